Context: an optimization exercise on an open-source flow, tuned for small area. The choices shown serve that exercise and are no tape-out recipe. At most, simulation tests tie the RTL to the original design; equivalence was not proved. Order is by start time. A run may have started before the one above it ended, and the first run may already hold edits. The series may have gaps, and a smaller design here may also do less where the tests do not look. The RTL of runs 5 to 8 was laid out without a check of its function. The clock cells of runs 17 to 19 come from the design's own scripts or RTL, not from TritonCTS. No driver is modelled on the clock port, so clock power and skew are understated where the tree is cut down; a real chip needs a root buffer or a tree.

==> design/flow/design.v <==
module color_proc
  # (parameter
      c_img_cols    = 160,  
      c_img_rows    = 120,  
      c_img_pxls    = c_img_cols * c_img_rows,
      c_nb_img_pxls = $clog2(c_img_pxls),  
      c_nb_cols     = $clog2(c_img_cols),
      c_nb_rows     = $clog2(c_img_rows),
      c_outframe_cols = 16,  
      c_outframe_rows = 8,   
      c_inframe_cols = c_img_cols-2*c_outframe_cols,  
      c_inframe_rows = c_img_rows-2*c_outframe_rows,  
      c_inframe_pxls = c_inframe_cols * c_inframe_rows,  
      c_nb_inframe_pxls = $clog2(c_inframe_pxls),  
      c_nb_inframe_cols = $clog2(c_inframe_cols),  
      c_hist_bins = 8,  
      c_nb_hist_bins = 3,  
      c_nb_hist_val = 11,  
      c_min_colorpixels = 128,   
    c_nb_buf_red   =  4,   
    c_nb_buf_green =  4,   
    c_nb_buf_blue  =  4,   
    c_nb_buf       =   c_nb_buf_red + c_nb_buf_green + c_nb_buf_blue
  )
  (
    input        rst,        
    input        clk,        
    input [2:0] rgbfilter,  
    input        new_frame_i,  
    input  [c_nb_buf-1:0]      orig_pxl,   
    output [c_nb_img_pxls-1:0] orig_addr,  
    output                     proc_we,   
    output [c_nb_buf-1:0]      proc_pxl,  
    output [c_nb_img_pxls-1:0] proc_addr,  
    output reg   new_frame_proc_o,  
    output reg [c_nb_inframe_pxls-1:0] colorpxls_o,
    output [c_nb_hist_val-1:0] colorpxls_bin0,
    output [c_nb_hist_val-1:0] colorpxls_bin1,
    output [c_nb_hist_val-1:0] colorpxls_bin2,
    output [c_nb_hist_val-1:0] colorpxls_bin3,
    output [c_nb_hist_val-1:0] colorpxls_bin4,
    output [c_nb_hist_val-1:0] colorpxls_bin5,
    output [c_nb_hist_val-1:0] colorpxls_bin6,
    output [c_nb_hist_val-1:0] colorpxls_bin7,
    output reg [c_nb_inframe_pxls-2:0] colorpxls_left_o,
    output reg [c_nb_inframe_pxls-2:0] colorpxls_rght_o,
    output reg [c_nb_inframe_pxls-2:0] colorpxls_bin012_o,
    output reg [c_nb_inframe_pxls-2:0] colorpxls_bin567_o,  
    output reg [c_nb_inframe_pxls-2:0] colorpxls_bin01_o,
    output reg [c_nb_inframe_pxls-2:0] colorpxls_bin67_o  
  );
  localparam c_msb_red = c_nb_buf-1;
  localparam c_msb_blu = c_nb_buf_blue-1;
  localparam c_msb_grn = c_msb_blu + c_nb_buf_green;
  reg [c_nb_img_pxls-1:0]  cnt_pxl;
  reg [c_nb_img_pxls-1:0]  cnt_pxl_proc;
  reg [c_nb_img_pxls-1:0]  cnt_pxl_proc_rg;  
  wire end_pxl_cnt;
  wire end_ln;
  wire inner_frame;  
  reg  inner_frame_rg;  
  wire [c_nb_buf_red-1:0]   red;
  wire [c_nb_buf_green-1:0] grn;
  wire [c_nb_buf_blue-1:0]  blu;
  wire [5:0] rgb222;
  reg    red_limit;
  reg    grn_limit;  
  reg    blu_limit;  
  reg    yel_limit;  
  reg    cya_limit;  
  reg    mag_limit;  
  reg    gra_limit;  
  reg    color_threshold;  
  wire    whi_limit;  
  wire red_gt_grn, red_gt_blu, grn_gt_blu;
  wire [c_nb_buf_red-1:0]  red_grn_absdif;
  wire [c_nb_buf_red-1:0]  red_blu_absdif;
  wire [c_nb_buf_green-1:0] grn_blu_absdif;
  localparam  [c_nb_buf_red-1:0] c_simil_limit = 2;  
  localparam  [c_nb_buf_red-1:0] c_vdif_limit = 7;  
  wire red_grn_simil, red_blu_simil, grn_blu_simil;
  wire red_grn_vdif, red_blu_vdif, grn_blu_vdif;
  localparam  C_BLACK_PXL = {c_nb_img_pxls{1'b0}};
  integer ind; 
  reg [c_nb_hist_val-1:0] histogram_tmp [c_hist_bins-1:0]; 
  reg [c_nb_hist_val-1:0] histogram     [c_hist_bins-1:0]; 
  reg [c_nb_inframe_pxls-1:0] colorpxls;
  reg [c_nb_inframe_pxls-2:0] colorpxls_left;
  reg [c_nb_inframe_pxls-2:0] colorpxls_rght;
  reg [c_nb_inframe_pxls-2:0] colorpxls_bin012;
  reg [c_nb_inframe_pxls-2:0] colorpxls_bin567;  
  reg [c_nb_inframe_pxls-2:0] colorpxls_bin01;
  reg [c_nb_inframe_pxls-2:0] colorpxls_bin67;  
  reg [c_nb_cols-1:0] col, col_rg;
  wire [c_nb_cols-1:0] col_inframe;
  wire [c_nb_hist_bins-1:0] hist_bin;
  reg  [c_nb_hist_bins-1:0] hist_bin_rg;  
  reg [c_nb_rows-1:0] row_num;
  reg       processing;  
  reg [c_nb_buf-1:0] orig_pxl_rg; 
  assign red = orig_pxl[c_msb_red:c_msb_grn+1];
  assign grn = orig_pxl[c_msb_grn:c_msb_blu+1];
  assign blu = orig_pxl[c_msb_blu:0];
  reg    proc_we_rg1, proc_we_rg2;
  always @ (posedge rst, posedge clk)
  begin
    if (rst) begin
      orig_pxl_rg     <= 0;
      inner_frame_rg  <= 1'b0;
      hist_bin_rg     <= 0;
      cnt_pxl_proc_rg <= 0;
      proc_we_rg2     <= 0;
    end
    else begin
      orig_pxl_rg    <= orig_pxl;
      inner_frame_rg <= inner_frame;
      hist_bin_rg    <= hist_bin;
      cnt_pxl_proc_rg <= cnt_pxl_proc;
      proc_we_rg2     <= proc_we_rg1;
    end
  end
  always @ (posedge rst, posedge clk)
  begin
    if (rst) begin
      cnt_pxl    <= 0;
      cnt_pxl_proc <= 0;
      processing <= 1'b0;    
      proc_we_rg1 <= 1'b0;    
    end
    else begin
      proc_we_rg1 <= processing;   
      if (processing) begin
        cnt_pxl_proc <= cnt_pxl;
        if (end_pxl_cnt) begin
          cnt_pxl <= 0;
          processing <= 1'b0;
        end
        else
          cnt_pxl <= cnt_pxl + 1'b1;
      end
      else begin  
        if (new_frame_i) begin
          processing <= 1'b1;
        end
      end
    end
  end
  assign end_pxl_cnt = (cnt_pxl == c_img_pxls-1) ? 1'b1 : 1'b0;
  assign orig_addr = cnt_pxl;
  assign proc_addr = cnt_pxl_proc_rg;
  assign end_ln = (col == c_img_cols-1)? 1'b1 : 1'b0;
  always @ (posedge clk, posedge rst) 
  begin
    if (rst) begin   
      row_num <=0;
    end 
    else begin
      if (processing) begin
        if (end_pxl_cnt) begin
          row_num <= 0;
        end
        else if (end_ln) begin
          row_num <= row_num +1'b1;
        end
      end
      else begin
        row_num <=0;
      end
    end 
  end
  always @ (posedge clk, posedge rst) 
  begin
    if (rst) begin   
      col <= 0;
    end 
    else begin
      if (processing) begin
        if (end_ln) begin
          col <= 0;
        end
        else begin
          col <= col +1'b1;
        end 
      end 
      else begin
        col <=0;
      end
    end
  end
  always @ (posedge clk, posedge rst)
  begin
    if (rst) begin
      col_rg <= 0;
    end
    else begin
      col_rg <= col;
    end
  end 
  assign inner_frame = (col_rg  >= c_outframe_cols  &&   
                        col_rg  <  c_img_cols-c_outframe_cols &&   
                        row_num >= c_outframe_rows &&    
                        row_num <  c_img_rows-c_outframe_rows)   
                     ? 1'b1 : 1'b0;
  assign rgb222 = {red[c_nb_buf_red-1:c_nb_buf_red-2],
                   grn[c_nb_buf_green-1:c_nb_buf_green-2],
                   blu[c_nb_buf_blue-1:c_nb_buf_blue-2]};
  assign red_gt_grn = (red > grn) ? 1'b1 : 1'b0;
  assign red_gt_blu = (red > blu) ? 1'b1 : 1'b0;
  assign grn_gt_blu = (grn > blu) ? 1'b1 : 1'b0;
  assign red_grn_absdif = red_gt_grn ? red - grn : grn - red;
  assign red_blu_absdif = red_gt_blu ? red - blu : blu - red;
  assign grn_blu_absdif = grn_gt_blu ? grn - blu : blu - grn;
  assign red_grn_simil = (red_grn_absdif <= c_simil_limit) ? 1'b1 : 1'b0;
  assign red_blu_simil = (red_blu_absdif <= c_simil_limit) ? 1'b1 : 1'b0;
  assign grn_blu_simil = (grn_blu_absdif <= c_simil_limit) ? 1'b1 : 1'b0;
  assign red_grn_vdif = (red_grn_absdif >= c_vdif_limit) ? 1'b1 : 1'b0;
  assign red_blu_vdif = (red_blu_absdif >= c_vdif_limit) ? 1'b1 : 1'b0;
  assign grn_blu_vdif = (grn_blu_absdif >= c_vdif_limit) ? 1'b1 : 1'b0;
  always @ (*)
  begin
    red_limit = 1'b0;
    grn_limit = 1'b0;
    blu_limit = 1'b0;
    yel_limit = 1'b0;
    cya_limit = 1'b0;
    mag_limit = 1'b0;
    gra_limit = 1'b0;
    if (red_gt_grn) begin               
      if (red_gt_blu) begin              
        if (grn_gt_blu) begin              
          if (red_grn_vdif) begin            
            red_limit = 1'b1;                 
          end
          else if (red_grn_simil) begin      
            if (red_blu_simil) begin         
              gra_limit = 1'b1;                 
            end
            else if (grn_blu_vdif) begin     
              yel_limit = 1'b1;                 
            end
          end
        end
        else begin                        
          if (red_blu_vdif) begin            
            red_limit = 1'b1;                 
          end
          else if (red_blu_simil) begin      
            if (red_grn_simil) begin         
              gra_limit = 1'b1;                 
            end
            else if (grn_blu_vdif) begin     
              mag_limit = 1'b1;                 
            end
          end
        end
      end
      else begin                          
        if (red_blu_vdif) begin             
          blu_limit = 1'b1;                   
        end
        else if (red_blu_simil) begin       
          if (grn_blu_simil) begin            
            gra_limit = 1'b1;                   
          end
          else if (red_grn_vdif) begin        
            mag_limit = 1'b1;                   
          end
        end
      end
    end
    else begin                          
      if (red_gt_blu) begin               
        if (red_grn_vdif) begin             
          grn_limit = 1'b1;                  
        end
        else if (red_grn_simil) begin     
          if (red_blu_vdif) begin          
            yel_limit = 1'b1;               
          end
          else if (grn_blu_simil) begin    
            gra_limit = 1'b1;                
          end
        end
      end
      else begin                          
        if (grn_gt_blu) begin               
          if (grn_blu_vdif) begin            
            grn_limit = 1'b1;                   
          end
          else if (grn_blu_simil) begin       
            if (red_blu_vdif) begin             
              cya_limit = 1'b1;                  
            end
            else if (red_grn_simil) begin       
              gra_limit = 1'b1;                   
            end
          end
        end
        else begin                        
          if (grn_blu_vdif) begin          
            blu_limit = 1'b1;                   
          end
          else if (grn_blu_simil) begin     
            if (red_blu_simil) begin         
              gra_limit = 1'b1;                   
            end
            else if (red_grn_vdif) begin     
              cya_limit = 1'b1;                  
            end
          end
        end
      end
    end
  end
  assign whi_limit = gra_limit &
                     red[c_nb_buf_red-1]   &
                     grn[c_nb_buf_green-1] &
                     blu[c_nb_buf_blue-1]  &
                     red[c_nb_buf_red-2]   &
                     grn[c_nb_buf_green-2] &
                     blu[c_nb_buf_blue-2];
  assign col_inframe = col_rg - c_outframe_cols;
  assign hist_bin = col_inframe[c_nb_inframe_cols-1:c_nb_inframe_cols-c_nb_hist_bins];   
  always @ (posedge clk, posedge rst) 
  begin
    if (rst) begin  
      for(ind=0;ind<c_hist_bins;ind=ind+1) begin
        histogram_tmp[ind] <=  0;  
      end
      colorpxls         <= 0;  
      colorpxls_left    <= 0;  
      colorpxls_rght    <= 0;  
      colorpxls_bin012 <= 0;
      colorpxls_bin567 <= 0; 
      colorpxls_bin01  <= 0; 
      colorpxls_bin67  <= 0; 
    end 
    else begin 
      if (end_pxl_cnt) begin
        for(ind=0;ind<c_hist_bins;ind=ind+1) begin
          histogram_tmp[ind]  <= 0;  
        end
        colorpxls         <= 0;  
        colorpxls_left    <= 0;  
        colorpxls_rght    <= 0;  
        colorpxls_bin012 <= 0;
        colorpxls_bin567 <= 0; 
        colorpxls_bin01  <= 0; 
        colorpxls_bin67  <= 0; 
      end
      else begin
        if (inner_frame_rg == 1'b1) begin
          if (color_threshold == 1'b1) begin  
            histogram_tmp[hist_bin_rg] <= histogram_tmp[hist_bin_rg] + 1'b1;
            colorpxls <= colorpxls + 1;
            case (hist_bin)
              3'd0: begin
                colorpxls_left   <= colorpxls_left   + 1'b1;  
                colorpxls_bin012 <= colorpxls_bin012 + 1'b1;  
                colorpxls_bin01  <= colorpxls_bin01  + 1'b1;  
              end
              3'd1: begin
                colorpxls_left   <= colorpxls_left   + 1'b1;  
                colorpxls_bin012 <= colorpxls_bin012 + 1'b1;  
                colorpxls_bin01  <= colorpxls_bin01  + 1'b1;  
              end
              3'd2: begin
                colorpxls_left   <= colorpxls_left   + 1'b1;  
                colorpxls_bin012 <= colorpxls_bin012 + 1'b1;  
              end
              3'd3: begin
                colorpxls_left   <= colorpxls_left + 1'b1;   
              end
              3'd4: begin
                colorpxls_rght   <= colorpxls_rght + 1'b1;   
              end
              3'd5: begin
                colorpxls_rght   <= colorpxls_rght  + 1'b1;   
                colorpxls_bin567 <= colorpxls_bin567 + 1'b1;  
              end
              3'd6: begin
                colorpxls_rght   <= colorpxls_rght   + 1'b1;  
                colorpxls_bin567 <= colorpxls_bin567 + 1'b1;  
                colorpxls_bin67  <= colorpxls_bin67  + 1'b1;  
              end
              3'd7: begin
                colorpxls_rght   <= colorpxls_rght   + 1'b1;  
                colorpxls_bin567 <= colorpxls_bin567 + 1'b1;  
                colorpxls_bin67  <= colorpxls_bin67  + 1'b1;  
              end
            endcase
          end
        end
      end
    end
  end
  always @ (posedge clk, posedge rst) 
  begin
    if (rst) begin
      new_frame_proc_o   <= 1'b0;
      for(ind=0;ind<c_hist_bins;ind=ind+1) begin
        histogram[ind] <= 0;  
      end     
      colorpxls_o        <= 0;
      colorpxls_left_o   <= 0;
      colorpxls_rght_o   <= 0;
      colorpxls_bin012_o <= 0;
      colorpxls_bin567_o <= 0;
      colorpxls_bin01_o  <= 0;
      colorpxls_bin67_o  <= 0;
    end
    else if (end_pxl_cnt) begin
      new_frame_proc_o   <= 1'b1;
      for(ind=0;ind<c_hist_bins;ind=ind+1) begin
        histogram[ind] <= histogram_tmp[ind];
      end   
      colorpxls_o        <= colorpxls;
      colorpxls_left_o   <= colorpxls_left;
      colorpxls_rght_o   <= colorpxls_rght;
      colorpxls_bin012_o <= colorpxls_bin012;
      colorpxls_bin567_o <= colorpxls_bin567;
      colorpxls_bin01_o  <= colorpxls_bin01;
      colorpxls_bin67_o  <= colorpxls_bin67;
    end
    else
      new_frame_proc_o  <= 1'b0;
  end
  assign colorpxls_bin0 = histogram[0];
  assign colorpxls_bin1 = histogram[1];
  assign colorpxls_bin2 = histogram[2];
  assign colorpxls_bin3 = histogram[3];
  assign colorpxls_bin4 = histogram[4];
  assign colorpxls_bin5 = histogram[5];
  assign colorpxls_bin6 = histogram[6];
  assign colorpxls_bin7 = histogram[7];
  assign proc_pxl = color_threshold ? orig_pxl_rg : C_BLACK_PXL;
  assign proc_we  = proc_we_rg2;
  always @ (posedge clk)  
  begin
    color_threshold <= 1'b1;
    case (rgbfilter)
      3'b000:  
        color_threshold <= 1'b1;
      3'b100: begin  
        color_threshold <= red_limit;
      end
      3'b010: begin  
        color_threshold <= grn_limit;
      end
      3'b001: begin  
        color_threshold <= blu_limit;
      end
      3'b110: begin  
        color_threshold <= yel_limit;
      end
      3'b101: begin  
        color_threshold <= mag_limit;
      end
      3'b011: begin  
        color_threshold <= cya_limit;
      end
      3'b111: begin  
        color_threshold <= whi_limit;
      end
    endcase
  end
endmodule
module centroid
  # (parameter
      c_img_cols    = 160,  
      c_img_rows    = 120,  
      c_img_pxls    = c_img_cols * c_img_rows,
      c_nb_img_pxls = $clog2(c_img_pxls),  
      c_nb_cols     = $clog2(c_img_cols),
      c_nb_rows     = $clog2(c_img_rows),
      c_inframe_cols = 128,  
      c_inframe_rows = 104,  
      c_inframe_pxls = c_inframe_cols * c_inframe_rows,  
      c_nb_inframe_pxls = $clog2(c_inframe_pxls),  
      c_hist_bins = 8,  
      c_nb_hist_bins = $clog2(c_hist_bins),  
      c_nb_hist_val = $clog2(c_inframe_rows *(c_inframe_cols/c_hist_bins)), 
      c_nb_centroid = 8,
      c_nb_prox  = 3,
      c_min_colorpxls = 128  
  )
  (
    input        rst,        
    input        clk,        
    input        new_frame_proc_i,  
    input [c_nb_inframe_pxls-1:0] colorpxls_i,
    input [c_nb_hist_val-1:0] colorpxls_bin0_i,
    input [c_nb_hist_val-1:0] colorpxls_bin7_i,
    input [c_nb_inframe_pxls-2:0] colorpxls_left_i,
    input [c_nb_inframe_pxls-2:0] colorpxls_rght_i,
    input [c_nb_inframe_pxls-2:0] colorpxls_bin012_i,  
    input [c_nb_inframe_pxls-2:0] colorpxls_bin567_i,  
    input [c_nb_inframe_pxls-2:0] colorpxls_bin01_i,  
    input [c_nb_inframe_pxls-2:0] colorpxls_bin67_i,  
    output reg [c_nb_centroid-1:0] centroid_o,
    output reg new_centroid_o,      
    output reg [c_nb_prox-1:0] proximity_o   
  );
  wire [c_nb_inframe_pxls-2:0] colorpxls_half;
  wire [c_nb_inframe_pxls-2:0] colorpxls_div;
  reg [c_nb_centroid-1:0] centroid_tmp;
  reg [c_nb_prox-1:0]     proximity_tmp;    
  wire left;
  wire [c_nb_inframe_pxls-2:0] absdif_lft_rght;
  assign left = (colorpxls_left_i > colorpxls_rght_i) ? 1'b1 : 1'b0;
  assign absdif_lft_rght = (left == 1'b1) ? (colorpxls_left_i - colorpxls_rght_i) :
                                            (colorpxls_rght_i - colorpxls_left_i);
  assign colorpxls_half = colorpxls_i[c_nb_inframe_pxls-1:1];
  assign colorpxls_div = {3'b0 , colorpxls_i[c_nb_inframe_pxls-1:4]};
  always @(*) 
  begin
    centroid_tmp = 0;  
    if (colorpxls_i <= c_min_colorpxls)  
      centroid_tmp = 0;
    else if (absdif_lft_rght < colorpxls_div)   
      centroid_tmp[4:3] = 2'b11;  
    else if (left) begin  
      if (colorpxls_bin0_i >= colorpxls_half) 
        centroid_tmp[0] = 1'b1;  
      else if (colorpxls_bin01_i >= colorpxls_half) 
        centroid_tmp[1] = 1'b1;  
      else if (colorpxls_bin012_i >= colorpxls_half) 
        centroid_tmp[2] = 1'b1;  
      else  
        centroid_tmp[3] = 1'b1;  
    end
    else begin  
      if (colorpxls_bin7_i >= colorpxls_half) 
        centroid_tmp[7] = 1'b1;  
      else if (colorpxls_bin67_i >= colorpxls_half) 
        centroid_tmp[6] = 1'b1;  
      else if (colorpxls_bin567_i >= colorpxls_half) 
        centroid_tmp[5] = 1'b1;  
      else  
        centroid_tmp[4] = 1'b1;  
    end
  end
  always @(*)
  begin
    if (colorpxls_i[c_nb_inframe_pxls-1] == 1'b1) begin  
        proximity_tmp = 3'd7; 
    end
    else if (colorpxls_i[c_nb_inframe_pxls-2] == 1'b1) begin  
      if (colorpxls_i[c_nb_inframe_pxls-3] == 1'b1) begin  
        proximity_tmp = 3'd7;   
      end
      else
        proximity_tmp = 3'd6;   
    end
    else if (colorpxls_i[c_nb_inframe_pxls-3] == 1'b1) begin  
      proximity_tmp = 3'd5;   
    end
    else if (colorpxls_i[c_nb_inframe_pxls-4] == 1'b1) begin  
      proximity_tmp = 3'd4;   
    end
    else if (colorpxls_i[c_nb_inframe_pxls-5] == 1'b1) begin  
      proximity_tmp = 3'd3;   
    end
    else if (colorpxls_i[c_nb_inframe_pxls-6] == 1'b1) begin  
      proximity_tmp = 3'd2;   
    end
    else if (colorpxls_i[c_nb_inframe_pxls-7] == 1'b1) begin  
      proximity_tmp = 3'd1;   
    end
    else
      proximity_tmp = 3'd0;   
  end
  always @ (posedge clk, posedge rst) 
  begin
    if (rst) begin
      new_centroid_o <= 1'b0;
      centroid_o <= 0; 
      proximity_o <= 0;
    end
    else begin
      new_centroid_o <= new_frame_proc_i;
      if (new_frame_proc_i == 1'b1) begin
        centroid_o <= centroid_tmp; 
        proximity_o <= proximity_tmp;
      end
    end
  end
endmodule
module color_centroid
  (
    input         clk,
    input         rst,           
    input  [2:0]  rgbfilter,     
    input         new_frame_i,   
    output [14:0] orig_addr,
    input  [11:0] orig_pxl,
    output        proc_we,
    output [14:0] proc_addr,
    output [11:0] proc_pxl,
    output [7:0]  centroid,
    output        new_centroid,
    output [2:0]  proximity
  );
  localparam c_img_cols      = 160;
  localparam c_img_rows      = 120;
  localparam c_img_pxls      = c_img_cols * c_img_rows;
  localparam c_nb_img_cols   = 8;
  localparam c_nb_img_rows   = 7;
  localparam c_nb_img_pxls   = 15;
  localparam c_outframe_cols = 16;
  localparam c_outframe_rows = 8;
  localparam c_inframe_cols  = c_img_cols-2*c_outframe_cols;  
  localparam c_inframe_rows  = c_img_rows-2*c_outframe_rows;  
  localparam c_inframe_pxls  = c_inframe_cols * c_inframe_rows;  
  localparam c_nb_inframe_pxls = 14;
  localparam c_hist_bins     = 8;
  localparam c_nb_hist_bins  = 3;
  localparam c_nb_hist_val   = 11;
  localparam c_nb_centroid   = 8;
  localparam c_nb_prox       = 3;
  localparam c_nb_buf_red    = 4;
  localparam c_nb_buf_green  = 4;
  localparam c_nb_buf_blue   = 4;
  localparam c_nb_buf        = 12;
  wire [c_nb_hist_val-1:0] colorpxls_bin0;
  wire [c_nb_hist_val-1:0] colorpxls_bin7;
  wire [c_nb_inframe_pxls-1:0] colorpxls;
  wire [c_nb_inframe_pxls-2:0] colorpxls_left;
  wire [c_nb_inframe_pxls-2:0] colorpxls_rght;
  wire [c_nb_inframe_pxls-2:0] colorpxls_bin012;
  wire [c_nb_inframe_pxls-2:0] colorpxls_bin567;
  wire [c_nb_inframe_pxls-2:0] colorpxls_bin01;
  wire [c_nb_inframe_pxls-2:0] colorpxls_bin67;
  wire new_frame_proc;
  color_proc
    #(
      .c_img_cols     (c_img_cols),
      .c_img_rows     (c_img_rows),
      .c_img_pxls     (c_img_pxls),
      .c_nb_cols      (c_nb_img_cols),
      .c_nb_rows      (c_nb_img_rows),
      .c_nb_img_pxls  (c_nb_img_pxls),
      .c_outframe_cols(c_outframe_cols),
      .c_outframe_rows(c_outframe_rows),
      .c_inframe_cols (c_inframe_cols),
      .c_inframe_rows (c_inframe_rows),
      .c_inframe_pxls (c_inframe_pxls),
      .c_hist_bins    (c_hist_bins),
      .c_nb_hist_val  (c_nb_hist_val),
      .c_nb_buf_red   (c_nb_buf_red),
      .c_nb_buf_green (c_nb_buf_green),
      .c_nb_buf_blue  (c_nb_buf_blue),
      .c_nb_buf       (c_nb_buf)
    )
    color_filter
    (
      .rst        (rst),
      .clk        (clk),
      .rgbfilter  (rgbfilter),
      .new_frame_i(new_frame_i),
      .orig_addr  (orig_addr),
      .orig_pxl   (orig_pxl),
      .proc_we    (proc_we),
      .proc_addr  (proc_addr),
      .proc_pxl   (proc_pxl),
      .new_frame_proc_o (new_frame_proc),
      .colorpxls_o    (colorpxls),
      .colorpxls_bin0 (colorpxls_bin0),
      .colorpxls_bin1 (),
      .colorpxls_bin2 (),
      .colorpxls_bin3 (),
      .colorpxls_bin4 (),
      .colorpxls_bin5 (),
      .colorpxls_bin6 (),
      .colorpxls_bin7 (colorpxls_bin7),
      .colorpxls_left_o   (colorpxls_left),
      .colorpxls_rght_o   (colorpxls_rght),
      .colorpxls_bin012_o (colorpxls_bin012),
      .colorpxls_bin567_o (colorpxls_bin567),
      .colorpxls_bin01_o  (colorpxls_bin01),
      .colorpxls_bin67_o  (colorpxls_bin67)
    );
  centroid
    #(
      .c_img_cols     (c_img_cols),
      .c_img_rows     (c_img_rows),
      .c_img_pxls     (c_img_pxls),
      .c_nb_cols      (c_nb_img_cols),
      .c_nb_rows      (c_nb_img_rows),
      .c_nb_img_pxls  (c_nb_img_pxls),
      .c_inframe_cols (c_inframe_cols),
      .c_inframe_rows (c_inframe_rows),
      .c_inframe_pxls (c_inframe_pxls),
      .c_hist_bins    (c_hist_bins),
      .c_nb_hist_bins (c_nb_hist_bins),
      .c_nb_hist_val  (c_nb_hist_val),
      .c_nb_centroid  (c_nb_centroid),
      .c_nb_prox      (c_nb_prox),
      .c_min_colorpxls(128)
    )
    centroid_calc
    (
      .rst              (rst),
      .clk              (clk),
      .new_frame_proc_i (new_frame_proc),
      .colorpxls_i      (colorpxls),
      .colorpxls_bin0_i (colorpxls_bin0),
      .colorpxls_bin7_i (colorpxls_bin7),
      .colorpxls_left_i  (colorpxls_left),
      .colorpxls_rght_i  (colorpxls_rght),
      .colorpxls_bin012_i(colorpxls_bin012),
      .colorpxls_bin567_i(colorpxls_bin567),
      .colorpxls_bin01_i (colorpxls_bin01),
      .colorpxls_bin67_i (colorpxls_bin67),
      .centroid_o     (centroid),
      .new_centroid_o (new_centroid),
      .proximity_o    (proximity)
    );
endmodule
==> design/flow/run.sh <==
#!/bin/bash
# synth_recipe.tcl (not shown) runs the flow's synth.tcl, then flattens the netlist and writes it again
# the make line also repeats each setting of config.mk as NAME=value (left out here)
make -C /OpenROAD-flow-scripts/flow DESIGN_CONFIG=/design/flow/config.mk WORK_HOME=/design/flow/orfs CLKGATE_MAP_FILE= SYNTH_SCRIPT=/design/flow/synth_recipe.tcl finish
==> design/flow/config.mk <==
export PLATFORM = sky130hd
export DESIGN_NAME = color_centroid
export DESIGN_NICKNAME = color_centroid
export VERILOG_FILES = /design/flow/design.v
export SDC_FILE = /design/flow/constraint.sdc
export NUM_CORES = 4
export LEC_CHECK = 0
export CAP_MARGIN = 20
export CORE_MARGIN = 2
export CORE_UTILIZATION = 40
export SLEW_MARGIN = 20
==> design/flow/constraint.sdc <==
create_clock -name core_clock -period 10.0 [get_ports {clk}]
set_input_delay 2.0000 -clock core_clock [delete_from_list [all_inputs] [get_ports {clk}]]
set_output_delay 2.0000 -clock core_clock [all_outputs]
set_load 0.01 [all_outputs]
==> run summary, run 1 <==
root buf cell = clkbuf_16
CTS tree = done
Clk Latency, worst-skew pair = 0.59 ns
max-cap violations = 0
post-synth top area share = 0.469
Slew headroom = 0.320
Post-CTS Hold Buffers = 0
Mapped Cells = 2155
die area = 0.0544 mm²
Final GP Congestion = 0.869
first-pass GRT wire length = 83000 µm
core area = 0.0516 mm²
WS Path Type = reg -> reg
Post-synth top cells = 394 x dfrtp_1, 377 x nand2_1, 167 x nor2_1
initial antenna violation count = 0
# H-tree levels = 2
most frequent cell after synthesis = dfrtp_1
pin count of the biggest net entering global routing = 184
cell taking the most area after synthesis = dfrtp_1
total number of vias = 15800
initial core utilization = 0.407
Post-synth EDFFs = 0
final WL = 50600 µm
CTS clk-pin slew, worst paths = 0.06 ns
grt ovf = 0
final setup fails = 0
diodes inserted = 0
routed len/inst = 17.3 µm
clock skew = 0.0294 ns
Critical Path Sink Type = flop
Synth warnings = 4
Final Critical Period = 5.19 ns
Final ANT Viol Nets = 0
flop and latch count out of synthesis = 395
DRC = 0
Starting DRT DRC Count = 995
# clock sinks = 395
slew at the pin with the worst max-slew slack = 1.01 ns
Cell Area, Synth = 0.0210 mm²
Clock Tree Buf Depth = 3
crit start category = flop
unrepaired setup endpoints after global routing = false
die width = 233 µm
post-CTS setup buffer count = 0
Worst EP required = 10.45 ns
Num CTS Buffers = 46
Port Buffers = 72
NumNets Final = 2387
top_reg_cell synth = dfrtp_1
Tcrit/Tclk final = 0.519
sequential share of the synthesized area = 0.470
Hold Path Cell Cnt = 0
DIE HEIGHT = 233 µm
dpl hpwl = 34400 µm
Max Freq = 193 MHz
layout cells sized above 1 = 0.0880
drt first pass iters = 5
DR vias/cell = 5.38
status = no timing/DRC/antenna violations
WP data arrival = 5.65 ns
Cell Rows = 83
Worst Path Max Fanout = 23
Hold Vio Cnt, Final = 0
Setup TNS Final = 0 ns
syn_area_per_cell = 9.75 µm²
R2R cell count = 20
io pins = 73
Slew Limit Fails = 0
top post-synthesis cells by area = dfrtp_1 47%, ha_1 8.8%, nand2_1 6.7%
GRT Overall Usage = 0.190
cts repair resizes = 0
vias in the first global route = 15800
worst min path class = reg -> reg
Async S/R FF share, synth = 0.997
post-synthesis cell type count = 93
Mapped Nets = 2328
Area growth syn-to-layout = 14.0%
sequential cells by signal (all words and copies together), names as in the netlist, 14 cells and up:
name                          flops
color_filter.cnt_pxl_proc_rg     15
color_filter.cnt_pxl             15
color_filter.cnt_pxl_proc        15
color_filter.histogram           22
color_filter.colorpxls_o         14
color_filter.colorpxls           14
color_filter.histogram_tmp       88
stage by stage:
| stage | setup WS, ns | util | instances | area [µm²] | hold WS (ns) |
|---|---|---|---|---|---|
| global route | 4.39 | 0.464 | 2929 | 23900 | 0.365 |
| finish | 4.81 | 0.464 | 2929 | 23900 | 0.352 |
| detailed placement | 4.51 | 0.433 | 2844 | 22400 | 0.341 |
| floorplan | 2.70 | - | 2155 | 21000 | 0.331 |
| CTS | 4.78 | 0.463 | 2927 | 23900 | 0.355 |
| global placement | 4.53 | 0.433 | 2844 | 22400 | 0.334 |
layout by cell type (no fill, tap or decap), types with 8 or more instances in the layout:
cell type / Yosys / layout
buf_4: 2 / 15
nor2b_1: 17 / 17
nand2b_1: 19 / 19
ha_1: 147 / 147
clkbuf_8: 0 / 11
inv_1: 91 / 90
nand2_1: 377 / 377
a21oi_1: 108 / 108
clkdlybuf4s50_1: 0 / 72
o21a_1: 9 / 9
dfrtp_1: 394 / 394
nand4_1: 40 / 40
fa_1: 8 / 8
clkinv_2: 0 / 8
nand3_1: 66 / 66
and2_1: 16 / 16
xor2_1: 72 / 72
and3_1: 32 / 32
o21ai_0: 148 / 148
or3_1: 22 / 21
a211oi_1: 17 / 17
mux2i_1: 22 / 22
mux2_2: 59 / 59
clkbuf_16: 0 / 47
clkbuf_1: 39 / 9
xnor2_1: 34 / 34
a21o_1: 30 / 30
nor3_1: 17 / 17
nor2_1: 167 / 167
worst max-delay path: stages (launching register included):
cell,delay (ns)
dfrtp_1,0.40
inv_1,0.11
ha_1,0.36
nor2b_1,0.16
o21ai_1,0.22
a211oi_2,0.14
nor4b_2,0.43
or2_1,0.81
mux2_2,0.42
a21oi_1,0.13
o21ai_0,0.11
xor2_1,0.16
ha_1,0.18
a21o_1,0.17
a211oi_1,0.22
a21oi_1,0.10
nor3_1,0.15
o21bai_1,0.10
nor3b_1,0.34
o211a_4,0.26
o32ai_2,0.10
layer usage:
layer	GRT usage	wire [µm]	part of all wire
met5	0	0	0
met4	0.0609	1230	0.024
met3	0.0266	1940	0.038
met2	0.325	24800	0.49
met1	0.247	22700	0.45
final cells by class:
| type | instances | area (µm²) |
|---|---|---|
| clock inverters | 16 | 163 |
| clock buffers | 67 | 1360 |
| flip-flops and latches | 395 | 9880 |
| repair buffers | 90 | 908 |
| multi-input cells | 1586 | 10400 |
| fillers | 4860 | 27700 |
| inverters | 95 | 365 |
| well taps | 680 | 851 |
cells by family after synthesis:
logic type / count (synthesis) / share of synthesized area
buffers and inverters: 174 / 0.0343
xor gates and xnor gates: 108 / 0.0457
and+or+nand+nor: 814 / 0.178
muxes: 87 / 0.0485
AOI/OAI and AO/OA: 422 / 0.128
adders and majority gates: 155 / 0.0952
DFF: 395 / 0.470
final timing paths:
kind	from	to	slack, ns
min in group asynchronous	rst	color_filter.colorpxls_bin01_o[6]	1.80
max reg2reg	color_filter.colorpxls_rght_o[1]	centroid_calc.centroid_o[7]	4.81
max in group asynchronous	rst	color_filter.cnt_pxl_proc_rg[13]	6.81
min reg2reg	color_filter.proc_we_rg1	color_filter.proc_we_rg2	0.35
min	color_filter.proc_we_rg1	color_filter.proc_we_rg2	0.35
max	color_filter.colorpxls_rght_o[1]	centroid_calc.centroid_o[7]	4.81
Power of run 1 is not shown: the default activity estimate is doubtful for this run.
==> run 2: changes to the inputs <==
==> design/flow/design.v (replaced) <==
module color_centroid
  (
    input         clk,
    input         rst,           
    input  [2:0]  rgbfilter,     
    input         new_frame_i,   
    output [14:0] orig_addr,
    input  [11:0] orig_pxl,
    output        proc_we,
    output [14:0] proc_addr,
    output [11:0] proc_pxl,
    output [7:0]  centroid,
    output        new_centroid,
    output [2:0]  proximity
  );
  reg [14:0] cnt;
  reg        processing;
  reg        we1, we2;
  wire end_cnt = cnt[14] & cnt[11] & cnt[9] & (&cnt[7:0]);  
  always @(posedge clk, posedge rst)
    if (rst) begin
      cnt        <= 15'd0;
      processing <= 1'b0;
      we1        <= 1'b0;
      we2        <= 1'b0;
    end else begin
      we1 <= processing;
      we2 <= we1;
      if (processing) begin
        if (end_cnt) begin
          cnt        <= 15'd0;
          processing <= 1'b0;
        end else
          cnt <= cnt + 1'b1;
      end else if (new_frame_i)
        processing <= 1'b1;
    end
  assign orig_addr = cnt;
  assign proc_we   = we2;
  wire        wnorm = processing & we1;
  wire [14:0] cnt_m2 = cnt - 15'd2;
  assign proc_addr = (cnt_m2 & ~({15{~wnorm}} & 15'h3500)) | {14'd0, ~we1};
  wire frame_done = we1 & ~processing;
  assign new_centroid = we2 & ~we1;
  reg [11:0] pxl_rg;
  reg        thr;
  wire [3:0] red = orig_pxl[11:8];
  wire [3:0] grn = orig_pxl[7:4];
  wire [3:0] blu = orig_pxl[3:0];
  wire red_gt_grn = red > grn;
  wire red_gt_blu = red > blu;
  wire grn_gt_blu = grn > blu;
  wire [3:0] rg_d = red_gt_grn ? red - grn : grn - red;
  wire [3:0] rb_d = red_gt_blu ? red - blu : blu - red;
  wire [3:0] gb_d = grn_gt_blu ? grn - blu : blu - grn;
  wire rg_s = rg_d <= 4'd2;
  wire rb_s = rb_d <= 4'd2;
  wire gb_s = gb_d <= 4'd2;
  wire rg_v = rg_d >= 4'd7;
  wire rb_v = rb_d >= 4'd7;
  wire gb_v = gb_d >= 4'd7;
  reg red_l, grn_l, blu_l, yel_l, cya_l, mag_l, gra_l;
  always @(*) begin
    red_l = 1'b0; grn_l = 1'b0; blu_l = 1'b0; yel_l = 1'b0;
    cya_l = 1'b0; mag_l = 1'b0; gra_l = 1'b0;
    if (red_gt_grn) begin
      if (red_gt_blu) begin
        if (grn_gt_blu) begin
          if (rg_v) red_l = 1'b1;
          else if (rg_s) begin
            if (rb_s) gra_l = 1'b1;
            else if (gb_v) yel_l = 1'b1;
          end
        end else begin
          if (rb_v) red_l = 1'b1;
          else if (rb_s) begin
            if (rg_s) gra_l = 1'b1;
            else if (gb_v) mag_l = 1'b1;
          end
        end
      end else begin
        if (rb_v) blu_l = 1'b1;
        else if (rb_s) begin
          if (gb_s) gra_l = 1'b1;
          else if (rg_v) mag_l = 1'b1;
        end
      end
    end else begin
      if (red_gt_blu) begin
        if (rg_v) grn_l = 1'b1;
        else if (rg_s) begin
          if (rb_v) yel_l = 1'b1;
          else if (gb_s) gra_l = 1'b1;
        end
      end else begin
        if (grn_gt_blu) begin
          if (gb_v) grn_l = 1'b1;
          else if (gb_s) begin
            if (rb_v) cya_l = 1'b1;
            else if (rg_s) gra_l = 1'b1;
          end
        end else begin
          if (gb_v) blu_l = 1'b1;
          else if (gb_s) begin
            if (rb_s) gra_l = 1'b1;
            else if (rg_v) cya_l = 1'b1;
          end
        end
      end
    end
  end
  wire whi_l = gra_l & (&red[3:2]) & (&grn[3:2]) & (&blu[3:2]);
  reg pass;
  always @(*)
    case (rgbfilter)
      3'b100:  pass = red_l;
      3'b010:  pass = grn_l;
      3'b001:  pass = blu_l;
      3'b110:  pass = yel_l;
      3'b101:  pass = mag_l;
      3'b011:  pass = cya_l;
      3'b111:  pass = whi_l;
      default: pass = 1'b1;
    endcase
  always @(posedge clk) begin
    pxl_rg <= orig_pxl;
    thr    <= pass;
  end
  assign proc_pxl = thr ? pxl_rg : 12'd0;
  reg  [3:0] bk;
  wire [3:0] lo = cnt_m2[3:0];
  always @(posedge clk)
    if (!processing)
      bk <= 4'd9;
    else if (cnt[3:0] == 4'd1)
      bk <= (bk == 4'd9) ? 4'd0 : bk + 1'b1;
  wire rowin = (cnt >= 15'd1280) && (cnt < 15'd17920);
  wire colin = (bk >= 4'd1) && (bk <= 4'd8);
  wire pi    = thr & colin & rowin;
  wire       lastc = (lo == 4'd15);
  wire [2:0] grp   = lastc ? bk[2:0] : bk[2:0] - 1'b1;
  reg [13:0] cnt_t;
  reg [12:0] cnt_l, cnt_012, cnt_567;
  reg [11:0] cnt_01, cnt_67;
  reg [10:0] cnt_0, cnt_7;
  wire clr = ~|cnt[14:10];
  always @(posedge clk)
    if (clr) begin
      cnt_t <= 0; cnt_l <= 0; cnt_012 <= 0; cnt_567 <= 0;
      cnt_01 <= 0; cnt_67 <= 0; cnt_0 <= 0; cnt_7 <= 0;
    end else if (pi) begin
      cnt_t <= cnt_t + 1'b1;
      if (grp <= 3'd3) cnt_l   <= cnt_l + 1'b1;
      if (grp <= 3'd2) cnt_012 <= cnt_012 + 1'b1;
      if (grp <= 3'd1) cnt_01  <= cnt_01 + 1'b1;
      if (grp >= 3'd5) cnt_567 <= cnt_567 + 1'b1;
      if (grp >= 3'd6) cnt_67  <= cnt_67 + 1'b1;
      if (bk == 4'd1)  cnt_0   <= cnt_0 + 1'b1;
      if (bk == 4'd8)  cnt_7   <= cnt_7 + 1'b1;
    end
  wire [14:0] dif  = {1'b0, cnt_l, 1'b0} - {1'b0, cnt_t};   
  wire        left = ~dif[14] & (|dif[13:0]);
  wire [13:0] adif = dif[14] ? (~dif[13:0] + 1'b1) : dif[13:0];
  wire [12:0] half = cnt_t[13:1];
  reg [7:0] cen_tmp;
  always @(*) begin
    cen_tmp = 8'd0;
    if (cnt_t <= 14'd128)
      cen_tmp = 8'd0;
    else if (adif < {4'd0, cnt_t[13:4]})
      cen_tmp = 8'b00011000;
    else if (left) begin
      if (cnt_0 >= half)        cen_tmp[0] = 1'b1;
      else if (cnt_01 >= half)  cen_tmp[1] = 1'b1;
      else if (cnt_012 >= half) cen_tmp[2] = 1'b1;
      else                      cen_tmp[3] = 1'b1;
    end else begin
      if (cnt_7 >= half)        cen_tmp[7] = 1'b1;
      else if (cnt_67 >= half)  cen_tmp[6] = 1'b1;
      else if (cnt_567 >= half) cen_tmp[5] = 1'b1;
      else                      cen_tmp[4] = 1'b1;
    end
  end
  reg [2:0] prox_tmp;
  always @(*)
    if (cnt_t[13])      prox_tmp = 3'd7;
    else if (cnt_t[12]) prox_tmp = cnt_t[11] ? 3'd7 : 3'd6;
    else if (cnt_t[11]) prox_tmp = 3'd5;
    else if (cnt_t[10]) prox_tmp = 3'd4;
    else if (cnt_t[9])  prox_tmp = 3'd3;
    else if (cnt_t[8])  prox_tmp = 3'd2;
    else if (cnt_t[7])  prox_tmp = 3'd1;
    else                prox_tmp = 3'd0;
  reg [7:0] cen_o;
  reg [2:0] prox_o;
  always @(posedge clk, posedge rst)
    if (rst) begin
      cen_o  <= 8'd0;
      prox_o <= 3'd0;
    end else if (frame_done) begin
      cen_o  <= cen_tmp;
      prox_o <= prox_tmp;
    end
  assign centroid  = cen_o;
  assign proximity = prox_o;
endmodule
==> run 2 against run 1 <==
Compared with the run above:
- still clean on timing, DRC and antenna
- synthesized cell count decreased by 43%
- die area decreased by 50%
- cell area decreased by 50%
- register-to-register slack improved by 0.03 ns
- clock skew decreased by 0.0079 ns
- global-route usage increased by 0.22 points
- synthesized area decreased by 50%
- sequential share of layout area decreased by 16 points
- cell count decreased by 44%
- non-clock buffer count decreased by 16
- critical path depth decreased by 9
- hold slack improved by 0.13 ns
- critical path type is now in -> reg
==> run summary, run 2 <==
status = no timing/DRC/antenna violations
post-synth top area share = 0.223
top_reg_cell synth = dfxtp_1
adder-cell share of the synthesized area = 0.176
post-CTS setup buffer count = 0
dpl hpwl = 18400 µm
worst reg2reg startpoint = cnt_t[1]
reg2reg setup slack = 4.84 ns
cts repair resizes = 0
Post-CTS Hold Buffers = 0
Final ANT Viol Nets = 0
HP Start = cen_o[1]
Num CTS Buffers = 17
Critical R2R Capture = cen_o[0]
WP data arrival = 5.72 ns
slew at the pin with the worst max-slew slack = 1.17 ns
hold_ws = 0.483 ns
Final GP Congestion = 0.858
initial core utilization = 0.404
critical path's slowest cell = a41oi_1
largest register by flop count = cnt
worst min path class = reg -> reg
Hold Vio Cnt, Final = 0
Mapped Cells = 1220
Clock Tree Buf Depth = 2
diodes inserted = 0
crit start category = input port
layout cells sized above 1 = 0.0448
clock skew = 0.0215 ns
Layout fillers = 2517
CTS tree = done
critical path's top delay family = compound AO/OA/AOI/OAI gates
die area = 0.0273 mm²
grt ovf = 0
Starting DRT DRC Count = 488
unrepaired setup endpoints after global routing = false
Post-synth EDFFs = 0
final WL = 25200 µm
Slew Limit Fails = 0
DIE HEIGHT = 165 µm
Mapped Nets = 1380
first-pass GRT wire length = 41500 µm
commonest cells after routing, fill and taps aside = 150 x nor2_1, 135 x ha_1, 116 x dfxtp_1
Critical Path Sink Type = flop
Async S/R FF share, synth = 0.200
xor/xnor share of the synthesized area = 0.106
post-synthesis cell type count = 79
final setup fails = 0
initial antenna violation count = 0
max-cap violations = 0
vias in the first global route = 8128
max reg flops = 15
GRT Overall Usage = 0.192
most frequent cell after synthesis = nor2_1
Max Freq = 186 MHz
die width = 165 µm
delay of the slowest critical-path stage = 0.89 ns
routed len/inst = 15.5 µm
most common cell after layout, fill and taps aside = nor2_1
# clock sinks = 145
Post-synth top cells = 150 x nor2_1, 135 x ha_1, 116 x dfxtp_1
pin count of the biggest net entering global routing = 100
cell taking the most area after synthesis = dfxtp_1
DRC = 0
worst-path cell chain = clkdlybuf4s50_1 > inv_1 > ha_1 > a41oi_1 > mux2i_1 > xnor2_1 > o211ai_1 > or4_1 > a211oi_1 > o21ai_0 > o221ai_1
Cell Area, Synth = 0.0104 mm²
Synth warnings = 1
root buf cell = clkbuf_16
simple-gate share of the synthesized area = 0.216
top post-synthesis cells by area = dfxtp_1 22%, ha_1 16%, dfrtp_1 7.0%
io pins = 73
mux share of post-synthesis cell area = 0.0193
WS Path Type = in -> reg
CP bufs+invs = 2
Tcrit/Tclk final = 0.536
Slew headroom = 0.214
drt first pass iters = 5
# H-tree levels = 4
DR vias/cell = 5.33
NumNets Final = 1441
Worst EP required = 10.35 ns
CTS clk-pin slew, worst paths = 0.07 ns
Hold Path Cell Cnt = 2
total number of vias = 8682
Clk Latency, worst-skew pair = 0.44 ns
Largest regs = cnt (15), cnt_t (14)
core area = 0.0258 mm²
Setup TNS Final = 0 ns
Area growth syn-to-layout = 15.7%
hold endpoint = cen_o[1]
Port Buffers = 72
flop and latch count out of synthesis = 145
R2R cell count = 19
compound-cell area share of the yosys netlist = 0.155
largest family of logic cells by synthesized area = simple AND/OR/NAND/NOR gates
syn_area_per_cell = 8.52 µm²
Final Critical Period = 5.36 ns
sequential share of the synthesized area = 0.293
Cell Rows = 59
Worst Path Max Fanout = 12
-- run 2: cell types whose count changed after synthesis, moves of 12 or more --
cell and delta:
inv_1 -35, dfrtp_1 -365, clkbuf_1 -14, nand2_1 -276
nor2_1 -17, nand3_1 -31, dfxtp_1 +115, mux2_2 -59
buf_2 -25, xnor2_1 +23, ha_1 -12, o21ai_0 -102
a21oi_1 -43
-- run 2: worst register-to-register path: cells and delay by family, from the launching register on --
kind / cells / cell delay [ns]
AOI/OAI and AO/OA: 12 / 2.56
DFF: 1 / 0.66
buffers and inverters: 1 / 0.23
adders and majority gates: 2 / 0.79
xor gates and xnor gates: 1 / 0.16
and+or+nand+nor: 3 / 0.65
-- run 2: per-layer routing --
layer,vias up,GRT usage,wire length [µm]
li1,4451,-,-
met1,4078,0.258,12400
met2,130,0.315,11600
met3,23,0.0330,870
met4,0,0.0581,381
met5,-,0,0
-- run 2: cells by family (layout without fill, tap and decap cells) --
family,after synthesis,after routing
and+or+nand+nor,462,462
buffers and inverters,89,163
AOI/OAI and AO/OA,237,237
DFF,145,145
muxes,20,20
xor gates and xnor gates,125,125
adders and majority gates,142,142
-- run 2: cell type report --
cell class	instances	area, µm²	share of cell area
well taps	335	419	0.0348
inverters	57	214	0.0178
clock buffers	17	425	0.0354
repair buffers	74	736	0.0611
multi-input cells	986	7000	0.582
clock inverters	15	189	0.0157
flip-flops and latches	145	3050	0.253
-- run 2: how the worst max path moves through the flow --
stage,endpoint,from,cells past startpoint,slack [ns]
after floorplan,thr,orig_pxl[8],15,5.25
after global placement,thr,orig_pxl[1],11,4.25
after detailed placement,thr,orig_pxl[1],11,4.19
after CTS,thr,orig_pxl[1],11,4.65
after global routing,cen_o[2],cnt_t[1],18,4.35
final,thr,orig_pxl[1],11,4.64
-- run 2: through the flow --
stage	utilization	cell area [µm²]	instances	worst slack, ns
2_1_floorplan	-	10400	1220	5.25
3_3_place_gp	0.443	11400	1597	4.25
3_5_place_dp	0.443	11400	1597	4.19
4_1_cts	0.467	12000	1629	4.65
5_1_grt	0.467	12000	1629	4.35
6_report	0.467	12000	1629	4.64
Power of run 2 is not shown: the default activity estimate is doubtful for this run.
==> run 3: changes to the inputs <==
--- a/design/flow/design.v
+++ b/design/flow/design.v
@@ -127,70 +127,128 @@
     thr    <= pass;
   end
   assign proc_pxl = thr ? pxl_rg : 12'd0;
+  wire [3:0] ph = cnt[3:0];
+  wire       ph1  = (ph == 4'd1);            
+  wire       init = (ph == 4'd2);            
+  wire       xf   = (ph >= 4'd2) && (ph <= 4'd5);
   reg  [3:0] bk;
-  wire [3:0] lo = cnt_m2[3:0];
   always @(posedge clk)
     if (!processing)
       bk <= 4'd9;
-    else if (cnt[3:0] == 4'd1)
+    else if (ph == 4'd5)
       bk <= (bk == 4'd9) ? 4'd0 : bk + 1'b1;
+  wire colin = xf ? (bk <= 4'd7) : (bk >= 4'd1 && bk <= 4'd8);
   wire rowin = (cnt >= 15'd1280) && (cnt < 15'd17920);
-  wire colin = (bk >= 4'd1) && (bk <= 4'd8);
   wire pi    = thr & colin & rowin;
-  wire       lastc = (lo == 4'd15);
-  wire [2:0] grp   = lastc ? bk[2:0] : bk[2:0] - 1'b1;
-  reg [13:0] cnt_t;
-  reg [12:0] cnt_l, cnt_012, cnt_567;
-  reg [11:0] cnt_01, cnt_67;
-  reg [10:0] cnt_0, cnt_7;
+  reg [3:0] pc;       
+  reg [3:0] sh;       
+  reg       f_last;   
+  always @(posedge clk) begin
+    pc <= ph1 ? 4'd0 : pc + {3'd0, pi};
+    sh <= ph1 ? pc : {1'b0, sh[3:1]};
+    if (ph1 && colin) f_last <= pi;
+  end
+  wire f_own = ph1 & pi;       
+  wire f_grp = ph1 & f_last;   
   wire clr = ~|cnt[14:10];
-  always @(posedge clk)
-    if (clr) begin
-      cnt_t <= 0; cnt_l <= 0; cnt_012 <= 0; cnt_567 <= 0;
-      cnt_01 <= 0; cnt_67 <= 0; cnt_0 <= 0; cnt_7 <= 0;
-    end else if (pi) begin
-      cnt_t <= cnt_t + 1'b1;
-      if (grp <= 3'd3) cnt_l   <= cnt_l + 1'b1;
-      if (grp <= 3'd2) cnt_012 <= cnt_012 + 1'b1;
-      if (grp <= 3'd1) cnt_01  <= cnt_01 + 1'b1;
-      if (grp >= 3'd5) cnt_567 <= cnt_567 + 1'b1;
-      if (grp >= 3'd6) cnt_67  <= cnt_67 + 1'b1;
-      if (bk == 4'd1)  cnt_0   <= cnt_0 + 1'b1;
-      if (bk == 4'd8)  cnt_7   <= cnt_7 + 1'b1;
-    end
-  wire [14:0] dif  = {1'b0, cnt_l, 1'b0} - {1'b0, cnt_t};   
-  wire        left = ~dif[14] & (|dif[13:0]);
-  wire [13:0] adif = dif[14] ? (~dif[13:0] + 1'b1) : dif[13:0];
-  wire [12:0] half = cnt_t[13:1];
+  wire e_0   = (bk == 4'd1);
+  wire e_7   = (bk == 4'd8);
+  wire e_l   = (bk >= 4'd1) && (bk <= 4'd4);
+  wire e_01  = (bk >= 4'd1) && (bk <= 4'd2);
+  wire e_012 = (bk >= 4'd1) && (bk <= 4'd3);
+  wire e_67  = (bk >= 4'd7) && (bk <= 4'd8);
+  wire e_567 = (bk >= 4'd6) && (bk <= 4'd8);
+  reg [15:0] r_t, r_l, r_0, r_01, r_012, r_7, r_67, r_567;
+  reg        c_t, c_l, c_0, c_01, c_012, c_7, c_67, c_567;
+  wire a_t   = sh[0];
+  wire a_l   = e_l   & sh[0];
+  wire a_0   = e_0   & sh[0];
+  wire a_01  = e_01  & sh[0];
+  wire a_012 = e_012 & sh[0];
+  wire a_7   = e_7   & sh[0];
+  wire a_67  = e_67  & sh[0];
+  wire a_567 = e_567 & sh[0];
+  wire [1:0] s_t = {(r_t[0] & a_t) | (c_t & (r_t[0] | a_t)), r_t[0] ^ a_t ^ c_t};
+  wire [1:0] s_l = {(r_l[0] & a_l) | (c_l & (r_l[0] | a_l)), r_l[0] ^ a_l ^ c_l};
+  wire [1:0] s_0 = {(r_0[0] & a_0) | (c_0 & (r_0[0] | a_0)), r_0[0] ^ a_0 ^ c_0};
+  wire [1:0] s_01 = {(r_01[0] & a_01) | (c_01 & (r_01[0] | a_01)), r_01[0] ^ a_01 ^ c_01};
+  wire [1:0] s_012 = {(r_012[0] & a_012) | (c_012 & (r_012[0] | a_012)), r_012[0] ^ a_012 ^ c_012};
+  wire [1:0] s_7 = {(r_7[0] & a_7) | (c_7 & (r_7[0] | a_7)), r_7[0] ^ a_7 ^ c_7};
+  wire [1:0] s_67 = {(r_67[0] & a_67) | (c_67 & (r_67[0] | a_67)), r_67[0] ^ a_67 ^ c_67};
+  wire [1:0] s_567 = {(r_567[0] & a_567) | (c_567 & (r_567[0] | a_567)), r_567[0] ^ a_567 ^ c_567};
+  always @(posedge clk) begin
+    r_t   <= {s_t[0]   & ~clr, r_t[15:1]};
+    r_l   <= {s_l[0]   & ~clr, r_l[15:1]};
+    r_0   <= {s_0[0]   & ~clr, r_0[15:1]};
+    r_01  <= {s_01[0]  & ~clr, r_01[15:1]};
+    r_012 <= {s_012[0] & ~clr, r_012[15:1]};
+    r_7   <= {s_7[0]   & ~clr, r_7[15:1]};
+    r_67  <= {s_67[0]  & ~clr, r_67[15:1]};
+    r_567 <= {s_567[0] & ~clr, r_567[15:1]};
+    c_t   <= s_t[1]   | f_own;
+    c_l   <= s_l[1]   | (e_l   & f_grp);
+    c_0   <= s_0[1]   | (e_0   & f_own);
+    c_01  <= s_01[1]  | (e_01  & f_grp);
+    c_012 <= s_012[1] | (e_012 & f_grp);
+    c_7   <= s_7[1]   | (e_7   & f_own);
+    c_67  <= s_67[1]  | (e_67  & f_grp);
+    c_567 <= s_567[1] | (e_567 & f_grp);
+  end
+  wire t_b = r_t[0];                         
+  wire h_b = r_t[1];                         
+  wire q_b = r_t[4] & ~(&ph[3:1]);           
+  wire u_b = r_l[15];                        
+  reg ge_0, ge_01, ge_012, ge_7, ge_67, ge_567;
+  reg gt_l, cy1, cy2, lt1, lt2;
+  wire cy1e = cy1 & ~init;
+  wire cy2e = cy2 & ~init;
+  wire s1 = t_b ^ q_b ^ cy1e;                
+  wire s2 = u_b ^ q_b ^ cy2e;                
+  always @(posedge clk) begin
+    ge_0   <= (r_0[0]   & ~h_b) | (~(r_0[0]   ^ h_b) & (ge_0   | init));
+    ge_01  <= (r_01[0]  & ~h_b) | (~(r_01[0]  ^ h_b) & (ge_01  | init));
+    ge_012 <= (r_012[0] & ~h_b) | (~(r_012[0] ^ h_b) & (ge_012 | init));
+    ge_7   <= (r_7[0]   & ~h_b) | (~(r_7[0]   ^ h_b) & (ge_7   | init));
+    ge_67  <= (r_67[0]  & ~h_b) | (~(r_67[0]  ^ h_b) & (ge_67  | init));
+    ge_567 <= (r_567[0] & ~h_b) | (~(r_567[0] ^ h_b) & (ge_567 | init));
+    gt_l   <= (u_b & ~t_b) | (~(u_b ^ t_b) & gt_l & ~init);
+    cy1    <= (t_b & q_b) | (cy1e & (t_b ^ q_b));
+    cy2    <= (u_b & q_b) | (cy2e & (u_b ^ q_b));
+    lt1    <= (~u_b & s1) | (~(u_b ^ s1) & lt1 & ~init);
+    lt2    <= (~t_b & s2) | (~(t_b ^ s2) & lt2 & ~init);
+  end
+  wire [13:0] tv = r_t[15:2];
+  wire few = ~|tv[13:8] & ~(tv[7] & |tv[6:0]);    
+  wire cen   = lt1 & lt2;                           
   reg [7:0] cen_tmp;
   always @(*) begin
     cen_tmp = 8'd0;
-    if (cnt_t <= 14'd128)
+    if (few)
       cen_tmp = 8'd0;
-    else if (adif < {4'd0, cnt_t[13:4]})
+    else if (cen)
       cen_tmp = 8'b00011000;
-    else if (left) begin
-      if (cnt_0 >= half)        cen_tmp[0] = 1'b1;
-      else if (cnt_01 >= half)  cen_tmp[1] = 1'b1;
-      else if (cnt_012 >= half) cen_tmp[2] = 1'b1;
-      else                      cen_tmp[3] = 1'b1;
+    else if (gt_l) begin
+      if (ge_0)        cen_tmp[0] = 1'b1;
+      else if (ge_01)  cen_tmp[1] = 1'b1;
+      else if (ge_012) cen_tmp[2] = 1'b1;
+      else             cen_tmp[3] = 1'b1;
     end else begin
-      if (cnt_7 >= half)        cen_tmp[7] = 1'b1;
-      else if (cnt_67 >= half)  cen_tmp[6] = 1'b1;
-      else if (cnt_567 >= half) cen_tmp[5] = 1'b1;
-      else                      cen_tmp[4] = 1'b1;
+      if (ge_7)        cen_tmp[7] = 1'b1;
+      else if (ge_67)  cen_tmp[6] = 1'b1;
+      else if (ge_567) cen_tmp[5] = 1'b1;
+      else             cen_tmp[4] = 1'b1;
     end
   end
   reg [2:0] prox_tmp;
   always @(*)
-    if (cnt_t[13])      prox_tmp = 3'd7;
-    else if (cnt_t[12]) prox_tmp = cnt_t[11] ? 3'd7 : 3'd6;
-    else if (cnt_t[11]) prox_tmp = 3'd5;
-    else if (cnt_t[10]) prox_tmp = 3'd4;
-    else if (cnt_t[9])  prox_tmp = 3'd3;
-    else if (cnt_t[8])  prox_tmp = 3'd2;
-    else if (cnt_t[7])  prox_tmp = 3'd1;
-    else                prox_tmp = 3'd0;
+    if (tv[13])      prox_tmp = 3'd7;
+    else if (tv[12]) prox_tmp = tv[11] ? 3'd7 : 3'd6;
+    else if (tv[11]) prox_tmp = 3'd5;
+    else if (tv[10]) prox_tmp = 3'd4;
+    else if (tv[9])  prox_tmp = 3'd3;
+    else if (tv[8])  prox_tmp = 3'd2;
+    else if (tv[7])  prox_tmp = 3'd1;
+    else             prox_tmp = 3'd0;
   reg [7:0] cen_o;
   reg [2:0] prox_o;
   always @(posedge clk, posedge rst)
==> run 3 against run 2 <==
Compared with the run above:
- register-to-register slack gained 2.5 ns
- routed wire length fell by 42%
- core utilization rose by 2.3 points
- still clean on timing, DRC and antenna
- cell count fell by 38%
- synthesized cell count decreased by 44%
- clock skew shrank 0.013 ns
- critical path depth down 1
- global-route usage is 4.4 points lower
- synthesized area shrank 28%
- die area fell by 27%
- clock-buffer cell count increased by 10
- sequential share of layout area is 21 points higher
- largest cell class is now registers
==> run summary, run 3 <==
status = no timing/DRC/antenna violations
top_reg_cell synth = dfxtp_1
Mapped Cells = 682
Starting DRT DRC Count = 309
worst reg2reg startpoint = cnt[1]
io pins = 73
layout cells sized above 1 = 0.0753
dpl hpwl = 10700 µm
Slew headroom = 0.492
routed len/inst = 14.5 µm
crit start category = flop
Port Buffers = 72
top post-synthesis cells by area = dfxtp_1 46%, dfrtp_1 9.7%, ha_1 6.3%
core area = 0.0186 mm²
Slew Limit Fails = 0
clock skew = 0.00840 ns
slew at the pin with the worst max-slew slack = 0.761 ns
# clock sinks = 202
Final ANT Viol Nets = 0
crit path launch = cnt[2]
GRT Overall Usage = 0.148
worst min path class = reg -> reg
Worst Path Max Fanout = 10
Cell Rows = 50
post-CTS setup buffer count = 0
sequential share of the synthesized area = 0.558
drt first pass iters = 5
NumNets Final = 827
post-synthesis cell type count = 64
Post-CTS Hold Buffers = 0
die area = 0.0199 mm²
Clk Latency, worst-skew pair = 0.49 ns
DR vias/cell = 5.00
Hold Vio Cnt, Final = 0
Mapped Nets = 754
syn_area_per_cell = 11.0 µm²
initial antenna violation count = 0
Critical Path Sink Type = output pin
Cell Area, Synth = 0.00752 mm²
diodes inserted = 0
cell taking the most area after synthesis = dfxtp_1
Clock Tree Buf Depth = 3
Synth warnings = 1
Async S/R FF share, synth = 0.144
most common cell after layout, fill and taps aside = dfxtp_1
flop and latch count out of synthesis = 202
critical path's slowest cell = clkdlybuf4s50_1
HP Start = r_01[1]
grt ovf = 0
final setup fails = 0
CTS tree = done
most frequent cell after synthesis = dfxtp_1
WS Path Type = reg -> out
most frequent CP cell = nor3_1
critical path's top delay family = simple AND/OR/NAND/NOR gates
max-cap violations = 0
Num CTS Buffers = 21
final WL = 14600 µm
Final GP Congestion = 0.835
Tcrit/Tclk final = 0.525
CP bufs+invs = 2
commonest cells after routing, fill and taps aside = 172 x dfxtp_1, 72 x clkdlybuf4s50_1, 49 x inv_1
Max Freq = 190 MHz
unrepaired setup endpoints after global routing = false
worst-path cell chain = inv_1 > ha_1 > nand2_1 > nor3_1 > nand2b_1 > or4_1 > nor3_1 > xnor2_1 > nor2_1 > clkdlybuf4s50_1
Post-synth top cells = 172 x dfxtp_1, 49 x inv_1, 48 x nor2_1
total number of vias = 5023
post-synth top area share = 0.458
die width = 141 µm
initial core utilization = 0.405
Final Critical Period = 5.25 ns
Final Util = 0.490
cts repair resizes = 0
Post-synth EDFFs = 1
DRC = 0
CTS clk-pin slew, worst paths = 0.06 ns
# H-tree levels = 1
vias in the first global route = 4889
DIE HEIGHT = 141 µm
WP data arrival = 3.25 ns
Worst EP required = 8.00 ns
delay of the slowest critical-path stage = 0.54 ns
Area growth syn-to-layout = 21.1%
first-pass GRT wire length = 24400 µm
pin count of the biggest net entering global routing = 20
Setup TNS Final = 0 ns
root buf cell = clkbuf_16
[run 3: cell count changes in the layout (fill, tap and decap cells not counted), sizes merged, moves of 42 or more]
cell   before  now
ha        135   38
dfxtp     116  172
xor2       67   13
xnor2      58   16
a21oi      65   12
nand2     101   44
nor2      150   48
[run 3: worst paths after layout]
path,endpoint,slack [ns],cells past startpoint
worst max register to register,pc[1],7.33,10
worst min-delay path,r_01[0],0.32,0
min in group asynchronous,prox_o[2],1.86,2
worst min register to register,r_01[0],0.32,0
max in group asynchronous,cnt[11],7.65,3
worst max-delay path,proc_addr[13],4.75,10
[run 3: cell families after synthesis]
| logic type | after synthesis | share of synthesized area |
|---|---|---|
| flip-flops | 202 | 0.558 |
| AO/OA/AOI/OAI | 102 | 0.102 |
| adder cells (fa/ha/maj) | 54 | 0.106 |
| XOR/XNOR | 29 | 0.0338 |
| buffers and inverters | 72 | 0.0381 |
| multiplexers | 8 | 0.0113 |
| AND/OR/NAND/NOR | 215 | 0.150 |
[run 3: final cells by class]
class | count | area, µm²
inverters | 49 | 184
flip-flops and latches | 202 | 4200
well taps | 234 | 293
clock buffers | 27 | 578
fillers | 1682 | 9470
repair buffers | 73 | 748
clock inverters | 11 | 71.3
multi-input cells | 408 | 3030
[run 3: metal layers]
layer / share of wire / global-route usage
met1: 0.47 / 0.200
met2: 0.47 / 0.244
met3: 0.043 / 0.0245
met4: 0.025 / 0.0453
met5: 0 / 0
[run 3: metrics by stage]
stage	area [µm²]	cells	setup WS [ns]	hold WS [ns]
floorplan	7520	682	5.57	0.310
finish	9110	1004	4.75	0.322
CTS	9110	1004	4.70	0.326
detailed placement	8460	966	4.62	0.312
global route	9110	1004	4.45	0.329
global placement	8430	965	4.74	0.311
Power of run 3 is not shown: the default activity estimate is doubtful for this run.
==> run 4: changes to the inputs <==
==> design/flow/design.v: back to that of run 2 <==
--- a/design/flow/config.mk
+++ b/design/flow/config.mk
@@ -5,6 +5,7 @@
 export SDC_FILE = /design/flow/constraint.sdc
 export NUM_CORES = 4
 export LEC_CHECK = 0
+export ABC_AREA = 1
 export CAP_MARGIN = 20
 export CORE_MARGIN = 2
 export CORE_UTILIZATION = 40
==> run 4 against run 3 <==
Compared with the run above:
- highest routed layer unchanged
- synthesized area grew 50%
- cell area grew 43%
- critical path depth is the same
- cell count grew 110%
- non-clock buffer count grew 2
- sequential share of layout area shrank 23 points
- maximum frequency grew 1.4%
- still clean on timing, DRC and antenna
- clock-buffer cell count shrank 10
- global-route usage grew 5.1 points
==> run summary, run 4 <==
status = no timing/DRC/antenna violations
Worst EP required = 8.00 ns
GRT Overall Usage = 0.198
delay of the slowest critical-path stage = 0.56 ns
Starting DRT DRC Count = 594
Slew headroom = 0.489
layout cells sized above 1 = 0.0446
Setup TNS Final = 0 ns
flop and latch count out of synthesis = 145
top post-synthesis cells by area = dfxtp_1 21%, ha_1 15%, nand2_1 12%
critical path's slowest cell = clkdlybuf4s50_1
Final ANT Viol Nets = 0
NumNets Final = 1872
Critical R2R Capture = cen_o[6]
DRC = 0
Mapped Cells = 1640
crit start category = flop
total number of vias = 10700
max-cap violations = 0
# clock sinks = 145
largest register by flop count = cnt
critical path depth = 10
Final Critical Period = 5.18 ns
CP bufs+invs = 2
most common cell after layout, fill and taps aside = nand2_1
commonest cells after routing, fill and taps aside = 350 x nand2_1, 255 x inv_1, 135 x nor2_1, 135 x ha_1, 130 x a21oi_1
Slew Limit Fails = 0
Synth warnings = 1
final setup fails = 0
post-CTS setup buffer count = 0
worst-path cell chain = inv_1 > ha_1 > nand3_1 > nor3_1 > nor3b_1 > nand3_1 > nor2_1 > nor2_1 > nor3_1 > clkdlybuf4s50_1
Final GP Congestion = 0.834
grt met2 use = 0.331
Clock Tree Buf Depth = 2
# H-tree levels = 4
max reg flops = 15
initial core utilization = 0.406
Post-synth top cells = 351 x nand2_1, 255 x inv_1, 135 x ha_1, 135 x nor2_1, 130 x a21oi_1
WP data arrival = 3.18 ns
Area growth syn-to-layout = 15.6%
Max Freq = 193 MHz
crit path launch = cnt[1]
R2R cell count = 22
top_reg_cell synth = dfxtp_1
Async S/R FF share, synth = 0.200
GR Util met1 = 0.263
sequential share of the synthesized area = 0.271
critical path's top delay family = simple AND/OR/NAND/NOR gates
Port Buffers = 72
grt ovf = 0
DR vias/cell = 5.10
final WL = 28600 µm
hold endpoint = cnt_7[10]
die area = 0.0295 mm²
worst reg2reg startpoint = cnt_t[9]
Cell Rows = 61
Critical Path Sink Type = output pin
cts repair resizes = 0
busiest grt layer = met2
initial antenna violation count = 0
CTS clk-pin slew, worst paths = 0.07 ns
slew at the pin with the worst max-slew slack = 0.767 ns
root buf cell = clkbuf_16
most frequent cell after synthesis = nand2_1
diodes inserted = 0
dpl hpwl = 21200 µm
WS Path Type = reg -> out
Hold Path Cell Cnt = 1
drt first pass iters = 6
syn_area_per_cell = 6.86 µm²
HP Start = cnt_7[10]
vias in the first global route = 9748
core area = 0.0277 mm²
Post-synth EDFFs = 0
unrepaired setup endpoints after global routing = false
cell taking the most area after synthesis = dfxtp_1
pin count of the biggest net entering global routing = 58
die width = 172 µm
Hold Vio Cnt, Final = 0
post-synth top area share = 0.206
Post-CTS Hold Buffers = 0
Num CTS Buffers = 17
Largest regs = cnt (15), cnt_t (14)
grt met3 use = 0.0336
Tcrit/Tclk final = 0.518
post-synthesis cell type count = 58
io pins = 73
reg2reg setup slack = 5.62 ns
DIE HEIGHT = 172 µm
CTS tree = done
first-pass GRT wire length = 46800 µm
worst min path class = reg -> reg
Mapped Nets = 1800
clock skew = 0.00989 ns
Clk Latency, worst-skew pair = 0.44 ns
Cell Area, Synth = 0.0113 mm²
Worst Path Max Fanout = 6
routed len/inst = 13.6 µm
## run 4: changes by cell type after synthesis, sizes merged, moves of 63 or more
| cell | delta |
|---|---|
| nor3 | +63 |
| nor2 | +97 |
| nand2 | +312 |
| ha | +97 |
| nand3 | +85 |
| o21ai | +67 |
| inv | +211 |
| a21oi | +118 |
## run 4: cell families after synthesis
group / count (synthesis) / synth area share
adder cells (fa/ha/maj): 142 / 0.163
XOR/XNOR: 33 / 0.0280
flip-flops: 145 / 0.271
buffers and inverters: 284 / 0.0960
AND/OR/NAND/NOR: 764 / 0.311
AO/OA/AOI/OAI: 272 / 0.132
## run 4: metrics by stage
step / hold slack (ns) / std cells / setup slack, ns / instance area, µm² / utilization
global placement: 0.459 / 2071 / 4.86 / 12400 / 0.447
CTS: 0.466 / 2103 / 4.79 / 13000 / 0.470
finish: 0.459 / 2103 / 4.82 / 13000 / 0.470
floorplan: 0.392 / 1640 / 5.95 / 11300 / -
detailed placement: 0.456 / 2071 / 4.84 / 12400 / 0.447
global route: 0.491 / 2103 / 4.62 / 13000 / 0.470
## run 4: metal layers
layer,vias to the layer above,routed length (µm)
met5,-,0
li1,5598,-
met3,35,1220
met4,0,486
met2,216,13100
met1,4885,13800
## run 4: final cells by class
class                           count  area [µm²]
Sequential cell                   145        3050
Inverter                          262         983
Tap cell                          378         473
Fill cell                        2845       14700
Timing Repair Buffer               75         743
Multi-Input combinational cell   1211        7130
Clock inverter                     15         208
Clock buffer                       17         425
## run 4: worst max path at each step
stage | end | slack (ns)
finish | proc_addr[13] | 4.82
global route | proc_addr[13] | 4.62
CTS | proc_addr[13] | 4.79
detailed placement | thr | 4.84
global placement | thr | 4.86
floorplan | proc_addr[13] | 5.95
Power of run 4 is not shown: the default activity estimate is doubtful for this run.
==> run 5: changes to the inputs <==
==> design/flow/design.v (replaced) <==
module color_centroid
  (
    input         clk,
    input         rst,           
    input  [2:0]  rgbfilter,     
    input         new_frame_i,   
    output [14:0] orig_addr,
    input  [11:0] orig_pxl,
    output        proc_we,
    output [14:0] proc_addr,
    output [11:0] proc_pxl,
    output [7:0]  centroid,
    output        new_centroid,
    output [2:0]  proximity
  );
  reg [14:0] cnt;
  reg        processing;
  reg        we1, we2;
  wire end_cnt = cnt[14] & cnt[11] & cnt[9] & (&cnt[7:0]);  
  always @(posedge clk, posedge rst)
    if (rst) begin
      cnt        <= 15'd0;
      processing <= 1'b0;
      we1        <= 1'b0;
      we2        <= 1'b0;
    end else begin
      we1 <= processing;
      we2 <= we1;
      if (processing) begin
        if (end_cnt) begin
          cnt        <= 15'd0;
          processing <= 1'b0;
        end else
          cnt <= cnt + 1'b1;
      end else if (new_frame_i)
        processing <= 1'b1;
    end
  assign orig_addr = cnt;
  assign proc_we   = we2;
  wire        wnorm = processing & we1;
  wire [14:0] cnt_m2 = cnt - 15'd2;
  assign proc_addr = (cnt_m2 & ~({15{~wnorm}} & 15'h3500)) | {14'd0, ~we1};
  wire frame_done = we1 & ~processing;
  assign new_centroid = we2 & ~we1;
  reg [11:0] pxl_rg;
  reg        thr;
  wire [3:0] red = orig_pxl[11:8];
  wire [3:0] grn = orig_pxl[7:4];
  wire [3:0] blu = orig_pxl[3:0];
  wire signed [4:0] d_rg = {1'b0, red} - {1'b0, grn};
  wire signed [4:0] d_rb = {1'b0, red} - {1'b0, blu};
  wire signed [4:0] d_gb = {1'b0, grn} - {1'b0, blu};
  wire v_rg = d_rg >= 5'sd7;
  wire v_gr = d_rg <= -5'sd7;
  wire s_rg = (d_rg >= -5'sd2) && (d_rg <= 5'sd2);
  wire v_rb = d_rb >= 5'sd7;
  wire v_br = d_rb <= -5'sd7;
  wire s_rb = (d_rb >= -5'sd2) && (d_rb <= 5'sd2);
  wire v_gb = d_gb >= 5'sd7;
  wire v_bg = d_gb <= -5'sd7;
  wire s_gb = (d_gb >= -5'sd2) && (d_gb <= 5'sd2);
  wire fr = rgbfilter[2];
  wire fg = rgbfilter[1];
  wire fb = rgbfilter[0];
  wire hi = &{red[3:2], grn[3:2], blu[3:2]};
  wire pass = (~(fr & ~fg) | v_rg) & (~(fr & ~fb) | v_rb) &
              (~(fg & ~fr) | v_gr) & (~(fg & ~fb) | v_gb) &
              (~(fb & ~fr) | v_br) & (~(fb & ~fg) | v_bg) &
              (~(fr & fg) | s_rg) & (~(fr & fb) | s_rb) & (~(fg & fb) | s_gb) &
              (~(fr & fg & fb) | hi);
  always @(posedge clk) begin
    pxl_rg <= orig_pxl;
    thr    <= pass;
  end
  assign proc_pxl = thr ? pxl_rg : 12'd0;
  wire [3:0] ph = cnt[3:0];
  wire       ph1  = (ph == 4'd1);            
  wire       init = (ph == 4'd2);            
  wire       xf   = (ph >= 4'd2) && (ph <= 4'd5);
  reg  [3:0] bk;
  always @(posedge clk)
    if (!processing)
      bk <= 4'd9;
    else if (ph == 4'd5)
      bk <= (bk == 4'd9) ? 4'd0 : bk + 1'b1;
  wire colin = xf ? (bk <= 4'd7) : (bk >= 4'd1 && bk <= 4'd8);
  wire rowin = (cnt >= 15'd1280) && (cnt < 15'd17920);
  wire pi    = thr & colin & rowin;
  reg [3:0] pc;       
  reg [3:0] sh;       
  reg       f_last;   
  always @(posedge clk) begin
    pc <= ph1 ? 4'd0 : pc + {3'd0, pi};
    sh <= ph1 ? pc : {1'b0, sh[3:1]};
    if (ph1 && colin) f_last <= pi;
  end
  wire f_own = ph1 & pi;       
  wire f_grp = ph1 & f_last;   
  wire clr = ~|cnt[14:10];
  wire e_0   = (bk == 4'd1);
  wire e_7   = (bk == 4'd8);
  wire e_l   = (bk >= 4'd1) && (bk <= 4'd4);
  wire e_01  = (bk >= 4'd1) && (bk <= 4'd2);
  wire e_012 = (bk >= 4'd1) && (bk <= 4'd3);
  wire e_67  = (bk >= 4'd7) && (bk <= 4'd8);
  wire e_567 = (bk >= 4'd6) && (bk <= 4'd8);
  reg [15:0] r_t, r_l, r_0, r_01, r_012, r_7, r_67, r_567;
  reg        c_t, c_l, c_0, c_01, c_012, c_7, c_67, c_567;
  wire a_t   = sh[0];
  wire a_l   = e_l   & sh[0];
  wire a_0   = e_0   & sh[0];
  wire a_01  = e_01  & sh[0];
  wire a_012 = e_012 & sh[0];
  wire a_7   = e_7   & sh[0];
  wire a_67  = e_67  & sh[0];
  wire a_567 = e_567 & sh[0];
  wire [1:0] s_t = {(r_t[0] & a_t) | (c_t & (r_t[0] | a_t)), r_t[0] ^ a_t ^ c_t};
  wire [1:0] s_l = {(r_l[0] & a_l) | (c_l & (r_l[0] | a_l)), r_l[0] ^ a_l ^ c_l};
  wire [1:0] s_0 = {(r_0[0] & a_0) | (c_0 & (r_0[0] | a_0)), r_0[0] ^ a_0 ^ c_0};
  wire [1:0] s_01 = {(r_01[0] & a_01) | (c_01 & (r_01[0] | a_01)), r_01[0] ^ a_01 ^ c_01};
  wire [1:0] s_012 = {(r_012[0] & a_012) | (c_012 & (r_012[0] | a_012)), r_012[0] ^ a_012 ^ c_012};
  wire [1:0] s_7 = {(r_7[0] & a_7) | (c_7 & (r_7[0] | a_7)), r_7[0] ^ a_7 ^ c_7};
  wire [1:0] s_67 = {(r_67[0] & a_67) | (c_67 & (r_67[0] | a_67)), r_67[0] ^ a_67 ^ c_67};
  wire [1:0] s_567 = {(r_567[0] & a_567) | (c_567 & (r_567[0] | a_567)), r_567[0] ^ a_567 ^ c_567};
  always @(posedge clk) begin
    r_t   <= {s_t[0]   & ~clr, r_t[15:1]};
    r_l   <= {s_l[0]   & ~clr, r_l[15:1]};
    r_0   <= {s_0[0]   & ~clr, r_0[15:1]};
    r_01  <= {s_01[0]  & ~clr, r_01[15:1]};
    r_012 <= {s_012[0] & ~clr, r_012[15:1]};
    r_7   <= {s_7[0]   & ~clr, r_7[15:1]};
    r_67  <= {s_67[0]  & ~clr, r_67[15:1]};
    r_567 <= {s_567[0] & ~clr, r_567[15:1]};
    c_t   <= s_t[1]   | f_own;
    c_l   <= s_l[1]   | (e_l   & f_grp);
    c_0   <= s_0[1]   | (e_0   & f_own);
    c_01  <= s_01[1]  | (e_01  & f_grp);
    c_012 <= s_012[1] | (e_012 & f_grp);
    c_7   <= s_7[1]   | (e_7   & f_own);
    c_67  <= s_67[1]  | (e_67  & f_grp);
    c_567 <= s_567[1] | (e_567 & f_grp);
  end
  wire t_b = r_t[0];                         
  wire h_b = r_t[1];                         
  wire q_b = r_t[4] & ~(&ph[3:1]);           
  wire u_b = r_l[15];                        
  reg ge_0, ge_01, ge_012, ge_7, ge_67, ge_567;
  reg gt_l, cy1, cy2, lt1, lt2;
  wire cy1e = cy1 & ~init;
  wire cy2e = cy2 & ~init;
  wire s1 = t_b ^ q_b ^ cy1e;                
  wire s2 = u_b ^ q_b ^ cy2e;                
  always @(posedge clk) begin
    ge_0   <= (r_0[0]   & ~h_b) | (~(r_0[0]   ^ h_b) & (ge_0   | init));
    ge_01  <= (r_01[0]  & ~h_b) | (~(r_01[0]  ^ h_b) & (ge_01  | init));
    ge_012 <= (r_012[0] & ~h_b) | (~(r_012[0] ^ h_b) & (ge_012 | init));
    ge_7   <= (r_7[0]   & ~h_b) | (~(r_7[0]   ^ h_b) & (ge_7   | init));
    ge_67  <= (r_67[0]  & ~h_b) | (~(r_67[0]  ^ h_b) & (ge_67  | init));
    ge_567 <= (r_567[0] & ~h_b) | (~(r_567[0] ^ h_b) & (ge_567 | init));
    gt_l   <= (u_b & ~t_b) | (~(u_b ^ t_b) & gt_l & ~init);
    cy1    <= (t_b & q_b) | (cy1e & (t_b ^ q_b));
    cy2    <= (u_b & q_b) | (cy2e & (u_b ^ q_b));
    lt1    <= (~u_b & s1) | (~(u_b ^ s1) & lt1 & ~init);
    lt2    <= (~t_b & s2) | (~(t_b ^ s2) & lt2 & ~init);
  end
  wire [13:0] tv = r_t[15:2];
  wire few = ~|tv[13:8] & ~(tv[7] & |tv[6:0]);    
  wire cen   = lt1 & lt2;                           
  reg [7:0] cen_tmp;
  always @(*) begin
    cen_tmp = 8'd0;
    if (few)
      cen_tmp = 8'd0;
    else if (cen)
      cen_tmp = 8'b00011000;
    else if (gt_l) begin
      if (ge_0)        cen_tmp[0] = 1'b1;
      else if (ge_01)  cen_tmp[1] = 1'b1;
      else if (ge_012) cen_tmp[2] = 1'b1;
      else             cen_tmp[3] = 1'b1;
    end else begin
      if (ge_7)        cen_tmp[7] = 1'b1;
      else if (ge_67)  cen_tmp[6] = 1'b1;
      else if (ge_567) cen_tmp[5] = 1'b1;
      else             cen_tmp[4] = 1'b1;
    end
  end
  reg [2:0] prox_tmp;
  always @(*)
    if (tv[13])      prox_tmp = 3'd7;
    else if (tv[12]) prox_tmp = tv[11] ? 3'd7 : 3'd6;
    else if (tv[11]) prox_tmp = 3'd5;
    else if (tv[10]) prox_tmp = 3'd4;
    else if (tv[9])  prox_tmp = 3'd3;
    else if (tv[8])  prox_tmp = 3'd2;
    else if (tv[7])  prox_tmp = 3'd1;
    else             prox_tmp = 3'd0;
  reg [7:0] cen_o;
  reg [2:0] prox_o;
  always @(posedge clk, posedge rst)
    if (rst) begin
      cen_o  <= 8'd0;
      prox_o <= 3'd0;
    end else if (frame_done) begin
      cen_o  <= cen_tmp;
      prox_o <= prox_tmp;
    end
  assign centroid  = cen_o;
  assign proximity = prox_o;
endmodule
--- a/design/flow/config.mk
+++ b/design/flow/config.mk
@@ -5,8 +5,8 @@
 export SDC_FILE = /design/flow/constraint.sdc
 export NUM_CORES = 4
 export LEC_CHECK = 0
-export ABC_AREA = 1
 export CAP_MARGIN = 20
 export CORE_MARGIN = 2
 export CORE_UTILIZATION = 40
+export CTS_BUF_LIST = sky130_fd_sc_hd__clkbuf_2
 export SLEW_MARGIN = 20
==> run 5 against run 4 <==
Compared with the run above:
- cell area decreased by 36%
- maximum frequency hardly changed
- cell count is 53% lower
- register-to-register slack improved by 1.8 ns
- first-iteration DRC count fell by 76%
- global-route usage shrank 5.2 points
- clock-buffer cell count up 53
- hold slack got worse by 0.14 ns
- largest cell class is now registers
==> run summary, run 5 <==
status = no timing/DRC/antenna violations
post-CTS setup buffer count = 0
Post-synth EDFFs = 1
Clk Latency, worst-skew pair = 0.75 ns
Mapped Cells = 618
Area growth syn-to-layout = 19.2%
HP Start = r_7[14]
# clock sinks = 202
Slew headroom = 0.572
Final Critical Period = 5.18 ns
Hold Vio Cnt, Final = 0
dpl hpwl = 8980 µm
cell taking the most area after synthesis = dfxtp_1
flop and latch count out of synthesis = 202
routed len/inst = 13.2 µm
Clock Tree Buf Depth = 3
footprint of the multi-input gates = 0.00250 mm²
Setup TNS Final = 0 ns
Async S/R FF share, synth = 0.144
top_reg_cell synth = dfxtp_1
worst-path cell chain = nor4_4 > nand2_1 > or4_4 > nor3_2 > xor2_1 > clkdlybuf4s50_1
CP bufs+invs = 1
reg2reg setup slack = 7.47 ns
DIE HEIGHT = 136 µm
initial core utilization = 0.405
CTS clk-pin slew, worst paths = 0.10 ns
unrepaired setup endpoints after global routing = false
critical path's top delay family = simple AND/OR/NAND/NOR gates
Post-CTS Hold Buffers = 0
delay of the slowest critical-path stage = 0.58 ns
Critical Path Sink Type = output pin
Worst Path Max Fanout = 14
drt first pass iters = 5
worst reg2reg startpoint = cnt[1]
sequential share of the synthesized area = 0.603
Mapped Nets = 679
Critical R2R Capture = pc[1]
Hold Path Cell Cnt = 0
first-pass GRT wire length = 21900 µm
total number of vias = 4665
pin count of the biggest net entering global routing = 30
most frequent cell after synthesis = dfxtp_1
R2R cell count = 10
cts repair resizes = 0
Layout fillers = 1624
die width = 136 µm
slew at the pin with the worst max-slew slack = 0.640 ns
hold_ws = 0.322 ns
initial antenna violation count = 1
final WL = 12900 µm
layout cells sized above 1 = 0.118
Final GP Congestion = 0.774
Slew Limit Fails = 0
CTS tree = done
syn_area_per_cell = 11.3 µm²
NumNets Final = 783
# H-tree levels = 2
post-synthesis cell type count = 53
Post-synth top cells = 172 x dfxtp_1, 47 x nand2_1, 44 x inv_1
Tcrit/Tclk final = 0.518
commonest cells after routing, fill and taps aside = 172 x dfxtp_1, 72 x clkdlybuf4s50_1, 70 x clkbuf_2
top post-synthesis cells by area = dfxtp_1 49%, dfrtp_1 10%, ha_1 5.4%
Synth warnings = 1
DRC = 0
vias in the first global route = 4797
hold endpoint = r_7[13]
critical path's slowest cell = dfrtp_1
worst min path class = reg -> reg
Num CTS Buffers = 48
most common cell after layout, fill and taps aside = dfxtp_1
max-cap violations = 0
FF/Latch Area = 0.00420 mm²
WS Path Type = reg -> out
io pins = 73
Cell Rows = 48
WP data arrival = 3.18 ns
Cell Area, Synth = 0.00696 mm²
Port Buffers = 72
grt ovf = 0
Worst EP required = 8.00 ns
die area = 0.0185 mm²
core area = 0.0172 mm²
final setup fails = 0
crit start category = flop
Max Freq = 193 MHz
root buf cell = clkbuf_2
GRT Overall Usage = 0.146
post-synth top area share = 0.495
Final ANT Viol Nets = 0
Starting DRT DRC Count = 142
DR vias/cell = 4.76
clock skew = 0.0365 ns
-- run 5: cells by family after synthesis --
logic type / after synthesis / synth area share
AND/OR/NAND/NOR: 188 / 0.139
multiplexers: 3 / 0.00432
XOR/XNOR: 34 / 0.0428
AO/OA/AOI/OAI: 85 / 0.0820
buffers and inverters: 63 / 0.0367
flip-flops: 202 / 0.603
adder cells (fa/ha/maj): 43 / 0.0914
-- run 5: worst max-delay path by stage --
stage	slack, ns	start	cells past startpoint	endpoint
detailed placement	5.59	cnt[3]	6	proc_addr[14]
finish	4.82	cnt[3]	6	proc_addr[14]
floorplan	6.22	cnt[4]	6	proc_addr[14]
global placement	5.63	cnt[3]	6	proc_addr[14]
global route	4.59	cnt[3]	6	proc_addr[14]
CTS	4.72	cnt[3]	6	proc_addr[14]
-- run 5: metrics by stage --
stage | utilization | cell area [µm²] | instances | worst slack (ns)
after global routing | 0.483 | 8300 | 981 | 4.59
final | 0.483 | 8300 | 981 | 4.82
after detailed placement | 0.459 | 7880 | 897 | 5.59
after global placement | 0.459 | 7880 | 897 | 5.63
after floorplan | - | 6960 | 618 | 6.22
after CTS | 0.483 | 8290 | 980 | 4.72
-- run 5: area by class of cell --
| type | count | share of cell area |
|---|---|---|
| well taps | 225 | 0.0339 |
| repair buffers | 73 | 0.0878 |
| multi-input cells | 353 | 0.302 |
| diodes | 1 | 0.000302 |
| flip-flops and latches | 202 | 0.506 |
| clock buffers | 70 | 0.0422 |
| clock inverters | 13 | 0.00784 |
| inverters | 44 | 0.0199 |
-- run 5: worst reg2reg max path, stage by stage, from the launching register on --
cell and delay, ns:
dfrtp_1 0.55, inv_1 0.21, ha_1 0.28, nor2_1 0.11
a211oi_1 0.08, nor4_1 0.24, xor2_1 0.25, nor2_1 0.09
ha_1 0.24, ha_1 0.26, and2_1 0.13
-- run 5: metal layers --
layer | GRT usage | vias to the layer above | part of all wire
li1 | - | 2309 | -
met2 | 0.240 | 123 | 0.47
met5 | 0 | - | 0
met4 | 0.0642 | 0 | 0.021
met3 | 0.0410 | 26 | 0.054
met1 | 0.180 | 2207 | 0.46
Power of run 5 is not shown: the default activity estimate is doubtful for this run.
==> run 6: changes to the inputs <==
--- a/design/flow/config.mk
+++ b/design/flow/config.mk
@@ -8,5 +8,5 @@
 export CAP_MARGIN = 20
 export CORE_MARGIN = 2
 export CORE_UTILIZATION = 40
-export CTS_BUF_LIST = sky130_fd_sc_hd__clkbuf_2
+export CTS_BUF_LIST = sky130_fd_sc_hd__clkbuf_4
 export SLEW_MARGIN = 20
==> run 6 against run 5 <==
Compared with the run above:
- still clean on timing, DRC and antenna
- critical path depth is the same
- die area stayed put
- first-iteration DRC count is 7.0% higher
- hold slack worse by 0.039 ns
- global-route usage about the same
- register-to-register slack better by 0.02 ns
- critical path type unchanged
==> run summary, run 6 <==
drt first pass iters = 4
NumNets Final = 784
initial antenna violation count = 1
final WL = 13000 µm
post-synth top area share = 0.495
DRC = 0
DIE HEIGHT = 136 µm
post-route cell area = 0.00850 mm²
cell taking the most area after synthesis = dfxtp_1
final worst setup slack = 4.93 ns
Port Buffers = 72
slew at the pin with the worst max-slew slack = 0.639 ns
Cell Area, Synth = 0.00696 mm²
largest family of logic cells by synthesized area = simple AND/OR/NAND/NOR gates
dpl hpwl = 8980 µm
commonest cells after routing, fill and taps aside = 172 x dfxtp_1, 72 x clkdlybuf4s50_1, 68 x clkbuf_4
Worst Path Max Fanout = 14
core area = 0.0172 mm²
status = no timing/DRC/antenna violations
Starting DRT DRC Count = 152
most common cell after layout, fill and taps aside = dfxtp_1
Critical Path Sink Type = output pin
Final Critical Period = 5.07 ns
top post-synthesis cells by area = dfxtp_1 49%, dfrtp_1 10%, ha_1 5.4%
crit start category = flop
WP data arrival = 3.07 ns
Top Layer Used = met4
Worst EP required = 8.00 ns
vias in the first global route = 4819
Tcrit/Tclk final = 0.507
CTS clk-pin slew, worst paths = 0.07 ns
most frequent cell after synthesis = dfxtp_1
Setup TNS Final = 0 ns
cts repair resizes = 0
Slew Limit Fails = 0
Max Freq = 197 MHz
Mapped Cells = 618
layout cells sized above 1 = 0.115
Area after DPL = 0.00788 mm²
Async S/R FF share, synth = 0.144
GRT Overall Usage = 0.146
io pins = 73
DR vias/cell = 4.72
Num CTS Buffers = 49
top_reg_cell synth = dfxtp_1
Slew headroom = 0.574
xor/xnor share of the synthesized area = 0.0428
Area growth syn-to-layout = 22.2%
routed len/inst = 13.2 µm
mux share of post-synthesis cell area = 0.00432
max-cap violations = 0
Hold Vio Cnt, Final = 0
flop and latch count out of synthesis = 202
Post-CTS Hold Buffers = 0
die width = 136 µm
adder-cell share of the synthesized area = 0.0914
root buf cell = clkbuf_4
WS Path Type = reg -> out
Final ANT Viol Nets = 0
Clk Latency, worst-skew pair = 0.65 ns
pin count of the biggest net entering global routing = 30
Synth warnings = 1
Post-synth EDFFs = 1
CTS tree = done
Post-Place Setup Slack = 5.59 ns
Final GP Congestion = 0.774
grt ovf = 0
unrepaired setup endpoints after global routing = false
# H-tree levels = 2
wire length on met3 = 652 µm
simple-gate share of the synthesized area = 0.139
die area = 0.0185 mm²
total number of vias = 4651
Cell Rows = 48
Clock Tree Buf Depth = 3
initial core utilization = 0.405
post-synthesis cell type count = 53
Post-synth top cells = 172 x dfxtp_1, 47 x nand2_1, 44 x inv_1
met1 WL = 5980 µm
metal2 WL = 6110 µm
final setup fails = 0
clock skew = 0.0632 ns
sequential share of the synthesized area = 0.603
worst min path class = reg -> reg
Mapped Nets = 679
post-CTS setup buffer count = 0
# clock sinks = 202
syn_area_per_cell = 11.3 µm²
first-pass GRT wire length = 21900 µm
compound-cell area share of the yosys netlist = 0.0820
-- run 6: changes by cell type in the layout (fill, tap and decap cells not counted), sizes merged --
cell	previous run	this run
bufinv	0	1
clkbuf	70	68
clkinv	12	15
clkinvlp	0	1
inv	45	46
-- run 6: layer usage --
layer / GRT usage / up-vias
li1: - / 2311
met1: 0.181 / 2194
met2: 0.238 / 128
met3: 0.0406 / 18
met4: 0.0660 / 0
met5: 0 / -
-- run 6: layout make-up --
| cell class | count | area, µm² |
|---|---|---|
| multi-input combinational | 353 | 2500 |
| inverter | 44 | 165 |
| clock inverter | 19 | 111 |
| clock buffer | 68 | 510 |
| tap | 225 | 282 |
| antenna | 1 | 2.50 |
| fill | 1605 | 8670 |
| sequential | 202 | 4200 |
| timing repair buffer | 73 | 728 |
-- run 6: cell families after synthesis --
group / count (synthesis)
DFF: 202
and+or+nand+nor: 188
AOI/OAI and AO/OA: 85
buffers and inverters: 63
adders and majority gates: 43
xor gates and xnor gates: 34
muxes: 3
-- run 6: final timing paths --
check                      startpoint  slack, ns             to  depth (start not counted)
setup / recovery               cnt[3]       4.93  proc_addr[14]                          6
hold / removal                r_0[14]       0.28        r_0[13]                          0
setup reg to reg               cnt[1]       7.49          pc[2]                         11
hold reg to reg               r_0[14]       0.28        r_0[13]                          0
max in group asynchronous         rst       7.80       cen_o[5]                          2
min in group asynchronous         rst       1.76         cnt[4]                          2
-- run 6: worst max-delay path: stages, from the launching register on --
cell,delay (ns)
dfrtp_1,0.56
nor4_4,0.39
nand2_1,0.12
or4_4,0.46
nor3_2,0.19
xor2_1,0.16
clkdlybuf4s50_1,0.55
-- run 6: metrics by stage --
stage / utilization / std cells / hold WS, ns
global route: 0.495 / 985 / 0.301
floorplan: - / 618 / 0.310
detailed placement: 0.459 / 897 / 0.312
finish: 0.495 / 985 / 0.284
global placement: 0.459 / 897 / 0.312
CTS: 0.495 / 984 / 0.297
Power of run 6 is not shown: the default activity estimate is doubtful for this run.
==> run 7: changes to the inputs <==
--- a/design/flow/config.mk
+++ b/design/flow/config.mk
@@ -8,5 +8,7 @@
 export CAP_MARGIN = 20
 export CORE_MARGIN = 2
 export CORE_UTILIZATION = 40
-export CTS_BUF_LIST = sky130_fd_sc_hd__clkbuf_4
+export CTS_BUF_LIST = sky130_fd_sc_hd__clkbuf_8
+export CTS_CLUSTER_DIAMETER = 60
+export CTS_CLUSTER_SIZE = 20
 export SLEW_MARGIN = 20
==> run 7 against run 6 <==
Compared with the run above:
- still clean
- core utilization decreased by 1.9 points
- routed wire length decreased by 3.8%
- cell area decreased by 3.7%
- flip-flop and latch count unchanged
- global-route usage decreased by 0.66 points
==> run summary, run 7 <==
Synth warnings = 1
CP bufs+invs = 1
drt first pass iters = 4
CTS clk-pin slew, worst paths = 0.12 ns
slew at the pin with the worst max-slew slack = 0.637 ns
die width = 136 µm
post-synth top area share = 0.495
# H-tree levels = 1
Post-synth top cells = 172 x dfxtp_1, 47 x nand2_1, 44 x inv_1
sequential share of the synthesized area = 0.603
Max Freq = 201 MHz
Final Critical Period = 4.97 ns
Clk Latency, worst-skew pair = 0.51 ns
worst-path cell chain = nor4_4 > nand2_1 > or4_4 > nor3_2 > xor2_1 > clkdlybuf4s50_1
Port Buffers = 72
Slew headroom = 0.574
diodes inserted = 0
Slew Limit Fails = 0
NumNets Final = 750
Worst EP required = 8.00 ns
Post-synth EDFFs = 1
crit start category = flop
post-synthesis cell type count = 53
DRC = 0
syn_area_per_cell = 11.3 µm²
Tcrit/Tclk final = 0.497
Layout fillers = 1609
initial core utilization = 0.405
DR vias/cell = 4.84
post-CTS setup buffer count = 0
critical path's top delay family = simple AND/OR/NAND/NOR gates
max-cap violations = 0
status = no timing/DRC/antenna violations
dpl hpwl = 8980 µm
final setup fails = 0
Post-CTS Hold Buffers = 0
Final GP Congestion = 0.774
clock skew = 0.0216 ns
delay of the slowest critical-path stage = 0.59 ns
Critical Path Sink Type = output pin
CTS tree = done
Mapped Nets = 679
WS Path Type = reg -> out
Num CTS Buffers = 15
die area = 0.0185 mm²
Non-Filler Instances = 920
# clock sinks = 202
core area = 0.0172 mm²
Worst Path Max Fanout = 14
worst min path class = reg -> reg
flop and latch count out of synthesis = 202
Clock Tree Buf Depth = 3
first-pass GRT wire length = 21200 µm
top_reg_cell synth = dfxtp_1
Area growth syn-to-layout = 17.6%
GRT Overall Usage = 0.140
final WL = 12500 µm
Cell Rows = 48
cts repair resizes = 0
io pins = 73
pin count of the biggest net entering global routing = 30
critical path's slowest cell = dfrtp_1
most frequent cell after synthesis = dfxtp_1
unrepaired setup endpoints after global routing = false
total number of vias = 4450
Cell Area, Synth = 0.00696 mm²
layout cells sized above 1 = 0.0518
top post-synthesis cells by area = dfxtp_1 49%, dfrtp_1 10%, ha_1 5.4%
Async S/R FF share, synth = 0.144
routed len/inst = 13.6 µm
Setup TNS Final = 0 ns
# placed instances = 897
commonest cells after routing, fill and taps aside = 172 x dfxtp_1, 72 x clkdlybuf4s50_1, 47 x nand2_1
grt ovf = 0
root buf cell = clkbuf_8
cell taking the most area after synthesis = dfxtp_1
most common cell after layout, fill and taps aside = dfxtp_1
vias in the first global route = 4501
initial antenna violation count = 0
WP data arrival = 2.97 ns
Final ANT Viol Nets = 0
Starting DRT DRC Count = 164
Hold Vio Cnt, Final = 0
DIE HEIGHT = 136 µm
Mapped Cells = 618
run 7: cell counts after synthesis:
No cell type changed its count.
run 7: logic make-up after synthesis:
family	after synthesis	share of synthesized area
adder cells (fa/ha/maj)	43	0.0914
buffers and inverters	63	0.0367
multiplexers	3	0.00432
flip-flops	202	0.603
AO/OA/AOI/OAI	85	0.0820
XOR/XNOR	34	0.0428
AND/OR/NAND/NOR	188	0.139
run 7: final cells by class:
cell class / instances / area (µm²) / share of cell area
Clock buffer: 16 / 220 / 0.0269
Clock inverter: 7 / 86.3 / 0.0105
Inverter: 44 / 165 / 0.0202
Multi-Input combinational cell: 353 / 2500 / 0.306
Sequential cell: 202 / 4200 / 0.513
Tap cell: 225 / 282 / 0.0344
Timing Repair Buffer: 73 / 728 / 0.0890
run 7: layer usage:
| layer | global-route usage | wire length [µm] | up-vias |
|---|---|---|---|
| met3 | 0.0265 | 607 | 22 |
| met2 | 0.234 | 5780 | 115 |
| li1 | - | - | 2201 |
| met4 | 0.0388 | 272 | 0 |
| met5 | 0 | 0 | - |
| met1 | 0.185 | 5820 | 2112 |
run 7: stage by stage:
stage | setup WS, ns | cell area [µm²] | util | hold WS [ns]
after floorplan | 6.22 | 6960 | - | 0.310
after global placement | 5.63 | 7880 | 0.459 | 0.312
after detailed placement | 5.59 | 7880 | 0.459 | 0.312
after CTS | 5.00 | 8180 | 0.476 | 0.325
after global routing | 4.85 | 8180 | 0.476 | 0.339
final | 5.03 | 8180 | 0.476 | 0.324
run 7: final timing paths:
kind	cells after the start	slack (ns)	endpoint	startpoint
worst max-delay path	6	5.03	proc_addr[14]	cnt[3]
worst min-delay path	0	0.32	r_l[7]	r_l[8]
worst max register to register	11	7.47	pc[2]	cnt[1]
worst min register to register	0	0.32	r_l[7]	r_l[8]
max in group asynchronous	2	7.68	cnt[11]	rst
min in group asynchronous	2	1.88	cnt[1]	rst
run 7: worst register-to-register path: cells and delay by family, from the launching register on:
family / cells / cell delay (ns)
buffers and inverters: 1 / 0.21
xor gates and xnor gates: 2 / 0.39
AOI/OAI and AO/OA: 1 / 0.08
and+or+nand+nor: 4 / 0.49
adders and majority gates: 3 / 0.71
DFF: 1 / 0.55
Power of run 7 is not shown: the default activity estimate is doubtful for this run.
==> run 8: changes to the inputs <==
==> design/flow/flow/run.sh (new file) <==
#!/bin/bash
# Standard ORFS layout; the only change is the cell used to buffer the
# ports (the smallest plain buffer instead of the default choice).
set -euo pipefail
export BUFFER_PORTS_ARGS="-buffer_cell sky130_fd_sc_hd__buf_1"
bash standard.sh > orfs_make.log 2>&1
==> design/flow/standard.sh (new file) <==
#!/bin/bash
# synth_recipe.tcl (not shown) runs the flow's synth.tcl, then flattens the netlist and writes it again
# the make line also repeats each setting of config.mk as NAME=value (left out here)
make -C /OpenROAD-flow-scripts/flow DESIGN_CONFIG=/design/flow/config.mk WORK_HOME=/design/flow/orfs CLKGATE_MAP_FILE= SYNTH_SCRIPT=/design/flow/synth_recipe.tcl "${@:-finish}"
removed: design/flow/run.sh
==> run 8 against run 7 <==
Compared with the run above:
- still clean on timing, DRC and antenna
- die area is the same
- hold slack lost 0.0016 ns
- global-route usage shrank 0.75 points
==> run summary, run 8 <==
status = no timing/DRC/antenna violations
Critical R2R Capture = pc[1]
Setup TNS Final = 0 ns
Post-synth EDFFs = 1
worst reg2reg startpoint = cnt[1]
Layout fillers = 1651
Port Buffers = 72
Slew Limit Fails = 0
cts repair resizes = 0
R2R cell count = 10
most frequent cell after synthesis = dfxtp_1
max-cap violations = 0
WS Path Type = reg -> out
GR Util met1 = 0.179
flop and latch count out of synthesis = 202
DRC = 0
Post-Place Setup Slack = 5.99 ns
FF/Latch Area = 0.00420 mm²
reg2reg setup slack = 7.41 ns
Async S/R FF share, synth = 0.144
Final Critical Period = 4.55 ns
Mapped Nets = 679
Hold Vio Cnt, Final = 0
post-route cell area = 0.00770 mm²
Final Util = 0.448
top post-synthesis cells by area = dfxtp_1 49%, dfrtp_1 10%, ha_1 5.4%
root buf cell = clkbuf_8
initial core utilization = 0.405
core area = 0.0172 mm²
# clock sinks = 202
clock skew = 0.0313 ns
CTS clk-pin slew, worst paths = 0.11 ns
Final ANT Viol Nets = 0
busiest grt layer = met2
Clock Tree Buf Depth = 3
Cell Rows = 48
Hold Path Cell Cnt = 0
HP Start = r_0[8]
routed len/inst = 13.0 µm
syn_area_per_cell = 11.3 µm²
hold endpoint = r_0[7]
CTS tree = done
initial antenna violation count = 0
io pins = 73
Area growth syn-to-layout = 10.6%
commonest cells after routing, fill and taps aside = 172 x dfxtp_1, 72 x buf_1, 47 x nand2_1
vias in the first global route = 4238
worst min path class = reg -> reg
NumNets Final = 750
layout cells sized above 1 = 0.0504
Worst Path Max Fanout = 14
Mapped Cells = 618
drt first pass iters = 5
final WL = 12000 µm
slew at the pin with the worst max-slew slack = 0.643 ns
final setup fails = 0
grt met3 use = 0.0283
final worst setup slack = 5.45 ns
unrepaired setup endpoints after global routing = false
DR vias/cell = 4.79
Post-synth top cells = 172 x dfxtp_1, 47 x nand2_1, 44 x inv_1
top_reg_cell synth = dfxtp_1
post-synth top area share = 0.495
post-synthesis cell type count = 53
post-CTS setup buffer count = 0
first-pass GRT wire length = 20100 µm
Synth warnings = 1
most common cell after layout, fill and taps aside = dfxtp_1
Max Freq = 220 MHz
sequential share of the synthesized area = 0.603
cell taking the most area after synthesis = dfxtp_1
Num CTS Buffers = 15
Final GP Congestion = 0.831
Clk Latency, worst-skew pair = 0.50 ns
diodes inserted = 0
total number of vias = 4398
die width = 136 µm
grt ovf = 0
die area = 0.0185 mm²
Post-CTS Hold Buffers = 0
Critical Path Sink Type = output pin
Area after DPL = 0.00743 mm²
Tcrit/Tclk final = 0.455
Starting DRT DRC Count = 150
pin count of the biggest net entering global routing = 30
dpl hpwl = 8560 µm
DIE HEIGHT = 136 µm
Slew headroom = 0.571
Worst EP required = 8.00 ns
# H-tree levels = 1
Cell Area, Synth = 0.00696 mm²
GRT Overall Usage = 0.132
WP data arrival = 2.55 ns
grt met2 use = 0.216
crit start category = flop
footprint of the multi-input gates = 0.00250 mm²
-- run 8: cell counts after synthesis --
Identical to the previous run, type by type.
-- run 8: final cells by class --
type / count / share of cell area
clock inverter: 7 / 0.00845
tap: 225 / 0.0366
sequential: 202 / 0.545
inverter: 44 / 0.0215
multi-input combinational: 353 / 0.325
timing repair buffer: 73 / 0.0361
clock buffer: 15 / 0.0268
-- run 8: worst max path at each step --
stage	startpoint	depth (start not counted)	endpoint
after global routing	cnt[3]	6	proc_addr[14]
after global placement	cnt[3]	6	proc_addr[14]
after floorplan	cnt[4]	6	proc_addr[14]
after detailed placement	orig_pxl[4]	11	thr
after CTS	cnt[3]	6	proc_addr[14]
final	cnt[3]	6	proc_addr[14]
-- run 8: metal layers --
metal,part of all wire,vias to the layer above
li1,-,2206
met3,0.046,21
met4,0.018,0
met1,0.48,2082
met5,0,-
met2,0.45,89
-- run 8: logic make-up (layout without fill, tap and decap cells) --
family	count (synthesis)	after routing	share of synthesized area
fa+ha+maj	43	43	0.0914
buf+inv	63	139	0.0367
compound gates	85	85	0.0820
xor+xnor	34	34	0.0428
flops	202	202	0.603
simple gates	188	188	0.139
mux	3	3	0.00432
-- run 8: critical path, cell delays in order (launching register included) --
cell,delay (ns)
dfrtp_1,0.58
nor4_4,0.38
nand2_1,0.12
or4_4,0.46
nor3_2,0.19
xor2_1,0.15
buf_1,0.17
-- run 8: through the flow --
stage / hold slack [ns] / instances
after detailed placement: 0.312 / 897
after global placement: 0.311 / 897
after global routing: 0.333 / 919
after floorplan: 0.310 / 618
after CTS: 0.325 / 919
final: 0.322 / 919
Power of run 8 is not shown: the default activity estimate is doubtful for this run.
==> run 9: changes to the inputs <==
--- a/design/flow/design.v
+++ b/design/flow/design.v
@@ -26,12 +26,9 @@
     end else begin
       we1 <= processing;
       we2 <= we1;
+      cnt <= (processing & ~end_cnt) ? cnt + 1'b1 : 15'd0;
       if (processing) begin
-        if (end_cnt) begin
-          cnt        <= 15'd0;
-          processing <= 1'b0;
-        end else
-          cnt <= cnt + 1'b1;
+        if (end_cnt) processing <= 1'b0;
       end else if (new_frame_i)
         processing <= 1'b1;
     end
@@ -144,47 +141,27 @@
   wire h_b = r_t[1];                         
   wire q_b = r_t[4] & ~(&ph[3:1]);           
   wire u_b = r_l[15];                        
-  reg ge_0, ge_01, ge_012, ge_7, ge_67, ge_567;
-  reg gt_l, cy1, cy2, lt1, lt2;
-  wire cy1e = cy1 & ~init;
-  wire cy2e = cy2 & ~init;
-  wire s1 = t_b ^ q_b ^ cy1e;                
-  wire s2 = u_b ^ q_b ^ cy2e;                
+  reg gt_l, side, bw, lt, ge0, ge1, ge2;
+  wire a_b = side ? u_b : t_b;
+  wire b_b = side ? t_b : u_b;
+  wire bwe = bw & ~init;
+  wire d_b = a_b ^ b_b ^ bwe;
+  wire x0 = side ? r_0[0]   : r_7[0];
+  wire x1 = side ? r_01[0]  : r_67[0];
+  wire x2 = side ? r_012[0] : r_567[0];
   always @(posedge clk) begin
-    ge_0   <= (r_0[0]   & ~h_b) | (~(r_0[0]   ^ h_b) & (ge_0   | init));
-    ge_01  <= (r_01[0]  & ~h_b) | (~(r_01[0]  ^ h_b) & (ge_01  | init));
-    ge_012 <= (r_012[0] & ~h_b) | (~(r_012[0] ^ h_b) & (ge_012 | init));
-    ge_7   <= (r_7[0]   & ~h_b) | (~(r_7[0]   ^ h_b) & (ge_7   | init));
-    ge_67  <= (r_67[0]  & ~h_b) | (~(r_67[0]  ^ h_b) & (ge_67  | init));
-    ge_567 <= (r_567[0] & ~h_b) | (~(r_567[0] ^ h_b) & (ge_567 | init));
-    gt_l   <= (u_b & ~t_b) | (~(u_b ^ t_b) & gt_l & ~init);
-    cy1    <= (t_b & q_b) | (cy1e & (t_b ^ q_b));
-    cy2    <= (u_b & q_b) | (cy2e & (u_b ^ q_b));
-    lt1    <= (~u_b & s1) | (~(u_b ^ s1) & lt1 & ~init);
-    lt2    <= (~t_b & s2) | (~(t_b ^ s2) & lt2 & ~init);
+    gt_l <= (u_b & ~t_b) | (~(u_b ^ t_b) & gt_l & ~init);
+    if (init) side <= gt_l;
+    bw   <= (~a_b & b_b) | (~(a_b ^ b_b) & bwe);
+    lt   <= (~d_b & q_b) | (~(d_b ^ q_b) & lt & ~init);
+    ge0  <= (x0 & ~h_b) | (~(x0 ^ h_b) & (ge0 | init));
+    ge1  <= (x1 & ~h_b) | (~(x1 ^ h_b) & (ge1 | init));
+    ge2  <= (x2 & ~h_b) | (~(x2 ^ h_b) & (ge2 | init));
   end
   wire [13:0] tv = r_t[15:2];
   wire few = ~|tv[13:8] & ~(tv[7] & |tv[6:0]);    
-  wire cen   = lt1 & lt2;                           
-  reg [7:0] cen_tmp;
-  always @(*) begin
-    cen_tmp = 8'd0;
-    if (few)
-      cen_tmp = 8'd0;
-    else if (cen)
-      cen_tmp = 8'b00011000;
-    else if (gt_l) begin
-      if (ge_0)        cen_tmp[0] = 1'b1;
-      else if (ge_01)  cen_tmp[1] = 1'b1;
-      else if (ge_012) cen_tmp[2] = 1'b1;
-      else             cen_tmp[3] = 1'b1;
-    end else begin
-      if (ge_7)        cen_tmp[7] = 1'b1;
-      else if (ge_67)  cen_tmp[6] = 1'b1;
-      else if (ge_567) cen_tmp[5] = 1'b1;
-      else             cen_tmp[4] = 1'b1;
-    end
-  end
+  wire [1:0] k = ge0 ? 2'd0 : ge1 ? 2'd1 : ge2 ? 2'd2 : 2'd3;
+  wire [3:0] code_tmp = few ? 4'b0000 : lt ? 4'b0100 : {1'b1, side, k};
   reg [2:0] prox_tmp;
   always @(*)
     if (tv[13])      prox_tmp = 3'd7;
@@ -195,16 +172,22 @@
     else if (tv[8])  prox_tmp = 3'd2;
     else if (tv[7])  prox_tmp = 3'd1;
     else             prox_tmp = 3'd0;
-  reg [7:0] cen_o;
+  reg [3:0] code;
   reg [2:0] prox_o;
   always @(posedge clk, posedge rst)
     if (rst) begin
-      cen_o  <= 8'd0;
+      code   <= 4'd0;
       prox_o <= 3'd0;
     end else if (frame_done) begin
-      cen_o  <= cen_tmp;
+      code   <= code_tmp;
       prox_o <= prox_tmp;
     end
-  assign centroid  = cen_o;
+  wire       cen_c = ~code[3] & code[2];
+  wire [3:0] kdec  = {code[1:0] == 2'd3, code[1:0] == 2'd2,
+                      code[1:0] == 2'd1, code[1:0] == 2'd0};
+  wire [3:0] lft   = {4{code[3] &  code[2]}} & kdec;
+  wire [3:0] rgt   = {4{code[3] & ~code[2]}} & kdec;
+  assign centroid  = {rgt[0], rgt[1], rgt[2], rgt[3] | cen_c,
+                      lft[3] | cen_c, lft[2], lft[1], lft[0]};
   assign proximity = prox_o;
 endmodule
==> design/flow/flow/run.sh (replaced) <==
#!/bin/bash
# Standard ORFS layout with two changes: the ports are buffered with the
# smallest plain buffer, and the clock tree options are given explicitly.
set -euo pipefail
export BUFFER_PORTS_ARGS="-buffer_cell sky130_fd_sc_hd__buf_1"
export CTS_ARGS="-sink_clustering_enable -repair_clock_nets -dont_use_dummy_load -buf_list sky130_fd_sc_hd__clkbuf_16 -sink_clustering_size 50 -sink_clustering_max_diameter 150"
bash standard.sh > orfs_make.log 2>&1
==> run 9 against run 8 <==
Compared with the run above:
- register-to-register slack better by 0.27 ns
- sequential share of layout area is 0.93 points lower
- clock-buffer cell count is 2 higher
- hold slack worse by 0.014 ns
- cell count is 4.1% lower
- largest cell class unchanged
- critical path type unchanged
- worst setup slack better by 0.35 ns
- cell area is 2.4% lower
- global-route usage is 0.40 points higher
- core utilization is 2.1 points higher
- highest routed layer unchanged
- still clean on timing, DRC and antenna
- first-iteration DRC count is 2.7% lower
- synthesized area is 5.0% lower
- flip-flop and latch count is 8 lower
==> run summary, run 9 <==
routed len/inst = 12.7 µm
crit path launch = cnt[3]
Area growth syn-to-layout = 13.7%
die width = 133 µm
Port Buffers = 72
adder-cell share of the synthesized area = 0.0837
dpl hpwl = 8040 µm
Layout fillers = 1523
Post-CTS Hold Buffers = 0
Slew Limit Fails = 0
# H-tree levels = 4
Critical Path Sink Type = output pin
max-cap violations = 0
DRC = 0
Final GP Congestion = 0.815
die area = 0.0176 mm²
Post-synth top cells = 167 x dfxtp_1, 49 x nor2_1, 46 x nand2_1
unrepaired setup endpoints after global routing = false
DIE HEIGHT = 133 µm
post-synthesis cell type count = 51
grt ovf = 0
total number of vias = 4152
Tcrit/Tclk final = 0.420
slew at the pin with the worst max-slew slack = 0.508 ns
Async S/R FF share, synth = 0.129
worst min path class = reg -> reg
status = no timing/DRC/antenna violations
most frequent CP cell = nand2_1
diodes inserted = 0
syn_area_per_cell = 11.1 µm²
Post-Place Setup Slack = 5.72 ns
Post-synth EDFFs = 2
Num CTS Buffers = 17
sequential share of the synthesized area = 0.610
Mapped Nets = 650
mux share of post-synthesis cell area = 0.0127
HP Start = r_567[14]
Top Layer Used = met4
Final Critical Period = 4.20 ns
FF/Latch Area = 0.00403 mm²
CTS tree = done
wire length on met3 = 412 µm
GRT Overall Usage = 0.136
cts repair resizes = 0
first-pass GRT wire length = 19200 µm
Cell Area, Synth = 0.00661 mm²
most common cell after layout, fill and taps aside = dfxtp_1
Worst EP required = 8.00 ns
Hold Vio Cnt, Final = 0
Final ANT Viol Nets = 0
# clock sinks = 194
final worst setup slack = 5.80 ns
io pins = 73
worst reg2reg startpoint = cnt[1]
initial core utilization = 0.413
critical path's slowest cell = dfrtp_1
initial antenna violation count = 0
root buf cell = clkbuf_16
Mapped Cells = 595
delay of the slowest critical-path stage = 0.53 ns
WS Path Type = reg -> out
post-CTS setup buffer count = 0
met1 WL = 5530 µm
compound-cell area share of the yosys netlist = 0.0685
simple-gate share of the synthesized area = 0.147
NumNets Final = 722
commonest cells after routing, fill and taps aside = 167 x dfxtp_1, 72 x buf_1, 49 x nor2_1
final setup fails = 0
most frequent cell after synthesis = dfxtp_1
final WL = 11200 µm
Starting DRT DRC Count = 146
post-route cell area = 0.00751 mm²
WP data arrival = 2.20 ns
Slew headroom = 0.660
Setup TNS Final = 0 ns
Synth warnings = 1
Clk Latency, worst-skew pair = 0.42 ns
Area after DPL = 0.00707 mm²
layout cells sized above 1 = 0.0466
drt first pass iters = 4
vias in the first global route = 3998
crit start category = flop
largest family of logic cells by synthesized area = simple AND/OR/NAND/NOR gates
DR vias/cell = 4.71
top post-synthesis cells by area = dfxtp_1 51%, dfrtp_1 9.5%, ha_1 4.7%
post-synth top area share = 0.506
Cell Rows = 46
Worst Path Max Fanout = 13
Max Freq = 238 MHz
footprint of the multi-input gates = 0.00235 mm²
cell taking the most area after synthesis = dfxtp_1
worst-path cell chain = nor3_1 > nand2_1 > nor2_1 > nand2_1 > xnor2_1 > buf_1
Clock Tree Buf Depth = 2
xor/xnor share of the synthesized area = 0.0437
flop and latch count out of synthesis = 194
top_reg_cell synth = dfxtp_1
metal2 WL = 5110 µm
CTS clk-pin slew, worst paths = 0.07 ns
core area = 0.0160 mm²
clock skew = 0.0240 ns
pin count of the biggest net entering global routing = 26
## run 9: worst paths after layout
kind / end / slack (ns) / cells past startpoint
worst max-delay path: proc_addr[14] / 5.80 / 6
worst min register to register: r_567[13] / 0.31 / 0
worst max register to register: pc[1] / 7.68 / 9
worst min-delay path: r_567[13] / 0.31 / 0
max in group asynchronous: cnt[10] / 8.13 / 3
min in group asynchronous: prox_o[0] / 1.47 / 2
## run 9: cell families after synthesis
kind of cell,count (synthesis)
and+or+nand+nor,196
DFF,194
AOI/OAI and AO/OA,67
buffers and inverters,60
adders and majority gates,37
xor gates and xnor gates,33
muxes,8
## run 9: cell type report
cell class,instances,area share
inverter,39,0.0195
multi-input combinational,341,0.313
clock buffer,17,0.0566
sequential,194,0.536
tap,216,0.0360
timing repair buffer,74,0.0390
## run 9: per-layer routing
metal / track usage / vias to the layer above
met2: 0.210 / 80
met4: 0.0520 / 0
met3: 0.0349 / 11
li1: - / 2087
met5: 0 / -
met1: 0.185 / 1974
## run 9: worst max-delay path: cells and delay by family (launching register included)
family        cells  cell delay (ns)
xor+xnor          1             0.17
simple gates      4             0.91
flops             1             0.53
buf+inv           1             0.18
## run 9: per-stage QoR
| step | instances | util | hold WS [ns] |
|---|---|---|---|
| floorplan | 595 | - | 0.310 |
| global placement | 863 | 0.442 | 0.311 |
| detailed placement | 863 | 0.442 | 0.312 |
| CTS | 880 | 0.469 | 0.314 |
| global route | 881 | 0.470 | 0.324 |
| finish | 881 | 0.470 | 0.308 |
Power of run 9 is not shown: the default activity estimate is doubtful for this run.
==> run 10: changes to the inputs <==
==> design/flow/flow/run.sh (replaced) <==
#!/bin/bash
# Standard ORFS layout with two changes: the ports are buffered with the
# smallest plain buffer, and the clock tree options are given explicitly.
set -euo pipefail
export BUFFER_PORTS_ARGS="-buffer_cell sky130_fd_sc_hd__buf_1"

bash standard.sh > orfs_make.log 2>&1
==> run 10 against run 9 <==
Compared with the run above:
- still clean on timing, DRC and antenna
- cell count grew 1.7%
- clock-buffer cell count stayed put
- die area unchanged
- clock skew shrank 0.014 ns
- sequential share of layout area is 0.13 points higher
- critical path type unchanged
- largest cell class unchanged
==> run summary, run 10 <==
status = no timing/DRC/antenna violations
Worst Path Max Fanout = 13
most frequent cell after synthesis = dfxtp_1
WS Path Type = reg -> out
Tcrit/Tclk final = 0.428
cts repair resizes = 0
unrepaired setup endpoints after global routing = false
Hold Vio Cnt, Final = 0
total number of vias = 4172
final setup fails = 0
Post-synth EDFFs = 2
core area = 0.0160 mm²
Post-synth top cells = 167 x dfxtp_1, 49 x nor2_1, 46 x nand2_1
NumNets Final = 722
Starting DRT DRC Count = 164
DRC = 0
CTS tree = done
vias in the first global route = 4017
Clk Latency, worst-skew pair = 0.47 ns
top post-synthesis cells by area = dfxtp_1 51%, dfrtp_1 9.5%, ha_1 4.7%
Num CTS Buffers = 17
Mapped Nets = 650
final WL = 11300 µm
CTS clk-pin slew, worst paths = 0.10 ns
Port Buffers = 72
GRT Overall Usage = 0.138
drt first pass iters = 4
Cell Area, Synth = 0.00661 mm²
slew at the pin with the worst max-slew slack = 0.495 ns
dpl hpwl = 8040 µm
worst min path class = reg -> reg
crit start category = flop
grt ovf = 0
HP Start = r_567[12]
initial antenna violation count = 0
commonest cells after routing, fill and taps aside = 167 x dfxtp_1, 72 x buf_1, 49 x nor2_1
# H-tree levels = 4
pin count of the biggest net entering global routing = 26
Setup TNS Final = 0 ns
Post-CTS Hold Buffers = 0
top_reg_cell synth = dfxtp_1
Max Freq = 234 MHz
routed len/inst = 12.6 µm
reg2reg setup slack = 7.65 ns
Final Critical Period = 4.28 ns
post-CTS setup buffer count = 0
Area growth syn-to-layout = 13.5%
die area = 0.0176 mm²
WP data arrival = 2.28 ns
Slew headroom = 0.669
crit path launch = cnt[3]
cell taking the most area after synthesis = dfxtp_1
layout cells sized above 1 = 0.0662
Worst EP required = 8.00 ns
Final GP Congestion = 0.815
root buf cell = clkbuf_8
DIE HEIGHT = 133 µm
Critical Path Sink Type = output pin
most common cell after layout, fill and taps aside = dfxtp_1
max-cap violations = 0
Mapped Cells = 595
clock skew = 0.0101 ns
# clock sinks = 194
io pins = 73
initial core utilization = 0.413
post-synthesis cell type count = 51
Slew Limit Fails = 0
Clock Tree Buf Depth = 2
Cell Rows = 46
Final ANT Viol Nets = 0
Async S/R FF share, synth = 0.129
Synth warnings = 1
die width = 133 µm
diodes inserted = 0
DR vias/cell = 4.66
worst reg2reg startpoint = cnt[1]
syn_area_per_cell = 11.1 µm²
sequential share of the synthesized area = 0.610
flop and latch count out of synthesis = 194
first-pass GRT wire length = 19300 µm
post-synth top area share = 0.506
-- run 10: cell counts after synthesis --
No cell type changed its count.
-- run 10: path summary, 6_finish.rpt --
kind / depth (start not counted) / end
worst max register to register: 9 / pc[1]
worst max-delay path: 6 / proc_addr[14]
max in group asynchronous: 3 / cnt[14]
worst min-delay path: 0 / r_567[11]
worst min register to register: 0 / r_567[11]
min in group asynchronous: 2 / prox_o[0]
-- run 10: logic make-up (layout without fill, tap and decap cells) --
kind of cell             Yosys count  after routing  synth area share
AO/OA/AOI/OAI                     67             67            0.0685
XOR/XNOR                          33             33            0.0437
adder cells (fa/ha/maj)           37             37            0.0837
buffers and inverters             60            145            0.0345
flip-flops                       194            194             0.610
multiplexers                       8              8            0.0127
AND/OR/NAND/NOR                  196            196             0.147
-- run 10: worst max-delay path, cell delays in order, from the launching register on --
cell	delay (ns)
dfrtp_1	0.55
nor3_1	0.40
nand2_1	0.21
nor2_1	0.21
nand2_1	0.09
xnor2_1	0.17
buf_1	0.18
-- run 10: layout make-up --
class / count / area, µm²
flip-flops and latches: 194 / 4030
inverters: 39 / 146
repair buffers: 74 / 293
clock buffers: 17 / 234
multi-input cells: 341 / 2350
clock inverters: 15 / 174
well taps: 216 / 270
fillers: 1539 / 8500
-- run 10: metal layers --
metal	up-vias	wire length, µm	track usage
met3	17	414	0.0372
met1	1977	5510	0.185
li1	2101	-	-
met4	0	214	0.0627
met5	-	0	0
met2	77	5130	0.210
-- run 10: per-stage QoR --
step	setup slack [ns]	cell area, µm²	std cells	util	hold WS, ns
2_1_floorplan	6.07	6610	595	-	0.310
3_3_place_gp	5.86	7070	863	0.442	0.311
3_5_place_dp	5.72	7070	863	0.442	0.312
4_1_cts	5.66	7480	895	0.468	0.330
5_1_grt	5.45	7500	896	0.469	0.336
6_report	5.72	7500	896	0.469	0.324
Power of run 10 is not shown: the default activity estimate is doubtful for this run.
==> run 11: changes to the inputs <==
==> design/flow/flow/run.sh (replaced) <==
#!/bin/bash
set -euo pipefail
WORK=$(pwd)
cp -r "$FLOW_HOME/scripts" "$WORK/orfs_scripts"
cp "$WORK/flow/abc_area_lean.script" "$WORK/orfs_scripts/abc_speed.script"
export SCRIPTS_DIR="$WORK/orfs_scripts"
export BUFFER_PORTS_ARGS="-buffer_cell sky130_fd_sc_hd__buf_1"
bash standard.sh > orfs_make.log 2>&1
==> design/flow/flow/abc_area_lean.script (new file) <==
strash
dc2
dch -f
amap
topo
stime -c
==> run 11 against run 10 <==
Compared with the run above:
- still clean
- register-to-register slack worse by 0.85 ns
- core utilization fell by 0.58 points
- worst setup slack lost 1.0 ns
- largest cell class unchanged
- highest routed layer unchanged
==> run summary, run 11 <==
post-synthesis cell type count = 43
CTS tree = done
Post-synth top cells = 167 x dfxtp_1, 78 x clkinv_1, 63 x nor2_1
vias in the first global route = 4057
Layout fillers = 1480
cts repair resizes = 0
Critical R2R Capture = pc[2]
Final Critical Period = 5.32 ns
io pins = 73
Mapped Cells = 581
reg2reg setup slack = 6.80 ns
crit start category = flop
Mapped Nets = 636
Post-synth EDFFs = 2
commonest cells after routing, fill and taps aside = 167 x dfxtp_1, 78 x clkinv_1, 72 x buf_1
most common cell after layout, fill and taps aside = dfxtp_1
core area = 0.0157 mm²
Num CTS Buffers = 17
diodes inserted = 0
Hold Path Cell Cnt = 0
hold_ws = 0.329 ns
max-cap violations = 0
# H-tree levels = 4
Area after DPL = 0.00694 mm²
drt first pass iters = 4
slew at the pin with the worst max-slew slack = 0.951 ns
clock skew = 0.00723 ns
Post-CTS Hold Buffers = 0
Clock Tree Buf Depth = 2
Clk Latency, worst-skew pair = 0.46 ns
status = no timing/DRC/antenna violations
DR vias/cell = 4.64
Port Buffers = 72
Cell Rows = 46
NumNets Final = 730
initial antenna violation count = 0
R2R cell count = 11
most frequent cell after synthesis = dfxtp_1
final WL = 10900 µm
Slew headroom = 0.362
HP Start = r_567[11]
Tcrit/Tclk final = 0.532
CTS clk-pin slew, worst paths = 0.09 ns
final setup fails = 0
Final GP Congestion = 0.858
Hold Vio Cnt, Final = 0
worst min path class = reg -> reg
pin count of the biggest net entering global routing = 26
post-synth top area share = 0.525
grt ovf = 0
post-route cell area = 0.00727 mm²
DIE HEIGHT = 130 µm
die area = 0.0169 mm²
Critical Path Sink Type = output pin
# clock sinks = 194
Slew Limit Fails = 0
top post-synthesis cells by area = dfxtp_1 52%, dfrtp_1 9.8%, ha_1 4.9%
Synth warnings = 1
DRC = 0
first-pass GRT wire length = 18600 µm
Setup TNS Final = 0 ns
Max Freq = 188 MHz
worst reg2reg startpoint = cnt[1]
layout cells sized above 1 = 0.0451
Starting DRT DRC Count = 195
initial core utilization = 0.405
post-CTS setup buffer count = 0
cell taking the most area after synthesis = dfxtp_1
Cell Area, Synth = 0.00637 mm²
Worst Path Max Fanout = 7
total number of vias = 4191
hold endpoint = r_567[10]
top_reg_cell synth = dfxtp_1
die width = 130 µm
sequential share of the synthesized area = 0.632
Final ANT Viol Nets = 0
routed len/inst = 12.0 µm
unrepaired setup endpoints after global routing = false
Area growth syn-to-layout = 14.1%
Worst EP required = 8.00 ns
flop and latch count out of synthesis = 194
GRT Overall Usage = 0.141
WS Path Type = reg -> out
Async S/R FF share, synth = 0.129
root buf cell = clkbuf_8
WP data arrival = 3.32 ns
dpl hpwl = 7970 µm
syn_area_per_cell = 11.0 µm²
run 11: worst max-delay path, stage by stage, from the launching register on:
cell      delay, ns
dfrtp_1        0.46
clkinv_1       0.14
ha_1           0.19
clkinv_1       0.08
or3_1          0.39
nor3_1         0.22
nand2_1        0.10
nor2_1         0.14
clkinv_1       0.10
nor3_1         0.26
clkinv_1       0.13
nor3_1         0.21
nor2_1         0.07
a211oi_1       0.21
buf_1          0.18
run 11: layout make-up:
| class | count | area, µm² | area share |
|---|---|---|---|
| Sequential cell | 194 | 4030 | 0.554 |
| Multi-Input combinational cell | 309 | 2060 | 0.283 |
| Timing Repair Buffer | 75 | 293 | 0.0403 |
| Inverter | 78 | 293 | 0.0403 |
| Tap cell | 216 | 270 | 0.0372 |
| Clock buffer | 19 | 262 | 0.0360 |
| Clock inverter | 12 | 68.8 | 0.00946 |
run 11: worst max path at each step:
stage / startpoint / end / cells past startpoint
finish: cnt[2] / proc_addr[13] / 14
floorplan: cnt[1] / proc_addr[13] / 13
detailed placement: cnt[2] / proc_addr[13] / 14
global placement: cnt[2] / proc_addr[13] / 14
CTS: cnt[2] / proc_addr[13] / 14
global route: cnt[1] / proc_addr[13] / 14
run 11: metrics by stage:
step / instances / utilization / worst slack, ns
2_1_floorplan: 581 / - / 5.39
3_3_place_gp: 872 / 0.442 / 5.21
3_5_place_dp: 872 / 0.442 / 5.18
4_1_cts: 903 / 0.463 / 4.62
5_1_grt: 903 / 0.463 / 4.30
6_report: 903 / 0.463 / 4.68
run 11: cell families (layout without fill, tap and decap cells):
family / count (synthesis) / after routing / synth area share
AO/OA/AOI/OAI: 109 / 109 / 0.114
flip-flops: 194 / 194 / 0.632
buffers and inverters: 78 / 184 / 0.0460
adder cells (fa/ha/maj): 37 / 37 / 0.0868
AND/OR/NAND/NOR: 163 / 163 / 0.120
run 11: routing by layer:
layer	wire, µm	GRT usage
met1	5310	0.187
met3	490	0.0431
met5	0	0
met4	178	0.0607
met2	4880	0.214
Power of run 11 is not shown: the default activity estimate is doubtful for this run.
==> run 12: changes to the inputs <==
--- a/design/flow/flow/run.sh
+++ b/design/flow/flow/run.sh
@@ -5,4 +5,5 @@
 cp "$WORK/flow/abc_area_lean.script" "$WORK/orfs_scripts/abc_speed.script"
 export SCRIPTS_DIR="$WORK/orfs_scripts"
 export BUFFER_PORTS_ARGS="-buffer_cell sky130_fd_sc_hd__buf_1"
+export CTS_ARGS="-sink_clustering_enable -repair_clock_nets -dont_use_dummy_load -buf_list sky130_fd_sc_hd__clkbuf_16 -root_buf sky130_fd_sc_hd__clkbuf_16 -sink_clustering_size 30 -sink_clustering_max_diameter 80"
 bash standard.sh > orfs_make.log 2>&1
==> run 12 against run 11 <==
Compared with the run above:
- still clean
- synthesized area unchanged
- die area did not move
- synthesized cell count is the same
- hold slack got worse by 0.0097 ns
- critical path type unchanged
- critical endpoint unchanged
- largest cell class unchanged
==> run summary, run 12 <==
NumNets Final = 730
Num CTS Buffers = 17
vias in the first global route = 4037
grt ovf = 0
diodes inserted = 0
die area = 0.0169 mm²
hold_ws = 0.320 ns
initial core utilization = 0.405
Worst Path Max Fanout = 7
Max Freq = 189 MHz
Synth warnings = 1
routed len/inst = 12.2 µm
Mapped Cells = 581
Async S/R FF share, synth = 0.129
Cell Area, Synth = 0.00637 mm²
pin count of the biggest net entering global routing = 26
# H-tree levels = 4
GRT Overall Usage = 0.141
DRC = 0
initial antenna violation count = 0
root buf cell = clkbuf_16
core area = 0.0157 mm²
cell taking the most area after synthesis = dfxtp_1
Area after DPL = 0.00694 mm²
total number of vias = 4143
CP Capture Point = proc_addr[13]
die width = 130 µm
io pins = 73
crit start category = flop
post-CTS setup buffer count = 0
dpl hpwl = 7970 µm
Layout fillers = 1464
WS Path Type = reg -> out
final worst setup slack = 4.72 ns
Mapped Nets = 636
Port Buffers = 72
CTS tree = done
clock skew = 0.0114 ns
Slew Limit Fails = 0
Cell Rows = 46
sequential share of the synthesized area = 0.632
max-cap violations = 0
commonest cells after routing, fill and taps aside = 167 x dfxtp_1, 78 x clkinv_1, 72 x buf_1
reg2reg setup slack = 6.79 ns
CTS clk-pin slew, worst paths = 0.06 ns
Starting DRT DRC Count = 177
R2R cell count = 11
Final Critical Period = 5.28 ns
worst-path cell chain = clkinv_1 > ha_1 > clkinv_1 > or3_1 > nor3_1 > nand2_1 > nor2_1 > clkinv_1 > nor3_1 > clkinv_1 > nor3_1 > nor2_1 > a211oi_1 > buf_1
cts repair resizes = 0
slew at the pin with the worst max-slew slack = 0.948 ns
crit path launch = cnt[2]
Slew headroom = 0.364
top post-synthesis cells by area = dfxtp_1 52%, dfrtp_1 9.8%, ha_1 4.9%
Area growth syn-to-layout = 15.6%
top_reg_cell synth = dfxtp_1
worst reg2reg startpoint = cnt[1]
critical path's slowest cell = dfrtp_1
Post-CTS Hold Buffers = 0
Critical R2R Capture = pc[2]
worst min path class = reg -> reg
DIE HEIGHT = 130 µm
most frequent cell after synthesis = dfxtp_1
Setup TNS Final = 0 ns
DR vias/cell = 4.66
Tcrit/Tclk final = 0.528
Post-synth top cells = 167 x dfxtp_1, 78 x clkinv_1, 63 x nor2_1
post-synthesis cell type count = 43
post-route cell area = 0.00737 mm²
flop and latch count out of synthesis = 194
Critical Path Sink Type = output pin
Worst EP required = 8.00 ns
layout cells sized above 1 = 0.0312
final setup fails = 0
Post-synth EDFFs = 2
Clock Tree Buf Depth = 2
# clock sinks = 194
Clk Latency, worst-skew pair = 0.42 ns
WP data arrival = 3.28 ns
unrepaired setup endpoints after global routing = false
Final GP Congestion = 0.858
Final ANT Viol Nets = 0
final WL = 10800 µm
delay of the slowest critical-path stage = 0.45 ns
Post-Place Setup Slack = 5.18 ns
syn_area_per_cell = 11.0 µm²
most common cell after layout, fill and taps aside = dfxtp_1
status = no timing/DRC/antenna violations
Hold Vio Cnt, Final = 0
post-synth top area share = 0.525
most frequent CP cell = clkinv_1
first-pass GRT wire length = 18600 µm
drt first pass iters = 4
-- run 12: worst min path at each step --
stage / from / end / slack (ns) / depth (start not counted)
floorplan: r_012[1] / r_012[0] / 0.31 / 0
detailed placement: r_012[10] / r_012[9] / 0.31 / 0
global placement: r_7[2] / r_7[1] / 0.31 / 0
finish: r_7[6] / r_7[5] / 0.32 / 0
CTS: r_012[15] / r_012[14] / 0.32 / 0
global route: r_7[6] / r_7[5] / 0.33 / 0
-- run 12: final cells by class --
| type | instances | area [µm²] | area share |
|---|---|---|---|
| Multi-Input combinational cell | 309 | 2060 | 0.279 |
| Sequential cell | 194 | 4030 | 0.547 |
| Timing Repair Buffer | 75 | 293 | 0.0397 |
| Tap cell | 216 | 270 | 0.0367 |
| Inverter | 78 | 293 | 0.0397 |
| Clock buffer | 17 | 425 | 0.0578 |
-- run 12: per-layer routing --
metal / track usage / part of all wire / up-vias
met1: 0.188 / 0.49 / 1922
li1: - / - / 2141
met4: 0.0550 / 0.013 / 0
met3: 0.0443 / 0.043 / 12
met2: 0.216 / 0.46 / 68
met5: 0 / 0 / -
-- run 12: per-stage QoR --
stage	instances	utilization
floorplan	581	-
global placement	872	0.442
detailed placement	872	0.442
CTS	889	0.469
global route	889	0.469
finish	889	0.469
-- run 12: logic make-up (layout without fill, tap and decap cells) --
| kind of cell | after synthesis | count (layout) | share of synthesized area |
|---|---|---|---|
| flip-flops | 194 | 194 | 0.632 |
| AND/OR/NAND/NOR | 163 | 163 | 0.120 |
| AO/OA/AOI/OAI | 109 | 109 | 0.114 |
| buffers and inverters | 78 | 170 | 0.0460 |
| adder cells (fa/ha/maj) | 37 | 37 | 0.0868 |
-- run 12: critical path, delay by kind of cell (launching register included) --
kind / cells / cell delay, ns
AO/OA/AOI/OAI: 1 / 0.21
adder cells (fa/ha/maj): 1 / 0.18
AND/OR/NAND/NOR: 7 / 1.39
buffers and inverters: 5 / 0.63
flip-flops: 1 / 0.45
Power of run 12 is not shown: the default activity estimate is doubtful for this run.
==> run 13: changes to the inputs <==
==> design/flow/flow/run.sh (replaced) <==
#!/bin/bash
set -euo pipefail
WORK=$(pwd)
cp -r "$FLOW_HOME/scripts" "$WORK/orfs_scripts"
cp "$WORK/flow/abc_area_lean.script" "$WORK/orfs_scripts/abc_speed.script"
export SCRIPTS_DIR="$WORK/orfs_scripts"
export BUFFER_PORTS_ARGS="-buffer_cell sky130_fd_sc_hd__buf_1"
export CTS_ARGS="-sink_clustering_enable -repair_clock_nets -dont_use_dummy_load -buf_list sky130_fd_sc_hd__clkbuf_8 -sink_clustering_size 20 -sink_clustering_max_diameter 60"
bash standard.sh > orfs_make.log 2>&1
==> run 13 against run 12 <==
Compared with the run above:
- cell count unchanged
- synthesized cell count unchanged
- core utilization down 1.2 points
- sequential share of layout area up 1.5 points
- worst setup slack worse by 0.037 ns
- cell area down 2.6%
- first-iteration DRC count up 11%
- flip-flop and latch count unchanged
- critical path depth unchanged
- clock-buffer cell count unchanged
- via count up 0.14%
- global-route usage down 0.20 points
- largest cell class unchanged
==> run summary, run 13 <==
status = no timing/DRC/antenna violations
final WL = 10800 µm
Area growth syn-to-layout = 12.6%
DRC = 0
Synth warnings = 1
final setup fails = 0
Cell Rows = 46
Final Critical Period = 5.32 ns
WS Path Type = reg -> out
Cell Area, Synth = 0.00637 mm²
unrepaired setup endpoints after global routing = false
post-synthesis cell type count = 43
# clock sinks = 194
largest family of logic cells by synthesized area = simple AND/OR/NAND/NOR gates
layout cells sized above 1 = 0.0312
post-CTS setup buffer count = 0
# H-tree levels = 4
Top Layer Used = met4
Post-CTS Hold Buffers = 0
die width = 130 µm
max-cap violations = 0
GRT Overall Usage = 0.139
mux share of post-synthesis cell area = 0
Post-synth top cells = 167 x dfxtp_1, 78 x clkinv_1, 63 x nor2_1
Hold Vio Cnt, Final = 0
DR vias/cell = 4.67
compound-cell area share of the yosys netlist = 0.114
flop and latch count out of synthesis = 194
NumNets Final = 730
Slew Limit Fails = 0
post-synth top area share = 0.525
routed len/inst = 12.2 µm
simple-gate share of the synthesized area = 0.120
grt ovf = 0
wire length on met3 = 440 µm
Post-synth EDFFs = 2
commonest cells after routing, fill and taps aside = 167 x dfxtp_1, 78 x clkinv_1, 72 x buf_1
WP data arrival = 3.32 ns
Critical Path Sink Type = output pin
CTS clk-pin slew, worst paths = 0.08 ns
core area = 0.0157 mm²
Final GP Congestion = 0.858
DIE HEIGHT = 130 µm
slew at the pin with the worst max-slew slack = 0.952 ns
xor/xnor share of the synthesized area = 0
initial antenna violation count = 0
Setup TNS Final = 0 ns
cell taking the most area after synthesis = dfxtp_1
vias in the first global route = 4012
crit start category = flop
first-pass GRT wire length = 18400 µm
most frequent cell after synthesis = dfxtp_1
Mapped Cells = 581
CTS tree = done
Starting DRT DRC Count = 196
met1 WL = 5320 µm
Final ANT Viol Nets = 0
cts repair resizes = 0
initial core utilization = 0.405
Async S/R FF share, synth = 0.129
diodes inserted = 0
metal2 WL = 4850 µm
Layout fillers = 1490
io pins = 73
Clock Tree Buf Depth = 2
sequential share of the synthesized area = 0.632
syn_area_per_cell = 11.0 µm²
Tcrit/Tclk final = 0.532
dpl hpwl = 7970 µm
Slew headroom = 0.361
most common cell after layout, fill and taps aside = dfxtp_1
total number of vias = 4149
root buf cell = clkbuf_8
pin count of the biggest net entering global routing = 26
Num CTS Buffers = 17
Worst EP required = 8.00 ns
worst min path class = reg -> reg
drt first pass iters = 4
Mapped Nets = 636
Max Freq = 188 MHz
top_reg_cell synth = dfxtp_1
Worst Path Max Fanout = 7
clock skew = 0.0192 ns
die area = 0.0169 mm²
Clk Latency, worst-skew pair = 0.45 ns
top post-synthesis cells by area = dfxtp_1 52%, dfrtp_1 9.8%, ha_1 4.9%
Port Buffers = 72
adder-cell share of the synthesized area = 0.0868
[run 13: worst max-delay path: stages, from the launching register on]
cell and delay, ns:
dfrtp_1 0.46, clkinv_1 0.14, ha_1 0.18, clkinv_1 0.08, or3_1 0.39, nor3_1 0.22, nand2_1 0.10, nor2_1 0.14
clkinv_1 0.10, nor3_1 0.26, clkinv_1 0.13, nor3_1 0.21, nor2_1 0.07, a211oi_1 0.21, buf_1 0.18
[run 13: path summary, 6_finish.rpt]
path,startpoint,end,slack (ns),depth (start not counted)
setup / recovery,cnt[2],proc_addr[13],4.68,14
hold / removal,r_012[15],r_012[14],0.32,0
setup reg to reg,cnt[1],pc[2],6.78,11
hold reg to reg,r_012[15],r_012[14],0.32,0
max in group asynchronous,rst,processing,7.93,2
min in group asynchronous,rst,prox_o[1],1.61,2
[run 13: per-stage QoR]
stage	instances	utilization	setup WS (ns)	instance area [µm²]	hold WS [ns]
floorplan	581	-	5.39	6370	0.310
global placement	872	0.442	5.21	6940	0.312
detailed placement	872	0.442	5.18	6940	0.312
CTS	889	0.457	4.63	7170	0.317
global route	889	0.457	4.32	7170	0.327
finish	889	0.457	4.68	7170	0.318
[run 13: cells by family (layout without fill, tap and decap cells)]
family	after synthesis	count (layout)
DFF	194	194
and+or+nand+nor	163	163
AOI/OAI and AO/OA	109	109
buffers and inverters	78	170
adders and majority gates	37	37
[run 13: final cells by class]
class                      count  area [µm²]  area share
inverter                      78         293      0.0408
timing repair buffer          75         293      0.0408
tap                          216         270      0.0377
clock buffer                  17         234      0.0326
multi-input combinational    309        2060       0.287
sequential                   194        4030       0.562
[run 13: metal layers]
metal  up-vias  global-route usage
met5         -                   0
met4         0              0.0727
met3        17              0.0320
met2        75               0.211
met1      1921               0.186
li1       2136                   -
Power of run 13 is not shown: the default activity estimate is doubtful for this run.
==> run 14: changes to the inputs <==
--- a/design/flow/design.v
+++ b/design/flow/design.v
@@ -70,77 +70,95 @@
     thr    <= pass;
   end
   assign proc_pxl = thr ? pxl_rg : 12'd0;
-  wire [3:0] ph = cnt[3:0];
-  wire       ph1  = (ph == 4'd1);            
-  wire       init = (ph == 4'd2);            
-  wire       xf   = (ph >= 4'd2) && (ph <= 4'd5);
+  wire [3:0] ph  = cnt[3:0];
+  wire       ph1 = (ph == 4'd1);             
+  reg  [3:0] p13;
+  always @(posedge clk)
+    p13 <= (!processing || p13 == 4'd12) ? 4'd0 : p13 + 1'b1;
+  wire z = (p13 == 4'd12);                   
+  wire start = z & (ph >= 4'd2) & (ph <= 4'd14);
+  reg  run;
+  always @(*)
+    case (p13)
+      4'd12:   run = (ph >= 4'd2) && (ph <= 4'd14);
+      4'd0:    run = (ph >= 4'd3);
+      4'd1:    run = (ph >= 4'd4) || (ph == 4'd0);
+      4'd2:    run = (ph >= 4'd5) || (ph <= 4'd1);
+      default: run = 1'b0;
+    endcase
   reg  [3:0] bk;
   always @(posedge clk)
     if (!processing)
       bk <= 4'd9;
-    else if (ph == 4'd5)
+    else if (ph1)
       bk <= (bk == 4'd9) ? 4'd0 : bk + 1'b1;
-  wire colin = xf ? (bk <= 4'd7) : (bk >= 4'd1 && bk <= 4'd8);
+  wire colin = (bk >= 4'd1) && (bk <= 4'd8);
   wire rowin = (cnt >= 15'd1280) && (cnt < 15'd17920);
   wire pi    = thr & colin & rowin;
   reg [3:0] pc;       
   reg [3:0] sh;       
+  reg       fo;       
   reg       f_last;   
   always @(posedge clk) begin
     pc <= ph1 ? 4'd0 : pc + {3'd0, pi};
-    sh <= ph1 ? pc : {1'b0, sh[3:1]};
-    if (ph1 && colin) f_last <= pi;
-  end
-  wire f_own = ph1 & pi;       
-  wire f_grp = ph1 & f_last;   
+    sh <= ph1 ? pc : run ? {1'b0, sh[3:1]} : sh;
+    if (ph1) fo <= pi;
+    if (start && bk >= 4'd2) f_last <= fo;
+  end
   wire clr = ~|cnt[14:10];
-  wire e_0   = (bk == 4'd1);
-  wire e_7   = (bk == 4'd8);
-  wire e_l   = (bk >= 4'd1) && (bk <= 4'd4);
-  wire e_01  = (bk >= 4'd1) && (bk <= 4'd2);
-  wire e_012 = (bk >= 4'd1) && (bk <= 4'd3);
-  wire e_67  = (bk >= 4'd7) && (bk <= 4'd8);
-  wire e_567 = (bk >= 4'd6) && (bk <= 4'd8);
-  reg [15:0] r_t, r_l, r_0, r_01, r_012, r_7, r_67, r_567;
+  wire e_0   = (bk == 4'd2);
+  wire e_7   = (bk == 4'd9);
+  wire e_l   = (bk >= 4'd2) && (bk <= 4'd5);
+  wire e_01  = (bk >= 4'd2) && (bk <= 4'd3);
+  wire e_012 = (bk >= 4'd2) && (bk <= 4'd4);
+  wire e_67  = (bk >= 4'd8) && (bk <= 4'd9);
+  wire e_567 = (bk >= 4'd7) && (bk <= 4'd9);
+  wire b0 = run & sh[0];
+  wire b1 = run & sh[1];
+  reg [12:0] r_t, r_l, r_0, r_01, r_012, r_7, r_67, r_567;
   reg        c_t, c_l, c_0, c_01, c_012, c_7, c_67, c_567;
-  wire a_t   = sh[0];
-  wire a_l   = e_l   & sh[0];
-  wire a_0   = e_0   & sh[0];
-  wire a_01  = e_01  & sh[0];
-  wire a_012 = e_012 & sh[0];
-  wire a_7   = e_7   & sh[0];
-  wire a_67  = e_67  & sh[0];
-  wire a_567 = e_567 & sh[0];
-  wire [1:0] s_t = {(r_t[0] & a_t) | (c_t & (r_t[0] | a_t)), r_t[0] ^ a_t ^ c_t};
-  wire [1:0] s_l = {(r_l[0] & a_l) | (c_l & (r_l[0] | a_l)), r_l[0] ^ a_l ^ c_l};
-  wire [1:0] s_0 = {(r_0[0] & a_0) | (c_0 & (r_0[0] | a_0)), r_0[0] ^ a_0 ^ c_0};
-  wire [1:0] s_01 = {(r_01[0] & a_01) | (c_01 & (r_01[0] | a_01)), r_01[0] ^ a_01 ^ c_01};
-  wire [1:0] s_012 = {(r_012[0] & a_012) | (c_012 & (r_012[0] | a_012)), r_012[0] ^ a_012 ^ c_012};
-  wire [1:0] s_7 = {(r_7[0] & a_7) | (c_7 & (r_7[0] | a_7)), r_7[0] ^ a_7 ^ c_7};
-  wire [1:0] s_67 = {(r_67[0] & a_67) | (c_67 & (r_67[0] | a_67)), r_67[0] ^ a_67 ^ c_67};
-  wire [1:0] s_567 = {(r_567[0] & a_567) | (c_567 & (r_567[0] | a_567)), r_567[0] ^ a_567 ^ c_567};
-  always @(posedge clk) begin
-    r_t   <= {s_t[0]   & ~clr, r_t[15:1]};
-    r_l   <= {s_l[0]   & ~clr, r_l[15:1]};
-    r_0   <= {s_0[0]   & ~clr, r_0[15:1]};
-    r_01  <= {s_01[0]  & ~clr, r_01[15:1]};
-    r_012 <= {s_012[0] & ~clr, r_012[15:1]};
-    r_7   <= {s_7[0]   & ~clr, r_7[15:1]};
-    r_67  <= {s_67[0]  & ~clr, r_67[15:1]};
-    r_567 <= {s_567[0] & ~clr, r_567[15:1]};
-    c_t   <= s_t[1]   | f_own;
-    c_l   <= s_l[1]   | (e_l   & f_grp);
-    c_0   <= s_0[1]   | (e_0   & f_own);
-    c_01  <= s_01[1]  | (e_01  & f_grp);
-    c_012 <= s_012[1] | (e_012 & f_grp);
-    c_7   <= s_7[1]   | (e_7   & f_own);
-    c_67  <= s_67[1]  | (e_67  & f_grp);
-    c_567 <= s_567[1] | (e_567 & f_grp);
-  end
-  wire t_b = r_t[0];                         
-  wire h_b = r_t[1];                         
-  wire q_b = r_t[4] & ~(&ph[3:1]);           
-  wire u_b = r_l[15];                        
+  reg        t0;
+  wire a_t   = b1;
+  wire a_l   = e_l   & b0;
+  wire a_0   = e_0   & b0;
+  wire a_01  = e_01  & b0;
+  wire a_012 = e_012 & b0;
+  wire a_7   = e_7   & b0;
+  wire a_67  = e_67  & b0;
+  wire a_567 = e_567 & b0;
+  wire i_t   = c_t   | (start & ((t0 & sh[0]) | (fo & (t0 | sh[0]))));
+  wire i_l   = c_l   | (start & e_l   & f_last);
+  wire i_0   = c_0   | (start & e_0   & fo);
+  wire i_01  = c_01  | (start & e_01  & f_last);
+  wire i_012 = c_012 | (start & e_012 & f_last);
+  wire i_7   = c_7   | (start & e_7   & fo);
+  wire i_67  = c_67  | (start & e_67  & f_last);
+  wire i_567 = c_567 | (start & e_567 & f_last);
+  always @(posedge clk) begin
+    r_t   <= {(r_t[0]   ^ a_t   ^ i_t)   & ~clr, r_t[12:1]};
+    r_l   <= {(r_l[0]   ^ a_l   ^ i_l)   & ~clr, r_l[12:1]};
+    r_0   <= {(r_0[0]   ^ a_0   ^ i_0)   & ~clr, r_0[12:1]};
+    r_01  <= {(r_01[0]  ^ a_01  ^ i_01)  & ~clr, r_01[12:1]};
+    r_012 <= {(r_012[0] ^ a_012 ^ i_012) & ~clr, r_012[12:1]};
+    r_7   <= {(r_7[0]   ^ a_7   ^ i_7)   & ~clr, r_7[12:1]};
+    r_67  <= {(r_67[0]  ^ a_67  ^ i_67)  & ~clr, r_67[12:1]};
+    r_567 <= {(r_567[0] ^ a_567 ^ i_567) & ~clr, r_567[12:1]};
+    c_t   <= (r_t[0]   & a_t)   | (i_t   & (r_t[0]   | a_t));
+    c_l   <= (r_l[0]   & a_l)   | (i_l   & (r_l[0]   | a_l));
+    c_0   <= (r_0[0]   & a_0)   | (i_0   & (r_0[0]   | a_0));
+    c_01  <= (r_01[0]  & a_01)  | (i_01  & (r_01[0]  | a_01));
+    c_012 <= (r_012[0] & a_012) | (i_012 & (r_012[0] | a_012));
+    c_7   <= (r_7[0]   & a_7)   | (i_7   & (r_7[0]   | a_7));
+    c_67  <= (r_67[0]  & a_67)  | (i_67  & (r_67[0]  | a_67));
+    c_567 <= (r_567[0] & a_567) | (i_567 & (r_567[0] | a_567));
+    t0    <= clr ? 1'b0 : start ? t0 ^ sh[0] ^ fo : t0;
+  end
+  wire init = z;
+  wire h_b = r_t[0];                         
+  wire t_b = init ? t0 : r_t[12];            
+  wire q_b = r_t[3] & ~(p13 >= 4'd9 && p13 <= 4'd11);  
+  wire u_b = r_l[12] & ~init;                
+  wire l_b = r_l[0];                         
   reg gt_l, side, bw, lt, ge0, ge1, ge2;
   wire a_b = side ? u_b : t_b;
   wire b_b = side ? t_b : u_b;
@@ -150,7 +168,7 @@
   wire x1 = side ? r_01[0]  : r_67[0];
   wire x2 = side ? r_012[0] : r_567[0];
   always @(posedge clk) begin
-    gt_l <= (u_b & ~t_b) | (~(u_b ^ t_b) & gt_l & ~init);
+    gt_l <= (l_b & ~h_b) | (~(l_b ^ h_b) & gt_l & ~init);
     if (init) side <= gt_l;
     bw   <= (~a_b & b_b) | (~(a_b ^ b_b) & bwe);
     lt   <= (~d_b & q_b) | (~(d_b ^ q_b) & lt & ~init);
@@ -158,7 +176,7 @@
     ge1  <= (x1 & ~h_b) | (~(x1 ^ h_b) & (ge1 | init));
     ge2  <= (x2 & ~h_b) | (~(x2 ^ h_b) & (ge2 | init));
   end
-  wire [13:0] tv = r_t[15:2];
+  wire [13:0] tv = {r_t, t0};
   wire few = ~|tv[13:8] & ~(tv[7] & |tv[6:0]);    
   wire [1:0] k = ge0 ? 2'd0 : ge1 ? 2'd1 : ge2 ? 2'd2 : 2'd3;
   wire [3:0] code_tmp = few ? 4'b0000 : lt ? 4'b0100 : {1'b1, side, k};
==> run 14 against run 13 <==
Compared with the run above:
- routed wire length grew 6.9%
- flip-flop and latch count shrank 18
- worst setup slack gained 0.32 ns
- cell count shrank 0.11%
- highest routed layer unchanged
==> run summary, run 14 <==
root buf cell = clkbuf_8
WS Path Type = reg -> out
Hold Vio Cnt, Final = 0
WP data arrival = 2.99 ns
crit start category = flop
largest register by flop count = cnt
Synth warnings = 1
Final ANT Viol Nets = 0
first-pass GRT wire length = 19600 µm
Post-synth EDFFs = 7
commonest cells after routing, fill and taps aside = 144 x dfxtp_1, 74 x clkinv_1, 72 x buf_1
Num CTS Buffers = 17
# clock sinks = 176
post-synth top area share = 0.459
top post-synthesis cells by area = dfxtp_1 46%, dfrtp_1 10%, ha_1 6.0%
final worst setup slack = 5.01 ns
grt ovf = 0
NumNets Final = 740
slew at the pin with the worst max-slew slack = 0.937 ns
core area = 0.0153 mm²
Final GP Congestion = 0.873
hold_ws = 0.295 ns
Final Critical Period = 4.99 ns
Slew Limit Fails = 0
DIE HEIGHT = 129 µm
Critical Path Sink Type = output pin
DRC = 0
Area growth syn-to-layout = 12.6%
final WL = 11600 µm
Max Freq = 200 MHz
footprint of the multi-input gates = 0.00230 mm²
delay of the slowest critical-path stage = 0.47 ns
diodes inserted = 0
FF/Latch Area = 0.00372 mm²
dpl hpwl = 8630 µm
Starting DRT DRC Count = 223
die width = 129 µm
Worst EP required = 8.00 ns
Clock Tree Buf Depth = 2
GRT Overall Usage = 0.150
max reg flops = 15
most common cell after layout, fill and taps aside = dfxtp_1
Mapped Nets = 648
Post-synth top cells = 144 x dfxtp_1, 75 x clkinv_1, 62 x nor2_1
Clk Latency, worst-skew pair = 0.44 ns
Post-CTS Hold Buffers = 0
Port Buffers = 72
status = no timing/DRC/antenna violations
Cell Rows = 45
worst-path cell chain = clkinv_1 > ha_1 > clkinv_1 > or3_1 > nor3_1 > nand2_1 > nor2_1 > nand2_1 > nor2_1 > a21oi_1 > a311oi_1 > buf_1
unrepaired setup endpoints after global routing = false
drt first pass iters = 4
Layout fillers = 1460
post-CTS setup buffer count = 0
initial antenna violation count = 0
routed len/inst = 13.0 µm
Setup TNS Final = 0 ns
Async S/R FF share, synth = 0.142
flop and latch count out of synthesis = 176
critical path's slowest cell = dfrtp_1
cell taking the most area after synthesis = dfxtp_1
Worst Path Max Fanout = 8
Tcrit/Tclk final = 0.499
worst min path class = reg -> reg
CTS clk-pin slew, worst paths = 0.09 ns
total number of vias = 4297
clock skew = 0.0263 ns
most frequent cell after synthesis = dfxtp_1
CTS tree = done
DR vias/cell = 4.84
syn_area_per_cell = 10.7 µm²
final setup fails = 0
die area = 0.0167 mm²
Cell Area, Synth = 0.00628 mm²
post-synthesis cell type count = 43
Non-Filler Instances = 888
vias in the first global route = 4121
max-cap violations = 0
sequential share of the synthesized area = 0.592
Slew headroom = 0.372
initial core utilization = 0.412
Post-Place Setup Slack = 5.51 ns
# H-tree levels = 4
pin count of the biggest net entering global routing = 26
layout cells sized above 1 = 0.0325
io pins = 73
Mapped Cells = 587
top_reg_cell synth = dfxtp_1
cts repair resizes = 0
# placed instances = 871
run 14: changes by cell type in the layout (fill, tap and decap cells not counted), moves of 4 or more:
| cell | before | now |
|---|---|---|
| a31o_1 | 2 | 8 |
| clkinv_1 | 78 | 74 |
| dfxtp_1 | 167 | 144 |
| edfxtp_1 | 2 | 7 |
| ha_1 | 25 | 30 |
| nor2b_1 | 19 | 28 |
| nor3_1 | 17 | 25 |
| o22ai_1 | 9 | 4 |
run 14: final cells by class:
type,count,share of cell area
Sequential cell,176,0.526
Multi-Input combinational cell,336,0.325
Inverter,75,0.0398
Timing Repair Buffer,73,0.0393
Tap cell,211,0.0373
Clock buffer,17,0.0331
run 14: worst paths after layout:
check,start,end,slack [ns],depth (start not counted)
hold / removal,r_l[8],r_l[7],0.29,0
max in group asynchronous,rst,cnt[10],7.99,2
setup reg to reg,p13[0],r_l[12],6.16,11
hold reg to reg,r_l[8],r_l[7],0.29,0
min in group asynchronous,rst,code[2],1.59,2
setup / recovery,cnt[2],proc_addr[13],5.01,12
run 14: kinds of logic after synthesis:
| family | Yosys count | synth area share |
|---|---|---|
| flip-flops | 176 | 0.592 |
| AO/OA/AOI/OAI | 118 | 0.130 |
| adder cells (fa/ha/maj) | 43 | 0.101 |
| buffers and inverters | 75 | 0.0448 |
| AND/OR/NAND/NOR | 175 | 0.132 |
run 14: layer usage:
layer	vias to the layer above	track usage	part of all wire
met5	-	0	0
met4	0	0.0531	0.013
met3	12	0.0438	0.052
met2	100	0.226	0.44
met1	2007	0.206	0.49
li1	2178	-	-
run 14: worst max-delay path: cells and delay by family (launching register included):
kind	cells	cell delay, ns
AND/OR/NAND/NOR	6	1.16
flip-flops	1	0.47
buffers and inverters	3	0.40
AO/OA/AOI/OAI	2	0.36
adder cells (fa/ha/maj)	1	0.18
run 14: through the flow:
stage | utilization | cell area [µm²]
after floorplan | - | 6280
after global placement | 0.448 | 6830
after detailed placement | 0.448 | 6830
after CTS | 0.463 | 7070
after global routing | 0.464 | 7070
final | 0.464 | 7070
Power of run 14 is not shown: the default activity estimate is doubtful for this run.
==> run 15: changes to the inputs <==
==> design/flow/config.mk (replaced) <==
export PLATFORM = sky130hd
export DESIGN_NAME = color_centroid
export DESIGN_NICKNAME = color_centroid
export VERILOG_FILES = /design/flow/design.v
export SDC_FILE = /design/flow/constraint.sdc
export NUM_CORES = 4
export LEC_CHECK = 0
export CAP_MARGIN = 20
export CORE_MARGIN = 2
export CORE_UTILIZATION = 65
export PLACE_DENSITY = 0.75
export SLEW_MARGIN = 20
==> run 15 against run 14 <==
Compared with the run above:
- core utilization up 28 points
- via count grew 1.6%
- cell count shrank 9.1%
- critical endpoint is now proc_addr[12]
- highest routed layer unchanged
==> run summary, run 15 <==
DR vias/cell = 5.41
initial core utilization = 0.673
pin count of the biggest net entering global routing = 26
final setup fails = 0
Critical Path Sink Type = output pin
max reg flops = 15
CTS tree = done
sequential share of the synthesized area = 0.592
Post-CTS Hold Buffers = 0
post-route cell area = 0.00697 mm²
routed len/inst = 14.0 µm
vias in the first global route = 4230
Worst EP required = 8.00 ns
Post-synth top cells = 144 x dfxtp_1, 75 x clkinv_1, 62 x nor2_1
Port Buffers = 72
Cell Rows = 35
NumNets Final = 741
io pins = 73
worst min path class = reg -> reg
top_reg_cell synth = dfxtp_1
post-CTS setup buffer count = 0
Clock Tree Buf Depth = 2
initial antenna violation count = 0
Starting DRT DRC Count = 169
Slew Limit Fails = 0
Final Critical Period = 5.02 ns
# clock sinks = 176
DIE HEIGHT = 102 µm
post-synth top area share = 0.459
Synth warnings = 1
WS Path Type = reg -> out
Post-synth EDFFs = 7
diodes inserted = 0
layout cells sized above 1 = 0.0310
most frequent cell after synthesis = dfxtp_1
syn_area_per_cell = 10.7 µm²
slew at the pin with the worst max-slew slack = 1.11 ns
Async S/R FF share, synth = 0.142
root buf cell = clkbuf_8
largest register by flop count = cnt
dpl hpwl = 8340 µm
top post-synthesis cells by area = dfxtp_1 46%, dfrtp_1 10%, ha_1 6.0%
Final ANT Viol Nets = 0
GRT Overall Usage = 0.238
Area after DPL = 0.00673 mm²
post-synthesis cell type count = 43
status = no timing/DRC/antenna violations
Mapped Nets = 648
Max Freq = 199 MHz
DRC = 0
Setup TNS Final = 0 ns
Clk Latency, worst-skew pair = 0.44 ns
CTS clk-pin slew, worst paths = 0.09 ns
drt first pass iters = 5
max-cap violations = 0
unrepaired setup endpoints after global routing = false
cts repair resizes = 0
core area = 0.00933 mm²
first-pass GRT wire length = 19200 µm
WP data arrival = 3.02 ns
clock skew = 0.0318 ns
Mapped Cells = 587
total number of vias = 4365
Num CTS Buffers = 17
Layout fillers = 672
commonest cells after routing, fill and taps aside = 144 x dfxtp_1, 74 x clkinv_1, 72 x buf_1
Hold Vio Cnt, Final = 0
Worst Path Max Fanout = 7
Slew headroom = 0.253
# H-tree levels = 4
Final GP Congestion = 0.862
Tcrit/Tclk final = 0.502
most common cell after layout, fill and taps aside = dfxtp_1
grt ovf = 0
crit start category = flop
final WL = 11300 µm
Area growth syn-to-layout = 11.0%
die area = 0.0105 mm²
flop and latch count out of synthesis = 176
Cell Area, Synth = 0.00628 mm²
cell taking the most area after synthesis = dfxtp_1
die width = 102 µm
run 15: cell types whose count changed in the layout (fill, tap and decap cells not counted), sizes merged:
cell / previous run / this run
buf: 73 / 74
run 15: final cells by class:
cell class,count,area [µm²],area share
Inverter,75,282,0.0404
Timing Repair Buffer,74,285,0.0409
Clock buffer,17,234,0.0336
Sequential cell,176,3720,0.534
Multi-Input combinational cell,336,2290,0.328
Tap cell,129,161,0.0232
run 15: final timing paths:
check                      cells past startpoint             to  slack, ns    from
hold / removal                                 0         r_7[0]       0.31  r_7[1]
hold reg to reg                                0         r_7[0]       0.31  r_7[1]
setup / recovery                              11  proc_addr[12]       4.98  cnt[1]
max in group asynchronous                      2        cnt[11]       7.99     rst
setup reg to reg                              11        r_0[12]       5.82  p13[0]
min in group asynchronous                      2        cnt[13]       1.62     rst
run 15: critical path: stages, from the launching register on:
cell	delay (ns)
dfrtp_1	0.43
clkinv_1	0.15
nand3_1	0.16
or3_1	0.41
nor3_1	0.27
clkinv_1	0.13
nor2_1	0.19
clkinv_1	0.16
nor2_1	0.17
nor2_1	0.07
a211oi_1	0.28
buf_1	0.19
run 15: per-layer routing:
layer  global-route usage  part of all wire  up-vias
met5                    0                 0        -
met4               0.0872             0.016        0
met3               0.0657             0.048       24
met2                0.385              0.47      129
met1                0.310              0.46     2023
li1                     -                 -     2189
run 15: cell families (layout without fill, tap and decap cells):
kind of cell               count (synthesis)  after routing  synth area share
buffers and inverters                     75            166            0.0448
AOI/OAI and AO/OA                        118            118             0.130
DFF                                      176            176             0.592
adders and majority gates                 43             43             0.101
and+or+nand+nor                          175            175             0.132
run 15: metrics by stage:
step,std cells,hold WS (ns),util,setup slack [ns]
after floorplan,587,0.310,-,5.69
after global placement,790,0.311,0.722,5.61
after detailed placement,790,0.312,0.722,5.47
after CTS,807,0.311,0.747,4.98
after global routing,807,0.315,0.747,4.61
final,807,0.311,0.747,4.98
Power of run 15 is not shown: the default activity estimate is doubtful for this run.
==> run 16: changes to the inputs <==
==> design/flow/flow/run.sh (replaced) <==
#!/bin/bash
set -euo pipefail
WORK=$(pwd)
cp -r "$FLOW_HOME/scripts" "$WORK/orfs_scripts"
cp "$WORK/flow/abc_area_lean.script" "$WORK/orfs_scripts/abc_speed.script"
export SCRIPTS_DIR="$WORK/orfs_scripts"
export BUFFER_PORTS_ARGS="-buffer_cell sky130_fd_sc_hd__buf_1"
export CTS_ARGS="-sink_clustering_enable -repair_clock_nets -dont_use_dummy_load -buf_list sky130_fd_sc_hd__clkbuf_8 -sink_clustering_size 24 -sink_clustering_max_diameter 50"
bash standard.sh > orfs_make.log 2>&1
==> run 16 against run 15 <==
Compared with the run above:
- non-clock buffer count is the same
- maximum frequency is the same
- worst setup slack is the same
- hold slack is the same
- die area is the same
- routed wire length is the same
- cell count is the same
- synthesized cell count is the same
- flip-flop and latch count is the same
- critical endpoint unchanged
- largest cell class unchanged
==> run summary, run 16 <==
status = no timing/DRC/antenna violations
most frequent cell after synthesis = dfxtp_1
Mapped Nets = 648
Port Buffers = 72
Async S/R FF share, synth = 0.142
Tcrit/Tclk final = 0.502
initial core utilization = 0.673
# clock sinks = 176
pin count of the biggest net entering global routing = 26
clock skew = 0.0318 ns
die area = 0.0105 mm²
Cell Rows = 35
Synth warnings = 1
flop and latch count out of synthesis = 176
Critical Path Sink Type = output pin
DIE HEIGHT = 102 µm
worst min path class = reg -> reg
Worst EP required = 8.00 ns
top post-synthesis cells by area = dfxtp_1 46%, dfrtp_1 10%, ha_1 6.0%
first-pass GRT wire length = 19200 µm
Cell Area, Synth = 0.00628 mm²
Final ANT Viol Nets = 0
DRC = 0
grt ovf = 0
Worst Path Max Fanout = 7
core area = 0.00933 mm²
max reg flops = 15
Setup TNS Final = 0 ns
Clk Latency, worst-skew pair = 0.44 ns
layout cells sized above 1 = 0.0310
post-CTS setup buffer count = 0
WP data arrival = 3.02 ns
# H-tree levels = 4
initial antenna violation count = 0
largest register by flop count = cnt
Area growth syn-to-layout = 11.0%
WS Path Type = reg -> out
root buf cell = clkbuf_8
Max Freq = 199 MHz
cell taking the most area after synthesis = dfxtp_1
Post-synth EDFFs = 7
post-synthesis cell type count = 43
unrepaired setup endpoints after global routing = false
Final Critical Period = 5.02 ns
DR vias/cell = 5.41
routed len/inst = 14.0 µm
Post-synth top cells = 144 x dfxtp_1, 75 x clkinv_1, 62 x nor2_1
Clock Tree Buf Depth = 2
final setup fails = 0
commonest cells after routing, fill and taps aside = 144 x dfxtp_1, 74 x clkinv_1, 72 x buf_1
max-cap violations = 0
total number of vias = 4365
Hold Path Cell Cnt = 0
crit start category = flop
NumNets Final = 741
slew at the pin with the worst max-slew slack = 1.11 ns
Num CTS Buffers = 17
Post-CTS Hold Buffers = 0
final WL = 11300 µm
Mapped Cells = 587
sequential share of the synthesized area = 0.592
syn_area_per_cell = 10.7 µm²
Final GP Congestion = 0.862
die width = 102 µm
CTS clk-pin slew, worst paths = 0.09 ns
dpl hpwl = 8340 µm
GRT Overall Usage = 0.238
diodes inserted = 0
post-synth top area share = 0.459
drt first pass iters = 5
most common cell after layout, fill and taps aside = dfxtp_1
cts repair resizes = 0
Slew headroom = 0.253
vias in the first global route = 4230
io pins = 73
top_reg_cell synth = dfxtp_1
Hold Vio Cnt, Final = 0
Starting DRT DRC Count = 169
CTS tree = done
Slew Limit Fails = 0
R2R cell count = 11
## run 16: metrics by stage
step | std cells | area (µm²) | setup WS (ns) | util | hold WS, ns
finish | 807 | 6970 | 4.98 | 0.747 | 0.311
global route | 807 | 6970 | 4.61 | 0.747 | 0.315
CTS | 807 | 6970 | 4.98 | 0.747 | 0.311
detailed placement | 790 | 6730 | 5.47 | 0.722 | 0.312
global placement | 790 | 6730 | 5.61 | 0.722 | 0.311
floorplan | 587 | 6280 | 5.69 | - | 0.310
## run 16: metal layers
metal  part of all wire  global-route usage  vias up
li1                   -                   -     2189
met3              0.048              0.0657       24
met4              0.016              0.0872        0
met1               0.46               0.310     2023
met5                  0                   0        -
met2               0.47               0.385      129
## run 16: worst paths after layout
| check | end | slack [ns] | start |
|---|---|---|---|
| min in group asynchronous | cnt[13] | 1.62 | rst |
| worst min register to register | r_7[0] | 0.31 | r_7[1] |
| worst max-delay path | proc_addr[12] | 4.98 | cnt[1] |
| worst min-delay path | r_7[0] | 0.31 | r_7[1] |
| worst max register to register | r_0[12] | 5.82 | p13[0] |
| max in group asynchronous | cnt[11] | 7.99 | rst |
## run 16: final cells by class
| cell class | count | area, µm² |
|---|---|---|
| fill | 672 | 2360 |
| inverter | 75 | 282 |
| timing repair buffer | 74 | 285 |
| multi-input combinational | 336 | 2290 |
| sequential | 176 | 3720 |
| clock buffer | 17 | 234 |
| tap | 129 | 161 |
## run 16: kinds of logic (layout without fill, tap and decap cells)
family                     Yosys count  in the layout  share of synthesized area
DFF                                176            176                      0.592
adders and majority gates           43             43                      0.101
buffers and inverters               75            166                     0.0448
and+or+nand+nor                    175            175                      0.132
AOI/OAI and AO/OA                  118            118                      0.130
## run 16: critical path, stage by stage (launching register included)
cell	delay (ns)
dfrtp_1	0.43
clkinv_1	0.15
nand3_1	0.16
or3_1	0.41
nor3_1	0.27
clkinv_1	0.13
nor2_1	0.19
clkinv_1	0.16
nor2_1	0.17
nor2_1	0.07
a211oi_1	0.28
buf_1	0.19
Power of run 16 is not shown: the default activity estimate is doubtful for this run.
==> run 17: changes to the inputs <==
==> design/flow/flow/run.sh (replaced) <==
#!/bin/bash
# Standard ORFS layout (standard.sh) with these changes:
#  - synthesis maps the logic with an area-oriented ABC script
#    (flow/abc_area_lean.script in place of ORFS's abc_speed.script);
#    the registers are the standard synthesis's, unchanged;
#  - the ports are buffered with the smallest plain buffer;
#  - the clock tree is built by flow/manual_cts.tcl (k-means groups of
#    registers, one clock buffer per group) in place of TritonCTS; the rest
#    of ORFS's CTS step (placement legalisation, timing repair) is kept.
set -euo pipefail
WORK=$(pwd)
cp -r "$FLOW_HOME/scripts" "$WORK/orfs_scripts"
cp "$WORK/flow/abc_area_lean.script" "$WORK/orfs_scripts/abc_speed.script"
sed -i 's|^log_cmd clock_tree_synthesis {\*}$cts_args|source $::env(MANUAL_CTS_TCL)|' "$WORK/orfs_scripts/cts.tcl"
grep -q MANUAL_CTS_TCL "$WORK/orfs_scripts/cts.tcl"
export SCRIPTS_DIR="$WORK/orfs_scripts"
export BUFFER_PORTS_ARGS="-buffer_cell sky130_fd_sc_hd__buf_1"
export MANUAL_CTS_TCL="$WORK/flow/manual_cts.tcl"
export MANUAL_CTS_NET=clk
export MANUAL_CTS_K=14
export MANUAL_CTS_BUF=sky130_fd_sc_hd__clkbuf_8
export MANUAL_CTS_ROOT=sky130_fd_sc_hd__clkbuf_16
bash standard.sh > orfs_make.log 2>&1
==> design/flow/flow/manual_cts.tcl (new file) <==
set mcts_k   $::env(MANUAL_CTS_K)
set mcts_buf $::env(MANUAL_CTS_BUF)
set mcts_root $::env(MANUAL_CTS_ROOT)
set block [ord::get_db_block]
set db [ord::get_db]
set clknet [$block findNet $::env(MANUAL_CTS_NET)]
$clknet setSigType CLOCK
set sinks {}
foreach it [$clknet getITerms] {
  lappend sinks $it
}
set n [llength $sinks]
puts "manual_cts: $n sinks, $mcts_k groups of $mcts_buf"
set xs {}; set ys {}
foreach it $sinks {
  set b [[$it getInst] getBBox]
  lappend xs [expr {([$b xMin] + [$b xMax]) / 2.0}]
  lappend ys [expr {([$b yMin] + [$b yMax]) / 2.0}]
}
# k-means, seeded with points spread along the sorted x+y order
set order [lsort -real -indices [lmap x $xs y $ys {expr {$x + $y}}]]
set cx {}; set cy {}
for {set k 0} {$k < $mcts_k} {incr k} {
  set i [lindex $order [expr {int(($k + 0.5) * $n / $mcts_k)}]]
  lappend cx [lindex $xs $i]; lappend cy [lindex $ys $i]
}
set asg [lrepeat $n 0]
for {set iter 0} {$iter < 50} {incr iter} {
  for {set i 0} {$i < $n} {incr i} {
    set best 0; set bd 1e30
    for {set k 0} {$k < $mcts_k} {incr k} {
      set dx [expr {[lindex $xs $i] - [lindex $cx $k]}]
      set dy [expr {[lindex $ys $i] - [lindex $cy $k]}]
      set d [expr {abs($dx) + abs($dy)}]
      if {$d < $bd} { set bd $d; set best $k }
    }
    lset asg $i $best
  }
  set sx [lrepeat $mcts_k 0.0]; set sy [lrepeat $mcts_k 0.0]; set sc [lrepeat $mcts_k 0]
  for {set i 0} {$i < $n} {incr i} {
    set k [lindex $asg $i]
    lset sx $k [expr {[lindex $sx $k] + [lindex $xs $i]}]
    lset sy $k [expr {[lindex $sy $k] + [lindex $ys $i]}]
    lset sc $k [expr {[lindex $sc $k] + 1}]
  }
  for {set k 0} {$k < $mcts_k} {incr k} {
    if {[lindex $sc $k] > 0} {
      lset cx $k [expr {[lindex $sx $k] / [lindex $sc $k]}]
      lset cy $k [expr {[lindex $sy $k] / [lindex $sc $k]}]
    }
  }
}
set master [$db findMaster $mcts_buf]
set src $clknet
if {$mcts_k > 4} {
  set rmaster [$db findMaster $mcts_root]
  set rb [odb::dbInst_create $block $rmaster "clkbuf_root_0"]
  set rn [odb::dbNet_create $block "clknet_root_0"]
  $rn setSigType CLOCK
  [$rb findITerm A] connect $clknet
  [$rb findITerm X] connect $rn
  set ax 0.0; set ay 0.0
  for {set k 0} {$k < $mcts_k} {incr k} {
    set ax [expr {$ax + [lindex $cx $k]}]; set ay [expr {$ay + [lindex $cy $k]}]
  }
  $rb setLocation [expr {int($ax / $mcts_k)}] [expr {int($ay / $mcts_k)}]
  $rb setPlacementStatus PLACED
  set src $rn
}
for {set k 0} {$k < $mcts_k} {incr k} {
  set b [odb::dbInst_create $block $master "clkbuf_leaf_$k"]
  set net [odb::dbNet_create $block "clknet_leaf_$k"]
  $net setSigType CLOCK
  [$b findITerm A] connect $src
  [$b findITerm X] connect $net
  $b setLocation [expr {int([lindex $cx $k])}] [expr {int([lindex $cy $k])}]
  $b setPlacementStatus PLACED
}
for {set i 0} {$i < $n} {incr i} {
  set it [lindex $sinks $i]
  set k [lindex $asg $i]
  set net [$block findNet "clknet_leaf_$k"]
  $it disconnect
  $it connect $net
}
puts "manual_cts: group sizes [lmap k [lsort -integer -unique $asg] {llength [lsearch -all $asg $k]}]"
--- a/design/flow/config.mk
+++ b/design/flow/config.mk
@@ -7,6 +7,5 @@
 export LEC_CHECK = 0
 export CAP_MARGIN = 20
 export CORE_MARGIN = 2
-export CORE_UTILIZATION = 65
-export PLACE_DENSITY = 0.75
+export CORE_UTILIZATION = 40
 export SLEW_MARGIN = 20
==> run 17 against run 16 <==
Compared with the run above:
- cell count increased by 9.8%
- cell area is 1.3% higher
- register-to-register slack better by 0.31 ns
- sequential share of layout area fell by 0.67 points
- synthesized cell count unchanged
- global-route usage down 10 points
- clock skew is 0.0049 ns higher
- core utilization is 28 points lower
- critical path depth is 1 higher
- worst setup slack improved by 0.10 ns
- largest cell class unchanged
==> run summary, run 17 <==
status = no timing/DRC/antenna violations
max reg flops = 15
final WL = 11400 µm
Final ANT Viol Nets = 0
first-pass GRT wire length = 19300 µm
delay of the slowest critical-path stage = 0.47 ns
Clk Latency, worst-skew pair = 0.38 ns
crit start category = flop
cell taking the most area after synthesis = dfxtp_1
clock skew = 0.0367 ns
largest register by flop count = cnt
post-synthesis cell type count = 43
die area = 0.0167 mm²
max-cap violations = 0
sequential share of the synthesized area = 0.592
hold_ws = 0.285 ns
Port Buffers = 72
commonest cells after routing, fill and taps aside = 144 x dfxtp_1, 74 x clkinv_1, 72 x buf_1
die width = 129 µm
Final Util = 0.462
Setup TNS Final = 0 ns
WS Path Type = reg -> out
CTS clk-pin slew, worst paths = 0.10 ns
Async S/R FF share, synth = 0.142
final setup fails = 0
Slew Limit Fails = 0
Mapped Nets = 648
Layout fillers = 1454
total number of vias = 4292
critical path's slowest cell = dfrtp_1
Synth warnings = 1
cts repair resizes = 0
Slew headroom = 0.372
Cell Rows = 45
Final GP Congestion = 0.873
core area = 0.0153 mm²
grt ovf = 0
DRC = 0
CP bufs+invs = 3
worst-path cell chain = clkinv_1 > ha_1 > clkinv_1 > or3_1 > nor3_1 > nand2_1 > nor2_1 > nand2_1 > nor2_1 > a21oi_1 > a311oi_1 > buf_1
unrepaired setup endpoints after global routing = false
layout cells sized above 1 = 0.0296
Post-CTS Hold Buffers = 0
Cell Area, Synth = 0.00628 mm²
Final Critical Period = 4.92 ns
io pins = 73
Post-synth EDFFs = 7
NumNets Final = 738
Top Layer Used = met4
syn_area_per_cell = 10.7 µm²
post-CTS setup buffer count = 0
DR vias/cell = 4.84
Hold Vio Cnt, Final = 0
DIE HEIGHT = 129 µm
most common cell after layout, fill and taps aside = dfxtp_1
top post-synthesis cells by area = dfxtp_1 46%, dfrtp_1 10%, ha_1 6.0%
worst reg2reg startpoint = p13[0]
diodes inserted = 0
slew at the pin with the worst max-slew slack = 0.938 ns
GRT Overall Usage = 0.138
initial core utilization = 0.412
flop and latch count out of synthesis = 176
vias in the first global route = 4105
HP Start = r_0[6]
routed len/inst = 12.9 µm
Max Freq = 203 MHz
top_reg_cell synth = dfxtp_1
Worst EP required = 8.00 ns
drt first pass iters = 5
Critical Path Sink Type = output pin
Post-synth top cells = 144 x dfxtp_1, 75 x clkinv_1, 62 x nor2_1
WP data arrival = 2.92 ns
crit path launch = cnt[2]
Tcrit/Tclk final = 0.492
Worst Path Max Fanout = 8
worst min path class = reg -> reg
met1 WL = 5580 µm
Post-Place Setup Slack = 5.51 ns
Mapped Cells = 587
pin count of the biggest net entering global routing = 26
Starting DRT DRC Count = 178
wire length on met3 = 548 µm
post-synth top area share = 0.459
most frequent cell after synthesis = dfxtp_1
Area growth syn-to-layout = 12.4%
initial antenna violation count = 0
critical path's top delay family = simple AND/OR/NAND/NOR gates
dpl hpwl = 8630 µm
metal2 WL = 5090 µm
final worst setup slack = 5.08 ns
## run 17: cell types whose count changed in the layout (fill, tap and decap cells not counted)
cell and delta:
clkbuf_8 -3, nor3_1 -2, nor3_2 +2, buf_4 -1, clkbuf_16 +1
## run 17: cells by family (layout without fill, tap and decap cells)
family | Yosys count | in the layout | synth area share
flip-flops | 176 | 176 | 0.592
AO/OA/AOI/OAI | 118 | 118 | 0.130
buffers and inverters | 75 | 163 | 0.0448
adder cells (fa/ha/maj) | 43 | 43 | 0.101
AND/OR/NAND/NOR | 175 | 175 | 0.132
## run 17: worst register-to-register path, stage by stage (launching register included)
cell	delay, ns
dfxtp_1	0.36
clkinv_1	0.09
ha_1	0.16
clkinv_1	0.10
nor3_2	0.53
o21ai_0	0.18
a31oi_1	0.73
a31oi_1	0.20
or2_0	0.39
nor4_1	0.34
fa_1	0.49
nor2b_1	0.14
## run 17: metal layers
layer,track usage,vias to the layer above
li1,-,2173
met1,0.201,2011
met2,0.223,90
met3,0.0190,18
met4,0.0211,0
met5,0,-
## run 17: worst paths after layout
check                                     end  slack (ns)  cells after the start
min in group asynchronous           prox_o[2]        1.64                      2
max in group asynchronous             cnt[14]        7.94                      2
worst min register to register         r_0[5]        0.28                      0
worst min-delay path                   r_0[5]        0.28                      0
worst max-delay path            proc_addr[13]        5.08                     12
worst max register to register        r_0[12]        6.13                     11
## run 17: cell type report
type	instances	area [µm²]	area share
Sequential cell	176	3720	0.527
Multi-Input combinational cell	336	2300	0.326
Tap cell	211	264	0.0374
Buffer	15	218	0.0309
Inverter	75	282	0.0399
Timing Repair Buffer	73	278	0.0394
## run 17: metrics by stage
stage | instance area [µm²] | std cells
finish | 7060 | 886
global route | 7060 | 886
global placement | 6830 | 871
detailed placement | 6830 | 871
CTS | 7050 | 886
floorplan | 6280 | 587
Power of run 17 is not shown: the default activity estimate is doubtful for this run.
==> run 18: changes to the inputs <==
--- a/design/flow/flow/run.sh
+++ b/design/flow/flow/run.sh
@@ -17,7 +17,7 @@
 export BUFFER_PORTS_ARGS="-buffer_cell sky130_fd_sc_hd__buf_1"
 export MANUAL_CTS_TCL="$WORK/flow/manual_cts.tcl"
 export MANUAL_CTS_NET=clk
-export MANUAL_CTS_K=14
-export MANUAL_CTS_BUF=sky130_fd_sc_hd__clkbuf_8
+export MANUAL_CTS_K=8
+export MANUAL_CTS_BUF=sky130_fd_sc_hd__clkbuf_16
 export MANUAL_CTS_ROOT=sky130_fd_sc_hd__clkbuf_16
 bash standard.sh > orfs_make.log 2>&1
==> run 18 against run 17 <==
Compared with the run above:
- still clean
- hold slack better by 0.014 ns
- first-iteration DRC count is 10% higher
- via count decreased by 0.84%
- die area unchanged
- cell count is 0.68% lower
- global-route usage is essentially flat
- core utilization is essentially flat
- routed wire length rose by 0.53%
- worst setup slack lost 0.016 ns
- largest cell class unchanged
- highest routed layer unchanged
==> run summary, run 18 <==
status = no timing/DRC/antenna violations
grt met2 use = 0.227
GR Util met1 = 0.200
GRT Overall Usage = 0.138
WP data arrival = 2.94 ns
Post-Place Setup Slack = 5.51 ns
cell taking the most area after synthesis = dfxtp_1
HP Start = r_67[5]
Tcrit/Tclk final = 0.494
busiest grt layer = met2
Final Critical Period = 4.94 ns
vias in the first global route = 4095
post-synthesis cell type count = 43
dpl hpwl = 8630 µm
Post-synth top cells = 144 x dfxtp_1, 75 x clkinv_1, 62 x nor2_1
Worst Path Max Fanout = 8
most common cell after layout, fill and taps aside = dfxtp_1
NumNets Final = 732
Final GP Congestion = 0.873
final worst setup slack = 5.06 ns
DR vias/cell = 4.84
Starting DRT DRC Count = 196
commonest cells after routing, fill and taps aside = 144 x dfxtp_1, 74 x clkinv_1, 72 x buf_1
unrepaired setup endpoints after global routing = false
crit start category = flop
Setup TNS Final = 0 ns
grt ovf = 0
Cell Area, Synth = 0.00628 mm²
Post-CTS Hold Buffers = 0
max reg flops = 15
Final ANT Viol Nets = 0
R2R cell count = 11
cts repair resizes = 0
Port Buffers = 72
die area = 0.0167 mm²
post-synth top area share = 0.459
largest register by flop count = cnt
slew at the pin with the worst max-slew slack = 0.952 ns
total number of vias = 4256
diodes inserted = 0
flop and latch count out of synthesis = 176
first-pass GRT wire length = 19400 µm
post-CTS setup buffer count = 0
reg2reg setup slack = 6.12 ns
Clk Latency, worst-skew pair = 0.38 ns
final WL = 11500 µm
final setup fails = 0
Max Freq = 203 MHz
Area growth syn-to-layout = 12.5%
WS Path Type = reg -> out
core area = 0.0153 mm²
Hold Path Cell Cnt = 0
syn_area_per_cell = 10.7 µm²
io pins = 73
pin count of the biggest net entering global routing = 34
Hold Vio Cnt, Final = 0
drt first pass iters = 4
Critical Path Sink Type = output pin
most frequent cell after synthesis = dfxtp_1
DRC = 0
max-cap violations = 0
clock skew = 0.0382 ns
Mapped Nets = 648
initial antenna violation count = 0
hold endpoint = r_67[4]
Slew headroom = 0.362
Post-synth EDFFs = 7
layout cells sized above 1 = 0.0209
Worst EP required = 8.00 ns
Area after DPL = 0.00683 mm²
Slew Limit Fails = 0
Mapped Cells = 587
initial core utilization = 0.412
worst min path class = reg -> reg
delay of the slowest critical-path stage = 0.47 ns
Synth warnings = 1
post-route cell area = 0.00706 mm²
Cell Rows = 45
die width = 129 µm
top post-synthesis cells by area = dfxtp_1 46%, dfrtp_1 10%, ha_1 6.0%
routed len/inst = 13.0 µm
DIE HEIGHT = 129 µm
critical path's slowest cell = dfrtp_1
Critical R2R Capture = r_0[12]
Async S/R FF share, synth = 0.142
grt met3 use = 0.0157
CTS clk-pin slew, worst paths = 0.10 ns
top_reg_cell synth = dfxtp_1
worst-path cell chain = clkinv_1 > ha_1 > clkinv_1 > or3_1 > nor3_1 > nand2_1 > nor2_1 > nand2_1 > nor2_1 > a21oi_1 > a311oi_1 > buf_1
worst reg2reg startpoint = p13[0]
sequential share of the synthesized area = 0.592
==> run 18: worst max-delay path, delay by kind of cell (launching register included) <==
kind,cells,cell delay [ns]
buffers and inverters,3,0.41
and+or+nand+nor,6,1.16
adders and majority gates,1,0.18
DFF,1,0.47
AOI/OAI and AO/OA,2,0.36
==> run 18: layout make-up <==
type | count | area, µm²
Fill cell | 1450 | 8190
Sequential cell | 176 | 3720
Multi-Input combinational cell | 336 | 2300
Inverter | 75 | 282
Timing Repair Buffer | 73 | 278
Tap cell | 211 | 264
Buffer | 9 | 225
==> run 18: metrics by stage <==
stage / hold slack, ns / instances / utilization
after global routing: 0.305 / 880 / 0.463
after CTS: 0.312 / 880 / 0.463
after global placement: 0.311 / 871 / 0.448
after floorplan: 0.310 / 587 / -
final: 0.299 / 880 / 0.463
after detailed placement: 0.312 / 871 / 0.448
==> run 18: cells by family after synthesis <==
logic type / after synthesis / synth area share
flops: 176 / 0.592
simple gates: 175 / 0.132
compound gates: 118 / 0.130
buf+inv: 75 / 0.0448
fa+ha+maj: 43 / 0.101
==> run 18: worst max path at each step <==
| stage | from | endpoint | slack [ns] | cells past startpoint |
|---|---|---|---|---|
| 3_3_place_gp | cnt[1] | proc_addr[13] | 5.53 | 12 |
| 5_1_grt | cnt[1] | proc_addr[13] | 4.79 | 12 |
| 3_5_place_dp | cnt[1] | proc_addr[13] | 5.51 | 12 |
| 4_1_cts | cnt[1] | proc_addr[13] | 5.48 | 12 |
| 2_1_floorplan | cnt[1] | proc_addr[13] | 5.69 | 11 |
| 6_report | cnt[2] | proc_addr[13] | 5.06 | 12 |
==> run 18: routing by layer <==
metal,up-vias,part of all wire
met1,1993,0.50
met2,84,0.44
li1,2167,-
met3,12,0.041
met5,-,0
met4,0,0.017
Power of run 18 is not shown: the default activity estimate is doubtful for this run.
==> run 19: changes to the inputs <==
--- a/design/flow/design.v
+++ b/design/flow/design.v
@@ -26,7 +26,7 @@
     end else begin
       we1 <= processing;
       we2 <= we1;
-      cnt <= (processing & ~end_cnt) ? cnt + 1'b1 : 15'd0;
+      cnt <= (cnt + {14'd0, processing}) & ~({15{end_cnt}} & 15'h4B00);
       if (processing) begin
         if (end_cnt) processing <= 1'b0;
       end else if (new_frame_i)
--- a/design/flow/flow/run.sh
+++ b/design/flow/flow/run.sh
@@ -17,7 +17,7 @@
 export BUFFER_PORTS_ARGS="-buffer_cell sky130_fd_sc_hd__buf_1"
 export MANUAL_CTS_TCL="$WORK/flow/manual_cts.tcl"
 export MANUAL_CTS_NET=clk
-export MANUAL_CTS_K=8
+export MANUAL_CTS_K=6
 export MANUAL_CTS_BUF=sky130_fd_sc_hd__clkbuf_16
-export MANUAL_CTS_ROOT=sky130_fd_sc_hd__clkbuf_16
+export MANUAL_CTS_ROOT=sky130_fd_sc_hd__clkbuf_8
 bash standard.sh > orfs_make.log 2>&1
==> run 19 against run 18 <==
Compared with the run above:
- largest cell class unchanged
- critical path depth is the same
- routed wire length fell by 3.2%
- critical path type unchanged
- hold slack improved by 0.022 ns
- register-to-register slack lost 0.36 ns
- flip-flop and latch count unchanged
- synthesized area shrank 1.0%
- sequential share of layout area rose by 1.1 points
- first-iteration DRC count fell by 17%
- clock skew up 0.0069 ns
- die area decreased by 0.96%
- cell area fell by 2.0%
==> run summary, run 19 <==
slew at the pin with the worst max-slew slack = 1.01 ns
vias in the first global route = 4173
most frequent cell after synthesis = dfxtp_1
Slew Limit Fails = 0
layout cells sized above 1 = 0.0135
Hold Vio Cnt, Final = 0
Final GP Congestion = 0.853
largest register by flop count = cnt
Mapped Cells = 586
Port Buffers = 72
die width = 129 µm
top_reg_cell synth = dfxtp_1
critical path's slowest cell = dfrtp_1
Tcrit/Tclk final = 0.499
max-cap violations = 0
GRT Overall Usage = 0.136
final WL = 11100 µm
Worst Path Max Fanout = 7
Area growth syn-to-layout = 11.3%
Cell Rows = 45
Mapped Nets = 645
worst-path cell chain = clkinv_1 > nand2_1 > nor2_1 > clkinv_1 > nor3_1 > clkinv_1 > nor3_1 > nand2_1 > nor2_1 > nor2_1 > a211oi_1 > buf_1
grt ovf = 0
Worst EP required = 8.00 ns
Post-CTS Hold Buffers = 0
CTS clk-pin slew, worst paths = 0.13 ns
Post-synth EDFFs = 7
initial core utilization = 0.409
max reg flops = 15
Max Freq = 200 MHz
cell taking the most area after synthesis = dfxtp_1
worst min path class = reg -> reg
Async S/R FF share, synth = 0.142
flop and latch count out of synthesis = 176
final setup fails = 0
Post-Place Setup Slack = 5.50 ns
post-CTS setup buffer count = 0
WS Path Type = reg -> out
WP data arrival = 2.99 ns
io pins = 73
Critical Path Sink Type = output pin
DR vias/cell = 4.94
pin count of the biggest net entering global routing = 43
NumNets Final = 728
Starting DRT DRC Count = 162
commonest cells after routing, fill and taps aside = 144 x dfxtp_1, 79 x clkinv_1, 72 x buf_1
syn_area_per_cell = 10.6 µm²
diodes inserted = 0
crit start category = flop
post-synth top area share = 0.464
drt first pass iters = 4
unrepaired setup endpoints after global routing = false
final worst setup slack = 5.01 ns
dpl hpwl = 8420 µm
total number of vias = 4226
clock skew = 0.0452 ns
first-pass GRT wire length = 19100 µm
DIE HEIGHT = 129 µm
most common cell after layout, fill and taps aside = dfxtp_1
delay of the slowest critical-path stage = 0.45 ns
routed len/inst = 13.0 µm
Slew headroom = 0.314
post-synthesis cell type count = 46
Final Critical Period = 4.99 ns
Cell Area, Synth = 0.00622 mm²
Post-synth top cells = 144 x dfxtp_1, 79 x clkinv_1, 62 x nor2_1
Final ANT Viol Nets = 0
DRC = 0
die area = 0.0166 mm²
cts repair resizes = 0
Setup TNS Final = 0 ns
Synth warnings = 1
sequential share of the synthesized area = 0.598
Layout fillers = 1445
core area = 0.0152 mm²
status = no timing/DRC/antenna violations
Clk Latency, worst-skew pair = 0.43 ns
initial antenna violation count = 0
top post-synthesis cells by area = dfxtp_1 46%, dfrtp_1 10%, ha_1 5.6%
## run 19: kinds of logic after synthesis
family / after synthesis / synth area share
adder cells (fa/ha/maj): 41 / 0.0982
buffers and inverters: 79 / 0.0477
AND/OR/NAND/NOR: 172 / 0.128
AO/OA/AOI/OAI: 118 / 0.128
flip-flops: 176 / 0.598
## run 19: through the flow
| stage | instance area [µm²] | cells | utilization | hold WS (ns) |
|---|---|---|---|---|
| 6_report | 6920 | 855 | 0.455 | 0.321 |
| 5_1_grt | 6920 | 855 | 0.455 | 0.320 |
| 4_1_cts | 6890 | 854 | 0.453 | 0.312 |
| 3_5_place_dp | 6730 | 847 | 0.443 | 0.312 |
| 3_3_place_gp | 6730 | 847 | 0.443 | 0.310 |
| 2_1_floorplan | 6220 | 586 | - | 0.310 |
## run 19: cell type report
type | count | area [µm²] | area share
buffer | 7 | 164 | 0.0237
inverter | 79 | 297 | 0.0428
multi-input combinational | 331 | 2200 | 0.318
sequential | 176 | 3720 | 0.537
tap | 188 | 235 | 0.0340
timing repair buffer | 74 | 305 | 0.0441
## run 19: critical path, delay by kind of cell (launching register included)
| family | cells | cell delay (ns) |
|---|---|---|
| compound gates | 1 | 0.21 |
| buf+inv | 4 | 0.58 |
| simple gates | 7 | 1.35 |
| flops | 1 | 0.45 |
## run 19: routing by layer
layer	track usage	up-vias	routed length (µm)
met3	0.0137	14	452
met5	0	-	0
met4	0.0230	0	234
met1	0.178	1977	5180
met2	0.248	83	5230
li1	-	2152	-
## run 19: path summary, 6_finish.rpt
kind	startpoint	end	slack, ns	cells after the start
max	cnt[3]	proc_addr[12]	5.01	12
min	r_567[1]	r_567[0]	0.32	0
max reg2reg	p13[0]	r_0[12]	5.76	11
min reg2reg	r_567[1]	r_567[0]	0.32	0
max in group asynchronous	rst	cnt[10]	8.12	3
min in group asynchronous	rst	code[0]	1.44	2
Power of run 19 is not shown: the default activity estimate is doubtful for this run.
==> run 20: changes to the inputs <==
==> design/flow/flow/run.sh (replaced) <==
#!/bin/bash
set -euo pipefail
WORK=$(pwd)
cp -r "$FLOW_HOME/scripts" "$WORK/orfs_scripts"
cp "$WORK/flow/abc_area_lean.script" "$WORK/orfs_scripts/abc_speed.script"
export SCRIPTS_DIR="$WORK/orfs_scripts"
export BUFFER_PORTS_ARGS="-buffer_cell sky130_fd_sc_hd__buf_1"
export CTS_ARGS="-sink_clustering_enable -repair_clock_nets -dont_use_dummy_load -buf_list sky130_fd_sc_hd__clkbuf_8 -sink_clustering_size 20 -sink_clustering_max_diameter 60"
bash standard.sh > orfs_make.log 2>&1
--- a/design/flow/config.mk
+++ b/design/flow/config.mk
@@ -8,4 +8,7 @@
 export CAP_MARGIN = 20
 export CORE_MARGIN = 2
 export CORE_UTILIZATION = 40
+export CTS_BUF_LIST = sky130_fd_sc_hd__clkbuf_8
+export CTS_CLUSTER_DIAMETER = 60
+export CTS_CLUSTER_SIZE = 20
 export SLEW_MARGIN = 20
removed: design/flow/flow/manual_cts.tcl
==> run 20 against run 19 <==
Compared with the run above:
- still clean on timing, DRC and antenna
- hold slack worse by 0.020 ns
- core utilization up 0.46 points
- via count up 1.1%
- die area unchanged
- cell count up 1.2%
- critical endpoint unchanged
- highest routed layer unchanged
==> run summary, run 20 <==
Final Critical Period = 5.01 ns
cell taking the most area after synthesis = dfxtp_1
vias in the first global route = 4235
Post-Place Setup Slack = 5.50 ns
delay of the slowest critical-path stage = 0.45 ns
post-synthesis cell type count = 46
WS Path Type = reg -> out
initial core utilization = 0.409
Hold Vio Cnt, Final = 0
Post-synth EDFFs = 7
# H-tree levels = 4
Port Buffers = 72
CTS tree = done
DR vias/cell = 4.94
unrepaired setup endpoints after global routing = false
WP data arrival = 3.01 ns
Mapped Nets = 645
root buf cell = clkbuf_8
Worst Path Max Fanout = 7
Final ANT Viol Nets = 0
Post-CTS Hold Buffers = 0
Num CTS Buffers = 17
worst-path cell chain = clkinv_1 > nand2_1 > nor2_1 > clkinv_1 > nor3_1 > clkinv_1 > nor3_1 > nand2_1 > nor2_1 > nor2_1 > a211oi_1 > buf_1
die area = 0.0166 mm²
total number of vias = 4271
CTS clk-pin slew, worst paths = 0.10 ns
final worst setup slack = 4.99 ns
worst reg2reg startpoint = p13[0]
DIE HEIGHT = 129 µm
final WL = 11100 µm
clock skew = 0.0392 ns
commonest cells after routing, fill and taps aside = 144 x dfxtp_1, 79 x clkinv_1, 72 x buf_1
syn_area_per_cell = 10.6 µm²
flop and latch count out of synthesis = 176
HP Start = r_01[11]
Critical Path Sink Type = output pin
status = no timing/DRC/antenna violations
Clk Latency, worst-skew pair = 0.44 ns
cts repair resizes = 0
Async S/R FF share, synth = 0.142
reg2reg setup slack = 5.76 ns
hold endpoint = r_01[10]
worst min path class = reg -> reg
largest register by flop count = cnt
grt ovf = 0
GRT Overall Usage = 0.146
Synth warnings = 1
drt first pass iters = 4
Slew headroom = 0.315
# clock sinks = 176
routed len/inst = 12.9 µm
most common cell after layout, fill and taps aside = dfxtp_1
dpl hpwl = 8420 µm
critical path's slowest cell = dfrtp_1
NumNets Final = 738
max reg flops = 15
top_reg_cell synth = dfxtp_1
Max Freq = 200 MHz
slew at the pin with the worst max-slew slack = 1.01 ns
Starting DRT DRC Count = 120
Mapped Cells = 586
top post-synthesis cells by area = dfxtp_1 46%, dfrtp_1 10%, ha_1 5.6%
Tcrit/Tclk final = 0.501
Worst EP required = 8.00 ns
layout cells sized above 1 = 0.0281
Cell Rows = 45
die width = 129 µm
post-CTS setup buffer count = 0
io pins = 73
Clock Tree Buf Depth = 2
Layout fillers = 1450
final setup fails = 0
post-synth top area share = 0.464
first-pass GRT wire length = 19200 µm
crit start category = flop
Post-synth top cells = 144 x dfxtp_1, 79 x clkinv_1, 62 x nor2_1
Slew Limit Fails = 0
pin count of the biggest net entering global routing = 26
DRC = 0
max-cap violations = 0
initial antenna violation count = 0
core area = 0.0152 mm²
Final GP Congestion = 0.853
Critical R2R Capture = r_0[12]
Cell Area, Synth = 0.00622 mm²
Area growth syn-to-layout = 12.5%
R2R cell count = 11
sequential share of the synthesized area = 0.598
most frequent cell after synthesis = dfxtp_1
Hold Path Cell Cnt = 0
Setup TNS Final = 0 ns
diodes inserted = 0
==> run 20: cell count changes in the layout (fill, tap and decap cells not counted), sizes merged <==
cell	before	now
clkbuf	7	17
==> run 20: layout make-up <==
| class | instances | area [µm²] | area share |
|---|---|---|---|
| Tap cell | 188 | 235 | 0.0336 |
| Inverter | 79 | 297 | 0.0424 |
| Clock buffer | 17 | 234 | 0.0335 |
| Multi-Input combinational cell | 331 | 2200 | 0.315 |
| Timing Repair Buffer | 74 | 305 | 0.0437 |
| Sequential cell | 176 | 3720 | 0.532 |
==> run 20: worst max-delay path: cells and delay by family (launching register included) <==
| family | cells | cell delay (ns) |
|---|---|---|
| AOI/OAI and AO/OA | 1 | 0.22 |
| buffers and inverters | 4 | 0.58 |
| and+or+nand+nor | 7 | 1.33 |
| DFF | 1 | 0.45 |
==> run 20: cells by family after synthesis <==
logic type,count (synthesis),share of synthesized area
and+or+nand+nor,172,0.128
DFF,176,0.598
adders and majority gates,41,0.0982
buffers and inverters,79,0.0477
AOI/OAI and AO/OA,118,0.128
==> run 20: layer usage <==
layer	GRT usage	share of wire	wire (µm)
met2	0.246	0.47	5250
met5	0	0	0
met3	0.0407	0.035	395
met1	0.183	0.48	5330
met4	0.0473	0.015	171
==> run 20: worst max-delay path by stage <==
stage            from             to  slack, ns  cells past startpoint
2_1_floorplan  cnt[1]  proc_addr[13]       5.72                     12
3_3_place_gp   cnt[1]  proc_addr[13]       5.61                     13
3_5_place_dp   cnt[1]  proc_addr[13]       5.50                     13
4_1_cts        cnt[2]  proc_addr[12]       5.01                     12
5_1_grt        cnt[3]  proc_addr[12]       4.62                     12
6_report       cnt[3]  proc_addr[12]       4.99                     12
==> run 20: through the flow <==
step,area [µm²],utilization,hold WS [ns],std cells
3_5_place_dp,6730,0.443,0.312,847
4_1_cts,6960,0.458,0.302,864
2_1_floorplan,6220,-,0.310,586
5_1_grt,6990,0.460,0.300,865
3_3_place_gp,6730,0.443,0.310,847
6_report,6990,0.460,0.301,865
Power of run 20 is not shown: the default activity estimate is doubtful for this run.

[separate check: timing with driven ports]
How much do the figures lean on ideal ports? The routed layouts below were timed once more, with nothing changed but the port constraints.
Step 1 (the two cells are an assumption about what drives the block):
set clk [get_ports {clk}]
set_driving_cell -lib_cell sky130_fd_sc_hd__clkbuf_16 $clk
set_driving_cell -lib_cell sky130_fd_sc_hd__buf_2 [delete_from_list [all_inputs] $clk]
Step 2, shift: input delay + t, output delay - t, t = (earliest + latest rising clock arrival at the registers) / 2. This alone moves slack from input paths to output paths.
a / b / c = ideal / step 1 / step 2; a / b = the first two.
| run | t (ns) | slack for setup (ns) | latest minus earliest clock arrival (ns) | slew at the worst register clock pin (ns) | cell pins on the clock port's net |
|---|---|---|---|---|---|
| run 1 | 0.628 | 4.807 / 4.807 / 4.498 | 0.030 / 0.030 | 0.07 / 0.07 | 1 |
| run 2 | 0.471 | 4.637 / 4.654 / 4.184 | 0.022 / 0.021 | 0.08 / 0.08 | 1 |
| run 3 | 0.520 | 4.749 / 4.713 / 4.530 | 0.011 / 0.011 | 0.06 / 0.06 | 1 |
| run 4 | 0.482 | 4.820 / 4.771 / 4.845 | 0.012 / 0.012 | 0.07 / 0.07 | 1 |
| run 5 | 0.764 | 4.818 / 4.784 / 5.547 | 0.041 / 0.041 | 0.11 / 0.11 | 1 |
| run 6 | 0.643 | 4.929 / 4.896 / 5.540 | 0.071 / 0.071 | 0.07 / 0.07 | 1 |
| run 7 | 0.532 | 5.034 / 4.999 / 5.531 | 0.024 / 0.025 | 0.12 / 0.12 | 1 |
| run 8 | 0.522 | 5.455 / 5.421 / 5.943 | 0.032 / 0.032 | 0.12 / 0.12 | 1 |
| run 9 | 0.451 | 5.802 / 5.761 / 5.698 | 0.025 / 0.025 | 0.07 / 0.07 | 1 |
| run 10 | 0.499 | 5.723 / 5.686 / 5.706 | 0.012 / 0.013 | 0.10 / 0.10 | 1 |
| run 11 | 0.487 | 4.678 / 4.643 / 5.130 | 0.008 / 0.008 | 0.09 / 0.09 | 1 |
| run 12 | 0.453 | 4.722 / 4.680 / 5.133 | 0.013 / 0.013 | 0.06 / 0.06 | 1 |
| run 13 | 0.475 | 4.684 / 4.648 / 5.123 | 0.020 / 0.020 | 0.09 / 0.09 | 1 |
| run 14 | 0.462 | 5.008 / 4.975 / 5.437 | 0.033 / 0.032 | 0.09 / 0.09 | 1 |
| run 15 | 0.465 | 4.978 / 4.942 / 5.406 | 0.045 / 0.045 | 0.10 / 0.10 | 1 |
| run 16 | 0.465 | 4.978 / 4.942 / 5.406 | 0.045 / 0.045 | 0.10 / 0.10 | 1 |
| run 17 | 0.402 | 5.080 / 5.040 / 5.442 | 0.045 / 0.045 | 0.11 / 0.11 | 1 |
| run 18 | 0.402 | 5.064 / 5.024 / 5.426 | 0.041 / 0.040 | 0.10 / 0.10 | 1 |
| run 19 | 0.446 | 5.005 / 4.970 / 5.416 | 0.047 / 0.048 | 0.13 / 0.13 | 1 |
| run 20 | 0.453 | 4.989 / 4.954 / 5.407 | 0.039 / 0.040 | 0.10 / 0.10 | 1 |
After both steps every run listed still meets setup and hold. The setup slack of run 2, which loses most, moves by +0.017 ns with the drivers and by -0.453 ns with both steps.
